Source: an optimization exercise on an open RTL-to-GDS flow (aim: small area and a short achievable clock period). Production flows keep margins and buffers that such runs may drop. RTL that was checked went through simulation tests only; none was proved equivalent to the original. Order is by start time. A run may have started before the one above it ended, and the first run may already hold edits. Not every run is shown, and edits may drop behaviour that the tests do not exercise. The RTL of runs 1, 5, 11, 13 and 14 was laid out without a check of its function. Power is estimated from default activity; no workload was simulated.

$ cat flow/run.sh
#!/bin/bash
# synth_recipe.tcl (not shown) runs the flow's synth.tcl, then flattens the netlist and writes it again
# the make line also repeats each setting of config.mk as NAME=value (left out here)
make -C /OpenROAD-flow-scripts/flow DESIGN_CONFIG=/design/flow/config.mk WORK_HOME=/design/flow/orfs CLKGATE_MAP_FILE= SYNTH_SCRIPT=/design/flow/synth_recipe.tcl finish
$ cat flow/config.mk
export PLATFORM = sky130hd
export DESIGN_NAME = packet_router
export DESIGN_NICKNAME = packet_router
export VERILOG_FILES = /design/flow/design.v
export SDC_FILE = /design/flow/constraint.sdc
export NUM_CORES = 4
export LEC_CHECK = 0
export CAP_MARGIN = 20
export CORE_MARGIN = 2
export CORE_UTILIZATION = 40
export SLEW_MARGIN = 20
$ cat flow/constraint.sdc
create_clock -name core_clock -period 5.0 [get_ports {iClk}]
set_input_delay 1.0000 -clock core_clock [delete_from_list [all_inputs] [get_ports {iClk}]]
set_output_delay 1.0000 -clock core_clock [all_outputs]
set_load 0.01 [all_outputs]
$ cat flow/design.v
`timescale 1ns/1ps
module packet_router #(
  parameter integer PATH_COUNT = 4,
  parameter integer DATA_WIDTH = 64
)(
  input   wire                                  iClk,
  input   wire                                  iRst,
  input   wire                                  iPktValid,
  input   wire  [DATA_WIDTH-1:0]                iPktData,
  output  wire  [DATA_WIDTH-1:0]                oData,
  output  wire  [PATH_COUNT-1:0]                oDataVld,
  input   wire  [PATH_COUNT-1:0] [31:0]         iRegMatchCriteria
);
reg [PATH_COUNT-1:0] packet_hit;
reg  [PATH_COUNT-1:0] [DATA_WIDTH-1:0]         mem_fifo0;
reg  [PATH_COUNT-1:0] [DATA_WIDTH-1:0]         mem_fifo1;
reg  [PATH_COUNT-1:0] [DATA_WIDTH-1:0]         mem_fifo2;
reg  [PATH_COUNT-1:0] [DATA_WIDTH-1:0]         mem_fifo3;
reg  [PATH_COUNT-1:0] [$clog2(PATH_COUNT):0]   fifo_size;
reg  [PATH_COUNT-1:0] [$clog2(PATH_COUNT)-1:0] fifo_wr_ptr;
reg  [PATH_COUNT-1:0] [$clog2(PATH_COUNT)-1:0] fifo_rd_ptr;
reg  [PATH_COUNT-1:0]                          fifo_rden;
reg  [PATH_COUNT-1:0]                          fifo_wren;
reg [$clog2(PATH_COUNT)-1:0]                      fifo_prev_sel;
reg [$clog2(PATH_COUNT)-1:0]                      fifo_sel;  
reg [DATA_WIDTH-1:0]                      dataOut;
reg [PATH_COUNT-1:0]                      dataOutVld;
genvar i;
generate
  for(i = 0; i < PATH_COUNT; i = i + 1) begin
    always @(*) begin
      packet_hit[i] = (iRegMatchCriteria[i][31:28] == iPktData[DATA_WIDTH-1:DATA_WIDTH-4]) ? iPktValid : 1'b0;
      fifo_wren[i]  = (iRegMatchCriteria[i][31:28] == iPktData[DATA_WIDTH-1:DATA_WIDTH-4]) ? iPktValid : 1'b0;
    end
  end
endgenerate
always @(posedge iClk) begin
  if(iRst) begin
    mem_fifo0[PATH_COUNT-1:0] <= {DATA_WIDTH{1'b0}};
    fifo_size[0]          <= {$clog2(PATH_COUNT){1'b0}};
    fifo_rd_ptr[0]            <= {$clog2(PATH_COUNT){1'b0}};
    fifo_wr_ptr[0]            <= {$clog2(PATH_COUNT){1'b0}};
  end else if(fifo_rden[0] & ~fifo_wren[0]) begin
    fifo_rd_ptr[0]    <= (fifo_rd_ptr[0] + 1'b1) % PATH_COUNT;
    fifo_size[0]  <= fifo_size[0] - 1'b1;
  end else if(~fifo_rden[0] & fifo_wren[0]) begin
    mem_fifo0[fifo_wr_ptr[0]] <= iPktData;
    fifo_wr_ptr[0]    <= (fifo_wr_ptr[0] + 1'b1) % PATH_COUNT;
    fifo_size[0]  <= fifo_size[0] + 1'b1;
  end else if(fifo_rden[0] & fifo_wren[0]) begin
    mem_fifo0[fifo_wr_ptr[0]] <= iPktData;
    fifo_wr_ptr[0]    <= (fifo_wr_ptr[0] + 1'b1) % PATH_COUNT;
    fifo_rd_ptr[0]    <= (fifo_rd_ptr[0] + 1'b1) % PATH_COUNT;
  end
end
always @(posedge iClk) begin
  if(iRst) begin
    mem_fifo1[PATH_COUNT-1:0] <= {DATA_WIDTH{1'b0}};
    fifo_size[1]          <= {$clog2(PATH_COUNT){1'b0}};
    fifo_rd_ptr[1]            <= {$clog2(PATH_COUNT){1'b0}};
    fifo_wr_ptr[1]            <= {$clog2(PATH_COUNT){1'b0}};
  end else if(fifo_rden[1] & ~fifo_wren[1]) begin
    fifo_rd_ptr[1]    <= (fifo_rd_ptr[1] + 1'b1) % PATH_COUNT;
    fifo_size[1]  <= fifo_size[1] - 1'b1;
  end else if(~fifo_rden[1] & fifo_wren[1]) begin
    mem_fifo1[fifo_wr_ptr[1]] <= iPktData;
    fifo_wr_ptr[1]    <= (fifo_wr_ptr[1] + 1'b1) % PATH_COUNT;
    fifo_size[1]  <= fifo_size[1] + 1'b1;
  end else if(fifo_rden[1] & fifo_wren[1]) begin
    mem_fifo1[fifo_wr_ptr[1]] <= iPktData;
    fifo_wr_ptr[1]    <= (fifo_wr_ptr[1] + 1'b1) % PATH_COUNT;
    fifo_rd_ptr[1]    <= (fifo_rd_ptr[1] + 1'b1) % PATH_COUNT;
  end
end
always @(posedge iClk) begin
  if(iRst) begin
    mem_fifo2[PATH_COUNT-1:0] <= {DATA_WIDTH{1'b0}};
    fifo_size[2]          <= {$clog2(PATH_COUNT){1'b0}};
    fifo_rd_ptr[2]            <= {$clog2(PATH_COUNT){1'b0}};
    fifo_wr_ptr[2]            <= {$clog2(PATH_COUNT){1'b0}};
  end else if(fifo_rden[2] & ~fifo_wren[2]) begin
    fifo_rd_ptr[2]    <= (fifo_rd_ptr[2] + 1'b1) % PATH_COUNT;
    fifo_size[2]  <= fifo_size[2] - 1'b1;
  end else if(~fifo_rden[2] & fifo_wren[2]) begin
    fifo_wr_ptr[2]    <= (fifo_wr_ptr[2] + 1'b1) % PATH_COUNT;
    fifo_size[2]  <= fifo_size[2] + 1'b1;
    mem_fifo2[fifo_wr_ptr[2]] <= iPktData;
  end else if(fifo_rden[2] & fifo_wren[2]) begin
    mem_fifo2[fifo_wr_ptr[2]] <= iPktData;
    fifo_wr_ptr[2]    <= (fifo_wr_ptr[2] + 1'b1) % PATH_COUNT;
    fifo_rd_ptr[2]    <= (fifo_rd_ptr[2] + 1'b1) % PATH_COUNT;
  end
end
always @(posedge iClk) begin
  if(iRst) begin
    mem_fifo3[PATH_COUNT-1:0] <= {DATA_WIDTH{1'b0}};
    fifo_size[3]          <= {$clog2(PATH_COUNT){1'b0}};
    fifo_rd_ptr[3]            <= {$clog2(PATH_COUNT){1'b0}};
    fifo_wr_ptr[3]            <= {$clog2(PATH_COUNT){1'b0}};
  end else if(fifo_rden[3] & ~fifo_wren[3]) begin
    fifo_rd_ptr[3]    <= (fifo_rd_ptr[3] + 1'b1) % PATH_COUNT;
    fifo_size[3]  <= fifo_size[3] - 1'b1;
  end else if(~fifo_rden[3] & fifo_wren[3]) begin
    fifo_wr_ptr[3]    <= (fifo_wr_ptr[3] + 1'b1) % PATH_COUNT;
    fifo_size[3]  <= fifo_size[3] + 1'b1;
    mem_fifo3[fifo_wr_ptr[3]] <= iPktData;
  end else if(fifo_rden[3] & fifo_wren[3]) begin
    mem_fifo3[fifo_wr_ptr[3]] <= iPktData;
    fifo_wr_ptr[3]    <= (fifo_wr_ptr[3] + 1'b1) % PATH_COUNT;
    fifo_rd_ptr[3]    <= (fifo_rd_ptr[3] + 1'b1) % PATH_COUNT;
  end
end
always @(posedge iClk) begin
  if(iRst) begin
    fifo_prev_sel <= {$clog2(PATH_COUNT){1'b0}};
  end else begin
    fifo_prev_sel          <= fifo_sel;
  end
end
always @(*) begin
  fifo_sel = (fifo_prev_sel + 1'b1);
  for(integer i = 0; i < PATH_COUNT; i++) begin
    if(fifo_size[fifo_sel] == 0) begin
      fifo_sel = fifo_sel + 1'b1;
    end
  end
end
genvar fifo_idx;
generate
  for(fifo_idx = 0; fifo_idx < PATH_COUNT; fifo_idx++)
    assign fifo_rden[fifo_idx] = (fifo_size[fifo_idx] > 0) && (fifo_sel == fifo_idx) ? 1'b1 : 1'b0;
endgenerate
always @(posedge iClk) begin
  if(iRst) begin
    dataOut[DATA_WIDTH-1:0] <= {DATA_WIDTH{1'b0}};
    dataOutVld              <= {PATH_COUNT{1'b0}};
  end else begin
    dataOut[DATA_WIDTH-1:0] <= (fifo_sel == 0 ? mem_fifo0[fifo_rd_ptr[0]] : (fifo_sel == 1 ? mem_fifo1[fifo_rd_ptr[1]] : (fifo_sel == 2 ? mem_fifo2[fifo_rd_ptr[2]] : mem_fifo3[fifo_rd_ptr[3]])));
    dataOutVld              <= fifo_rden;
  end
end
assign oData    = dataOut;
assign oDataVld = dataOutVld;
endmodule
==> results.py, run 1 <==
metrics = {
    "logic_synthesis": {
        "synthAdderAreaFrac_pct": 0.9372,
        "synth_area_leaders": "dfxtp_1 (49%), a22oi_1 (14%), mux4_2 (13%)",
        "synth_top_area_cell": "dfxtp_1",
        "syn-cell-area_um2": 45930,
        "synthArstFlopShare_pct": 0,
        "synth-compound-area-share_pct": 18.03,
        "synth.mux.area_fraction_pct": 13.58,
        "yosys_register_bits": 1122,
        "synth_edf_count": 0,
        "synth_xor_area_share_pct": 0.6293,
        "synth_top_family_by_area": "compound AO/OA/AOI/OAI gates",
        "ys_seq_area_share_pct": 48.91,
        "synth_flop_cell": "dfxtp_1",
        "yosys.area_share.simple_pct": 12.89,
        "yosysWarningCount": 5,
        "synthCells": 4757,
        "syn_nets": 4984,
        "ys_types": 45,
        "synth_top_cell_area_share_pct": 48.91,
        "synth_area_per_cell_um2": 9.654,
    },
    "clocking": {
        "cts_tree": "yes",
        "cts_htree_levels": 3,
        "postCtsHoldBufs": 0,
        "cts_buffers": 116,
        "cts_sinks": 1122,
        "cts_setup_buffers": 0,
        "clk_pin_slew_worst_paths_ns": 0.06,
        "cts_root_buf": "clkbuf_16",
        "clkLatencyLatePin_ns": 0.71,
        "cts.repair.resized": 0,
        "clock_path_buffers": 3,
    },
    "detailed_routing": {
        "vias": 37428,
        "via_per_inst": 6.074,
        "drt_iter0_markers": 4296,
        "first_pass_iters": 8,
        "drc": 0,
        "wire_per_inst_um": 24.58,
        "drt-total-wl_um": 151500,
        "ant_nets": 0,
    },
    "floorplanning": {
        "core_area_um2": 114000,
        "ioPinCount": 263,
        "die-area_um2": 117500,
        "start_util_pct": 40.27,
        "rows": 124,
        "die_y_um": 342.8,
        "die_w_um": 342.8,
    },
    "power": {
        "comb_power_share_pct": 15.0,
        "ir_drop_mv": 0.4711,
        "p_int_mw": 15.55,
        "pwr-share-clk_pct": 42.1,
        "leakage_nw": 17.77,
        "p_sw_mw": 6.253,
        "power_mw": 21.81,
        "p_seq_share_pct": 42.9,
        "switching_share_pct": 28.68,
        "p_per_area_nw_per_um2": 413.3,
    },
    "grt": {
        "grt_overflow_total": 0,
        "grt_pass1_vias": 36040,
        "grt_pass1_wl_um": 228900,
        "grt_max_degree": 216,
        "antenna_found_initial": 9,
        "grt_usage_pct": 25.24,
    },
    "worst_setup_path": {
        "crit_slowest_cell": "dfxtp_1",
        "crit_type": "register to register",
        "cp-startpoint": "fifo_prev_sel[0]",
        "critPathMaxStageDelay_ns": 0.56,
        "cp-start-kind": "register",
        "crit_top_cell": "inv_1",
        "timing.rr.start": "fifo_prev_sel[0]",
        "cp_max_fo": 30,
        "arrival_ns": 4.64,
        "endpoint_kind": "register",
        "required_ns": 5.61,
        "path_cells": "inv_1 > or3_1 > a211oi_2 > o21ai_1 > inv_1 > ha_1 > o21ba_2 > nor2b_1 > and3_4 > buf_4 > a22oi_1 > nor2_1",
    },
    "run": {
        "drv_cap": 0,
    },
    "sta": {
        "slew_viol_final": 0,
        "tightest_slew_ns": 1.243,
        "fin_skew_ns": 0.03048,
        "fin_crit_ns": 4.024,
        "rsz0062_at_grt": "no",
        "slew_headroom_pct": 17.16,
        "finalHoldViolations": 0,
        "max_freq_ghz": 0.2485,
        "tns_ns": 0,
        "setup_viol": 0,
        "finalCritPeriodShare_pct": 80.49,
    },
    "min_path": {
        "hold_class": "register to register",
        "hp-start": "mem_fifo1[53]",
    },
    "layout": {
        "final_cells": 6162,
        "drive_above_1_share_pct": 13.09,
        "num-nets-final": 4776,
        "area_delta_synth_final_pct": 14.90,
        "final_cell_mix": "dfxtp_1 (1,114), a22oi_1 (828), nor2_1 (801), a21oi_1 (297), nand3_1 (282)",
        "nFillCells": 10621,
        "layout_commonest_cell": "dfxtp_1",
    },
    "placed_design": {
        "routabilityCongestion": 0.8057,
        "dp_hpwl_um": 82020,
        "io_buffers": 150,
        "placed_cells": 5941,
    },
    "outcome": {
        "status": "no timing/DRC/antenna violations",
    },
}
==> layout make-up <==
| type | count | area (µm²) | share of cell area (%) |
|---|---|---|---|
| Antenna cell | 4 | 10.01 | 0.01897 |
| Clock buffer | 168 | 3462 | 6.561 |
| Clock inverter | 47 | 611.8 | 1.160 |
| Inverter | 29 | 108.9 | 0.2063 |
| Multi-Input combinational cell | 3034 | 21430 | 40.62 |
| Sequential cell | 1122 | 22490 | 42.62 |
| Tap cell | 1512 | 1892 | 3.585 |
| Timing Repair Buffer | 246 | 2759 | 5.228 |
==> routing by layer <==
metal / global-route usage [%] / vias up / share of wire (%)
li1: - / 16702 / -
met1: 33.25 / 18574 / 40
met2: 41.81 / 1771 / 48
met3: 3.552 / 371 / 8.4
met4: 10.01 / 10 / 3.8
met5: 0 / - / 0.042
==> power by group through the flow <==
stage | Combinational, mW | Clock, mW | Sequential [mW]
2_1_floorplan | 2.11 | 0 | 9.34
3_3_place_gp | 3.19 | 0 | 9.55
3_5_place_dp | 3.22 | 0 | 9.56
4_1_cts | 3.22 | 9.31 | 9.36
5_1_grt | 3.41 | 9.66 | 9.38
6_report | 3.27 | 9.17 | 9.36
==> cell usage after synthesis (2+ instances only) <==
cell,n
o22ai_1,4
or3_1,10
and2_1,4
o211ai_1,2
mux2i_1,47
a22oi_1,829
inv_1,29
buf_6,4
xor2_1,23
a21oi_2,2
nand2_1,286
nor3b_1,2
buf_2,17
nor3_1,7
a22o_1,3
a211oi_1,2
or4_1,2
clkbuf_1,482
o21ba_2,4
dfxtp_1,1122
a21oi_1,297
ha_1,28
nor2b_1,5
mux4_2,256
xnor2_1,10
nand3_1,282
fa_1,4
nand4_1,2
o21ai_0,25
nand2b_1,21
o21ai_1,49
and3_1,4
buf_1,69
nor2_1,813
==> stage by stage <==
stage / hold WS [ns] / utilization (%) / setup slack [ns] / cell area (µm²)
after detailed placement: 0.4434 / 42.64 / 0.5829 / 48620
after floorplan: 0.4290 / - / 1.482 / 45930
after global routing: 0.4642 / 46.26 / 0.7739 / 52760
final: 0.4495 / 46.27 / 0.9757 / 52770
after global placement: 0.4355 / 42.64 / 0.6072 / 48620
after CTS: 0.4516 / 46.21 / 1.055 / 52700
==> worst max-delay path, delay by kind of cell (launching register included) <==
| family | cells | cell delay (ns) |
|---|---|---|
| DFF | 1 | 0.56 |
| buffers and inverters | 3 | 0.82 |
| adders and majority gates | 1 | 0.16 |
| and+or+nand+nor | 4 | 1.13 |
| AOI/OAI and AO/OA | 4 | 1.20 |
==> kinds of logic after synthesis <==
kind of cell / after synthesis
compound gates: 1224
buf+inv: 601
mux: 303
flops: 1122
simple gates: 1442
xor+xnor: 33
fa+ha+maj: 32
==> flip-flops by register name (all words and copies together) (netlist names), 4 cells and up <==
| signal | count |
|---|---|
| fifo_size | 12 |
| fifo_wr_ptr | 8 |
| mem_fifo0 | 256 |
| dataOut | 64 |
| dataOutVld | 4 |
| mem_fifo2 | 256 |
| mem_fifo3 | 256 |
| fifo_rd_ptr | 8 |
| mem_fifo1 | 256 |
==> path summary, 6_finish.rpt <==
path,end,slack (ns),cells after the start
max,mem_fifo2[115],0.98,12
min,mem_fifo1[53],0.45,2
max reg2reg,mem_fifo2[115],0.98,12
min reg2reg,mem_fifo1[53],0.45,2
==> run 2, diff against run 1 <==
==> flow/design.v (replaced) <==
`timescale 1ns/1ps
module packet_router #(
  parameter integer PATH_COUNT = 4,
  parameter integer DATA_WIDTH = 64
)(
  input   wire                                  iClk,
  input   wire                                  iRst,
  input   wire                                  iPktValid,
  input   wire  [DATA_WIDTH-1:0]                iPktData,
  output  wire  [DATA_WIDTH-1:0]                oData,
  output  wire  [PATH_COUNT-1:0]                oDataVld,
  input   wire  [PATH_COUNT-1:0] [31:0]         iRegMatchCriteria
);
reg  [3:0]            ne;         
reg  [3:0]            wp [0:3];   
reg  [3:0]            rp [0:3];   
reg  [DATA_WIDTH-1:0] mem [0:15];  
reg  [1:0]            prev;
reg  [DATA_WIDTH-1:0] dataOut;
reg  [3:0]            dataOutVld;
wire [3:0] wr;
genvar q, k;
generate
  for (q = 0; q < 4; q = q + 1) begin : g_wr
    assign wr[q] = iPktValid & (iRegMatchCriteria[q][31:28] == iPktData[DATA_WIDTH-1:DATA_WIDTH-4]);
  end
endgenerate
reg [3:0] sel;    
reg [1:0] sel_idx;
always @(*) begin
  sel = 4'b0;
  sel_idx = prev + 2'd1;
  if      (ne[prev + 2'd1]) sel_idx = prev + 2'd1;
  else if (ne[prev + 2'd2]) sel_idx = prev + 2'd2;
  else if (ne[prev + 2'd3]) sel_idx = prev + 2'd3;
  else if (ne[prev])        sel_idx = prev;
  sel[sel_idx] = 1'b1;
end
wire [3:0] rd = sel & ne;
wire [DATA_WIDTH-1:0] head [0:3];
generate
  for (q = 0; q < 4; q = q + 1) begin : g_head
    assign head[q] = ({DATA_WIDTH{rp[q][0]}} & mem[4*q+0])
                   | ({DATA_WIDTH{rp[q][1]}} & mem[4*q+1])
                   | ({DATA_WIDTH{rp[q][2]}} & mem[4*q+2])
                   | ({DATA_WIDTH{rp[q][3]}} & mem[4*q+3]);
  end
endgenerate
wire [DATA_WIDTH-1:0] rdata = ({DATA_WIDTH{sel[0]}} & head[0])
                            | ({DATA_WIDTH{sel[1]}} & head[1])
                            | ({DATA_WIDTH{sel[2]}} & head[2])
                            | ({DATA_WIDTH{sel[3]}} & head[3]);
generate
  for (q = 0; q < 4; q = q + 1) begin : g_q
    wire [3:0] rp_nxt = {rp[q][2:0], rp[q][3]};
    wire [3:0] wp_nxt = {wp[q][2:0], wp[q][3]};
    always @(posedge iClk) begin
      if (iRst) begin
        ne[q] <= 1'b0;
        wp[q] <= 4'b0001;
        rp[q] <= 4'b0001;
      end else begin
        ne[q] <= wr[q] | (ne[q] & ~(rd[q] & (rp_nxt == wp[q])));
        if (wr[q]) wp[q] <= wp_nxt;
        if (rd[q]) rp[q] <= rp_nxt;
      end
    end
    for (k = 0; k < 4; k = k + 1) begin : g_slot
      always @(posedge iClk) begin
        if (wr[q] && wp[q][k])
          mem[4*q+k] <= iPktData;
      end
    end
  end
endgenerate
always @(posedge iClk) begin
  if (iRst) begin
    prev       <= 2'd0;
    dataOutVld <= 4'd0;
  end else begin
    prev       <= sel_idx;
    dataOutVld <= rd;
  end
  dataOut <= rdata;
end
assign oData    = dataOut;
assign oDataVld = dataOutVld;
endmodule
==> run 2 against run 1 <==
Effect of this change: first-iteration DRC count decreased by 33%; maximum frequency grew 11%; register-to-register slack better by 1.1 ns; critical path depth shrank 6; core utilization is 1.2 points higher; sequential cell count is 8 higher; cell count down 36%; synthesized cell count shrank 51%; design area decreased by 9.8%; die area is 11% lower.
==> results.py, run 2 <==
metrics = {
    "floorplanning": {
        "rows": 116,
        "start_util_pct": 40.47,
        "core_area_um2": 100300,
        "ioPinCount": 263,
        "die_w_um": 322.6,
        "die-area_um2": 104000,
        "die_y_um": 322.6,
    },
    "sta": {
        "slew_headroom_pct": 23.17,
        "max_freq_ghz": 0.2766,
        "worst_slack_ns": 1.385,
        "slew_viol_final": 0,
        "tns_ns": 0,
        "finalCritPeriodShare_pct": 72.30,
        "rsz0062_at_grt": "no",
        "setup_viol": 0,
        "tightest_slew_ns": 1.152,
        "fin_crit_ns": 3.615,
        "fin_skew_ns": 0.04395,
        "finalHoldViolations": 0,
        "whs_ns": 0.5285,
    },
    "logic_synthesis": {
        "synth_flop_cell": "edfxtp_1",
        "synthTopCellsByCount": "edfxtp_1 (1,024), a22oi_1 (412), nand2_1 (227)",
        "syn-cell-area_um2": 40590,
        "synth_edf_count": 1024,
        "syn_nets": 2527,
        "synth_area_leaders": "edfxtp_1 (76%), a22oi_1 (7.6%), dfxtp_1 (5.2%)",
        "synthCells": 2332,
        "synthArstFlopShare_pct": 0,
        "ys_types": 47,
        "synth_top_area_cell": "edfxtp_1",
        "yosys_register_bits": 1130,
        "synth_area_per_cell_um2": 17.41,
        "yosysWarningCount": 4,
        "synth_top_cell_area_share_pct": 75.75,
        "ys_seq_area_share_pct": 80.98,
        "synth.most_common_cell": "edfxtp_1",
    },
    "clocking": {
        "cts_sinks": 1130,
        "cts_setup_buffers": 0,
        "clock_path_buffers": 3,
        "cts.repair.resized": 0,
        "cts_tree": "yes",
        "cts_buffers": 111,
        "cts_htree_levels": 3,
        "postCtsHoldBufs": 0,
        "clkLatencyLatePin_ns": 0.70,
        "cts_root_buf": "clkbuf_16",
        "clk_pin_slew_worst_paths_ns": 0.06,
    },
    "worst_setup_path": {
        "cp_max_fo": 32,
        "endpoint_kind": "register",
        "worst-path-buf-inv": 3,
        "cp-start-kind": "input port",
        "crit_type": "input port to register",
        "critical_path.top_delay_family": "buffers and inverters",
        "arrival_ns": 3.97,
        "path_cells": "clkdlybuf4s50_1 > inv_1 > a22o_1 > nor4_4 > and2_4 > buf_12",
        "crit_slowest_cell": "clkdlybuf4s50_1",
        "critPathMaxStageDelay_ns": 1.02,
        "required_ns": 5.36,
    },
    "layout": {
        "final_cells": 3951,
        "num-nets-final": 2692,
        "final_cell_area_um2": 47580,
        "seqCellArea_um2": 32930,
        "largest_register": "mem",
        "multi_input_area_um2": 7117,
        "layout_commonest_cell": "edfxtp_1",
        "top_regs": "mem: 1024 flops, dataOut: 64 flops",
        "antenna-diode-count": 0,
        "area_delta_synth_final_pct": 17.21,
        "final_cell_mix": "edfxtp_1 (1,024), a22oi_1 (412), nand2_1 (227), clkdlybuf4s50_1 (150), clkbuf_16 (112)",
        "largest_reg_flops": 1024,
        "nFillCells": 8289,
        "drive_above_1_share_pct": 10.02,
    },
    "run": {
        "drv_cap": 0,
    },
    "power": {
        "ir_drop_mv": 0.3255,
        "leakage_nw": 15.21,
        "p_per_area_nw_per_um2": 427.3,
    },
    "grt": {
        "gr-usage-met3_pct": 3.761,
        "busiest_layer": "met2",
        "grt_overflow_total": 0,
        "antenna_found_initial": 5,
        "grt_util_met2_pct": 31.68,
        "grt_max_degree": 68,
        "grt_usage_pct": 19.47,
        "grt_pass1_wl_um": 149800,
        "grt_pass1_vias": 22986,
        "met1_usage_pct": 26.57,
    },
    "detailed_routing": {
        "first_pass_iters": 8,
        "wire_per_inst_um": 25.91,
        "ant_nets": 0,
        "drc": 0,
        "vias": 22644,
        "via_per_inst": 5.731,
        "drt-total-wl_um": 102400,
        "drt_iter0_markers": 2877,
    },
    "placed_design": {
        "placed_area_um2": 43800,
        "dp_slack_ns": 0.6660,
        "io_buffers": 150,
        "routabilityCongestion": 0.7454,
        "placed_cells": 3738,
        "dp_hpwl_um": 55260,
    },
    "min_path": {
        "hold_class": "register to register",
    },
    "outcome": {
        "status": "no timing/DRC/antenna violations",
    },
}
-- run 2: per-stage QoR --
step / total power [mW] / utilization [%]
after global routing: 20.96 / 47.44
after floorplan: 11.32 / -
after detailed placement: 12.13 / 43.67
after CTS: 20.47 / 47.38
final: 20.33 / 47.44
after global placement: 12.12 / 43.67
-- run 2: path summary, 6_finish.rpt --
| kind | startpoint | endpoint | slack (ns) | cells past startpoint |
|---|---|---|---|---|
| min | mem[5][40] | dataOut[40] | 0.53 | 2 |
| max reg2reg | prev[0] | dataOut[4] | 2.03 | 6 |
| max | iPktData[61] | mem[2][33] | 1.38 | 6 |
| min reg2reg | mem[5][40] | dataOut[40] | 0.53 | 2 |
-- run 2: cell type report --
cell class / instances / area share [%]
flip-flops and latches: 1130 / 69.22
multi-input cells: 1042 / 14.96
well taps: 1357 / 3.569
repair buffers: 204 / 4.381
inverters: 8 / 0.06311
clock inverters: 71 / 1.562
clock buffers: 139 / 6.251
-- run 2: where the power goes --
part,total (mW),switching (mW),leakage [nW],internal [mW]
Combinational,1.33,0.776,3.30,0.551
Sequential,10.6,0.111,10.1,10.5
Clock,8.38,3.53,1.81,4.85
Total,20.3,4.42,15.2,15.9
-- run 2: worst reg2reg max path: cells and delay by family (launching register included) --
family          cells  cell delay [ns]
compound gates      3             0.84
simple gates        2             0.99
flops               1             0.65
buf+inv             1             0.33
-- run 2: routing by layer --
metal	share of wire, %	vias to the layer above	wire [µm]
met5	0.040	-	41
met1	42	11672	43080
met3	8.0	154	8207
met2	47	969	48400
met4	2.6	6	2664
li1	-	9843	-
-- run 2: cell families after synthesis --
family	share of synthesized area (%)
DFF	80.98
and+or+nand+nor	3.304
AOI/OAI and AO/OA	12.90
muxes	0.5671
xor gates and xnor gates	0.6473
buffers and inverters	1.606
==> run 3, diff against run 2 <==
--- a/flow/config.mk
+++ b/flow/config.mk
@@ -7,5 +7,6 @@
 export LEC_CHECK = 0
 export CAP_MARGIN = 20
 export CORE_MARGIN = 2
-export CORE_UTILIZATION = 40
+export CORE_UTILIZATION = 55
+export SETUP_SLACK_MARGIN = 3.0
 export SLEW_MARGIN = 20
==> run 3 against run 2 <==
Effect of this change: clock-buffer cell count up 23; core utilization up 27 points; routed wire length up 35%; highest routed layer unchanged.
==> results.py, run 3 <==
metrics = {
    "grt": {
        "grt_pass1_wl_um": 185100,
        "grt_usage_pct": 35.07,
        "antenna_found_initial": 4,
        "grt_overflow_total": 0,
        "grt_max_degree": 68,
        "grt_pass1_vias": 25197,
    },
    "logic_synthesis": {
        "synth_flop_cell": "edfxtp_1",
        "synthCells": 2332,
        "yosysWarningCount": 4,
        "synth_top_cell_area_share_pct": 75.75,
        "synth_area_leaders": "edfxtp_1 (76%), a22oi_1 (7.6%), dfxtp_1 (5.2%)",
        "synth_area_per_cell_um2": 17.41,
        "synth_edf_count": 1024,
        "synth.most_common_cell": "edfxtp_1",
        "ys_seq_area_share_pct": 80.98,
        "syn_nets": 2527,
        "synth_top_area_cell": "edfxtp_1",
        "yosys_register_bits": 1130,
        "synthArstFlopShare_pct": 0,
        "synthTopCellsByCount": "edfxtp_1 (1,024), a22oi_1 (412), nand2_1 (227)",
        "syn-cell-area_um2": 40590,
        "ys_types": 47,
    },
    "layout": {
        "drive_above_1_share_pct": 27.95,
        "final_cell_mix": "edfxtp_1 (1,024), a22oi_1 (395), nand2_1 (223), clkbuf_16 (139), buf_6 (135)",
        "top_regs": "mem: 1024 flops, dataOut: 64 flops",
        "largest_register": "mem",
        "largest_reg_flops": 1024,
        "layout_commonest_cell": "edfxtp_1",
        "area_delta_synth_final_pct": 34.37,
        "num-nets-final": 3089,
        "final_cells": 3952,
    },
    "worst_setup_path": {
        "cp-startpoint": "ne[2]",
        "cp-start-kind": "register",
        "required_ns": 5.50,
        "cp_max_fo": 10,
        "crit_type": "register to register",
        "endpoint_kind": "register",
        "arrival_ns": 2.87,
        "timing.rr.start": "ne[2]",
    },
    "min_path": {
        "hp-start": "mem[5][38]",
        "hold_class": "register to register",
    },
    "detailed_routing": {
        "ant_nets": 0,
        "drt_iter0_markers": 3712,
        "drc": 0,
        "wire_per_inst_um": 35.06,
        "drt-total-wl_um": 138600,
        "via_per_inst": 6.719,
        "first_pass_iters": 8,
        "vias": 26552,
    },
    "floorplanning": {
        "ioPinCount": 263,
        "die_w_um": 275.7,
        "die-area_um2": 75990,
        "die_y_um": 275.7,
        "rows": 99,
        "start_util_pct": 55.64,
        "core_area_um2": 72960,
    },
    "power": {
        "leakage_nw": 18.61,
        "p_int_mw": 16.11,
        "p_per_area_nw_per_um2": 381.8,
        "switching_share_pct": 22.64,
        "pwr-share-clk_pct": 39.8,
        "power_mw": 20.82,
        "p_sw_mw": 4.715,
        "p_seq_share_pct": 51.1,
        "ir_drop_mv": 0.3615,
        "comb_power_share_pct": 9.2,
    },
    "sta": {
        "slew_headroom_pct": 26.62,
        "rsz0062_at_grt": "yes",
        "finalHoldViolations": 0,
        "tightest_slew_ns": 1.101,
        "tns_ns": 0,
        "setup_viol": 0,
        "fin_crit_ns": 2.371,
        "finalCritPeriodShare_pct": 47.42,
        "slew_viol_final": 0,
        "whs_ns": 0.5169,
        "max_freq_ghz": 0.4218,
        "fin_skew_ns": 0.02152,
    },
    "clocking": {
        "cts_htree_levels": 3,
        "cts_buffers": 111,
        "cts_tree": "yes",
        "cts_sinks": 1130,
        "cts_root_buf": "clkbuf_16",
        "clk_pin_slew_worst_paths_ns": 0.07,
        "postCtsHoldBufs": 0,
        "clock_path_buffers": 3,
        "clkLatencyLatePin_ns": 0.69,
    },
    "run": {
        "drv_cap": 0,
    },
    "placed_design": {
        "io_buffers": 150,
        "placed_cells": 3348,
        "routabilityCongestion": 0.7746,
        "dp_hpwl_um": 53740,
    },
    "outcome": {
        "status": "no timing/DRC/antenna violations",
    },
}
run 3: final timing paths:
check,end,slack [ns],depth (start not counted)
worst max register to register,dataOut[3],2.63,6
worst max-delay path,dataOut[3],2.63,6
worst min-delay path,dataOut[38],0.52,2
worst min register to register,dataOut[38],0.52,2
run 3: area by class of cell:
type | instances | area, µm²
repair buffers | 579 | 8871
well taps | 959 | 1200
clock inverters | 48 | 387.9
flip-flops and latches | 1130 | 33000
multi-input cells | 1064 | 7811
clock buffers | 162 | 3237
inverters | 8 | 36.28
fillers | 4083 | 18420
diodes | 2 | 5.005
run 3: power by group through the flow:
stage / clock (mW) / sequential, mW / combinational, mW
after floorplan: 0 / 10.9 / 0.463
after global placement: 0 / 10.8 / 1.30
after detailed placement: 0 / 10.8 / 1.31
after CTS: 8.27 / 10.6 / 1.67
after global routing: 8.67 / 10.6 / 1.97
final: 8.28 / 10.6 / 1.91
run 3: metal layers:
| layer | vias up | GRT usage (%) | part of all wire [%] |
|---|---|---|---|
| met2 | 1772 | 56.00 | 47 |
| li1 | 10725 | - | - |
| met5 | - | 0 | 0.032 |
| met3 | 378 | 7.508 | 11 |
| met1 | 13671 | 46.88 | 35 |
| met4 | 6 | 15.48 | 6.1 |
run 3: kinds of logic after synthesis:
logic type	count (synthesis)	synth area share, %
simple gates	312	3.304
xor+xnor	30	0.6473
buf+inv	160	1.606
mux	23	0.5671
flops	1130	80.98
compound gates	677	12.90
run 3: what timing repair did:
| action | 4_1_cts | 5_1_grt |
|---|---|---|
| setup buffers | 208 | 58 |
| endpoints found under the setup margin | 1192 | 1154 |
| pin swaps | 55 | 68 |
| resized for setup | 689 | 197 |
| cloned | 98 | 28 |
run 3: through the flow:
stage / worst slack, ns / instance area, µm² / util, %
2_1_floorplan: 2.207 / 40690 / -
3_3_place_gp: 0.9287 / 43500 / 59.62
3_5_place_dp: 0.8969 / 43500 / 59.62
4_1_cts: 2.679 / 52610 / 72.11
5_1_grt: 2.663 / 54540 / 74.75
6_report: 2.629 / 54540 / 74.76
run 3: critical path: stages, from the launching register on:
cell and delay [ns]:
dfxtp_4 0.47, buf_4 0.20, a2111oi_4 0.05, clkbuf_16 0.19, or2_4 0.33, a222oi_1 0.72
o21ai_1 0.22
==> run 4, diff against run 3 <==
--- a/flow/config.mk
+++ b/flow/config.mk
@@ -7,6 +7,6 @@
 export LEC_CHECK = 0
 export CAP_MARGIN = 20
 export CORE_MARGIN = 2
-export CORE_UTILIZATION = 55
-export SETUP_SLACK_MARGIN = 3.0
+export CORE_UTILIZATION = 40
+export SETUP_SLACK_MARGIN = 2.5
 export SLEW_MARGIN = 20
==> run 4 against run 3 <==
Effect of this change: still clean; worst setup slack worse by 0.16 ns; first-iteration DRC count decreased by 22%; sequential cell count unchanged; largest cell class unchanged; highest routed layer unchanged.
==> results.py, run 4 <==
metrics = {
    "grt": {
        "grt_pass1_wl_um": 162200,
        "grt_overflow_total": 0,
        "antenna_found_initial": 4,
        "grt_usage_pct": 21.46,
        "grt_max_degree": 70,
        "grt_pass1_vias": 23528,
    },
    "layout": {
        "layout_commonest_cell": "edfxtp_1",
        "drive_above_1_share_pct": 13.37,
        "largest_reg_flops": 1024,
        "area_delta_synth_final_pct": 19.47,
        "top_regs": "mem: 1024 flops, dataOut: 64 flops",
        "nFillCells": 8307,
        "final_cell_mix": "edfxtp_1 (1,024), a22oi_1 (412), nand2_1 (227), clkbuf_16 (114), dfxtp_1 (83)",
        "num-nets-final": 2785,
        "largest_register": "mem",
    },
    "sta": {
        "finalHoldViolations": 0,
        "max_freq_ghz": 0.3944,
        "fin_skew_ns": 0.02788,
        "tns_ns": 0,
        "slew_headroom_pct": 25.87,
        "rsz0062_at_grt": "yes",
        "finalCritPeriodShare_pct": 50.71,
        "slew_viol_final": 0,
        "worst_slack_ns": 2.464,
        "tightest_slew_ns": 1.112,
        "setup_viol": 0,
        "fin_crit_ns": 2.536,
    },
    "floorplanning": {
        "die_y_um": 322.6,
        "die-area_um2": 104000,
        "rows": 116,
        "core_area_um2": 100300,
        "ioPinCount": 263,
        "die_w_um": 322.6,
        "start_util_pct": 40.47,
    },
    "logic_synthesis": {
        "yosysWarningCount": 4,
        "synthArstFlopShare_pct": 0,
        "yosys_register_bits": 1130,
        "ys_seq_area_share_pct": 80.98,
        "synth_area_leaders": "edfxtp_1 (76%), a22oi_1 (7.6%), dfxtp_1 (5.2%)",
        "syn_nets": 2527,
        "synth_edf_count": 1024,
        "syn-cell-area_um2": 40590,
        "synthCells": 2332,
        "ys_types": 47,
        "synth_top_area_cell": "edfxtp_1",
        "synthTopCellsByCount": "edfxtp_1 (1,024), a22oi_1 (412), nand2_1 (227)",
        "synth.most_common_cell": "edfxtp_1",
        "synth_top_cell_area_share_pct": 75.75,
        "synth_flop_cell": "edfxtp_1",
        "synth_area_per_cell_um2": 17.41,
    },
    "clocking": {
        "cts_buffers": 109,
        "cts_sinks": 1130,
        "cts_root_buf": "clkbuf_16",
        "postCtsHoldBufs": 0,
        "clk_pin_slew_worst_paths_ns": 0.06,
        "cts_tree": "yes",
        "clkLatencyLatePin_ns": 0.68,
        "clock_path_buffers": 3,
        "cts_htree_levels": 3,
    },
    "worst_setup_path": {
        "crit_type": "register to register",
        "reg2reg_slack_ns": 2.46,
        "crit_slowest_cell": "a222oi_1",
        "worstRegToRegCells": 5,
        "cp_max_fo": 12,
        "endpoint_kind": "register",
        "critPathMaxStageDelay_ns": 0.79,
        "cp-start-kind": "register",
        "path_cells": "nor2b_1 > a211o_4 > or2_2 > a222oi_1 > o21ai_0",
        "timing.rr.end": "dataOut[16]",
        "arrival_ns": 3.05,
        "required_ns": 5.52,
        "timing.rr.start": "ne[3]",
    },
    "detailed_routing": {
        "ant_nets": 0,
        "drt_iter0_markers": 2884,
        "wire_per_inst_um": 27.97,
        "highest_layer": "met5",
        "vias": 23547,
        "first_pass_iters": 7,
        "via_per_inst": 5.823,
        "dr_wl_met2_um": 54600,
        "drc": 0,
        "wl_met3_um": 9164,
        "drt-total-wl_um": 113100,
        "wl_met1_um": 45160,
    },
    "power": {
        "p_per_area_nw_per_um2": 412.9,
        "power_mw": 20.03,
        "ir_drop_mv": 0.2802,
        "leakage_nw": 15.84,
    },
    "min_path": {
        "hold_path_end": "dataOut[26]",
        "hold_class": "register to register",
        "hp-start": "mem[5][26]",
        "hold_depth": 2,
    },
    "placed_design": {
        "dp_hpwl_um": 55350,
        "routabilityCongestion": 0.7535,
        "io_buffers": 150,
        "dp_slack_ns": 0.7157,
    },
    "run": {
        "drv_cap": 0,
    },
    "outcome": {
        "status": "no timing/DRC/antenna violations",
    },
}
run 4: cell families after synthesis:
family / share of synthesized area [%]
XOR/XNOR: 0.6473
AO/OA/AOI/OAI: 12.90
flip-flops: 80.98
AND/OR/NAND/NOR: 3.304
buffers and inverters: 1.606
multiplexers: 0.5671
run 4: what timing repair did:
| action | 4_1_cts | 5_1_grt |
|---|---|---|
| cloned | 20 | 3 |
| endpoints found under the setup margin | 1172 | 455 |
| buffers inserted | 51 | 17 |
| pin swaps | 18 | 9 |
| gates resized for setup | 114 | 17 |
run 4: final cells by class:
class / instances / area [µm²] / area share, %
sequential: 1130 / 32950 / 67.94
antenna: 1 / 2.502 / 0.005160
clock inverter: 45 / 390.4 / 0.8049
clock buffer: 162 / 3059 / 6.308
multi-input combinational: 1061 / 7383 / 15.22
inverter: 8 / 30.03 / 0.06192
tap: 1357 / 1698 / 3.501
timing repair buffer: 280 / 2984 / 6.153
run 4: power by group:
| part | leakage, nW | total (mW) | internal [mW] | switching, mW |
|---|---|---|---|---|
| clock network | 1.68 | 7.91 | 4.45 | 3.45 |
| registers | 10.1 | 10.6 | 10.5 | 0.0994 |
| logic | 4.06 | 1.51 | 0.580 | 0.932 |
run 4: per-stage QoR:
stage	hold WS [ns]	cells	util [%]	cell area (µm²)
after floorplan	0.4875	2332	-	40690
after global placement	0.5071	3745	43.87	43990
after detailed placement	0.5176	3745	43.87	43990
after CTS	0.5287	4023	48.00	48140
after global routing	0.5513	4043	48.35	48500
final	0.5194	4044	48.36	48500
run 4: worst max path at each step:
stage                      start          end  cells after the start
floorplan           iPktData[63]    mem[3][0]                      4
global placement    iPktData[61]   mem[15][4]                      6
detailed placement  iPktData[61]  mem[15][27]                      6
CTS                        ne[3]  dataOut[54]                      6
global route               ne[3]  dataOut[16]                      5
finish                     ne[3]  dataOut[16]                      5
run 4: metal layers:
layer / track usage [%] / vias up
met5: 0 / -
met4: 7.913 / 4
met3: 3.836 / 224
met2: 35.52 / 1132
met1: 28.38 / 12117
li1: - / 10070
run 4: worst max-delay path: cells and delay by family, from the launching register on:
family          cells  cell delay (ns)
compound gates      3             1.35
flops               1             0.40
simple gates        2             0.61
==> run 5, diff against run 4 <==
--- a/flow/design.v
+++ b/flow/design.v
@@ -15,7 +15,7 @@
 reg  [3:0]            wp [0:3];   
 reg  [3:0]            rp [0:3];   
 reg  [DATA_WIDTH-1:0] mem [0:15];  
-reg  [1:0]            prev;
+reg  [3:0]            sel;
 reg  [DATA_WIDTH-1:0] dataOut;
 reg  [3:0]            dataOutVld;
 wire [3:0] wr;
@@ -25,17 +25,6 @@
     assign wr[q] = iPktValid & (iRegMatchCriteria[q][31:28] == iPktData[DATA_WIDTH-1:DATA_WIDTH-4]);
   end
 endgenerate
-reg [3:0] sel;    
-reg [1:0] sel_idx;
-always @(*) begin
-  sel = 4'b0;
-  sel_idx = prev + 2'd1;
-  if      (ne[prev + 2'd1]) sel_idx = prev + 2'd1;
-  else if (ne[prev + 2'd2]) sel_idx = prev + 2'd2;
-  else if (ne[prev + 2'd3]) sel_idx = prev + 2'd3;
-  else if (ne[prev])        sel_idx = prev;
-  sel[sel_idx] = 1'b1;
-end
 wire [3:0] rd = sel & ne;
 wire [DATA_WIDTH-1:0] head [0:3];
 generate
@@ -50,35 +39,56 @@
                             | ({DATA_WIDTH{sel[1]}} & head[1])
                             | ({DATA_WIDTH{sel[2]}} & head[2])
                             | ({DATA_WIDTH{sel[3]}} & head[3]);
+wire [3:0] ne_nxt;
 generate
   for (q = 0; q < 4; q = q + 1) begin : g_q
     wire [3:0] rp_nxt = {rp[q][2:0], rp[q][3]};
     wire [3:0] wp_nxt = {wp[q][2:0], wp[q][3]};
+    assign ne_nxt[q] = wr[q] | (ne[q] & ~(rd[q] & (rp_nxt == wp[q])));
     always @(posedge iClk) begin
       if (iRst) begin
         ne[q] <= 1'b0;
         wp[q] <= 4'b0001;
         rp[q] <= 4'b0001;
       end else begin
-        ne[q] <= wr[q] | (ne[q] & ~(rd[q] & (rp_nxt == wp[q])));
+        ne[q] <= ne_nxt[q];
         if (wr[q]) wp[q] <= wp_nxt;
         if (rd[q]) rp[q] <= rp_nxt;
       end
     end
+    wire full = ne[q] & (wp[q] == rp[q]);
+    wire wfree = ~full | sel[q];
     for (k = 0; k < 4; k = k + 1) begin : g_slot
       always @(posedge iClk) begin
-        if (wr[q] && wp[q][k])
+        if (wp[q][k] && wfree)
           mem[4*q+k] <= iPktData;
       end
     end
   end
 endgenerate
+reg [3:0] sel_nxt;
+integer j;
+always @(*) begin
+  sel_nxt = {sel[2:0], sel[3]};
+  for (j = 3; j >= 0; j = j - 1) begin
+    if (ne_nxt & rot(sel, j + 1))
+      sel_nxt = rot(sel, j + 1);
+  end
+end
+function [3:0] rot(input [3:0] v, input integer n);
+  integer m;
+  begin
+    rot = v;
+    for (m = 0; m < n; m = m + 1)
+      rot = {rot[2:0], rot[3]};
+  end
+endfunction
 always @(posedge iClk) begin
   if (iRst) begin
-    prev       <= 2'd0;
+    sel        <= 4'b0010;
     dataOutVld <= 4'd0;
   end else begin
-    prev       <= sel_idx;
+    sel        <= sel_nxt;
     dataOutVld <= rd;
   end
   dataOut <= rdata;
--- a/flow/config.mk
+++ b/flow/config.mk
@@ -7,6 +7,7 @@
 export LEC_CHECK = 0
 export CAP_MARGIN = 20
 export CORE_MARGIN = 2
-export CORE_UTILIZATION = 40
-export SETUP_SLACK_MARGIN = 2.5
+export CORE_UTILIZATION = 60
+export SETUP_SLACK_MARGIN = 3.0
 export SLEW_MARGIN = 20
+export TNS_END_PERCENT = 5
==> run 5 against run 4 <==
Effect of this change: core utilization grew 24 points; synthesized cell count grew 2.0%; first-iteration DRC count increased by 14%; power up 4.3%; hold slack lost 0.021 ns; synthesized area rose by 0.39%; critical endpoint is now sel[3].
==> results.py, run 5 <==
metrics = {
    "logic_synthesis": {
        "synth_top_cell_area_share_pct": 75.45,
        "synth_flop_cell": "edfxtp_1",
        "ys_types": 45,
        "ys_seq_area_share_pct": 80.76,
        "syn_nets": 2574,
        "syn-cell-area_um2": 40750,
        "synth_edf_count": 1024,
        "synthArstFlopShare_pct": 0,
        "yosys_register_bits": 1132,
        "yosysWarningCount": 4,
        "synth_area_leaders": "edfxtp_1 (75%), a22oi_1 (9.5%), dfxtp_1 (5.3%)",
        "synthTopCellsByCount": "edfxtp_1 (1,024), a22oi_1 (514), a21oi_1 (271)",
        "synth.most_common_cell": "edfxtp_1",
        "synth_top_area_cell": "edfxtp_1",
        "synthCells": 2379,
        "synth_area_per_cell_um2": 17.13,
    },
    "placed_design": {
        "io_buffers": 150,
        "routabilityCongestion": 0.8015,
        "dp_hpwl_um": 53110,
        "placed_area_um2": 43320,
    },
    "worst_setup_path": {
        "worst-path-buf-inv": 2,
        "required_ns": 5.57,
        "critPathMaxStageDelay_ns": 0.35,
        "critical_path.top_delay_family": "compound AO/OA/AOI/OAI gates",
        "crit_type": "register to register",
        "reg2reg_slack_ns": 2.44,
        "cp-start-kind": "register",
        "endpoint_kind": "register",
        "cp_max_fo": 5,
        "arrival_ns": 3.13,
        "crit_slowest_cell": "dfxtp_4",
        "crit_top_cell": "buf_4",
        "path_cells": "xor2_1 > nor4_2 > buf_4 > a21boi_4 > a221oi_2 > o211ai_1 > buf_4 > a311oi_1 > a211oi_1 > o41ai_2",
    },
    "power": {
        "ir_drop_mv": 0.4418,
        "p_sw_mw": 4.818,
        "switching_share_pct": 23.07,
        "p_seq_share_pct": 52.7,
        "p_per_area_nw_per_um2": 431.2,
        "p_int_mw": 16.07,
        "power_mw": 20.88,
        "comb_power_share_pct": 9.0,
        "leakage_nw": 16.10,
        "pwr-share-clk_pct": 38.2,
    },
    "floorplanning": {
        "core_area_um2": 67160,
        "die-area_um2": 70020,
        "start_util_pct": 60.68,
        "rows": 95,
        "die_y_um": 264.6,
        "ioPinCount": 263,
        "die_w_um": 264.6,
    },
    "grt": {
        "grt_pass1_vias": 24630,
        "grt_pass1_wl_um": 170200,
        "grt_usage_pct": 34.45,
        "grt_overflow_total": 0,
        "grt_max_degree": 67,
        "antenna_found_initial": 8,
    },
    "clocking": {
        "clock_path_buffers": 3,
        "clk_pin_slew_worst_paths_ns": 0.06,
        "cts_tree": "yes",
        "cts_htree_levels": 3,
        "postCtsHoldBufs": 0,
        "cts_sinks": 1132,
        "cts_buffers": 107,
        "cts_root_buf": "clkbuf_16",
        "clkLatencyLatePin_ns": 0.68,
    },
    "sta": {
        "tns_ns": 0,
        "setup_viol": 0,
        "slew_headroom_pct": 19.66,
        "max_freq_ghz": 0.3901,
        "rsz0062_at_grt": "yes",
        "slew_viol_final": 0,
        "finalHoldViolations": 0,
        "fin_skew_ns": 0.02419,
        "tightest_slew_ns": 1.205,
        "fin_crit_ns": 2.563,
        "finalCritPeriodShare_pct": 51.26,
    },
    "detailed_routing": {
        "ant_nets": 0,
        "wire_per_inst_um": 33.42,
        "vias": 25031,
        "drt-total-wl_um": 121300,
        "drt_iter0_markers": 3289,
        "drc": 0,
        "via_per_inst": 6.899,
        "first_pass_iters": 5,
    },
    "outcome": {
        "status": "no timing/DRC/antenna violations",
    },
    "min_path": {
        "hold_class": "register to register",
    },
    "layout": {
        "final_cell_area_um2": 48430,
        "nFillCells": 4148,
        "num-nets-final": 2853,
        "area_delta_synth_final_pct": 18.84,
        "layout_commonest_cell": "edfxtp_1",
        "largest_reg_flops": 1024,
        "top_regs": "mem: 1024 flops, dataOut: 64 flops",
        "drive_above_1_share_pct": 16.43,
        "largest_register": "mem",
        "final_cell_mix": "edfxtp_1 (1,024), a22oi_1 (514), a21oi_1 (271), buf_4 (135), clkbuf_16 (114)",
    },
    "run": {
        "drv_cap": 0,
    },
}
-- run 5: cell types whose count changed in the layout (fill, tap and decap cells not counted), sizes merged, moves of 36 or more --
cell	previous run	this run
a22oi	412	514
or4	0	64
a21oi	7	271
a221oi	64	5
nand2	227	24
a22o	65	1
buf	128	168
o21ai	42	6
-- run 5: path summary, 6_finish.rpt --
check,from,endpoint,cells past startpoint
worst max register to register,rp[1][3],sel[3],10
worst max-delay path,rp[1][3],sel[3],10
worst min-delay path,rp[3][2],rp[3][2],2
worst min register to register,rp[3][2],rp[3][2],2
-- run 5: kinds of logic after synthesis --
logic type / after synthesis / share of synthesized area (%)
AO/OA/AOI/OAI: 833 / 13.69
XOR/XNOR: 42 / 0.9027
buffers and inverters: 180 / 1.676
flip-flops: 1132 / 80.76
multiplexers: 13 / 0.3224
AND/OR/NAND/NOR: 179 / 2.647
-- run 5: what timing repair did --
item / in CTS / in global routing
endpoints found under the setup margin: 1176 / 1151
buffers inserted: 102 / 9
pin swaps: 59 / 9
gates resized for setup: 207 / 15
cloned: 24 / 2
-- run 5: power by group through the flow --
stage	combinational, mW	sequential, mW	clock (mW)
after floorplan	0.727	11.2	0
after global placement	1.79	11.2	0
after detailed placement	1.81	11.2	0
after CTS	1.82	11.0	8.06
after global routing	1.98	11.0	8.40
final	1.88	11.0	7.98
-- run 5: worst register-to-register path, stage by stage (launching register included) --
cell      delay (ns)
dfxtp_4         0.35
xor2_1          0.17
nor4_2          0.29
buf_4           0.18
a21boi_4        0.07
a221oi_2        0.34
o211ai_1        0.18
buf_4           0.20
a311oi_1        0.29
a211oi_1        0.11
o41ai_2         0.28
-- run 5: layout make-up --
class	instances	area [µm²]	area share (%)
Multi-Input combinational cell	1087	7662	15.82
Antenna cell	4	10.01	0.02067
Clock buffer	153	3098	6.397
Sequential cell	1132	33030	68.19
Tap cell	873	1092	2.255
Inverter	11	76.32	0.1576
Timing Repair inverter	2	17.52	0.03617
Timing Repair Buffer	317	3039	6.275
Clock inverter	49	410.4	0.8474
-- run 5: routing by layer --
layer  track usage [%]  vias to the layer above  wire [µm]
li1                  -                    10327          -
met1             47.45                    12761      45250
met2             53.35                     1640      55720
met3             8.778                      297      15210
met4             13.85                        6       5041
met5                 0                        -         33
-- run 5: per-stage QoR --
| step | cells | hold slack, ns | worst slack (ns) | utilization (%) |
|---|---|---|---|---|
| after global placement | 3285 | 0.5262 | 0.7817 | 64.50 |
| final | 3628 | 0.4983 | 2.437 | 72.12 |
| after global routing | 3626 | 0.5208 | 2.349 | 72.11 |
| after detailed placement | 3285 | 0.5455 | 0.6226 | 64.50 |
| after floorplan | 2379 | 0.5010 | 2.124 | - |
| after CTS | 3613 | 0.5547 | 2.595 | 71.86 |
==> run 6, diff against run 5 <==
--- a/flow/design.v
+++ b/flow/design.v
@@ -11,9 +11,9 @@
   output  wire  [PATH_COUNT-1:0]                oDataVld,
   input   wire  [PATH_COUNT-1:0] [31:0]         iRegMatchCriteria
 );
-reg  [3:0]            ne;         
-reg  [3:0]            wp [0:3];   
-reg  [3:0]            rp [0:3];   
+reg  [3:0]            occ [0:3];  
+reg  [3:0]            wp  [0:3];  
+reg  [3:0]            rp  [0:3];  
 reg  [DATA_WIDTH-1:0] mem [0:15];  
 reg  [3:0]            sel;
 reg  [DATA_WIDTH-1:0] dataOut;
@@ -25,6 +25,7 @@
     assign wr[q] = iPktValid & (iRegMatchCriteria[q][31:28] == iPktData[DATA_WIDTH-1:DATA_WIDTH-4]);
   end
 endgenerate
+wire [3:0] ne = {occ[3][0], occ[2][0], occ[1][0], occ[0][0]};
 wire [3:0] rd = sel & ne;
 wire [DATA_WIDTH-1:0] head [0:3];
 generate
@@ -42,22 +43,22 @@
 wire [3:0] ne_nxt;
 generate
   for (q = 0; q < 4; q = q + 1) begin : g_q
-    wire [3:0] rp_nxt = {rp[q][2:0], rp[q][3]};
-    wire [3:0] wp_nxt = {wp[q][2:0], wp[q][3]};
-    assign ne_nxt[q] = wr[q] | (ne[q] & ~(rd[q] & (rp_nxt == wp[q])));
+    assign ne_nxt[q] = wr[q] | occ[q][1] | (occ[q][0] & ~sel[q]);
     always @(posedge iClk) begin
       if (iRst) begin
-        ne[q] <= 1'b0;
-        wp[q] <= 4'b0001;
-        rp[q] <= 4'b0001;
+        occ[q] <= 4'b0000;
+        wp[q]  <= 4'b0001;
+        rp[q]  <= 4'b0001;
       end else begin
-        ne[q] <= ne_nxt[q];
-        if (wr[q]) wp[q] <= wp_nxt;
-        if (rd[q]) rp[q] <= rp_nxt;
+        if (wr[q] & ~rd[q])
+          occ[q] <= {occ[q][2:0], 1'b1};
+        else if (rd[q] & ~wr[q])
+          occ[q] <= {1'b0, occ[q][3:1]};
+        if (wr[q]) wp[q] <= {wp[q][2:0], wp[q][3]};
+        if (rd[q]) rp[q] <= {rp[q][2:0], rp[q][3]};
       end
     end
-    wire full = ne[q] & (wp[q] == rp[q]);
-    wire wfree = ~full | sel[q];
+    wire wfree = ~occ[q][3] | sel[q];
     for (k = 0; k < 4; k = k + 1) begin : g_slot
       always @(posedge iClk) begin
         if (wp[q][k] && wfree)
@@ -66,15 +67,6 @@
     end
   end
 endgenerate
-reg [3:0] sel_nxt;
-integer j;
-always @(*) begin
-  sel_nxt = {sel[2:0], sel[3]};
-  for (j = 3; j >= 0; j = j - 1) begin
-    if (ne_nxt & rot(sel, j + 1))
-      sel_nxt = rot(sel, j + 1);
-  end
-end
 function [3:0] rot(input [3:0] v, input integer n);
   integer m;
   begin
@@ -83,6 +75,15 @@
       rot = {rot[2:0], rot[3]};
   end
 endfunction
+reg [3:0] sel_nxt;
+integer j;
+always @(*) begin
+  sel_nxt = rot(sel, 1);
+  for (j = 3; j >= 0; j = j - 1) begin
+    if (ne_nxt & rot(sel, j + 1))
+      sel_nxt = rot(sel, j + 1);
+  end
+end
 always @(posedge iClk) begin
   if (iRst) begin
     sel        <= 4'b0010;
==> run 6 against run 5 <==
Effect of this change: still clean on timing, DRC and antenna; combinational power decreased by 35%; design area increased by 0.26%; synthesized area increased by 0.56%; hold slack improved by 0.022 ns; via count increased by 0.29%; sequential share of layout area increased by 0.27 points; first-iteration DRC count increased by 4.5%; critical endpoint is now sel[0]; largest cell class unchanged; highest routed layer unchanged.
==> results.py, run 6 <==
metrics = {
    "worst_setup_path": {
        "critPathMaxStageDelay_ns": 0.39,
        "endpoint_kind": "register",
        "cp_max_fo": 5,
        "crit_type": "input port to register",
        "arrival_ns": 2.87,
        "timing.rr.end": "dataOut[62]",
        "reg2reg_slack_ns": 2.73,
        "timing.rr.start": "sel[0]",
        "crit_top_cell": "buf_4",
        "required_ns": 5.53,
        "cp-start-kind": "input port",
        "crit_slowest_cell": "a2111oi_4",
        "worstRegToRegCells": 5,
        "path_cells": "buf_16 > xor2_4 > nor4_4 > buf_4 > buf_6 > a222oi_1 > buf_4 > and3_4 > a2111oi_4 > a221o_1 > a211oi_2",
    },
    "layout": {
        "largest_register": "mem",
        "nFillCells": 4149,
        "largest_reg_flops": 1024,
        "top_regs": "mem: 1024 flops, dataOut: 64 flops",
        "layout_commonest_cell": "edfxtp_1",
        "num-nets-final": 2824,
        "area_delta_synth_final_pct": 18.49,
        "drive_above_1_share_pct": 16.04,
        "final_cell_mix": "edfxtp_1 (1,024), a22oi_1 (513), a21oi_1 (297), clkbuf_16 (114), dfxtp_1 (89)",
    },
    "logic_synthesis": {
        "synthTopCellsByCount": "edfxtp_1 (1,024), a22oi_1 (514), a21oi_1 (299)",
        "syn-cell-area_um2": 40980,
        "synth_area_per_cell_um2": 16.98,
        "synthArstFlopShare_pct": 0,
        "synth_flop_cell": "edfxtp_1",
        "synth.most_common_cell": "edfxtp_1",
        "syn_nets": 2612,
        "ys_seq_area_share_pct": 80.90,
        "synthCells": 2413,
        "synth_top_cell_area_share_pct": 75.03,
        "ys_types": 46,
        "synth_edf_count": 1024,
        "synth_area_leaders": "edfxtp_1 (75%), a22oi_1 (9.4%), dfxtp_1 (5.9%)",
        "yosys_register_bits": 1144,
        "yosysWarningCount": 5,
        "synth_top_area_cell": "edfxtp_1",
    },
    "detailed_routing": {
        "first_pass_iters": 7,
        "drc": 0,
        "drt-total-wl_um": 119800,
        "vias": 25104,
        "ant_nets": 0,
        "wire_per_inst_um": 33.27,
        "via_per_inst": 6.969,
        "drt_iter0_markers": 3438,
    },
    "sta": {
        "tightest_slew_ns": 1.229,
        "fin_skew_ns": 0.02746,
        "finalHoldViolations": 0,
        "max_freq_ghz": 0.4267,
        "tns_ns": 0,
        "rsz0062_at_grt": "yes",
        "finalCritPeriodShare_pct": 46.87,
        "slew_viol_final": 0,
        "slew_headroom_pct": 18.10,
        "setup_viol": 0,
        "fin_crit_ns": 2.344,
    },
    "floorplanning": {
        "start_util_pct": 60.81,
        "core_area_um2": 67400,
        "ioPinCount": 263,
        "die_w_um": 265.3,
        "rows": 95,
        "die_y_um": 265.3,
        "die-area_um2": 70410,
    },
    "clocking": {
        "cts_root_buf": "clkbuf_16",
        "clkLatencyLatePin_ns": 0.68,
        "clk_pin_slew_worst_paths_ns": 0.06,
        "cts_htree_levels": 3,
        "cts_sinks": 1144,
        "clock_path_buffers": 3,
        "postCtsHoldBufs": 0,
        "cts_tree": "yes",
        "cts_buffers": 111,
    },
    "placed_design": {
        "routabilityCongestion": 0.7565,
        "io_buffers": 150,
        "dp_hpwl_um": 52020,
    },
    "power": {
        "p_seq_share_pct": 51.2,
        "p_per_area_nw_per_um2": 438.7,
        "p_sw_mw": 4.428,
        "pwr-share-clk_pct": 43.1,
        "comb_power_share_pct": 5.7,
        "leakage_nw": 15.93,
        "p_int_mw": 16.88,
        "switching_share_pct": 20.78,
        "power_mw": 21.30,
        "ir_drop_mv": 0.3402,
    },
    "grt": {
        "grt_usage_pct": 34.11,
        "antenna_found_initial": 12,
        "grt_pass1_wl_um": 169800,
        "grt_pass1_vias": 24559,
        "grt_max_degree": 67,
        "grt_overflow_total": 0,
    },
    "min_path": {
        "hold_class": "register to register",
        "hold_depth": 2,
        "hp-start": "occ[0][2]",
        "hold_path_end": "occ[0][2]",
    },
    "run": {
        "drv_cap": 0,
    },
    "outcome": {
        "status": "no timing/DRC/antenna violations",
    },
}
[run 6: cell types whose count changed in the layout (fill, tap and decap cells not counted), sizes merged, moves of 8 or more]
cell,delta
bufinv,+18
nand2,+38
buf,-76
xor2,-18
dlygate4sd2,-36
a21oi,+28
clkdlybuf4s15,+16
xnor2,-8
dfxtp,+12
nor2,+13
and2,+14
[run 6: worst max path at each step]
stage	start	end	slack, ns
3_5_place_dp	iPktData[63]	sel[0]	0.74
4_1_cts	iPktData[63]	sel[0]	2.71
6_report	iPktData[63]	sel[0]	2.66
5_1_grt	iPktData[60]	sel[0]	2.60
3_3_place_gp	iPktData[63]	occ[2][2]	0.88
2_1_floorplan	iPktValid	sel[3]	2.28
[run 6: metal layers]
metal / wire length, µm / track usage (%)
met5: 53 / 0
met4: 4018 / 12.03
met1: 43860 / 46.82
met2: 57270 / 54.68
met3: 14630 / 7.480
[run 6: repair_timing]
item / in CTS / in global routing
setup buffers: 24 / 7
setup endpoints to repair: 1081 / 783
pin swaps: 49 / 16
endpoints found under the hold margin: 0 / 0
gates cloned: 34 / 0
resized for setup: 305 / 27
[run 6: cells by family (layout without fill, tap and decap cells)]
kind of cell	count (synthesis)	after routing	synth area share [%]
mux	9	9	0.2198
xor+xnor	16	16	0.3419
flops	1144	1144	80.90
other cells	0	5	0
buf+inv	163	444	1.499
fa+ha+maj	4	4	0.1221
simple gates	231	261	3.206
compound gates	846	846	13.71
[run 6: area by class of cell]
class | count | area, µm² | area share (%)
flip-flops and latches | 1144 | 33240 | 68.46
well taps | 873 | 1092 | 2.249
clock inverters | 66 | 954.7 | 1.966
diodes | 5 | 12.51 | 0.02577
repair buffers | 224 | 2163 | 4.455
multi-input cells | 1136 | 7886 | 16.24
inverters | 8 | 42.54 | 0.08761
clock buffers | 146 | 3163 | 6.514
[run 6: worst max-delay path, delay by kind of cell]
family / cells / cell delay [ns]
xor+xnor: 1 / 0.16
compound gates: 4 / 0.72
simple gates: 2 / 0.41
buf+inv: 4 / 0.58
[run 6: per-stage QoR]
| step | cells | hold slack, ns | instance area, µm² | worst slack (ns) | utilization (%) |
|---|---|---|---|---|---|
| global placement | 3320 | 0.4519 | 43390 | 0.8848 | 64.38 |
| floorplan | 2413 | 0.4404 | 41030 | 2.283 | - |
| global route | 3598 | 0.5598 | 48550 | 2.604 | 72.03 |
| detailed placement | 3320 | 0.4688 | 43390 | 0.7375 | 64.38 |
| finish | 3602 | 0.5207 | 48560 | 2.656 | 72.05 |
| CTS | 3590 | 0.5277 | 48430 | 2.714 | 71.86 |
[run 6: power groups by stage]
stage	combinational, mW	sequential (mW)	clock (mW)
6_report	1.22	10.9	9.19
5_1_grt	1.29	10.9	9.61
4_1_cts	1.20	10.9	9.23
3_5_place_dp	1.20	11.1	0
3_3_place_gp	1.18	11.1	0
2_1_floorplan	0.452	11.1	0
==> run 7, diff against run 6 <==
--- a/flow/config.mk
+++ b/flow/config.mk
@@ -10,4 +10,4 @@
 export CORE_UTILIZATION = 60
 export SETUP_SLACK_MARGIN = 3.0
 export SLEW_MARGIN = 20
-export TNS_END_PERCENT = 5
+export TNS_END_PERCENT = 25
==> run 7 against run 6 <==
Effect of this change: still clean; routed wire length increased by 3.1%; via count decreased by 0.15%; clock-buffer cell count increased by 8; sequential share of layout area about the same; hold slack improved by 0.017 ns; die area unchanged; clock skew increased by 0.0022 ns; sequential power about the same.
==> results.py, run 7 <==
metrics = {
    "worst_setup_path": {
        "worstRegToRegCells": 4,
        "crit_type": "input port to register",
        "cp_max_fo": 6,
        "crit_top_cell": "a21oi_1",
        "cp-start-kind": "input port",
        "crit_slowest_cell": "or4_4",
        "path_cells": "buf_16 > xor2_4 > nor4_4 > a22o_1 > or4_4 > a2111oi_4 > buf_4 > a21oi_1 > a21oi_1",
        "arrival_ns": 2.92,
        "endpoint_kind": "register",
        "critPathMaxStageDelay_ns": 0.59,
        "required_ns": 5.59,
    },
    "layout": {
        "top_regs": "mem: 1024 flops, dataOut: 64 flops",
        "nFillCells": 4174,
        "largest_reg_flops": 1024,
        "num-nets-final": 2843,
        "final_cells": 3622,
        "final_cell_mix": "edfxtp_1 (1,024), a22oi_1 (513), a21oi_1 (298), clkbuf_16 (114), or4_1 (64)",
        "area_delta_synth_final_pct": 18.65,
        "largest_register": "mem",
        "final_util_pct": 72.14,
        "layout_commonest_cell": "edfxtp_1",
        "drive_above_1_share_pct": 18.73,
    },
    "clocking": {
        "cts_root_buf": "clkbuf_16",
        "cts_sinks": 1144,
        "cts_buffers": 109,
        "postCtsHoldBufs": 0,
        "clkLatencyLatePin_ns": 0.68,
        "cts_tree": "yes",
        "cts_htree_levels": 3,
        "clk_pin_slew_worst_paths_ns": 0.06,
        "clock_path_buffers": 3,
    },
    "detailed_routing": {
        "vias": 25067,
        "ant_nets": 0,
        "via_per_inst": 6.921,
        "drt-total-wl_um": 123600,
        "drc": 0,
        "drt_iter0_markers": 3592,
        "wire_per_inst_um": 34.13,
        "first_pass_iters": 6,
    },
    "logic_synthesis": {
        "syn_nets": 2612,
        "yosysWarningCount": 5,
        "synth_top_area_cell": "edfxtp_1",
        "synth.most_common_cell": "edfxtp_1",
        "ys_types": 46,
        "synth_top_cell_area_share_pct": 75.03,
        "ys_seq_area_share_pct": 80.90,
        "synthCells": 2413,
        "synth_flop_cell": "edfxtp_1",
        "syn-cell-area_um2": 40980,
        "synthArstFlopShare_pct": 0,
        "yosys_register_bits": 1144,
        "synth_area_leaders": "edfxtp_1 (75%), a22oi_1 (9.4%), dfxtp_1 (5.9%)",
        "synth_edf_count": 1024,
        "synthTopCellsByCount": "edfxtp_1 (1,024), a22oi_1 (514), a21oi_1 (299)",
        "synth_area_per_cell_um2": 16.98,
    },
    "sta": {
        "tightest_slew_ns": 1.016,
        "finalHoldViolations": 0,
        "fin_skew_ns": 0.02971,
        "finalCritPeriodShare_pct": 46.46,
        "tns_ns": 0,
        "fin_crit_ns": 2.323,
        "slew_viol_final": 0,
        "setup_viol": 0,
        "rsz0062_at_grt": "yes",
        "slew_headroom_pct": 32.25,
        "max_freq_ghz": 0.4305,
    },
    "power": {
        "p_int_mw": 16.21,
        "p_seq_share_pct": 53.0,
        "ir_drop_mv": 0.3257,
        "pwr-share-clk_pct": 40.7,
        "p_sw_mw": 4.388,
        "comb_power_share_pct": 6.3,
        "switching_share_pct": 21.30,
        "p_per_area_nw_per_um2": 423.7,
        "leakage_nw": 15.92,
    },
    "floorplanning": {
        "die_y_um": 265.3,
        "die_w_um": 265.3,
        "start_util_pct": 60.81,
        "core_area_um2": 67400,
        "ioPinCount": 263,
        "die-area_um2": 70410,
        "rows": 95,
    },
    "grt": {
        "antenna_found_initial": 17,
        "grt_usage_pct": 35.24,
        "grt_overflow_total": 0,
        "grt_pass1_vias": 24461,
        "grt_max_degree": 57,
        "grt_pass1_wl_um": 173500,
    },
    "outcome": {
        "status": "no timing/DRC/antenna violations",
    },
    "min_path": {
        "hold_depth": 2,
        "hold_class": "register to register",
    },
    "placed_design": {
        "io_buffers": 150,
        "routabilityCongestion": 0.7785,
        "dp_hpwl_um": 52290,
        "placed_cells": 3320,
    },
    "run": {
        "drv_cap": 0,
    },
}
==> run 7: cell counts after synthesis <==
Identical to the previous run, type by type.
==> run 7: power groups by stage <==
stage | clock network (mW) | registers [mW] | logic [mW]
floorplan | 0 | 11.1 | 0.455
global placement | 0 | 11.1 | 1.18
detailed placement | 0 | 11.1 | 1.20
CTS | 8.44 | 10.9 | 1.22
global route | 8.80 | 10.9 | 1.37
finish | 8.38 | 10.9 | 1.30
==> run 7: path summary, 6_finish.rpt <==
path                                    to          from  slack (ns)
worst min-delay path             occ[0][3]     occ[0][3]        0.54
worst max-delay path                sel[2]  iPktData[60]        2.68
worst min register to register   occ[0][3]     occ[0][3]        0.54
worst max register to register  mem[0][14]        sel[0]        2.73
==> run 7: per-layer routing <==
layer  share of wire (%)  track usage [%]
met1                  37            48.04
met4                 4.5            17.09
met3                  12            7.813
met2                  47            54.65
met5               0.075                0
==> run 7: logic make-up (layout without fill, tap and decap cells) <==
kind of cell | Yosys count | in the layout | share of synthesized area [%]
flops | 1144 | 1144 | 80.90
compound gates | 846 | 846 | 13.71
simple gates | 231 | 263 | 3.206
buf+inv | 163 | 457 | 1.499
xor+xnor | 16 | 16 | 0.3419
mux | 9 | 9 | 0.2198
fa+ha+maj | 4 | 4 | 0.1221
other cells | 0 | 10 | 0
==> run 7: layout make-up <==
type | instances | area [µm²] | share of cell area [%]
inverter | 8 | 48.80 | 0.1004
clock inverter | 52 | 533.0 | 1.096
tap | 873 | 1092 | 2.247
antenna | 10 | 25.02 | 0.05147
sequential | 1144 | 33280 | 68.45
multi-input combinational | 1138 | 7996 | 16.45
clock buffer | 154 | 3162 | 6.503
timing repair buffer | 243 | 2484 | 5.108
==> run 7: repair_timing <==
| item | CTS | global route |
|---|---|---|
| pin swaps | 48 | 9 |
| gates cloned | 36 | 1 |
| endpoints found under the setup margin | 1192 | 607 |
| setup buffers | 31 | 18 |
| gates resized for setup | 364 | 253 |
==> run 7: critical path, delay by kind of cell <==
family	cells	cell delay, ns
AOI/OAI and AO/OA	4	0.75
buffers and inverters	2	0.33
xor gates and xnor gates	1	0.18
and+or+nand+nor	2	0.67
==> run 7: stage by stage <==
step           total power [mW]  instance area (µm²)  setup slack, ns  hold slack, ns
2_1_floorplan             11.56                41050            2.290          0.4404
3_3_place_gp              12.26                43390           0.8711          0.4554
3_5_place_dp              12.29                43390           0.8032          0.4723
4_1_cts                   20.56                48220            2.731          0.5367
5_1_grt                   21.12                48600            2.605          0.5694
6_report                  20.60                48620            2.677          0.5380
==> run 8, diff against run 7 <==
--- a/flow/design.v
+++ b/flow/design.v
@@ -67,21 +67,20 @@
     end
   end
 endgenerate
-function [3:0] rot(input [3:0] v, input integer n);
-  integer m;
-  begin
-    rot = v;
-    for (m = 0; m < n; m = m + 1)
-      rot = {rot[2:0], rot[3]};
-  end
-endfunction
-reg [3:0] sel_nxt;
-integer j;
+wire [3:0] n = ne_nxt;
+reg  [3:0] sel_nxt;
+integer p, j;
 always @(*) begin
-  sel_nxt = rot(sel, 1);
-  for (j = 3; j >= 0; j = j - 1) begin
-    if (ne_nxt & rot(sel, j + 1))
-      sel_nxt = rot(sel, j + 1);
+  for (j = 0; j < 4; j = j + 1) begin
+    sel_nxt[j] = 1'b0;
+    for (p = 0; p < 4; p = p + 1) begin
+      case ((j - p) & 3)
+        1: sel_nxt[j] = sel_nxt[j] | (sel[p] & (n[j] | ~(n[(p+2)&3] | n[(p+3)&3] | n[p])));
+        2: sel_nxt[j] = sel_nxt[j] | (sel[p] & n[j] & ~n[(p+1)&3]);
+        3: sel_nxt[j] = sel_nxt[j] | (sel[p] & n[j] & ~n[(p+1)&3] & ~n[(p+2)&3]);
+        default: sel_nxt[j] = sel_nxt[j] | (sel[p] & n[j] & ~n[(p+1)&3] & ~n[(p+2)&3] & ~n[(p+3)&3]);
+      endcase
+    end
   end
 end
 always @(posedge iClk) begin
==> run 8 against run 7 <==
Effect of this change: synthesized area grew 0.55%; design area is 1.3% lower; synthesized cell count grew 3.6%; combinational power shrank 26%; sequential share of layout area up 0.94 points; global-route usage shrank 1.5 points; clock skew decreased by 0.0064 ns; sequential power about the same; cell count up 1.9%; largest cell class unchanged.
==> results.py, run 8 <==
metrics = {
    "power": {
        "power_mw": 19.97,
        "p_per_area_nw_per_um2": 416.3,
        "ir_drop_mv": 0.3587,
        "leakage_nw": 16.33,
    },
    "floorplanning": {
        "ioPinCount": 263,
        "core_area_um2": 68350,
        "start_util_pct": 60.29,
        "die-area_um2": 70790,
        "die_w_um": 266.1,
        "die_y_um": 266.1,
        "rows": 96,
    },
    "logic_synthesis": {
        "synthCells": 2501,
        "synthTopCellsByCount": "edfxtp_1 (1,024), a22oi_1 (640), nand2_1 (346)",
        "synthArstFlopShare_pct": 0,
        "synthAdderAreaFrac_pct": 0.1215,
        "yosys_register_bits": 1144,
        "synth_xor_area_share_pct": 0.2763,
        "synth_top_family_by_area": "compound AO/OA/AOI/OAI gates",
        "synth_top_cell_area_share_pct": 74.62,
        "yosys.area_share.simple_pct": 4.691,
        "synth_flop_cell": "edfxtp_1",
        "syn_nets": 2700,
        "synth.most_common_cell": "edfxtp_1",
        "ys_seq_area_share_pct": 80.45,
        "syn-cell-area_um2": 41210,
        "yosysWarningCount": 5,
        "synth.mux.area_fraction_pct": 0.4858,
        "synth_top_area_cell": "edfxtp_1",
        "synth_edf_count": 1024,
        "synth_area_per_cell_um2": 16.48,
        "synth-compound-area-share_pct": 12.49,
        "ys_types": 42,
        "synth_area_leaders": "edfxtp_1 (75%), a22oi_1 (12%), dfxtp_1 (5.8%)",
    },
    "layout": {
        "layout_commonest_cell": "edfxtp_1",
        "num-nets-final": 2905,
        "final_cell_area_um2": 47970,
        "top_regs": "mem: 1024 flops, dataOut: 64 flops",
        "largest_register": "mem",
        "drive_above_1_share_pct": 15.45,
        "final_cell_mix": "edfxtp_1 (1,024), a22oi_1 (640), nand2_1 (346), clkbuf_16 (113), clkdlybuf4s50_1 (66)",
        "largest_reg_flops": 1024,
        "area_delta_synth_final_pct": 16.42,
    },
    "worst_setup_path": {
        "worst-path-buf-inv": 1,
        "timing.rr.start": "sel[1]",
        "path_cells": "buf_6",
        "timing.rr.end": "mem[7][50]",
        "cp-start-kind": "register",
        "cp_max_fo": 1,
        "crit_slowest_cell": "dfxtp_4",
        "cp-startpoint": "dataOut[14]",
        "reg2reg_slack_ns": 2.84,
        "endpoint_kind": "primary output",
        "path_depth": 1,
        "arrival_ns": 1.17,
        "critPathMaxStageDelay_ns": 0.38,
        "critical_path.endpoint": "oData[14]",
        "required_ns": 4.00,
        "worstRegToRegCells": 2,
        "critical_path.top_delay_family": "flip-flops",
        "crit_type": "register to primary output",
    },
    "grt": {
        "grt_max_degree": 67,
        "grt_usage_pct": 33.72,
        "antenna_found_initial": 8,
        "grt_pass1_vias": 23799,
        "grt_pass1_wl_um": 167600,
        "grt_overflow_total": 0,
    },
    "placed_design": {
        "routabilityCongestion": 0.7360,
        "dp_hpwl_um": 51830,
        "placed_area_um2": 43640,
        "io_buffers": 150,
    },
    "sta": {
        "slew_viol_final": 0,
        "rsz0062_at_grt": "yes",
        "fin_skew_ns": 0.02328,
        "whs_ns": 0.5310,
        "max_freq_ghz": 0.4619,
        "slew_headroom_pct": 18.55,
        "setup_viol": 0,
        "tns_ns": 0,
        "fin_crit_ns": 2.165,
        "finalHoldViolations": 0,
        "finalCritPeriodShare_pct": 43.30,
        "tightest_slew_ns": 1.222,
    },
    "detailed_routing": {
        "wl_met3_um": 13730,
        "drt_iter0_markers": 3305,
        "drt-total-wl_um": 120200,
        "ant_nets": 0,
        "highest_layer": "met5",
        "first_pass_iters": 7,
        "via_per_inst": 6.704,
        "wl_met1_um": 45610,
        "wire_per_inst_um": 32.56,
        "dr_wl_met2_um": 57260,
        "vias": 24753,
        "drc": 0,
    },
    "min_path": {
        "hold_class": "register to register",
        "hp-start": "occ[3][2]",
    },
    "clocking": {
        "clkLatencyLatePin_ns": 0.67,
        "cts_buffers": 110,
        "cts_tree": "yes",
        "cts_sinks": 1144,
        "cts_htree_levels": 3,
        "clk_pin_slew_worst_paths_ns": 0.06,
        "clock_path_buffers": 3,
        "cts_root_buf": "clkbuf_16",
    },
    "run": {
        "drv_cap": 0,
    },
    "outcome": {
        "status": "no timing/DRC/antenna violations",
    },
}
## run 8: cell types whose count changed after synthesis, moves of 9 or more
cell / delta
nand2_1: +284
a21oi_1: -270
a22oi_1: +126
or4_1: -64
nor2_1: +17
buf_1: +12
mux2i_1: +11
clkbuf_1: -10
xor2_1: -9
## run 8: through the flow
stage | setup slack [ns] | utilization, % | std cells
final | 2.835 | 70.19 | 3692
after global routing | 2.817 | 70.17 | 3685
after CTS | 2.700 | 70.01 | 3677
after detailed placement | 0.9471 | 63.85 | 3417
after global placement | 1.068 | 63.85 | 3417
after floorplan | 2.357 | - | 2501
## run 8: logic make-up after synthesis
logic type / Yosys count
flip-flops: 1144
AO/OA/AOI/OAI: 693
XOR/XNOR: 13
multiplexers: 20
adder cells (fa/ha/maj): 4
AND/OR/NAND/NOR: 466
buffers and inverters: 161
## run 8: cell type report
class	instances	area [µm²]
Clock buffer	151	3070
Sequential cell	1144	33290
Multi-Input combinational cell	1224	7819
Inverter	3	11.26
Tap cell	882	1104
Clock inverter	57	514.2
Timing Repair Buffer	223	2146
Fill cell	4484	20370
Antenna cell	8	20.02
## run 8: worst min path at each step
stage                      to  slack [ns]  cells past startpoint
finish              occ[3][2]        0.53                      2
global route        occ[2][2]        0.57                      2
CTS                 occ[3][2]        0.53                      2
detailed placement   wp[1][0]        0.49                      1
global placement     wp[2][0]        0.46                      1
floorplan            wp[1][0]        0.45                      1
## run 8: report_power, final
group,switching (mW),internal [mW],total (mW)
logic,0.568,0.389,0.957
registers,0.130,10.7,10.8
clock network,3.42,4.75,8.17
total,4.12,15.9,20.0
## run 8: metal layers
metal | track usage, % | vias up
li1 | - | 10392
met1 | 47.55 | 12685
met2 | 53.66 | 1464
met3 | 6.885 | 208
met4 | 10.64 | 4
met5 | 0 | -
## run 8: what timing repair did
item	4_1_cts	5_1_grt
resized for setup	247	205
cloned	28	0
pin swaps	28	0
endpoints found under the hold margin	0	0
buffers inserted	24	7
setup endpoints to repair	1012	553
hold buffers	0	0
==> run 9, diff against run 8 <==
--- a/flow/config.mk
+++ b/flow/config.mk
@@ -8,6 +8,8 @@
 export CAP_MARGIN = 20
 export CORE_MARGIN = 2
 export CORE_UTILIZATION = 60
+export CTS_CLUSTER_DIAMETER = 80
+export CTS_CLUSTER_SIZE = 25
 export SETUP_SLACK_MARGIN = 3.0
 export SLEW_MARGIN = 20
 export TNS_END_PERCENT = 25
==> run 9 against run 8 <==
Effect of this change: still clean; via count fell by 1.9%; synthesized cell count unchanged; die area did not move; sequential share of layout area rose by 3.2 points; clock-buffer cell count fell by 61; non-clock buffer count is 5 lower; register-to-register slack got worse by 0.02 ns; routed wire length fell by 2.7%; cell count down 3.2%; global-route usage fell by 0.69 points; clock skew rose by 0.0040 ns; combinational power rose by 0.5%; critical endpoint is now mem[3][36]; highest routed layer unchanged.
==> results.py, run 9 <==
metrics = {
    "outcome": {
        "status": "no timing/DRC/antenna violations",
    },
    "logic_synthesis": {
        "synth_area_per_cell_um2": 16.48,
        "syn_nets": 2700,
        "synth_top_cell_area_share_pct": 74.62,
        "syn-cell-area_um2": 41210,
        "synth_top_area_cell": "edfxtp_1",
        "synth_flop_cell": "edfxtp_1",
        "synthTopCellsByCount": "edfxtp_1 (1,024), a22oi_1 (640), nand2_1 (346)",
        "yosys_register_bits": 1144,
        "ys_seq_area_share_pct": 80.45,
        "synth.most_common_cell": "edfxtp_1",
        "yosysWarningCount": 5,
        "synth_edf_count": 1024,
        "ys_types": 42,
        "synthArstFlopShare_pct": 0,
        "synth_area_leaders": "edfxtp_1 (75%), a22oi_1 (12%), dfxtp_1 (5.8%)",
        "synthCells": 2501,
    },
    "worst_setup_path": {
        "timing.rr.start": "sel[0]",
        "crit_slowest_cell": "and2_2",
        "critPathMaxStageDelay_ns": 0.79,
        "path_cells": "nand2b_4 > and2_2",
        "timing.rr.end": "mem[3][36]",
        "cp-start-kind": "register",
        "crit_type": "register to register",
        "critical_path.top_delay_family": "simple AND/OR/NAND/NOR gates",
        "worstRegToRegCells": 2,
        "required_ns": 5.26,
        "reg2reg_slack_ns": 2.82,
        "endpoint_kind": "register",
        "cp_max_fo": 21,
        "worst-path-buf-inv": 0,
        "arrival_ns": 2.44,
    },
    "min_path": {
        "hold_class": "register to register",
        "hold_depth": 2,
        "hp-start": "occ[2][2]",
        "hold_path_end": "occ[2][2]",
    },
    "power": {
        "p_int_mw": 13.15,
        "switching_share_pct": 21.08,
        "p_sw_mw": 3.512,
        "pwr-share-clk_pct": 29.2,
        "comb_power_share_pct": 5.8,
        "leakage_nw": 15.28,
        "p_per_area_nw_per_um2": 363.1,
        "ir_drop_mv": 0.3859,
        "p_seq_share_pct": 65.0,
    },
    "detailed_routing": {
        "drt-total-wl_um": 117000,
        "drt_iter0_markers": 2983,
        "ant_nets": 0,
        "vias": 24286,
        "via_per_inst": 6.793,
        "wire_per_inst_um": 32.71,
        "drc": 0,
        "first_pass_iters": 6,
    },
    "run": {
        "drv_cap": 0,
    },
    "clocking": {
        "cts_buffers": 52,
        "clkLatencyLatePin_ns": 0.65,
        "cts_htree_levels": 2,
        "cts_tree": "yes",
        "cts_root_buf": "clkbuf_16",
        "cts_sinks": 1144,
        "clk_pin_slew_worst_paths_ns": 0.09,
        "clock_path_buffers": 3,
    },
    "layout": {
        "largest_register": "mem",
        "final_cell_mix": "edfxtp_1 (1,024), a22oi_1 (640), nand2_1 (346), clkdlybuf4s50_1 (66), buf_6 (60)",
        "nFillCells": 4677,
        "area_delta_synth_final_pct": 11.37,
        "largest_reg_flops": 1024,
        "num-nets-final": 2842,
        "layout_commonest_cell": "edfxtp_1",
        "top_regs": "mem: 1024 flops, dataOut: 64 flops",
        "drive_above_1_share_pct": 12.73,
    },
    "sta": {
        "fin_crit_ns": 2.179,
        "tightest_slew_ns": 1.192,
        "fin_skew_ns": 0.02731,
        "rsz0062_at_grt": "yes",
        "finalHoldViolations": 0,
        "worst_slack_ns": 2.821,
        "max_freq_ghz": 0.4590,
        "setup_viol": 0,
        "finalCritPeriodShare_pct": 43.57,
        "slew_headroom_pct": 20.54,
        "slew_viol_final": 0,
        "tns_ns": 0,
    },
    "floorplanning": {
        "die-area_um2": 70790,
        "core_area_um2": 68350,
        "die_w_um": 266.1,
        "start_util_pct": 60.29,
        "die_y_um": 266.1,
        "ioPinCount": 263,
        "rows": 96,
    },
    "placed_design": {
        "dp_slack_ns": 0.9471,
        "io_buffers": 150,
        "routabilityCongestion": 0.7360,
        "dp_hpwl_um": 51830,
    },
    "grt": {
        "grt_overflow_total": 0,
        "grt_pass1_wl_um": 163800,
        "antenna_found_initial": 10,
        "grt_pass1_vias": 23109,
        "grt_max_degree": 67,
        "grt_usage_pct": 33.03,
    },
}
## run 9: worst max-delay path by stage
stage | slack, ns | from | end | depth (start not counted)
after floorplan | 2.36 | sel[2] | mem[10][0] | 3
after global placement | 1.07 | iPktData[61] | occ[2][1] | 9
final | 2.82 | sel[0] | mem[3][36] | 2
after global routing | 2.79 | rp[2][0] | dataOut[63] | 5
after detailed placement | 0.95 | iPktData[61] | occ[1][1] | 8
after CTS | 2.72 | dataOut[31] | oData[31] | 1
## run 9: cells by family (layout without fill, tap and decap cells)
kind of cell | Yosys count | in the layout | synth area share (%)
buffers and inverters | 161 | 318 | 1.482
xor gates and xnor gates | 13 | 13 | 0.2763
DFF | 1144 | 1144 | 80.45
other | 0 | 7 | 0
AOI/OAI and AO/OA | 693 | 693 | 12.49
muxes | 20 | 20 | 0.4858
and+or+nand+nor | 466 | 494 | 4.691
adders and majority gates | 4 | 4 | 0.1215
## run 9: timing repair
action,CTS,global route
cloned,26,2
hold buffers,0,0
pin swaps,29,2
endpoints found under the setup margin,1018,573
buffers inserted,24,2
gates resized for setup,227,239
## run 9: routing by layer
layer | track usage [%] | part of all wire [%] | vias to the layer above
li1 | - | - | 10212
met1 | 46.22 | 39 | 12484
met2 | 53.33 | 48 | 1398
met3 | 7.089 | 11 | 186
met4 | 9.004 | 2.9 | 6
met5 | 0 | 0.030 | -
## run 9: power by group through the flow
stage	Clock (mW)	Combinational, mW	Sequential (mW)
global placement	0	0.890	11.0
floorplan	0	0.386	11.0
detailed placement	0	0.910	11.0
global route	5.22	1.04	10.9
finish	4.87	0.962	10.8
CTS	4.91	0.930	10.8
## run 9: cell type report
type | count | area [µm²] | share of cell area, %
multi-input cells | 1224 | 7825 | 17.05
well taps | 882 | 1104 | 2.405
repair buffers | 218 | 2100 | 4.575
clock buffers | 90 | 1485 | 3.236
flip-flops and latches | 1144 | 33300 | 72.56
inverters | 3 | 11.26 | 0.02454
clock inverters | 7 | 51.30 | 0.1118
diodes | 7 | 17.52 | 0.03817
## run 9: worst reg2reg max path, cell delays in order (launching register included)
cell and delay, ns:
dfxtp_4 0.60, nand2b_4 0.38, and2_2 0.81
## run 9: stage by stage
step	util (%)	total power, mW	std cells	hold slack (ns)	instance area, µm²
finish	67.15	16.66	3575	0.5399	45890
CTS	66.96	16.64	3564	0.5415	45760
global route	67.13	17.11	3571	0.5765	45880
floorplan	-	11.40	2501	0.4490	41230
detailed placement	63.85	11.94	3417	0.4887	43640
global placement	63.85	11.90	3417	0.4647	43640
==> run 10, diff against run 9 <==
--- a/flow/design.v
+++ b/flow/design.v
@@ -27,19 +27,19 @@
 endgenerate
 wire [3:0] ne = {occ[3][0], occ[2][0], occ[1][0], occ[0][0]};
 wire [3:0] rd = sel & ne;
-wire [DATA_WIDTH-1:0] head [0:3];
+wire [15:0] rsel;
 generate
-  for (q = 0; q < 4; q = q + 1) begin : g_head
-    assign head[q] = ({DATA_WIDTH{rp[q][0]}} & mem[4*q+0])
-                   | ({DATA_WIDTH{rp[q][1]}} & mem[4*q+1])
-                   | ({DATA_WIDTH{rp[q][2]}} & mem[4*q+2])
-                   | ({DATA_WIDTH{rp[q][3]}} & mem[4*q+3]);
+  for (q = 0; q < 4; q = q + 1) begin : g_rsel
+    assign rsel[4*q+3:4*q] = rp[q] & {4{sel[q]}};
   end
 endgenerate
-wire [DATA_WIDTH-1:0] rdata = ({DATA_WIDTH{sel[0]}} & head[0])
-                            | ({DATA_WIDTH{sel[1]}} & head[1])
-                            | ({DATA_WIDTH{sel[2]}} & head[2])
-                            | ({DATA_WIDTH{sel[3]}} & head[3]);
+reg [DATA_WIDTH-1:0] rdata;
+integer e;
+always @(*) begin
+  rdata = {DATA_WIDTH{1'b0}};
+  for (e = 0; e < 16; e = e + 1)
+    rdata = rdata | ({DATA_WIDTH{rsel[e]}} & mem[e]);
+end
 wire [3:0] ne_nxt;
 generate
   for (q = 0; q < 4; q = q + 1) begin : g_q
==> flow/flow/run.sh (new file) <==
#!/bin/bash
# Layout flow: the standard ORFS flow (standard.sh, unchanged synthesis,
# floorplan, placement, CTS and routing), with the smallest buffer given to
# buffer_ports for the port buffers; timing repair still resizes them.
cp standard.sh standard_sh.log
export BUFFER_PORTS_ARGS="-buffer_cell sky130_fd_sc_hd__buf_1"
bash standard.sh > standard.log 2>&1
==> flow/standard.sh (new file) <==
#!/bin/bash
# synth_recipe.tcl (not shown) runs the flow's synth.tcl, then flattens the netlist and writes it again
# the make line also repeats each setting of config.mk as NAME=value (left out here)
make -C /OpenROAD-flow-scripts/flow DESIGN_CONFIG=/design/flow/config.mk WORK_HOME=/design/flow/orfs CLKGATE_MAP_FILE= SYNTH_SCRIPT=/design/flow/synth_recipe.tcl "${@:-finish}"
removed: flow/run.sh
==> run 10 against run 9 <==
Effect of this change: clock-buffer cell count unchanged; sequential share of layout area increased by 1.6 points; cell count decreased by 7.6%; die area decreased by 2.4%; sequential cell count unchanged; routed wire length increased by 2.7%; register-to-register slack got worse by 0.02 ns; clock power about the same; power decreased by 0.64%.
==> results.py, run 10 <==
metrics = {
    "outcome": {
        "status": "no timing/DRC/antenna violations",
    },
    "power": {
        "power_mw": 16.56,
        "p_per_area_nw_per_um2": 370.0,
        "ir_drop_mv": 0.3509,
        "leakage_nw": 14.41,
    },
    "grt": {
        "grt_max_degree": 56,
        "grt_pass1_wl_um": 166100,
        "grt_pass1_vias": 22003,
        "antenna_found_initial": 11,
        "grt_overflow_total": 0,
        "grt_usage_pct": 34.29,
    },
    "layout": {
        "drive_above_1_share_pct": 13.62,
        "num-nets-final": 2589,
        "nFillCells": 4395,
        "final_cell_area_um2": 44750,
        "seqCellArea_um2": 33200,
        "multi_input_area_um2": 6780,
        "largest_reg_flops": 1024,
        "area_delta_synth_final_pct": 11.34,
        "final_cell_mix": "edfxtp_1 (1,024), a22oi_1 (171), buf_1 (117), a222oi_1 (104), a22o_1 (103)",
        "layout_commonest_cell": "edfxtp_1",
        "final_cells": 3302,
        "largest_register": "mem",
        "top_regs": "mem: 1024 flops, dataOut: 64 flops",
    },
    "sta": {
        "setup_viol": 0,
        "tns_ns": 0,
        "fin_crit_ns": 2.200,
        "worst_slack_ns": 2.800,
        "finalHoldViolations": 0,
        "tightest_slew_ns": 0.9772,
        "fin_skew_ns": 0.01469,
        "slew_headroom_pct": 34.86,
        "max_freq_ghz": 0.4545,
        "finalCritPeriodShare_pct": 44.00,
        "rsz0062_at_grt": "yes",
        "slew_viol_final": 0,
    },
    "logic_synthesis": {
        "synth_xor_area_share_pct": 0.2833,
        "ys_seq_area_share_pct": 82.48,
        "synth_area_leaders": "edfxtp_1 (77%), dfxtp_1 (6.0%), a22oi_1 (3.2%)",
        "synthCells": 2175,
        "yosys_register_bits": 1144,
        "syn-cell-area_um2": 40190,
        "synthTopCellsByCount": "edfxtp_1 (1,024), a22oi_1 (171), dfxtp_1 (120)",
        "synth-compound-area-share_pct": 11.68,
        "synthAdderAreaFrac_pct": 0.1245,
        "synth_area_per_cell_um2": 18.48,
        "synthArstFlopShare_pct": 0,
        "syn_nets": 2374,
        "synth_top_area_cell": "edfxtp_1",
        "yosysWarningCount": 5,
        "synth_top_family_by_area": "compound AO/OA/AOI/OAI gates",
        "synth.most_common_cell": "edfxtp_1",
        "synth_top_cell_area_share_pct": 76.51,
        "synth.mux.area_fraction_pct": 0.5977,
        "synth_edf_count": 1024,
        "yosys.area_share.simple_pct": 3.188,
        "synth_flop_cell": "edfxtp_1",
        "ys_types": 51,
    },
    "worst_setup_path": {
        "cp-start-kind": "register",
        "cp_max_fo": 20,
        "crit_type": "register to register",
        "arrival_ns": 2.48,
        "required_ns": 5.28,
        "endpoint_kind": "register",
    },
    "clocking": {
        "cts_buffers": 51,
        "cts_htree_levels": 2,
        "clock_path_buffers": 3,
        "clkLatencyLatePin_ns": 0.65,
        "cts_sinks": 1144,
        "cts_tree": "yes",
        "clk_pin_slew_worst_paths_ns": 0.10,
        "cts_root_buf": "clkbuf_16",
    },
    "floorplanning": {
        "die_y_um": 262.8,
        "ioPinCount": 263,
        "rows": 94,
        "die-area_um2": 69070,
        "die_w_um": 262.8,
        "start_util_pct": 60.81,
        "core_area_um2": 66100,
    },
    "placed_design": {
        "dp_slack_ns": 1.355,
        "io_buffers": 150,
        "dp_hpwl_um": 54550,
        "placed_area_um2": 41940,
        "placed_cells": 3111,
        "routabilityCongestion": 0.7847,
    },
    "min_path": {
        "hold_class": "register to register",
    },
    "detailed_routing": {
        "ant_nets": 0,
        "highest_layer": "met5",
        "wl_met3_um": 13920,
        "dr_wl_met2_um": 57140,
        "wl_met1_um": 44850,
        "drt_iter0_markers": 3734,
        "first_pass_iters": 8,
        "vias": 23467,
        "wire_per_inst_um": 36.37,
        "via_per_inst": 7.107,
        "drt-total-wl_um": 120100,
        "drc": 0,
    },
    "run": {
        "drv_cap": 0,
    },
}
[run 10: cell count changes in the layout (fill, tap and decap cells not counted), moves of 66 or more]
cell / before / now
clkdlybuf4s50_1: 66 / 0
a22o_1: 0 / 103
nand3_1: 13 / 90
a22oi_1: 640 / 171
nand2_1: 346 / 31
buf_1: 0 / 117
a221oi_1: 1 / 86
a222oi_1: 1 / 104
[run 10: worst paths after layout]
path,endpoint,slack (ns),cells past startpoint,startpoint
setup / recovery,mem[9][4],2.80,2,sel[2]
hold / removal,dataOut[10],0.48,2,mem[10][10]
setup reg to reg,mem[9][4],2.80,2,sel[2]
hold reg to reg,dataOut[10],0.48,2,mem[10][10]
[run 10: what timing repair did]
item                                    in CTS  in global routing
hold buffers                                 0                  0
cloned                                      28                  6
gates resized for setup                     83                 84
endpoints found under the setup margin    1069                547
setup buffers                               43                 13
pin swaps                                   27                  7
[run 10: logic make-up (layout without fill, tap and decap cells)]
logic type	Yosys count	in the layout
AOI/OAI and AO/OA	566	566
xor gates and xnor gates	13	13
adders and majority gates	4	4
buffers and inverters	169	396
DFF	1144	1144
muxes	24	24
other	0	7
and+or+nand+nor	255	284
[run 10: report_power, final]
group          internal, mW  total, mW  leakage, nW  switching (mW)
combinational         0.301      0.871         3.08           0.570
sequential             10.7       10.8         10.6           0.113
clock                  2.03       4.87        0.720            2.84
[run 10: area by class of cell]
cell class                 count  area share [%]
antenna                        7         0.03914
clock buffer                  90           3.249
clock inverter                 4          0.1062
inverter                      28          0.2461
multi-input combinational    891           15.15
sequential                  1144           74.19
tap                          864           2.416
timing repair buffer         274           4.599
[run 10: critical path, stage by stage, from the launching register on]
cell and delay [ns]:
dfxtp_2 0.51, nand2b_2 0.43, and2_2 0.87
[run 10: per-layer routing]
metal	vias up	global-route usage (%)
met5	-	0
met4	8	10.32
met3	220	4.919
met2	1533	55.97
met1	12183	48.79
li1	9523	-
[run 10: through the flow]
step	utilization (%)	hold slack, ns
2_1_floorplan	-	0.4444
3_3_place_gp	63.45	0.4612
3_5_place_dp	63.46	0.4602
4_1_cts	67.07	0.4830
5_1_grt	67.68	0.5044
6_report	67.70	0.4806
==> run 11, diff against run 10 <==
--- a/flow/design.v
+++ b/flow/design.v
@@ -12,8 +12,8 @@
   input   wire  [PATH_COUNT-1:0] [31:0]         iRegMatchCriteria
 );
 reg  [3:0]            occ [0:3];  
-reg  [3:0]            wp  [0:3];  
-reg  [3:0]            rp  [0:3];  
+reg  [1:0]            wp  [0:3];  
+reg  [1:0]            rp  [0:3];  
 reg  [DATA_WIDTH-1:0] mem [0:15];  
 reg  [3:0]            sel;
 reg  [DATA_WIDTH-1:0] dataOut;
@@ -30,7 +30,9 @@
 wire [15:0] rsel;
 generate
   for (q = 0; q < 4; q = q + 1) begin : g_rsel
-    assign rsel[4*q+3:4*q] = rp[q] & {4{sel[q]}};
+    for (k = 0; k < 4; k = k + 1) begin : g_k
+      assign rsel[4*q+k] = sel[q] & (rp[q] == k);
+    end
   end
 endgenerate
 reg [DATA_WIDTH-1:0] rdata;
@@ -47,21 +49,21 @@
     always @(posedge iClk) begin
       if (iRst) begin
         occ[q] <= 4'b0000;
-        wp[q]  <= 4'b0001;
-        rp[q]  <= 4'b0001;
+        wp[q]  <= 2'd0;
+        rp[q]  <= 2'd0;
       end else begin
         if (wr[q] & ~rd[q])
           occ[q] <= {occ[q][2:0], 1'b1};
         else if (rd[q] & ~wr[q])
           occ[q] <= {1'b0, occ[q][3:1]};
-        if (wr[q]) wp[q] <= {wp[q][2:0], wp[q][3]};
-        if (rd[q]) rp[q] <= {rp[q][2:0], rp[q][3]};
+        if (wr[q]) wp[q] <= wp[q] + 2'd1;
+        if (rd[q]) rp[q] <= rp[q] + 2'd1;
       end
     end
-    wire wfree = ~occ[q][3] | sel[q];
+    wire wfree = ~occ[q][3] | wr[q];
     for (k = 0; k < 4; k = k + 1) begin : g_slot
       always @(posedge iClk) begin
-        if (wp[q][k] && wfree)
+        if (wp[q] == k && wfree)
           mem[4*q+k] <= iPktData;
       end
     end
==> run 11 against run 10 <==
Effect of this change: power shrank 0.29%; die area shrank 0.56%; register-to-register slack lost 0.02 ns; global-route usage grew 1.7 points; sequential share of layout area shrank 5.4 points; synthesized area shrank 0.57%; core utilization grew 4.9 points; cell count grew 3.9%; sequential cell count shrank 16; routed wire length grew 4.6%; critical endpoint is now mem[13][38]; largest power group unchanged.
==> results.py, run 11 <==
metrics = {
    "outcome": {
        "status": "no timing/DRC/antenna violations",
    },
    "grt": {
        "grt_overflow_total": 0,
        "grt_pass1_wl_um": 168800,
        "grt_pass1_vias": 22535,
        "antenna_found_initial": 7,
        "grt_max_degree": 44,
        "grt_usage_pct": 35.94,
    },
    "logic_synthesis": {
        "yosys_register_bits": 1128,
        "syn_nets": 2378,
        "synthCells": 2147,
        "ys_seq_area_share_pct": 82.15,
        "ys_types": 49,
        "synth_top_area_cell": "edfxtp_1",
        "synth_flop_cell": "edfxtp_1",
        "syn-cell-area_um2": 39960,
        "synthArstFlopShare_pct": 0,
        "synth_area_leaders": "edfxtp_1 (77%), dfxtp_1 (5.2%), a22oi_1 (4.2%)",
        "yosysWarningCount": 5,
        "synth_edf_count": 1024,
        "synth.most_common_cell": "edfxtp_1",
        "synthTopCellsByCount": "edfxtp_1 (1,024), a22oi_1 (221), a222oi_1 (114)",
        "synth_area_per_cell_um2": 18.61,
        "synth_top_cell_area_share_pct": 76.94,
    },
    "worst_setup_path": {
        "required_ns": 5.38,
        "cp-start-kind": "input port",
        "arrival_ns": 2.66,
        "crit_type": "input port to register",
        "endpoint_kind": "register",
        "cp_max_fo": 21,
    },
    "layout": {
        "largest_reg_flops": 1024,
        "largest_register": "mem",
        "drive_above_1_share_pct": 19.31,
        "top_regs": "mem: 1024 flops, dataOut: 64 flops, occ: 16 flops",
        "final_cell_mix": "edfxtp_1 (1,024), a22oi_1 (219), buf_1 (137), a222oi_1 (114), buf_4 (106)",
        "nFillCells": 4013,
        "layout_commonest_cell": "edfxtp_1",
        "area_delta_synth_final_pct": 19.68,
        "num-nets-final": 2755,
    },
    "sta": {
        "fin_crit_ns": 2.282,
        "finalHoldViolations": 0,
        "tns_ns": 0,
        "setup_viol": 0,
        "slew_headroom_pct": 33.83,
        "finalCritPeriodShare_pct": 45.64,
        "rsz0062_at_grt": "yes",
        "worst_slack_ns": 2.718,
        "fin_skew_ns": 0.02687,
        "tightest_slew_ns": 0.9925,
        "max_freq_ghz": 0.4383,
        "slew_viol_final": 0,
    },
    "clocking": {
        "cts_htree_levels": 2,
        "cts_root_buf": "clkbuf_16",
        "clk_pin_slew_worst_paths_ns": 0.09,
        "clock_path_buffers": 3,
        "postCtsHoldBufs": 0,
        "cts_sinks": 1128,
        "cts_buffers": 51,
        "clkLatencyLatePin_ns": 0.66,
        "cts_tree": "yes",
    },
    "detailed_routing": {
        "wire_per_inst_um": 36.60,
        "via_per_inst": 6.985,
        "first_pass_iters": 10,
        "drt_iter0_markers": 3970,
        "ant_nets": 0,
        "drt-total-wl_um": 125600,
        "drc": 0,
        "vias": 23974,
    },
    "run": {
        "drv_cap": 0,
    },
    "min_path": {
        "hold_class": "register to register",
    },
    "power": {
        "p_seq_share_pct": 64.7,
        "p_int_mw": 12.96,
        "p_per_area_nw_per_um2": 345.2,
        "switching_share_pct": 21.47,
        "ir_drop_mv": 0.2997,
        "leakage_nw": 15.70,
        "comb_power_share_pct": 6.0,
        "pwr-share-clk_pct": 29.3,
        "p_sw_mw": 3.544,
    },
    "placed_design": {
        "dp_slack_ns": 0.9542,
        "dp_hpwl_um": 56120,
        "io_buffers": 150,
        "routabilityCongestion": 0.7872,
    },
    "floorplanning": {
        "die-area_um2": 68690,
        "start_util_pct": 60.68,
        "die_y_um": 262.1,
        "core_area_um2": 65860,
        "die_w_um": 262.1,
        "rows": 94,
        "ioPinCount": 263,
    },
}
run 11: power by group through the flow:
| stage | Combinational (mW) | Sequential, mW | Clock, mW |
|---|---|---|---|
| 6_report | 0.986 | 10.7 | 4.84 |
| 5_1_grt | 1.04 | 10.7 | 5.16 |
| 4_1_cts | 0.909 | 10.7 | 4.86 |
| 3_5_place_dp | 0.758 | 10.9 | 0 |
| 3_3_place_gp | 0.743 | 10.9 | 0 |
| 2_1_floorplan | 0.315 | 10.9 | 0 |
run 11: critical path, stage by stage:
cell	delay [ns]
buf_12	0.13
or2b_1	0.17
o2111ai_2	0.12
or3_4	0.47
nand2_8	0.12
and2_4	0.21
buf_12	0.15
buf_12	0.12
buf_16	0.14
run 11: worst paths after layout:
| path | endpoint | startpoint | depth (start not counted) | slack [ns] |
|---|---|---|---|---|
| worst min register to register | dataOut[15] | mem[0][15] | 2 | 0.48 |
| worst min-delay path | dataOut[15] | mem[0][15] | 2 | 0.48 |
| worst max register to register | dataOut[42] | rp[0][0] | 6 | 2.78 |
| worst max-delay path | mem[13][38] | iPktData[61] | 9 | 2.72 |
run 11: cell type report:
class / instances / area [µm²] / area share [%]
clock buffers: 88 / 1458 / 3.048
well taps: 864 / 1081 / 2.260
repair buffers: 425 / 4943 / 10.34
clock inverters: 5 / 46.29 / 0.09680
diodes: 4 / 10.01 / 0.02093
inverters: 25 / 111.4 / 0.2328
multi-input cells: 893 / 7296 / 15.25
flip-flops and latches: 1128 / 32880 / 68.75
run 11: logic make-up after synthesis:
logic type | after synthesis | share of synthesized area [%]
flip-flops | 1128 | 82.15
AO/OA/AOI/OAI | 558 | 11.67
AND/OR/NAND/NOR | 242 | 2.921
buffers and inverters | 154 | 1.471
adder cells (fa/ha/maj) | 36 | 1.127
XOR/XNOR | 21 | 0.4602
multiplexers | 8 | 0.2004
run 11: through the flow:
step	cell area [µm²]	util, %	power, mW	std cells	hold WS, ns
2_1_floorplan	40020	-	11.21	2147	0.4471
3_3_place_gp	41910	63.63	11.62	3100	0.4681
3_5_place_dp	41910	63.63	11.65	3100	0.4675
4_1_cts	46790	71.04	16.45	3378	0.4910
5_1_grt	47820	72.60	16.90	3429	0.5116
6_report	47830	72.62	16.51	3432	0.4832
run 11: repair_timing:
item                        CTS  global route
hold endpoints to repair      0             0
buffers inserted            130            40
gates resized for setup     236           104
pin swaps                    56            28
cloned                       55            10
setup endpoints to repair  1183          1129
run 11: routing by layer:
| layer | share of wire, % | track usage, % | up-vias | routed length, µm |
|---|---|---|---|---|
| met2 | 48 | 57.41 | 1599 | 60000 |
| met1 | 35 | 47.54 | 12307 | 43990 |
| met4 | 4.6 | 14.31 | 8 | 5805 |
| li1 | - | - | 9753 | - |
| met3 | 13 | 9.693 | 307 | 15790 |
| met5 | 0.036 | 0 | - | 45 |
==> run 12, diff against run 11 <==
--- a/flow/design.v
+++ b/flow/design.v
@@ -12,8 +12,8 @@
   input   wire  [PATH_COUNT-1:0] [31:0]         iRegMatchCriteria
 );
 reg  [3:0]            occ [0:3];  
-reg  [1:0]            wp  [0:3];  
-reg  [1:0]            rp  [0:3];  
+reg  [3:0]            wp  [0:3];  
+reg  [3:0]            rp  [0:3];  
 reg  [DATA_WIDTH-1:0] mem [0:15];  
 reg  [3:0]            sel;
 reg  [DATA_WIDTH-1:0] dataOut;
@@ -30,9 +30,7 @@
 wire [15:0] rsel;
 generate
   for (q = 0; q < 4; q = q + 1) begin : g_rsel
-    for (k = 0; k < 4; k = k + 1) begin : g_k
-      assign rsel[4*q+k] = sel[q] & (rp[q] == k);
-    end
+    assign rsel[4*q+3:4*q] = rp[q] & {4{sel[q]}};
   end
 endgenerate
 reg [DATA_WIDTH-1:0] rdata;
@@ -49,21 +47,21 @@
     always @(posedge iClk) begin
       if (iRst) begin
         occ[q] <= 4'b0000;
-        wp[q]  <= 2'd0;
-        rp[q]  <= 2'd0;
+        wp[q]  <= 4'b0001;
+        rp[q]  <= 4'b0001;
       end else begin
         if (wr[q] & ~rd[q])
           occ[q] <= {occ[q][2:0], 1'b1};
         else if (rd[q] & ~wr[q])
           occ[q] <= {1'b0, occ[q][3:1]};
-        if (wr[q]) wp[q] <= wp[q] + 2'd1;
-        if (rd[q]) rp[q] <= rp[q] + 2'd1;
+        if (wr[q]) wp[q] <= {wp[q][2:0], wp[q][3]};
+        if (rd[q]) rp[q] <= {rp[q][2:0], rp[q][3]};
       end
     end
-    wire wfree = ~occ[q][3] | wr[q];
+    wire wfree = ~occ[q][3] | sel[q];
     for (k = 0; k < 4; k = k + 1) begin : g_slot
       always @(posedge iClk) begin
-        if (wp[q] == k && wfree)
+        if (wp[q][k] && wfree)
           mem[4*q+k] <= iPktData;
       end
     end
==> flow/run.sh (new file) <==
#!/bin/bash
# synth_recipe.tcl (not shown) runs the flow's synth.tcl, then flattens the netlist and writes it again
# the make line also repeats each setting of config.mk as NAME=value (left out here)
make -C /OpenROAD-flow-scripts/flow DESIGN_CONFIG=/design/flow/config.mk WORK_HOME=/design/flow/orfs CLKGATE_MAP_FILE= SYNTH_SCRIPT=/design/flow/synth_recipe.tcl finish
removed: flow/flow/run.sh
removed: flow/standard.sh
==> run 12 against run 11 <==
Effect of this change: still clean on timing, DRC and antenna; power grew 0.76%; die area grew 0.57%; register-to-register slack gained 0.08 ns; global-route usage shrank 1.3 points; sequential power is essentially flat; largest cell class unchanged; largest power group unchanged; highest routed layer unchanged.
==> results.py, run 12 <==
metrics = {
    "worst_setup_path": {
        "worst-path-buf-inv": 1,
        "critical_path.top_delay_family": "flip-flops",
        "cp_max_fo": 1,
        "crit_type": "register to primary output",
        "critPathMaxStageDelay_ns": 0.38,
        "endpoint_kind": "primary output",
        "crit_slowest_cell": "dfxtp_2",
        "path_cells": "buf_6",
        "required_ns": 4.00,
        "arrival_ns": 1.14,
        "cp-start-kind": "register",
    },
    "floorplanning": {
        "die_y_um": 262.8,
        "die_w_um": 262.8,
        "rows": 94,
        "start_util_pct": 60.81,
        "die-area_um2": 69070,
        "core_area_um2": 66100,
        "ioPinCount": 263,
    },
    "logic_synthesis": {
        "ys_types": 51,
        "synthCells": 2175,
        "synthAdderAreaFrac_pct": 0.1245,
        "synth_edf_count": 1024,
        "yosysWarningCount": 5,
        "synth_top_family_by_area": "compound AO/OA/AOI/OAI gates",
        "synth_top_cell_area_share_pct": 76.51,
        "synth_area_leaders": "edfxtp_1 (77%), dfxtp_1 (6.0%), a22oi_1 (3.2%)",
        "yosys.area_share.simple_pct": 3.188,
        "synthArstFlopShare_pct": 0,
        "yosys_register_bits": 1144,
        "synth_flop_cell": "edfxtp_1",
        "synthTopCellsByCount": "edfxtp_1 (1,024), a22oi_1 (171), dfxtp_1 (120)",
        "synth.mux.area_fraction_pct": 0.5977,
        "synth_xor_area_share_pct": 0.2833,
        "synth.most_common_cell": "edfxtp_1",
        "ys_seq_area_share_pct": 82.48,
        "syn-cell-area_um2": 40190,
        "synth_top_area_cell": "edfxtp_1",
        "synth_area_per_cell_um2": 18.48,
        "synth-compound-area-share_pct": 11.68,
        "syn_nets": 2374,
    },
    "sta": {
        "finalCritPeriodShare_pct": 42.88,
        "max_freq_ghz": 0.4665,
        "fin_crit_ns": 2.144,
        "finalHoldViolations": 0,
        "fin_skew_ns": 0.03992,
        "slew_headroom_pct": 34.58,
        "rsz0062_at_grt": "yes",
        "tns_ns": 0,
        "whs_ns": 0.4769,
        "setup_viol": 0,
        "slew_viol_final": 0,
        "tightest_slew_ns": 0.9814,
    },
    "grt": {
        "grt_usage_pct": 34.69,
        "grt_overflow_total": 0,
        "grt_pass1_wl_um": 166800,
        "grt_max_degree": 55,
        "grt_pass1_vias": 22045,
        "antenna_found_initial": 10,
    },
    "placed_design": {
        "routabilityCongestion": 0.7374,
        "io_buffers": 150,
        "placed_cells": 3109,
        "dp_hpwl_um": 53800,
    },
    "power": {
        "p_per_area_nw_per_um2": 363.9,
        "ir_drop_mv": 0.3754,
        "leakage_nw": 14.97,
        "power_mw": 16.63,
    },
    "clocking": {
        "clk_pin_slew_worst_paths_ns": 0.10,
        "cts_sinks": 1144,
        "clkLatencyLatePin_ns": 0.65,
        "clock_path_buffers": 3,
        "cts_root_buf": "clkbuf_16",
        "cts_htree_levels": 2,
        "cts_tree": "yes",
        "cts_buffers": 52,
    },
    "layout": {
        "area_delta_synth_final_pct": 13.73,
        "layout_commonest_cell": "edfxtp_1",
        "final_cells": 3322,
        "final_cell_mix": "edfxtp_1 (1,024), a22oi_1 (171), a222oi_1 (104), a22o_1 (103), buf_4 (100)",
        "top_regs": "mem: 1024 flops, dataOut: 64 flops",
        "num-nets-final": 2611,
        "largest_register": "mem",
        "largest_reg_flops": 1024,
        "drive_above_1_share_pct": 17.41,
    },
    "outcome": {
        "status": "no timing/DRC/antenna violations",
    },
    "detailed_routing": {
        "via_per_inst": 7.042,
        "drt_iter0_markers": 4143,
        "drc": 0,
        "ant_nets": 0,
        "drt-total-wl_um": 120800,
        "first_pass_iters": 7,
        "wire_per_inst_um": 36.36,
        "vias": 23393,
    },
    "run": {
        "drv_cap": 0,
    },
    "min_path": {
        "hold_class": "register to register",
    },
}
run 12: through the flow:
stage / instance area, µm² / worst slack [ns] / util (%)
after CTS: 45450 / 2.771 / 68.76
after floorplan: 40210 / 2.323 / -
after global routing: 45700 / 2.845 / 69.14
after global placement: 42820 / 1.162 / 64.79
final: 45710 / 2.856 / 69.16
after detailed placement: 42820 / 1.091 / 64.79
run 12: worst paths after layout:
kind	start	endpoint	slack (ns)	depth (start not counted)
max	dataOut[53]	oData[53]	2.86	1
min	mem[5][22]	dataOut[22]	0.48	2
max reg2reg	sel[2]	mem[10][24]	2.86	2
min reg2reg	mem[5][22]	dataOut[22]	0.48	2
run 12: layout make-up:
| class | instances | area, µm² |
|---|---|---|
| flip-flops and latches | 1144 | 33240 |
| fillers | 4317 | 20390 |
| multi-input cells | 899 | 6970 |
| repair buffers | 287 | 2790 |
| clock buffers | 92 | 1473 |
| well taps | 864 | 1081 |
| inverters | 28 | 110.1 |
| clock inverters | 3 | 35.03 |
| diodes | 5 | 12.51 |
run 12: logic make-up after synthesis:
family / after synthesis
AOI/OAI and AO/OA: 566
adders and majority gates: 4
xor gates and xnor gates: 13
muxes: 24
and+or+nand+nor: 255
DFF: 1144
buffers and inverters: 169
run 12: routing by layer:
| metal | track usage [%] | routed length (µm) |
|---|---|---|
| met1 | 48.47 | 44830 |
| met4 | 13.44 | 5358 |
| met2 | 54.68 | 56250 |
| met5 | 0 | 54 |
| met3 | 6.990 | 14290 |
run 12: repair_timing:
action / in CTS / in global routing
endpoints found under the setup margin: 1106 / 460
pin swaps: 43 / 20
resized for setup: 352 / 172
hold buffers: 0 / 0
gates cloned: 41 / 1
setup buffers: 46 / 25
run 12: where the power goes:
group          switching [mW]  leakage (nW)  internal, mW
combinational           0.577          3.64         0.395
clock                    2.81         0.717          2.03
sequential              0.116          10.6          10.7
==> run 13, diff against run 12 <==
--- a/flow/design.v
+++ b/flow/design.v
@@ -12,8 +12,8 @@
   input   wire  [PATH_COUNT-1:0] [31:0]         iRegMatchCriteria
 );
 reg  [3:0]            occ [0:3];  
-reg  [3:0]            wp  [0:3];  
-reg  [3:0]            rp  [0:3];  
+reg  [1:0]            wp  [0:3];  
+reg  [1:0]            rp  [0:3];  
 reg  [DATA_WIDTH-1:0] mem [0:15];  
 reg  [3:0]            sel;
 reg  [DATA_WIDTH-1:0] dataOut;
@@ -30,7 +30,9 @@
 wire [15:0] rsel;
 generate
   for (q = 0; q < 4; q = q + 1) begin : g_rsel
-    assign rsel[4*q+3:4*q] = rp[q] & {4{sel[q]}};
+    for (k = 0; k < 4; k = k + 1) begin : g_k
+      assign rsel[4*q+k] = sel[q] & (rp[q] == k);
+    end
   end
 endgenerate
 reg [DATA_WIDTH-1:0] rdata;
@@ -41,27 +43,27 @@
     rdata = rdata | ({DATA_WIDTH{rsel[e]}} & mem[e]);
 end
 wire [3:0] ne_nxt;
+wire [3:0] occ_nxt [0:3];
+reg  [3:0] wfree;
 generate
   for (q = 0; q < 4; q = q + 1) begin : g_q
     assign ne_nxt[q] = wr[q] | occ[q][1] | (occ[q][0] & ~sel[q]);
+    assign occ_nxt[q] = (wr[q] & ~rd[q]) ? {occ[q][2:0], 1'b1} :
+                        (rd[q] & ~wr[q]) ? {1'b0, occ[q][3:1]} : occ[q];
     always @(posedge iClk) begin
       if (iRst) begin
         occ[q] <= 4'b0000;
-        wp[q]  <= 4'b0001;
-        rp[q]  <= 4'b0001;
+        wp[q]  <= 2'd0;
+        rp[q]  <= 2'd0;
       end else begin
-        if (wr[q] & ~rd[q])
-          occ[q] <= {occ[q][2:0], 1'b1};
-        else if (rd[q] & ~wr[q])
-          occ[q] <= {1'b0, occ[q][3:1]};
-        if (wr[q]) wp[q] <= {wp[q][2:0], wp[q][3]};
-        if (rd[q]) rp[q] <= {rp[q][2:0], rp[q][3]};
+        occ[q] <= occ_nxt[q];
+        if (wr[q]) wp[q] <= wp[q] + 2'd1;
+        if (rd[q]) rp[q] <= rp[q] + 2'd1;
       end
     end
-    wire wfree = ~occ[q][3] | sel[q];
     for (k = 0; k < 4; k = k + 1) begin : g_slot
       always @(posedge iClk) begin
-        if (wp[q][k] && wfree)
+        if (wp[q] == k && wfree[q])
           mem[4*q+k] <= iPktData;
       end
     end
@@ -86,9 +88,11 @@
 always @(posedge iClk) begin
   if (iRst) begin
     sel        <= 4'b0010;
+    wfree      <= 4'b1111;
     dataOutVld <= 4'd0;
   end else begin
     sel        <= sel_nxt;
+    wfree      <= ~{occ_nxt[3][3], occ_nxt[2][3], occ_nxt[1][3], occ_nxt[0][3]} | sel_nxt;
     dataOutVld <= rd;
   end
   dataOut <= rdata;
==> run 13 against run 12 <==
Effect of this change: sequential cell count down 12; critical path depth stayed put; register-to-register slack worse by 0.06 ns; power rose by 0.93%; worst setup slack got worse by 0.083 ns; critical path type unchanged; largest power group unchanged.
==> results.py, run 13 <==
metrics = {
    "outcome": {
        "status": "no timing/DRC/antenna violations",
    },
    "clocking": {
        "clkLatencyLatePin_ns": 0.66,
        "cts_sinks": 1132,
        "clock_path_buffers": 3,
        "cts_htree_levels": 2,
        "cts_tree": "yes",
        "cts_root_buf": "clkbuf_16",
        "cts_buffers": 52,
        "clk_pin_slew_worst_paths_ns": 0.09,
    },
    "worst_setup_path": {
        "cp_max_fo": 1,
        "endpoint_kind": "primary output",
        "path_cells": "dlygate4sd2_1",
        "timing.rr.end": "mem[5][53]",
        "worst-path-buf-inv": 1,
        "critPathMaxStageDelay_ns": 0.31,
        "crit_slowest_cell": "dfxtp_1",
        "path_depth": 1,
        "worstRegToRegCells": 3,
        "arrival_ns": 1.23,
        "reg2reg_slack_ns": 2.80,
        "critical_path.top_delay_family": "flip-flops",
        "required_ns": 4.00,
        "timing.rr.start": "wp[1][1]",
        "crit_type": "register to primary output",
        "cp-start-kind": "register",
    },
    "logic_synthesis": {
        "yosys.area_share.simple_pct": 3.166,
        "synth_flop_cell": "edfxtp_1",
        "synthArstFlopShare_pct": 0,
        "synthCells": 2200,
        "synth.most_common_cell": "edfxtp_1",
        "synth_edf_count": 1024,
        "synth_area_per_cell_um2": 18.40,
        "yosysWarningCount": 5,
        "ys_types": 52,
        "ys_seq_area_share_pct": 81.32,
        "synth_area_leaders": "edfxtp_1 (76%), dfxtp_1 (5.3%), a22oi_1 (3.1%)",
        "yosys_register_bits": 1132,
        "syn-cell-area_um2": 40470,
        "synth_top_family_by_area": "compound AO/OA/AOI/OAI gates",
        "synth_xor_area_share_pct": 0.4545,
        "synthAdderAreaFrac_pct": 1.237,
        "syn_nets": 2435,
        "synth_top_cell_area_share_pct": 75.98,
        "synthTopCellsByCount": "edfxtp_1 (1,024), a22oi_1 (167), a222oi_1 (113)",
        "synth_top_area_cell": "edfxtp_1",
        "synth.mux.area_fraction_pct": 0.09893,
        "synth-compound-area-share_pct": 11.58,
    },
    "sta": {
        "tightest_slew_ns": 1.057,
        "fin_crit_ns": 2.227,
        "finalCritPeriodShare_pct": 44.54,
        "slew_headroom_pct": 29.55,
        "whs_ns": 0.4881,
        "setup_viol": 0,
        "max_freq_ghz": 0.4490,
        "rsz0062_at_grt": "yes",
        "finalHoldViolations": 0,
        "slew_viol_final": 0,
        "tns_ns": 0,
        "worst_slack_ns": 2.773,
        "fin_skew_ns": 0.03511,
    },
    "placed_design": {
        "placed_cells": 3143,
        "placed_area_um2": 43010,
        "dp_hpwl_um": 52210,
        "io_buffers": 150,
        "dp_slack_ns": 1.109,
        "routabilityCongestion": 0.7475,
    },
    "detailed_routing": {
        "via_per_inst": 6.993,
        "ant_nets": 0,
        "drc": 0,
        "wire_per_inst_um": 35.55,
        "first_pass_iters": 6,
        "drt_iter0_markers": 4041,
        "vias": 23642,
        "drt-total-wl_um": 120200,
    },
    "power": {
        "p_per_area_nw_per_um2": 362.2,
        "p_sw_mw": 3.659,
        "leakage_nw": 15.39,
        "p_int_mw": 13.13,
        "switching_share_pct": 21.80,
        "comb_power_share_pct": 6.7,
        "p_seq_share_pct": 64.3,
        "pwr-share-clk_pct": 29.0,
        "ir_drop_mv": 0.2946,
        "power_mw": 16.79,
    },
    "layout": {
        "drive_above_1_share_pct": 17.55,
        "layout_commonest_cell": "edfxtp_1",
        "top_regs": "mem: 1024 flops, dataOut: 64 flops, occ: 16 flops",
        "final_util_pct": 69.27,
        "final_cells": 3381,
        "largest_reg_flops": 1024,
        "largest_register": "mem",
        "final_cell_area_um2": 46350,
        "num-nets-final": 2692,
        "final_cell_mix": "edfxtp_1 (1,024), a22oi_1 (166), a222oi_1 (113), a22o_1 (99), buf_4 (97)",
        "area_delta_synth_final_pct": 14.54,
    },
    "min_path": {
        "hold_depth": 2,
        "hp-start": "mem[1][47]",
        "hold_path_end": "dataOut[47]",
        "hold_class": "register to register",
    },
    "grt": {
        "grt_pass1_wl_um": 163500,
        "grt_overflow_total": 0,
        "grt_max_degree": 46,
        "grt_pass1_vias": 22248,
        "grt_usage_pct": 33.56,
        "antenna_found_initial": 15,
    },
    "floorplanning": {
        "rows": 95,
        "die-area_um2": 69540,
        "ioPinCount": 263,
        "die_y_um": 263.7,
        "core_area_um2": 66920,
        "start_util_pct": 60.47,
        "die_w_um": 263.7,
    },
    "run": {
        "drv_cap": 0,
    },
}
==> run 13: changes by cell type after synthesis, moves of 11 or more <==
cell,before,now
ha_1,4,40
nand2_1,33,22
a21oi_1,53,72
buf_1,20,6
o2111a_1,23,8
nor2_1,61,39
clkbuf_1,105,64
buf_2,13,47
mux2i_1,24,4
dfxtp_1,120,108
inv_1,25,67
==> run 13: cells by family (layout without fill, tap and decap cells) <==
group / after synthesis / in the layout
compound gates: 568 / 568
xor+xnor: 21 / 21
fa+ha+maj: 40 / 40
buf+inv: 196 / 461
flops: 1132 / 1132
mux: 4 / 4
other cells: 0 / 7
simple gates: 239 / 275
==> run 13: area by class of cell <==
type                       instances  area [µm²]
antenna                            7       17.52
clock buffer                      92        1473
clock inverter                     6       67.56
fill                            4336       20570
inverter                          68       260.3
multi-input combinational        908        7476
sequential                      1132       33000
tap                              873        1092
timing repair buffer             295        2972
==> run 13: worst max path at each step <==
stage | endpoint | startpoint | slack, ns
2_1_floorplan | wfree[1] | iPktData[63] | 2.31
3_3_place_gp | wfree[1] | iPktData[62] | 1.19
3_5_place_dp | wfree[1] | iPktData[62] | 1.11
4_1_cts | mem[14][16] | wp[3][0] | 2.70
5_1_grt | oData[53] | dataOut[53] | 2.74
6_report | oData[55] | dataOut[55] | 2.77
==> run 13: metal layers <==
metal  GRT usage, %  part of all wire (%)  vias up
met1          48.99                    38    12200
met3          6.711                    13      225
met2          52.29                    46     1538
met4          9.653                   3.4       10
li1               -                     -     9669
met5              0                 0.054        -
==> run 13: power by group through the flow <==
stage	clock [mW]	combinational, mW	sequential [mW]
after floorplan	0	0.409	11.0
after global placement	0	1.03	11.0
after detailed placement	0	1.05	11.0
after CTS	4.91	1.10	10.8
after global routing	5.23	1.19	10.8
final	4.87	1.13	10.8
==> run 13: what timing repair did <==
action	CTS	global route
setup endpoints to repair	548	618
gates resized for setup	455	23
gates cloned	32	11
setup buffers	69	21
hold buffers	0	0
pin swaps	74	2
==> run 14, diff against run 13 <==
==> flow/flow/run.sh (new file) <==
#!/bin/bash
# Layout flow: the standard ORFS flow (standard.sh, unchanged synthesis,
# floorplan, placement, CTS and routing), with the smallest buffer given to
# buffer_ports for the port buffers; timing repair still resizes them.
cp standard.sh standard_sh.log
export BUFFER_PORTS_ARGS="-buffer_cell sky130_fd_sc_hd__buf_1"
bash standard.sh > standard.log 2>&1
==> flow/standard.sh (new file) <==
#!/bin/bash
# synth_recipe.tcl (not shown) runs the flow's synth.tcl, then flattens the netlist and writes it again
# the make line also repeats each setting of config.mk as NAME=value (left out here)
make -C /OpenROAD-flow-scripts/flow DESIGN_CONFIG=/design/flow/config.mk WORK_HOME=/design/flow/orfs CLKGATE_MAP_FILE= SYNTH_SCRIPT=/design/flow/synth_recipe.tcl "${@:-finish}"
removed: flow/run.sh
==> run 14 against run 13 <==
Effect of this change: non-clock buffer count down 24; largest power group unchanged; maximum frequency down 3.2%; largest cell class unchanged; hold slack worse by 0.0082 ns; synthesized area unchanged.
==> results.py, run 14 <==
metrics = {
    "outcome": {
        "status": "no timing/DRC/antenna violations",
    },
    "logic_synthesis": {
        "synth_area_per_cell_um2": 18.40,
        "syn-cell-area_um2": 40470,
        "synth_area_leaders": "edfxtp_1 (76%), dfxtp_1 (5.3%), a22oi_1 (3.1%)",
        "ys_seq_area_share_pct": 81.32,
        "yosys_register_bits": 1132,
        "synthTopCellsByCount": "edfxtp_1 (1,024), a22oi_1 (167), a222oi_1 (113)",
        "synth_edf_count": 1024,
        "synth_top_cell_area_share_pct": 75.98,
        "synth.most_common_cell": "edfxtp_1",
        "synthCells": 2200,
        "ys_types": 52,
        "synth_flop_cell": "edfxtp_1",
        "synthArstFlopShare_pct": 0,
        "yosysWarningCount": 5,
        "syn_nets": 2435,
        "synth_top_area_cell": "edfxtp_1",
    },
    "layout": {
        "final_cell_mix": "edfxtp_1 (1,024), a22oi_1 (167), buf_1 (139), a222oi_1 (113), a22o_1 (99)",
        "num-nets-final": 2673,
        "layout_commonest_cell": "edfxtp_1",
        "area_delta_synth_final_pct": 12.26,
        "final_cells": 3361,
        "largest_reg_flops": 1024,
        "drive_above_1_share_pct": 14.56,
        "largest_register": "mem",
        "top_regs": "mem: 1024 flops, dataOut: 64 flops, occ: 16 flops",
    },
    "floorplanning": {
        "die-area_um2": 69540,
        "die_w_um": 263.7,
        "start_util_pct": 60.47,
        "die_y_um": 263.7,
        "core_area_um2": 66920,
        "rows": 95,
        "ioPinCount": 263,
    },
    "grt": {
        "antenna_found_initial": 8,
        "grt_usage_pct": 34.36,
        "grt_max_degree": 49,
        "grt_pass1_wl_um": 165900,
        "grt_overflow_total": 0,
        "grt_pass1_vias": 21980,
    },
    "detailed_routing": {
        "via_per_inst": 7.043,
        "drt_iter0_markers": 3996,
        "wire_per_inst_um": 36.61,
        "drt-total-wl_um": 123000,
        "ant_nets": 0,
        "first_pass_iters": 7,
        "drc": 0,
        "vias": 23670,
    },
    "sta": {
        "max_freq_ghz": 0.4345,
        "tns_ns": 0,
        "slew_headroom_pct": 28.70,
        "fin_skew_ns": 0.01755,
        "rsz0062_at_grt": "yes",
        "finalCritPeriodShare_pct": 46.03,
        "finalHoldViolations": 0,
        "worst_slack_ns": 2.699,
        "setup_viol": 0,
        "tightest_slew_ns": 1.070,
        "slew_viol_final": 0,
        "fin_crit_ns": 2.301,
    },
    "placed_design": {
        "dp_hpwl_um": 51510,
        "routabilityCongestion": 0.7678,
        "io_buffers": 150,
        "placed_cells": 3138,
        "dp_slack_ns": 1.280,
    },
    "clocking": {
        "cts_htree_levels": 2,
        "cts_buffers": 52,
        "clock_path_buffers": 3,
        "cts_sinks": 1132,
        "postCtsHoldBufs": 0,
        "clkLatencyLatePin_ns": 0.66,
        "cts_root_buf": "clkbuf_16",
        "cts_tree": "yes",
        "clk_pin_slew_worst_paths_ns": 0.10,
    },
    "worst_setup_path": {
        "reg2reg_slack_ns": 2.70,
        "cp_max_fo": 23,
        "endpoint_kind": "register",
        "timing.rr.start": "wp[1][0]",
        "arrival_ns": 2.60,
        "critPathMaxStageDelay_ns": 0.59,
        "path_cells": "inv_1 > ha_1 > and2_4 > buf_4",
        "crit_type": "register to register",
        "cp-startpoint": "wp[1][0]",
        "crit_slowest_cell": "and2_4",
        "critical_path.endpoint": "mem[6][59]",
        "timing.rr.end": "mem[6][59]",
        "cp-start-kind": "register",
        "worstRegToRegCells": 4,
        "required_ns": 5.30,
    },
    "power": {
        "p_per_area_nw_per_um2": 368.5,
        "power_mw": 16.74,
        "leakage_nw": 14.81,
        "ir_drop_mv": 0.2906,
    },
    "min_path": {
        "hold_class": "register to register",
    },
    "run": {
        "drv_cap": 0,
    },
}
## run 14: cell counts after synthesis
No cell type changed its count.
## run 14: how the worst min path moves through the flow
stage	from	to	slack, ns	cells past startpoint
after global routing	mem[5][42]	dataOut[42]	0.50	2
final	mem[0][19]	dataOut[19]	0.48	2
after CTS	mem[5][12]	dataOut[12]	0.49	2
after detailed placement	mem[5][12]	dataOut[12]	0.46	2
after floorplan	mem[11][60]	dataOut[60]	0.44	2
after global placement	mem[0][9]	dataOut[9]	0.46	2
## run 14: cell type report
cell class | instances | area [µm²]
clock inverter | 9 | 73.82
timing repair buffer | 271 | 2068
sequential | 1132 | 32960
tap | 873 | 1092
fill | 4490 | 21490
multi-input combinational | 913 | 7497
antenna | 8 | 20.02
inverter | 68 | 255.2
clock buffer | 87 | 1464
## run 14: cell families (layout without fill, tap and decap cells)
kind of cell             count (synthesis)  count (layout)  share of synthesized area [%]
XOR/XNOR                                21              21                         0.4545
AND/OR/NAND/NOR                        239             280                          3.166
adder cells (fa/ha/maj)                 40              40                          1.237
flip-flops                            1132            1132                          81.32
multiplexers                             4               4                        0.09894
buffers and inverters                  196             435                          2.139
other                                    0               8                              0
AO/OA/AOI/OAI                          568             568                          11.58
## run 14: power breakdown
group	leakage (nW)	total [mW]	switching, mW	internal [mW]
clock	0.739	4.91	2.87	2.04
combinational	3.56	1.04	0.700	0.344
sequential	10.5	10.8	0.147	10.6
total	14.8	16.7	3.72	13.0
## run 14: repair_timing
action / CTS / global route
pin swaps: 60 / 4
cloned: 38 / 8
endpoints found under the setup margin: 570 / 504
gates resized for setup: 158 / 33
buffers inserted: 66 / 7
## run 14: metrics by stage
stage | util [%] | cell area (µm²) | hold slack, ns
final | 67.89 | 45430 | 0.4799
after global routing | 67.86 | 45410 | 0.5046
after detailed placement | 62.82 | 42040 | 0.4614
after CTS | 67.57 | 45220 | 0.4852
after global placement | 62.82 | 42040 | 0.4596
after floorplan | - | 40580 | 0.4431
## run 14: critical path, delay by kind of cell, from the launching register on
family	cells	cell delay, ns
simple gates	1	0.59
flops	1	0.37
buf+inv	2	0.60
fa+ha+maj	1	0.33
## run 14: layer usage
layer	track usage, %	wire length, µm	vias up	part of all wire [%]
met5	0	41	-	0.033
met4	9.143	3861	6	3.1
met3	5.910	14330	223	12
met2	54.23	57370	1516	47
met1	50.48	47440	12287	39
li1	-	-	9638	-
==> run 15, diff against run 14 <==
--- a/flow/design.v
+++ b/flow/design.v
@@ -12,8 +12,8 @@
   input   wire  [PATH_COUNT-1:0] [31:0]         iRegMatchCriteria
 );
 reg  [3:0]            occ [0:3];  
-reg  [1:0]            wp  [0:3];  
-reg  [1:0]            rp  [0:3];  
+reg  [3:0]            wp  [0:3];  
+reg  [3:0]            rp  [0:3];  
 reg  [DATA_WIDTH-1:0] mem [0:15];  
 reg  [3:0]            sel;
 reg  [DATA_WIDTH-1:0] dataOut;
@@ -30,9 +30,7 @@
 wire [15:0] rsel;
 generate
   for (q = 0; q < 4; q = q + 1) begin : g_rsel
-    for (k = 0; k < 4; k = k + 1) begin : g_k
-      assign rsel[4*q+k] = sel[q] & (rp[q] == k);
-    end
+    assign rsel[4*q+3:4*q] = rp[q] & {4{sel[q]}};
   end
 endgenerate
 reg [DATA_WIDTH-1:0] rdata;
@@ -44,26 +42,28 @@
 end
 wire [3:0] ne_nxt;
 wire [3:0] occ_nxt [0:3];
-reg  [3:0] wfree;
+wire [3:0] wp_nxt  [0:3];
+reg  [3:0] wen     [0:3];  
 generate
   for (q = 0; q < 4; q = q + 1) begin : g_q
     assign ne_nxt[q] = wr[q] | occ[q][1] | (occ[q][0] & ~sel[q]);
     assign occ_nxt[q] = (wr[q] & ~rd[q]) ? {occ[q][2:0], 1'b1} :
                         (rd[q] & ~wr[q]) ? {1'b0, occ[q][3:1]} : occ[q];
+    assign wp_nxt[q] = wr[q] ? {wp[q][2:0], wp[q][3]} : wp[q];
     always @(posedge iClk) begin
       if (iRst) begin
         occ[q] <= 4'b0000;
-        wp[q]  <= 2'd0;
-        rp[q]  <= 2'd0;
+        wp[q]  <= 4'b0001;
+        rp[q]  <= 4'b0001;
       end else begin
         occ[q] <= occ_nxt[q];
-        if (wr[q]) wp[q] <= wp[q] + 2'd1;
-        if (rd[q]) rp[q] <= rp[q] + 2'd1;
+        wp[q]  <= wp_nxt[q];
+        if (rd[q]) rp[q] <= {rp[q][2:0], rp[q][3]};
       end
     end
     for (k = 0; k < 4; k = k + 1) begin : g_slot
       always @(posedge iClk) begin
-        if (wp[q] == k && wfree[q])
+        if (wen[q][k])
           mem[4*q+k] <= iPktData;
       end
     end
@@ -85,14 +85,17 @@
     end
   end
 end
+integer r;
 always @(posedge iClk) begin
   if (iRst) begin
     sel        <= 4'b0010;
-    wfree      <= 4'b1111;
+    for (r = 0; r < 4; r = r + 1)
+      wen[r]   <= 4'b0001;
     dataOutVld <= 4'd0;
   end else begin
     sel        <= sel_nxt;
-    wfree      <= ~{occ_nxt[3][3], occ_nxt[2][3], occ_nxt[1][3], occ_nxt[0][3]} | sel_nxt;
+    for (r = 0; r < 4; r = r + 1)
+      wen[r]   <= wp_nxt[r] & {4{~occ_nxt[r][3] | sel_nxt[r]}};
     dataOutVld <= rd;
   end
   dataOut <= rdata;
==> flow/run.sh (new file) <==
#!/bin/bash
# synth_recipe.tcl (not shown) runs the flow's synth.tcl, then flattens the netlist and writes it again
# the make line also repeats each setting of config.mk as NAME=value (left out here)
make -C /OpenROAD-flow-scripts/flow DESIGN_CONFIG=/design/flow/config.mk WORK_HOME=/design/flow/orfs CLKGATE_MAP_FILE= SYNTH_SCRIPT=/design/flow/synth_recipe.tcl finish
removed: flow/flow/run.sh
removed: flow/standard.sh
==> run 15 against run 14 <==
Effect of this change: design area increased by 0.67%; non-clock buffer count decreased by 23; clock power about the same; via count fell by 4.2%; hold slack worse by 0.0022 ns; global-route usage shrank 2.6 points; routed wire length shrank 8.8%; sequential cell count is 28 higher; critical path depth fell by 3; combinational power decreased by 13%; first-iteration DRC count shrank 17%.
==> results.py, run 15 <==
metrics = {
    "outcome": {
        "status": "no timing/DRC/antenna violations",
    },
    "detailed_routing": {
        "drt-total-wl_um": 112200,
        "via_per_inst": 6.955,
        "drc": 0,
        "ant_nets": 0,
        "drt_iter0_markers": 3319,
        "vias": 22686,
        "wire_per_inst_um": 34.40,
        "first_pass_iters": 7,
    },
    "sta": {
        "tns_ns": 0,
        "slew_viol_final": 0,
        "setup_viol": 0,
        "rsz0062_at_grt": "yes",
        "fin_crit_ns": 2.156,
        "finalCritPeriodShare_pct": 43.11,
        "slew_headroom_pct": 24.36,
        "max_freq_ghz": 0.4639,
        "tightest_slew_ns": 1.135,
        "fin_skew_ns": 0.02987,
        "finalHoldViolations": 0,
    },
    "logic_synthesis": {
        "synth_area_per_cell_um2": 18.80,
        "yosysWarningCount": 6,
        "synth_flop_cell": "edfxtp_1",
        "synth.most_common_cell": "edfxtp_1",
        "synth_edf_count": 1024,
        "synthArstFlopShare_pct": 0,
        "syn_nets": 2365,
        "synth_top_cell_area_share_pct": 75.64,
        "synthCells": 2162,
        "synth_top_area_cell": "edfxtp_1",
        "yosys_register_bits": 1160,
        "synth_area_leaders": "edfxtp_1 (76%), dfxtp_1 (6.7%), a22oi_1 (3.4%)",
        "syn-cell-area_um2": 40650,
        "ys_seq_area_share_pct": 82.34,
        "ys_types": 49,
        "synthTopCellsByCount": "edfxtp_1 (1,024), a22oi_1 (186), dfxtp_1 (136)",
    },
    "worst_setup_path": {
        "reg2reg_slack_ns": 2.93,
        "worst-path-buf-inv": 1,
        "cp_max_fo": 1,
        "cp-start-kind": "register",
        "critical_path.top_delay_family": "flip-flops",
        "path_cells": "buf_6",
        "arrival_ns": 1.16,
        "endpoint_kind": "primary output",
        "crit_slowest_cell": "dfxtp_4",
        "crit_type": "register to primary output",
        "critPathMaxStageDelay_ns": 0.38,
        "required_ns": 4.00,
    },
    "clocking": {
        "postCtsHoldBufs": 0,
        "cts_htree_levels": 2,
        "clock_path_buffers": 3,
        "clk_pin_slew_worst_paths_ns": 0.10,
        "cts_buffers": 52,
        "cts_tree": "yes",
        "cts_sinks": 1160,
        "clkLatencyLatePin_ns": 0.66,
        "cts_root_buf": "clkbuf_16",
    },
    "grt": {
        "grt_overflow_total": 0,
        "antenna_found_initial": 4,
        "grt_max_degree": 64,
        "grt_usage_pct": 31.78,
        "grt_pass1_wl_um": 157100,
        "grt_pass1_vias": 21928,
    },
    "floorplanning": {
        "core_area_um2": 67160,
        "die_w_um": 264.3,
        "die-area_um2": 69850,
        "rows": 95,
        "die_y_um": 264.3,
        "start_util_pct": 60.53,
        "ioPinCount": 263,
    },
    "power": {
        "p_seq_share_pct": 65.4,
        "power_mw": 16.83,
        "switching_share_pct": 20.92,
        "p_int_mw": 13.31,
        "leakage_nw": 14.66,
        "p_sw_mw": 3.521,
        "p_per_area_nw_per_um2": 368.0,
        "ir_drop_mv": 0.3335,
        "comb_power_share_pct": 5.4,
        "pwr-share-clk_pct": 29.3,
    },
    "layout": {
        "nFillCells": 4396,
        "top_regs": "mem: 1024 flops, dataOut: 64 flops",
        "layout_commonest_cell": "edfxtp_1",
        "area_delta_synth_final_pct": 12.50,
        "largest_register": "mem",
        "final_cell_mix": "edfxtp_1 (1,024), a22oi_1 (186), a222oi_1 (118), a22o_1 (81), buf_4 (78)",
        "drive_above_1_share_pct": 17.13,
        "num-nets-final": 2547,
        "largest_reg_flops": 1024,
    },
    "placed_design": {
        "routabilityCongestion": 0.7443,
        "dp_hpwl_um": 52310,
        "io_buffers": 150,
    },
    "min_path": {
        "hold_class": "register to register",
    },
    "run": {
        "drv_cap": 0,
    },
}
run 15: logic make-up after synthesis:
group	synth area share (%)
compound gates	12.53
flops	82.34
fa+ha+maj	0.2462
buf+inv	1.474
simple gates	2.770
mux	0.2955
xor+xnor	0.3447
run 15: timing repair:
| action | CTS | global route |
|---|---|---|
| setup buffers | 41 | 10 |
| pin swaps | 47 | 6 |
| gates resized for setup | 462 | 48 |
| cloned | 12 | 3 |
| endpoints found under the setup margin | 187 | 242 |
run 15: final cells by class:
class                      count  area, µm²  share of cell area [%]
antenna                        1      2.502                0.005472
sequential                  1160      33630                   73.54
clock inverter                 3      30.03                 0.06566
tap                          873       1092                   2.388
multi-input combinational    870       7132                   15.59
inverter                      12      55.05                  0.1204
timing repair buffer         248       2266                   4.955
clock buffer                  95       1525                   3.335
run 15: tightest hold or removal path, cell delays in order (launching register included):
cell and delay [ns]:
edfxtp_1 0.33, a22oi_1 0.06, nand3_1 0.07
run 15: stage by stage:
stage	setup slack [ns]	util, %	cell area [µm²]	std cells	hold WS [ns]
3_5_place_dp	0.8633	64.61	43390	3097	0.4648
5_1_grt	2.824	68.10	45730	3261	0.5052
6_report	2.844	68.10	45730	3262	0.4776
3_3_place_gp	0.9494	64.61	43390	3097	0.4623
2_1_floorplan	2.428	-	40890	2162	0.4471
4_1_cts	2.821	67.66	45440	3248	0.4799
run 15: path summary, 6_finish.rpt:
| check | start | endpoint | depth (start not counted) |
|---|---|---|---|
| worst min-delay path | mem[1][0] | dataOut[0] | 2 |
| worst max register to register | sel[0] | wen[1][2] | 7 |
| worst min register to register | mem[1][0] | dataOut[0] | 2 |
| worst max-delay path | dataOut[0] | oData[0] | 1 |
run 15: layer usage:
layer | wire length, µm | track usage (%)
met4 | 2671 | 6.987
met3 | 11550 | 5.099
met5 | 30 | 0
met1 | 43720 | 45.48
met2 | 54240 | 52.38
run 15: power by group through the flow:
stage / registers [mW] / logic (mW) / clock network (mW)
after floorplan: 11.2 / 0.308 / 0
after global placement: 11.2 / 0.845 / 0
after detailed placement: 11.2 / 0.859 / 0
after CTS: 11.0 / 0.861 / 4.97
after global routing: 11.0 / 0.963 / 5.29
final: 11.0 / 0.906 / 4.92
==> run 16, diff against run 15 <==
--- a/flow/config.mk
+++ b/flow/config.mk
@@ -7,7 +7,7 @@
 export LEC_CHECK = 0
 export CAP_MARGIN = 20
 export CORE_MARGIN = 2
-export CORE_UTILIZATION = 60
+export CORE_UTILIZATION = 70
 export CTS_CLUSTER_DIAMETER = 80
 export CTS_CLUSTER_SIZE = 25
 export SETUP_SLACK_MARGIN = 3.0
==> run 16 against run 15 <==
Effect of this change: design area down 0.18%; critical path depth unchanged; synthesized cell count unchanged; register-to-register slack about the same; via count up 2.1%; clock skew down 0.0018 ns; power down 0.68%.
==> results.py, run 16 <==
metrics = {
    "worst_setup_path": {
        "required_ns": 4.00,
        "cp_max_fo": 1,
        "path_cells": "buf_6",
        "timing.rr.end": "dataOut[58]",
        "critical_path.top_delay_family": "flip-flops",
        "reg2reg_slack_ns": 2.94,
        "endpoint_kind": "primary output",
        "critPathMaxStageDelay_ns": 0.40,
        "worstRegToRegCells": 6,
        "cp-start-kind": "register",
        "arrival_ns": 1.16,
        "timing.rr.start": "sel[3]",
        "path_depth": 1,
        "crit_type": "register to primary output",
        "crit_slowest_cell": "dfxtp_4",
        "worst-path-buf-inv": 1,
    },
    "floorplanning": {
        "die_y_um": 245.0,
        "rows": 88,
        "die-area_um2": 60020,
        "start_util_pct": 70.60,
        "core_area_um2": 57590,
        "die_w_um": 245.0,
        "ioPinCount": 263,
    },
    "sta": {
        "fin_crit_ns": 2.159,
        "finalCritPeriodShare_pct": 43.18,
        "rsz0062_at_grt": "yes",
        "setup_viol": 0,
        "finalHoldViolations": 0,
        "slew_headroom_pct": 24.19,
        "slew_viol_final": 0,
        "max_freq_ghz": 0.4631,
        "tightest_slew_ns": 1.137,
        "fin_skew_ns": 0.02807,
        "tns_ns": 0,
    },
    "grt": {
        "antenna_found_initial": 8,
        "grt_max_degree": 52,
        "grt_pass1_wl_um": 152800,
        "grt_overflow_total": 0,
        "grt_pass1_vias": 22682,
        "grt_usage_pct": 36.28,
    },
    "layout": {
        "layout_commonest_cell": "edfxtp_1",
        "largest_reg_flops": 1024,
        "final_cell_mix": "edfxtp_1 (1,024), a22oi_1 (186), a222oi_1 (118), buf_4 (85), a22o_1 (81)",
        "final_cells": 3166,
        "num-nets-final": 2556,
        "final_util_pct": 79.28,
        "final_cell_area_um2": 45650,
        "top_regs": "mem: 1024 flops, dataOut: 64 flops",
        "drive_above_1_share_pct": 17.62,
        "nFillCells": 2990,
        "area_delta_synth_final_pct": 12.30,
        "largest_register": "mem",
    },
    "power": {
        "leakage_nw": 14.71,
        "ir_drop_mv": 0.3843,
        "p_per_area_nw_per_um2": 366.2,
    },
    "clocking": {
        "postCtsHoldBufs": 0,
        "cts_root_buf": "clkbuf_16",
        "cts_htree_levels": 2,
        "cts_sinks": 1160,
        "cts_buffers": 52,
        "clk_pin_slew_worst_paths_ns": 0.10,
        "clkLatencyLatePin_ns": 0.66,
        "cts_tree": "yes",
        "clock_path_buffers": 3,
    },
    "logic_synthesis": {
        "yosysWarningCount": 6,
        "synth_flop_cell": "edfxtp_1",
        "syn-cell-area_um2": 40650,
        "ys_seq_area_share_pct": 82.34,
        "synth.most_common_cell": "edfxtp_1",
        "synthTopCellsByCount": "edfxtp_1 (1,024), a22oi_1 (186), dfxtp_1 (136)",
        "synthCells": 2162,
        "ys_types": 49,
        "synth_area_leaders": "edfxtp_1 (76%), dfxtp_1 (6.7%), a22oi_1 (3.4%)",
        "synth_top_area_cell": "edfxtp_1",
        "synth_top_cell_area_share_pct": 75.64,
        "synth_edf_count": 1024,
        "yosys_register_bits": 1160,
        "synthArstFlopShare_pct": 0,
        "syn_nets": 2365,
        "synth_area_per_cell_um2": 18.80,
    },
    "detailed_routing": {
        "drt_iter0_markers": 3764,
        "ant_nets": 0,
        "first_pass_iters": 7,
        "drc": 0,
        "wire_per_inst_um": 34.54,
        "drt-total-wl_um": 109400,
        "via_per_inst": 7.319,
        "vias": 23173,
    },
    "placed_design": {
        "placed_cells": 2989,
        "placed_area_um2": 43230,
        "io_buffers": 150,
        "dp_hpwl_um": 52500,
        "routabilityCongestion": 0.8190,
    },
    "min_path": {
        "hp-start": "mem[7][8]",
        "hold_depth": 2,
        "hold_path_end": "dataOut[8]",
        "hold_class": "register to register",
    },
    "outcome": {
        "status": "no timing/DRC/antenna violations",
    },
    "run": {
        "drv_cap": 0,
    },
}
==> run 16: cell counts after synthesis <==
Identical to the previous run, type by type.
==> run 16: final cells by class <==
class,count,area [µm²],share of cell area [%]
Sequential cell,1160,33610,73.63
Multi-Input combinational cell,868,7188,15.75
Timing Repair Buffer,259,2308,5.057
Clock buffer,92,1473,3.226
Tap cell,765,957.2,2.097
Inverter,12,60.06,0.1316
Clock inverter,4,37.54,0.08222
Antenna cell,6,15.01,0.03289
==> run 16: metrics by stage <==
step                      hold WS, ns  total power, mW  setup slack [ns]
after CTS                      0.4794            16.67             2.824
after global placement         0.4631            12.01            0.9521
after floorplan                0.4471            11.50             2.428
final                          0.4797            16.72             2.841
after global routing           0.5087            17.11             2.801
after detailed placement       0.4674            12.05            0.8265
==> run 16: logic make-up after synthesis <==
family / count (synthesis) / synth area share (%)
AO/OA/AOI/OAI: 595 / 12.53
XOR/XNOR: 16 / 0.3447
flip-flops: 1160 / 82.34
buffers and inverters: 146 / 1.474
AND/OR/NAND/NOR: 225 / 2.770
multiplexers: 12 / 0.2955
adder cells (fa/ha/maj): 8 / 0.2462
==> run 16: how the worst max path moves through the flow <==
stage                            from   endpoint  slack, ns
6_report                  dataOut[21]  oData[21]       2.84
5_1_grt        iRegMatchCriteria[124]  occ[3][1]       2.80
4_1_cts                   dataOut[21]  oData[21]       2.82
3_5_place_dp             iPktData[63]  wen[3][2]       0.83
3_3_place_gp             iPktData[63]  wen[3][1]       0.95
2_1_floorplan            iPktData[63]  wen[2][0]       2.43
==> run 16: what timing repair did <==
item	in CTS	in global routing
resized for setup	459	61
buffers inserted	38	23
pin swaps	41	32
cloned	11	3
endpoints found under the setup margin	184	144
==> run 16: power by group <==
group,switching [mW],internal (mW),total (mW)
clock,2.80,2.03,4.83
combinational,0.524,0.375,0.900
sequential,0.159,10.8,11.0
==> run 16: tightest hold or removal path: stages, from the launching register on <==
cell	delay, ns
edfxtp_1	0.33
a22oi_1	0.06
nand3_1	0.08
==> run 16: metal layers <==
layer	GRT usage, %	part of all wire [%]
met5	0	0.037
met4	13.79	3.6
met3	7.730	13
met2	58.11	48
met1	50.05	35
==> run 17, diff against run 16 <==
==> flow/flow/run.sh (new file) <==
#!/bin/bash
# Layout flow: the standard ORFS flow (standard.sh, unchanged synthesis,
# floorplan, placement, CTS and routing), with the smallest buffer given to
# buffer_ports for the port buffers; timing repair still resizes them.
cp standard.sh standard_sh.log
export BUFFER_PORTS_ARGS="-buffer_cell sky130_fd_sc_hd__buf_1"
bash standard.sh > standard.log 2>&1
==> flow/standard.sh (new file) <==
#!/bin/bash
# synth_recipe.tcl (not shown) runs the flow's synth.tcl, then flattens the netlist and writes it again
# the make line also repeats each setting of config.mk as NAME=value (left out here)
make -C /OpenROAD-flow-scripts/flow DESIGN_CONFIG=/design/flow/config.mk WORK_HOME=/design/flow/orfs CLKGATE_MAP_FILE= SYNTH_SCRIPT=/design/flow/synth_recipe.tcl "${@:-finish}"
--- a/flow/config.mk
+++ b/flow/config.mk
@@ -7,7 +7,7 @@
 export LEC_CHECK = 0
 export CAP_MARGIN = 20
 export CORE_MARGIN = 2
-export CORE_UTILIZATION = 70
+export CORE_UTILIZATION = 60
 export CTS_CLUSTER_DIAMETER = 80
 export CTS_CLUSTER_SIZE = 25
 export SETUP_SLACK_MARGIN = 3.0
removed: flow/run.sh
==> run 17 against run 16 <==
Effect of this change: first-iteration DRC count fell by 3.3%; global-route usage shrank 4.1 points; clock skew grew 0.0067 ns; synthesized area unchanged; clock power increased by 4.8%; sequential power hardly changed; clock-buffer cell count up 3; via count shrank 1.7%; die area up 16%; sequential share of layout area is 0.71 points higher; synthesized cell count unchanged; critical endpoint is now oData[0].
==> results.py, run 17 <==
metrics = {
    "layout": {
        "largest_reg_flops": 1024,
        "drive_above_1_share_pct": 15.08,
        "num-nets-final": 2545,
        "layout_commonest_cell": "edfxtp_1",
        "final_cell_mix": "edfxtp_1 (1,024), a22oi_1 (186), a222oi_1 (118), buf_1 (113), dfxtp_1 (82)",
        "area_delta_synth_final_pct": 11.21,
        "top_regs": "mem: 1024 flops, dataOut: 64 flops",
        "nFillCells": 4461,
        "final_cells": 3262,
        "final_cell_area_um2": 45210,
        "largest_register": "mem",
    },
    "logic_synthesis": {
        "synth.most_common_cell": "edfxtp_1",
        "ys_types": 49,
        "synthCells": 2162,
        "synth_area_per_cell_um2": 18.80,
        "synth_edf_count": 1024,
        "synthArstFlopShare_pct": 0,
        "yosysWarningCount": 6,
        "synth_flop_cell": "edfxtp_1",
        "synthTopCellsByCount": "edfxtp_1 (1,024), a22oi_1 (186), dfxtp_1 (136)",
        "yosys_register_bits": 1160,
        "synth_top_cell_area_share_pct": 75.64,
        "ys_seq_area_share_pct": 82.34,
        "syn-cell-area_um2": 40650,
        "synth_area_leaders": "edfxtp_1 (76%), dfxtp_1 (6.7%), a22oi_1 (3.4%)",
        "syn_nets": 2365,
        "synth_top_area_cell": "edfxtp_1",
    },
    "detailed_routing": {
        "first_pass_iters": 6,
        "drt_iter0_markers": 3640,
        "ant_nets": 0,
        "wire_per_inst_um": 34.50,
        "wl_met1_um": 43100,
        "highest_layer": "met5",
        "drc": 0,
        "dr_wl_met2_um": 53600,
        "drt-total-wl_um": 112500,
        "vias": 22771,
        "wl_met3_um": 12730,
        "via_per_inst": 6.981,
    },
    "sta": {
        "fin_skew_ns": 0.03475,
        "finalHoldViolations": 0,
        "setup_viol": 0,
        "finalCritPeriodShare_pct": 43.06,
        "fin_crit_ns": 2.153,
        "slew_headroom_pct": 20.70,
        "max_freq_ghz": 0.4644,
        "rsz0062_at_grt": "yes",
        "tns_ns": 0,
        "tightest_slew_ns": 1.189,
        "slew_viol_final": 0,
    },
    "worst_setup_path": {
        "required_ns": 4.00,
        "timing.rr.start": "sel[1]",
        "crit_slowest_cell": "dfxtp_4",
        "worstRegToRegCells": 8,
        "cp-start-kind": "register",
        "path_cells": "buf_6",
        "critPathMaxStageDelay_ns": 0.37,
        "crit_type": "register to primary output",
        "critical_path.endpoint": "oData[0]",
        "critical_path.top_delay_family": "flip-flops",
        "arrival_ns": 1.15,
        "path_depth": 1,
        "worst-path-buf-inv": 1,
        "timing.rr.end": "wen[3][1]",
        "cp-startpoint": "dataOut[0]",
        "cp_max_fo": 1,
        "endpoint_kind": "primary output",
        "reg2reg_slack_ns": 2.92,
    },
    "floorplanning": {
        "start_util_pct": 60.53,
        "rows": 95,
        "die_y_um": 264.3,
        "die-area_um2": 69850,
        "ioPinCount": 263,
        "die_w_um": 264.3,
        "core_area_um2": 67160,
    },
    "power": {
        "p_per_area_nw_per_um2": 373.3,
        "ir_drop_mv": 0.3718,
        "leakage_nw": 14.32,
        "power_mw": 16.88,
    },
    "grt": {
        "grt_pass1_wl_um": 157100,
        "grt_max_degree": 58,
        "grt_usage_pct": 32.17,
        "grt_overflow_total": 0,
        "grt_pass1_vias": 21596,
        "antenna_found_initial": 6,
    },
    "clocking": {
        "clk_pin_slew_worst_paths_ns": 0.10,
        "cts_root_buf": "clkbuf_16",
        "cts_tree": "yes",
        "clkLatencyLatePin_ns": 0.66,
        "cts_htree_levels": 2,
        "cts_buffers": 53,
        "cts_sinks": 1160,
        "clock_path_buffers": 3,
    },
    "placed_design": {
        "routabilityCongestion": 0.7770,
        "io_buffers": 150,
        "dp_hpwl_um": 52630,
        "placed_area_um2": 42480,
        "placed_cells": 3098,
    },
    "outcome": {
        "status": "no timing/DRC/antenna violations",
    },
    "run": {
        "drv_cap": 0,
    },
    "min_path": {
        "hold_class": "register to register",
        "hp-start": "mem[7][9]",
    },
}
==> run 17: logic make-up (layout without fill, tap and decap cells) <==
family                   after synthesis  after routing  share of synthesized area [%]
adder cells (fa/ha/maj)                8              8                         0.2462
buffers and inverters                146            358                          1.474
flip-flops                          1160           1160                          82.34
AO/OA/AOI/OAI                        595            595                          12.53
other                                  0              2                              0
AND/OR/NAND/NOR                      225            238                          2.770
XOR/XNOR                              16             16                         0.3447
multiplexers                          12             12                         0.2955
==> run 17: routing by layer <==
layer	vias to the layer above	track usage (%)
met5	-	0.4851
met4	10	8.584
met3	179	6.982
met2	1340	51.22
met1	11793	45.73
li1	9449	-
==> run 17: through the flow <==
stage / utilization [%] / hold slack (ns) / setup slack [ns]
floorplan: - / 0.4471 / 2.428
finish: 67.32 / 0.4861 / 2.847
CTS: 66.86 / 0.4895 / 2.826
global route: 67.31 / 0.5130 / 2.794
global placement: 63.25 / 0.4652 / 1.551
detailed placement: 63.25 / 0.4685 / 1.503
==> run 17: cell type report <==
class	count	area (µm²)	area share, %
multi-input cells	869	7136	15.78
repair buffers	246	1682	3.720
clock inverters	5	73.82	0.1633
diodes	2	5.005	0.01107
well taps	873	1092	2.416
inverters	12	55.05	0.1218
clock buffers	95	1558	3.446
flip-flops and latches	1160	33610	74.34
==> run 17: worst min-delay path, cell delays in order, from the launching register on <==
cell	delay, ns
edfxtp_1	0.33
a22oi_1	0.06
nand3_1	0.08
==> run 17: worst min path at each step <==
stage                             end  slack (ns)  cells after the start
after global placement     dataOut[0]        0.47                      2
after detailed placement  dataOut[52]        0.47                      2
after CTS                 dataOut[37]        0.49                      2
after global routing      dataOut[62]        0.51                      2
final                      dataOut[9]        0.49                      2
after floorplan           dataOut[21]        0.45                      2
==> run 17: power by group <==
part / leakage (nW) / switching, mW / internal (mW)
sequential: 10.7 / 0.167 / 10.8
clock: 0.774 / 2.86 / 2.20
combinational: 2.80 / 0.508 / 0.317
total: 14.3 / 3.54 / 13.3
==> run 17: what timing repair did <==
item | 4_1_cts | 5_1_grt
hold buffers | 0 | 0
pin swaps | 31 | 20
cloned | 16 | 0
endpoints found under the setup margin | 183 | 121
gates resized for setup | 132 | 58
setup buffers | 32 | 14
==> run 18, diff against run 17 <==
==> flow/run.sh (new file) <==
#!/bin/bash
# synth_recipe.tcl (not shown) runs the flow's synth.tcl, then flattens the netlist and writes it again
# the make line also repeats each setting of config.mk as NAME=value (left out here)
make -C /OpenROAD-flow-scripts/flow DESIGN_CONFIG=/design/flow/config.mk WORK_HOME=/design/flow/orfs CLKGATE_MAP_FILE= SYNTH_SCRIPT=/design/flow/synth_recipe.tcl finish
--- a/flow/config.mk
+++ b/flow/config.mk
@@ -10,6 +10,6 @@
 export CORE_UTILIZATION = 60
 export CTS_CLUSTER_DIAMETER = 80
 export CTS_CLUSTER_SIZE = 25
-export SETUP_SLACK_MARGIN = 3.0
+export SETUP_SLACK_MARGIN = 3.2
 export SLEW_MARGIN = 20
-export TNS_END_PERCENT = 25
+export TNS_END_PERCENT = 40
removed: flow/flow/run.sh
removed: flow/standard.sh
==> run 18 against run 17 <==
Effect of this change: clock skew decreased by 0.011 ns; synthesized cell count is the same; critical path depth did not move; die area unchanged; still clean; core utilization is 2.6 points higher.
==> results.py, run 18 <==
metrics = {
    "logic_synthesis": {
        "synthArstFlopShare_pct": 0,
        "synth_area_per_cell_um2": 18.80,
        "ys_types": 49,
        "syn_nets": 2365,
        "synth.most_common_cell": "edfxtp_1",
        "yosysWarningCount": 6,
        "synth_flop_cell": "edfxtp_1",
        "synth_top_cell_area_share_pct": 75.64,
        "synth_top_area_cell": "edfxtp_1",
        "synthTopCellsByCount": "edfxtp_1 (1,024), a22oi_1 (186), dfxtp_1 (136)",
        "synthCells": 2162,
        "synth_area_leaders": "edfxtp_1 (76%), dfxtp_1 (6.7%), a22oi_1 (3.4%)",
        "yosys_register_bits": 1160,
        "synth_edf_count": 1024,
        "ys_seq_area_share_pct": 82.34,
        "syn-cell-area_um2": 40650,
    },
    "floorplanning": {
        "core_area_um2": 67160,
        "rows": 95,
        "ioPinCount": 263,
        "die-area_um2": 69850,
        "start_util_pct": 60.53,
        "die_y_um": 264.3,
        "die_w_um": 264.3,
    },
    "detailed_routing": {
        "ant_nets": 0,
        "drc": 0,
        "wire_per_inst_um": 35.85,
        "vias": 23431,
        "first_pass_iters": 7,
        "via_per_inst": 7.047,
        "drt_iter0_markers": 3552,
        "drt-total-wl_um": 119200,
    },
    "layout": {
        "largest_register": "mem",
        "num-nets-final": 2609,
        "layout_commonest_cell": "edfxtp_1",
        "area_delta_synth_final_pct": 15.54,
        "top_regs": "mem: 1024 flops, dataOut: 64 flops",
        "largest_reg_flops": 1024,
        "final_cell_mix": "edfxtp_1 (1,024), a22oi_1 (186), a222oi_1 (118), buf_4 (92), a22o_1 (81)",
        "final_cell_area_um2": 46970,
        "drive_above_1_share_pct": 20.78,
    },
    "placed_design": {
        "placed_area_um2": 43390,
        "dp_hpwl_um": 52310,
        "routabilityCongestion": 0.7443,
        "io_buffers": 150,
    },
    "grt": {
        "grt_usage_pct": 33.25,
        "grt_pass1_vias": 22463,
        "antenna_found_initial": 4,
        "grt_pass1_wl_um": 163000,
        "grt_max_degree": 64,
        "grt_overflow_total": 0,
    },
    "sta": {
        "tightest_slew_ns": 0.9517,
        "fin_crit_ns": 2.156,
        "finalCritPeriodShare_pct": 43.12,
        "tns_ns": 0,
        "max_freq_ghz": 0.4638,
        "setup_viol": 0,
        "rsz0062_at_grt": "yes",
        "slew_viol_final": 0,
        "finalHoldViolations": 0,
        "fin_skew_ns": 0.02402,
        "slew_headroom_pct": 36.55,
    },
    "worst_setup_path": {
        "critical_path.top_delay_family": "flip-flops",
        "cp_max_fo": 1,
        "worst-path-buf-inv": 1,
        "path_cells": "buf_6",
        "required_ns": 4.00,
        "cp-start-kind": "register",
        "endpoint_kind": "primary output",
        "crit_type": "register to primary output",
        "crit_slowest_cell": "dfxtp_4",
        "arrival_ns": 1.16,
        "critPathMaxStageDelay_ns": 0.40,
    },
    "clocking": {
        "clock_path_buffers": 3,
        "cts_buffers": 52,
        "clkLatencyLatePin_ns": 0.65,
        "cts_root_buf": "clkbuf_16",
        "clk_pin_slew_worst_paths_ns": 0.10,
        "cts_sinks": 1160,
        "cts_tree": "yes",
        "postCtsHoldBufs": 0,
        "cts_htree_levels": 2,
    },
    "power": {
        "ir_drop_mv": 0.3346,
        "p_per_area_nw_per_um2": 361.0,
        "leakage_nw": 15.19,
    },
    "run": {
        "drv_cap": 0,
    },
    "min_path": {
        "hold_class": "register to register",
    },
    "outcome": {
        "status": "no timing/DRC/antenna violations",
    },
}
## run 18: cell types whose count changed in the layout (fill, tap and decap cells not counted), sizes merged
cell,before,now
and2,29,32
clkdlybuf4s50,0,60
inv,13,10
clkinv,0,1
clkinvlp,3,4
clkbuf,97,98
bufinv,1,0
buf,241,237
clkdlybuf4s15,0,4
dlygate4sd2,0,1
## run 18: per-layer routing
layer	wire [µm]	track usage, %	share of wire (%)	vias to the layer above
met2	57430	54.02	48	1486
li1	-	-	-	9575
met5	24	0	0.020	-
met1	44870	47.50	38	12188
met3	13730	5.891	12	178
met4	3154	8.292	2.6	4
## run 18: final timing paths
path / from / end / slack, ns / cells past startpoint
setup reg to reg: wen[2][2] / mem[10][35] / 3.05 / 1
hold / removal: mem[1][0] / dataOut[0] / 0.48 / 2
hold reg to reg: mem[1][0] / dataOut[0] / 0.48 / 2
setup / recovery: dataOut[21] / oData[21] / 2.84 / 1
## run 18: final cells by class
cell class                 instances  area (µm²)
antenna                            2       5.005
clock buffer                      95        1525
clock inverter                     3       30.03
fill                            4231       20190
inverter                          12       58.81
multi-input combinational        872        7346
sequential                      1160       33650
tap                              873        1092
timing repair buffer             308        3259
## run 18: cells by family after synthesis
family / synth area share, %
buf+inv: 1.474
fa+ha+maj: 0.2462
simple gates: 2.770
flops: 82.34
compound gates: 12.53
xor+xnor: 0.3447
mux: 0.2955
## run 18: repair_timing
item	4_1_cts	5_1_grt
gates resized for setup	574	48
pin swaps	77	32
buffers inserted	81	25
gates cloned	18	4
setup endpoints to repair	626	473
## run 18: power by group
group	total (mW)	switching [mW]	internal [mW]
clock network	4.94	2.85	2.09
logic	1.03	0.574	0.459
registers	11.0	0.153	10.8
## run 18: stage by stage
step	instances	hold slack (ns)	setup slack, ns	util (%)	total power [mW]
after floorplan	2162	0.4471	2.428	-	11.50
after global placement	3097	0.4623	0.9494	64.61	12.03
after detailed placement	3097	0.4648	0.8633	64.61	12.06
after CTS	3294	0.4799	2.821	69.07	16.92
after global routing	3324	0.5052	2.825	69.94	17.38
final	3325	0.4757	2.844	69.94	16.96
==> run 19, diff against run 18 <==
==> flow/flow/run.sh (new file) <==
#!/bin/bash
# Layout flow: the standard ORFS flow (standard.sh, unchanged synthesis,
# floorplan, placement, CTS and routing), with the smallest buffer given to
# buffer_ports for the port buffers; timing repair still resizes them.
cp standard.sh standard_sh.log
export BUFFER_PORTS_ARGS="-buffer_cell sky130_fd_sc_hd__buf_1"
bash standard.sh > standard.log 2>&1
==> flow/standard.sh (new file) <==
#!/bin/bash
# synth_recipe.tcl (not shown) runs the flow's synth.tcl, then flattens the netlist and writes it again
# the make line also repeats each setting of config.mk as NAME=value (left out here)
make -C /OpenROAD-flow-scripts/flow DESIGN_CONFIG=/design/flow/config.mk WORK_HOME=/design/flow/orfs CLKGATE_MAP_FILE= SYNTH_SCRIPT=/design/flow/synth_recipe.tcl "${@:-finish}"
--- a/flow/config.mk
+++ b/flow/config.mk
@@ -10,6 +10,6 @@
 export CORE_UTILIZATION = 60
 export CTS_CLUSTER_DIAMETER = 80
 export CTS_CLUSTER_SIZE = 25
-export SETUP_SLACK_MARGIN = 3.2
+export SETUP_SLACK_MARGIN = 2.9
 export SLEW_MARGIN = 20
-export TNS_END_PERCENT = 40
+export TNS_END_PERCENT = 25
removed: flow/run.sh
==> run 19 against run 18 <==
Effect of this change: still clean; routed wire length down 7.9%; critical path depth unchanged; clock power down 0.8%; die area unchanged; critical path type unchanged; critical endpoint is now oData[58]; largest cell class unchanged; largest power group unchanged.
==> results.py, run 19 <==
metrics = {
    "detailed_routing": {
        "via_per_inst": 6.940,
        "first_pass_iters": 9,
        "drc": 0,
        "drt-total-wl_um": 109800,
        "ant_nets": 0,
        "drt_iter0_markers": 3182,
        "wire_per_inst_um": 34.00,
        "vias": 22416,
    },
    "worst_setup_path": {
        "critPathMaxStageDelay_ns": 0.37,
        "critical_path.top_delay_family": "flip-flops",
        "required_ns": 4.00,
        "cp-start-kind": "register",
        "worst-path-buf-inv": 1,
        "crit_type": "register to primary output",
        "reg2reg_slack_ns": 2.85,
        "path_cells": "buf_1",
        "endpoint_kind": "primary output",
        "timing.rr.start": "rp[1][1]",
        "timing.rr.end": "dataOut[48]",
        "arrival_ns": 1.17,
        "path_depth": 1,
        "crit_slowest_cell": "dfxtp_1",
        "worstRegToRegCells": 6,
        "cp_max_fo": 1,
    },
    "floorplanning": {
        "start_util_pct": 60.53,
        "ioPinCount": 263,
        "core_area_um2": 67160,
        "rows": 95,
        "die-area_um2": 69850,
        "die_y_um": 264.3,
        "die_w_um": 264.3,
    },
    "logic_synthesis": {
        "ys_seq_area_share_pct": 82.34,
        "synth_edf_count": 1024,
        "syn-cell-area_um2": 40650,
        "synth_area_per_cell_um2": 18.80,
        "syn_nets": 2365,
        "synth.most_common_cell": "edfxtp_1",
        "synthCells": 2162,
        "ys_types": 49,
        "synthArstFlopShare_pct": 0,
        "synth_top_area_cell": "edfxtp_1",
        "synth_top_cell_area_share_pct": 75.64,
        "synthTopCellsByCount": "edfxtp_1 (1,024), a22oi_1 (186), dfxtp_1 (136)",
        "yosysWarningCount": 6,
        "synth_flop_cell": "edfxtp_1",
        "synth_area_leaders": "edfxtp_1 (76%), dfxtp_1 (6.7%), a22oi_1 (3.4%)",
        "yosys_register_bits": 1160,
    },
    "clocking": {
        "cts_buffers": 52,
        "cts_sinks": 1160,
        "postCtsHoldBufs": 0,
        "cts_htree_levels": 2,
        "cts_tree": "yes",
        "cts_root_buf": "clkbuf_16",
        "clk_pin_slew_worst_paths_ns": 0.10,
        "clock_path_buffers": 3,
        "clkLatencyLatePin_ns": 0.65,
    },
    "outcome": {
        "status": "no timing/DRC/antenna violations",
    },
    "power": {
        "p_per_area_nw_per_um2": 372.5,
        "leakage_nw": 14.08,
        "ir_drop_mv": 0.3568,
    },
    "layout": {
        "num-nets-final": 2517,
        "layout_commonest_cell": "edfxtp_1",
        "area_delta_synth_final_pct": 10.22,
        "antenna-diode-count": 0,
        "final_cell_area_um2": 44810,
        "largest_reg_flops": 1024,
        "largest_register": "mem",
        "drive_above_1_share_pct": 12.43,
        "nFillCells": 4442,
        "top_regs": "mem: 1024 flops, dataOut: 64 flops",
        "final_cell_mix": "edfxtp_1 (1,024), a22oi_1 (186), buf_1 (125), a222oi_1 (118), dfxtp_1 (88)",
    },
    "sta": {
        "finalHoldViolations": 0,
        "slew_headroom_pct": 28.53,
        "fin_crit_ns": 2.167,
        "tightest_slew_ns": 1.072,
        "setup_viol": 0,
        "slew_viol_final": 0,
        "finalCritPeriodShare_pct": 43.34,
        "fin_skew_ns": 0.03167,
        "max_freq_ghz": 0.4615,
        "rsz0062_at_grt": "yes",
        "tns_ns": 0,
    },
    "grt": {
        "grt_pass1_wl_um": 154100,
        "antenna_found_initial": 7,
        "grt_max_degree": 56,
        "grt_pass1_vias": 21586,
        "grt_usage_pct": 31.17,
        "grt_overflow_total": 0,
    },
    "min_path": {
        "hold_depth": 2,
        "hold_path_end": "dataOut[4]",
        "hp-start": "mem[5][4]",
        "hold_class": "register to register",
    },
    "placed_design": {
        "dp_hpwl_um": 52220,
        "io_buffers": 150,
        "routabilityCongestion": 0.7385,
        "placed_area_um2": 42390,
    },
    "run": {
        "drv_cap": 0,
    },
}
[run 19: cell families after synthesis]
group	Yosys count	share of synthesized area (%)
xor gates and xnor gates	16	0.3447
and+or+nand+nor	225	2.770
adders and majority gates	8	0.2462
muxes	12	0.2955
AOI/OAI and AO/OA	595	12.53
buffers and inverters	146	1.474
DFF	1160	82.34
[run 19: metrics by stage]
| stage | utilization (%) | setup WS [ns] | hold WS, ns | std cells | power [mW] |
|---|---|---|---|---|---|
| 3_3_place_gp | 63.12 | 1.406 | 0.4653 | 3094 | 11.87 |
| 4_1_cts | 66.20 | 2.747 | 0.4865 | 3222 | 16.69 |
| 6_report | 66.72 | 2.833 | 0.4828 | 3230 | 16.69 |
| 3_5_place_dp | 63.12 | 1.273 | 0.4663 | 3094 | 11.90 |
| 5_1_grt | 66.72 | 2.801 | 0.5159 | 3230 | 17.14 |
| 2_1_floorplan | - | 2.428 | 0.4471 | 2162 | 11.50 |
[run 19: how the worst max path moves through the flow]
stage	slack (ns)	startpoint	end
final	2.83	dataOut[58]	oData[58]
after global routing	2.80	dataOut[58]	oData[58]
after CTS	2.75	dataOut[10]	oData[10]
after detailed placement	1.27	iPktData[61]	wen[2][0]
after global placement	1.41	iPktData[61]	wen[2][0]
after floorplan	2.43	iPktData[63]	wen[2][0]
[run 19: power by group]
group | internal, mW | leakage [nW] | total [mW] | switching [mW]
combinational | 0.304 | 2.60 | 0.804 | 0.500
sequential | 10.8 | 10.7 | 11.0 | 0.163
clock | 2.07 | 0.728 | 4.90 | 2.84
total | 13.2 | 14.1 | 16.7 | 3.50
[run 19: layout make-up]
class | instances | area (µm²) | share of cell area, %
inverter | 12 | 57.56 | 0.1284
tap | 873 | 1092 | 2.438
clock inverter | 2 | 32.53 | 0.07260
sequential | 1160 | 33590 | 74.97
clock buffer | 95 | 1505 | 3.359
multi-input combinational | 863 | 7019 | 15.66
timing repair buffer | 225 | 1508 | 3.365
[run 19: routing by layer]
metal	wire length, µm	vias up	global-route usage (%)
met5	58	-	0
met2	53840	1118	51.96
met3	10230	154	4.856
met1	43300	11760	44.04
met4	2389	10	7.110
li1	-	9374	-
[run 19: what timing repair did]
action                                  CTS  global route
setup buffers                            22             8
pin swaps                                17            13
gates resized for setup                  84            99
gates cloned                              9             0
endpoints found under the setup margin  184           117
==> run 20, diff against run 19 <==
--- a/flow/config.mk
+++ b/flow/config.mk
@@ -8,8 +8,8 @@
 export CAP_MARGIN = 20
 export CORE_MARGIN = 2
 export CORE_UTILIZATION = 60
-export CTS_CLUSTER_DIAMETER = 80
-export CTS_CLUSTER_SIZE = 25
-export SETUP_SLACK_MARGIN = 2.9
+export CTS_CLUSTER_DIAMETER = 100
+export CTS_CLUSTER_SIZE = 30
+export SETUP_SLACK_MARGIN = 3.0
 export SLEW_MARGIN = 20
 export TNS_END_PERCENT = 25
==> run 20 against run 19 <==
Effect of this change: core utilization increased by 0.16 points; largest power group unchanged; power decreased by 2.4%; cell count increased by 0.25%; clock power decreased by 9.2%; via count increased by 1.0%; design area increased by 0.24%; clock skew decreased by 0.0098 ns.
==> results.py, run 20 <==
metrics = {
    "outcome": {
        "status": "no timing/DRC/antenna violations",
    },
    "floorplanning": {
        "start_util_pct": 60.53,
        "rows": 95,
        "ioPinCount": 263,
        "die_w_um": 264.3,
        "core_area_um2": 67160,
        "die-area_um2": 69850,
        "die_y_um": 264.3,
    },
    "power": {
        "ir_drop_mv": 0.3198,
        "p_per_area_nw_per_um2": 362.6,
        "leakage_nw": 14.16,
    },
    "grt": {
        "grt_pass1_wl_um": 156500,
        "grt_max_degree": 58,
        "grt_usage_pct": 32.05,
        "grt_pass1_vias": 21488,
        "grt_overflow_total": 0,
        "antenna_found_initial": 6,
    },
    "clocking": {
        "cts_sinks": 1160,
        "clk_pin_slew_worst_paths_ns": 0.11,
        "cts_buffers": 44,
        "cts_htree_levels": 2,
        "cts_tree": "yes",
        "clkLatencyLatePin_ns": 0.62,
        "postCtsHoldBufs": 0,
        "cts_root_buf": "clkbuf_16",
        "clock_path_buffers": 3,
    },
    "worst_setup_path": {
        "critPathMaxStageDelay_ns": 0.39,
        "worstRegToRegCells": 8,
        "worst-path-buf-inv": 1,
        "crit_slowest_cell": "dfxtp_4",
        "critical_path.endpoint": "oData[21]",
        "reg2reg_slack_ns": 2.95,
        "cp_max_fo": 1,
        "critical_path.top_delay_family": "flip-flops",
        "path_cells": "buf_6",
        "timing.rr.end": "wen[3][2]",
        "cp-startpoint": "dataOut[21]",
        "timing.rr.start": "sel[1]",
        "path_depth": 1,
        "endpoint_kind": "primary output",
        "required_ns": 4.00,
        "crit_type": "register to primary output",
        "arrival_ns": 1.13,
        "cp-start-kind": "register",
    },
    "detailed_routing": {
        "wire_per_inst_um": 34.61,
        "drt_iter0_markers": 3624,
        "drc": 0,
        "ant_nets": 0,
        "vias": 22648,
        "first_pass_iters": 6,
        "drt-total-wl_um": 112100,
        "via_per_inst": 6.994,
    },
    "sta": {
        "worst_slack_ns": 2.873,
        "slew_headroom_pct": 21.22,
        "rsz0062_at_grt": "yes",
        "finalCritPeriodShare_pct": 42.54,
        "tns_ns": 0,
        "setup_viol": 0,
        "slew_viol_final": 0,
        "fin_crit_ns": 2.127,
        "max_freq_ghz": 0.4701,
        "fin_skew_ns": 0.02190,
        "tightest_slew_ns": 1.182,
        "whs_ns": 0.4876,
        "finalHoldViolations": 0,
    },
    "logic_synthesis": {
        "synthArstFlopShare_pct": 0,
        "ys_types": 49,
        "synth_flop_cell": "edfxtp_1",
        "synth_edf_count": 1024,
        "syn-cell-area_um2": 40650,
        "synth_top_cell_area_share_pct": 75.64,
        "synth.most_common_cell": "edfxtp_1",
        "synthTopCellsByCount": "edfxtp_1 (1,024), a22oi_1 (186), dfxtp_1 (136)",
        "syn_nets": 2365,
        "synthCells": 2162,
        "synth_area_per_cell_um2": 18.80,
        "synth_top_area_cell": "edfxtp_1",
        "ys_seq_area_share_pct": 82.34,
        "synth_area_leaders": "edfxtp_1 (76%), dfxtp_1 (6.7%), a22oi_1 (3.4%)",
        "yosysWarningCount": 6,
        "yosys_register_bits": 1160,
    },
    "min_path": {
        "hold_class": "register to register",
    },
    "layout": {
        "area_delta_synth_final_pct": 10.49,
        "layout_commonest_cell": "edfxtp_1",
        "final_util_pct": 66.88,
        "top_regs": "mem: 1024 flops, dataOut: 64 flops",
        "largest_reg_flops": 1024,
        "largest_register": "mem",
        "drive_above_1_share_pct": 14.97,
        "num-nets-final": 2534,
        "final_cell_mix": "edfxtp_1 (1,024), a22oi_1 (186), a222oi_1 (118), buf_1 (108), a22o_1 (81)",
    },
    "placed_design": {
        "io_buffers": 150,
        "dp_slack_ns": 1.503,
        "routabilityCongestion": 0.7770,
        "dp_hpwl_um": 52630,
    },
    "run": {
        "drv_cap": 0,
    },
}
==> run 20: power by group <==
part / internal (mW) / total (mW) / leakage (nW) / switching [mW]
clock network: 1.73 / 4.45 / 0.598 / 2.72
logic: 0.328 / 0.839 / 2.81 / 0.511
registers: 10.8 / 11.0 / 10.8 / 0.167
total: 12.9 / 16.3 / 14.2 / 3.40
==> run 20: metal layers <==
| metal | global-route usage, % | share of wire, % | up-vias |
|---|---|---|---|
| met2 | 50.99 | 47 | 1390 |
| met1 | 46.16 | 39 | 11675 |
| li1 | - | - | 9412 |
| met4 | 8.216 | 2.7 | 8 |
| met5 | 0 | 0.039 | - |
| met3 | 6.450 | 11 | 163 |
==> run 20: worst reg2reg max path, cell delays in order, from the launching register on <==
cell and delay [ns]:
dfxtp_4 0.41, inv_1 0.07, buf_8 0.21, a21o_1 0.28
a31o_4 0.27, o31ai_4 0.34, a211oi_2 0.12, buf_4 0.16
nor3_2 0.13
==> run 20: area by class of cell <==
class / count / area, µm²
sequential: 1160 / 33620
fill: 4500 / 22240
multi-input combinational: 869 / 7171
timing repair buffer: 244 / 1718
clock buffer: 77 / 1246
tap: 873 / 1092
inverter: 12 / 55.05
clock inverter: 2 / 12.51
antenna: 1 / 2.502
==> run 20: kinds of logic after synthesis <==
family | Yosys count | synth area share, %
adder cells (fa/ha/maj) | 8 | 0.2462
buffers and inverters | 146 | 1.474
multiplexers | 12 | 0.2955
AND/OR/NAND/NOR | 225 | 2.770
AO/OA/AOI/OAI | 595 | 12.53
flip-flops | 1160 | 82.34
XOR/XNOR | 16 | 0.3447
==> run 20: how the worst min path moves through the flow <==
stage               slack, ns  depth (start not counted)          end   startpoint
finish                   0.49                          2  dataOut[52]   mem[9][52]
global route             0.52                          2   dataOut[9]    mem[7][9]
CTS                      0.49                          2  dataOut[52]   mem[9][52]
detailed placement       0.47                          2  dataOut[52]   mem[9][52]
global placement         0.47                          2   dataOut[0]    mem[1][0]
floorplan                0.45                          2  dataOut[21]  mem[14][21]
==> run 20: stage by stage <==
| step | cells | power (mW) | area [µm²] |
|---|---|---|---|
| after floorplan | 2162 | 11.50 | 40890 |
| after global placement | 3098 | 11.88 | 42480 |
| after detailed placement | 3098 | 11.91 | 42480 |
| after CTS | 3228 | 16.29 | 44580 |
| after global routing | 3237 | 16.74 | 44920 |
| final | 3238 | 16.29 | 44920 |
==> run 20: timing repair <==
| item | 4_1_cts | 5_1_grt |
|---|---|---|
| gates cloned | 16 | 0 |
| resized for setup | 142 | 78 |
| pin swaps | 34 | 19 |
| setup buffers | 35 | 9 |
| hold endpoints to repair | 0 | 0 |
| setup endpoints to repair | 225 | 158 |

==> what the ideal ports hide <==
The results above use ideal ports. As a check the final layouts listed here were re-extracted and re-timed, cells and wires unchanged.
Step 1 sets driving cells, clkbuf_16 on the clock port and buf_2 on the other inputs (assumed; they add their load-dependent delay and slew).
Step 2, shift: input delay + t, output delay - t, t = (earliest + latest rising clock arrival at the registers) / 2. This alone moves slack from input paths to output paths.
Three values: ideal ports, drivers, drivers and shift; two values: the first two.
run	t (ns)	setup slack, ns	worst register clock-pin slew, ns
run 1	0.760	0.976 / 0.976 / 0.512	0.07 / 0.07
run 2	0.742	1.385 / 1.415 / 0.674	0.07 / 0.07
run 3	0.742	2.629 / 2.629 / 1.994	0.07 / 0.07
run 4	0.739	2.464 / 2.464 / 1.812	0.06 / 0.06
run 5	0.730	2.437 / 2.437 / 1.828	0.07 / 0.07
run 6	0.738	2.656 / 2.581 / 1.843	0.06 / 0.06
run 7	0.730	2.677 / 2.554 / 1.823	0.07 / 0.07
run 8	0.728	2.835 / 2.767 / 2.261	0.07 / 0.07
run 9	0.708	2.821 / 2.782 / 2.272	0.11 / 0.11
run 10	0.717	2.800 / 2.770 / 2.161	0.10 / 0.10
run 11	0.712	2.718 / 2.715 / 2.018	0.11 / 0.11
run 12	0.695	2.856 / 2.790 / 2.214	0.10 / 0.10
run 13	0.710	2.773 / 2.705 / 2.106	0.10 / 0.10
run 14	0.716	2.699 / 2.668 / 2.144	0.10 / 0.10
run 15	0.709	2.844 / 2.777 / 2.210	0.10 / 0.10
run 16	0.704	2.841 / 2.776 / 2.222	0.10 / 0.10
run 17	0.712	2.847 / 2.781 / 2.188	0.10 / 0.10
run 18	0.706	2.844 / 2.778 / 2.234	0.10 / 0.10
run 19	0.700	2.833 / 2.768 / 2.181	0.10 / 0.10
run 20	0.676	2.873 / 2.809 / 2.225	0.12 / 0.12
After both steps setup and hold are still met in every run listed. The setup slack of run 7, which loses most, moves by -0.123 ns with the drivers and by -0.854 ns with both steps.
